Background: an optimization exercise with open tools, aiming at small area and a short achievable clock period. Do not read the settings as production practice. Only simulation tests tie the RTL to the original design; equivalence was not proved. Order is by start time. A run may have started before the one above it ended, and the first run may already hold edits. The series may have gaps, and a smaller design here may also do less where the tests do not look. Power is estimated from default activity; no workload was simulated.

`flow/config.mk`:
```
export PLATFORM = sky130hd
export DESIGN_NAME = mips
export DESIGN_NICKNAME = mips
export VERILOG_FILES = /design/flow/design.v
export SDC_FILE = /design/flow/constraint.sdc
export NUM_CORES = 4
export LEC_CHECK = 0
export CAP_MARGIN = 20
export CORE_MARGIN = 2
export CORE_UTILIZATION = 40
export SLEW_MARGIN = 20
```
`flow/constraint.sdc`:
```
create_clock -name core_clock -period 9.0 [get_ports {clk}]
set_input_delay 1.8000 -clock core_clock [delete_from_list [all_inputs] [get_ports {clk}]]
set_output_delay 1.8000 -clock core_clock [all_outputs]
set_load 0.01 [all_outputs]
```
`flow/design.v`:
```
module adder_1_bit (input A, input B, input carryIn, output R);
	xor xor1(R,A,B,carryIn);
endmodule
module mux2x1_1bit (output out, input in1, in2, selection);
	wire selection_not;
	wire w1, w2;
	not not1(selection_not, selection);
	and and1(w1, in1, selection_not);
	and and2(w2, in2, selection);
	or or1(out, w1, w2);
endmodule
module mux2x1_32bit (output [31:0] out, input [31:0] in1, in2, input selection);
	mux2x1_1bit mux1(out[0], in1[0], in2[0], selection);
	mux2x1_1bit mux2(out[1], in1[1], in2[1], selection);
	mux2x1_1bit mux3(out[2], in1[2], in2[2], selection);
	mux2x1_1bit mux4(out[3], in1[3], in2[3], selection);
	mux2x1_1bit mux5(out[4], in1[4], in2[4], selection);
	mux2x1_1bit mux6(out[5], in1[5], in2[5], selection);
	mux2x1_1bit mux7(out[6], in1[6], in2[6], selection);
	mux2x1_1bit mux8(out[7], in1[7], in2[7], selection);
	mux2x1_1bit mux9(out[8], in1[8], in2[8], selection);
	mux2x1_1bit mux10(out[9], in1[9], in2[9], selection);
	mux2x1_1bit mux11(out[10], in1[10], in2[10], selection);
	mux2x1_1bit mux12(out[11], in1[11], in2[11], selection);
	mux2x1_1bit mux13(out[12], in1[12], in2[12], selection);
	mux2x1_1bit mux14(out[13], in1[13], in2[13], selection);
	mux2x1_1bit mux15(out[14], in1[14], in2[14], selection);
	mux2x1_1bit mux16(out[15], in1[15], in2[15], selection);
	mux2x1_1bit mux17(out[16], in1[16], in2[16], selection);
	mux2x1_1bit mux18(out[17], in1[17], in2[17], selection);
	mux2x1_1bit mux19(out[18], in1[18], in2[18], selection);
	mux2x1_1bit mux20(out[19], in1[19], in2[19], selection);
	mux2x1_1bit mux21(out[20], in1[20], in2[20], selection);
	mux2x1_1bit mux22(out[21], in1[21], in2[21], selection);
	mux2x1_1bit mux23(out[22], in1[22], in2[22], selection);
	mux2x1_1bit mux24(out[23], in1[23], in2[23], selection);
	mux2x1_1bit mux25(out[24], in1[24], in2[24], selection);
	mux2x1_1bit mux26(out[25], in1[25], in2[25], selection);
	mux2x1_1bit mux27(out[26], in1[26], in2[26], selection);
	mux2x1_1bit mux28(out[27], in1[27], in2[27], selection);
	mux2x1_1bit mux29(out[28], in1[28], in2[28], selection);
	mux2x1_1bit mux30(out[29], in1[29], in2[29], selection);
	mux2x1_1bit mux31(out[30], in1[30], in2[30], selection);
	mux2x1_1bit mux32(out[31], in1[31], in2[31], selection);
endmodule
module mux8x1_1bit (output R, input in1, in2, in3, in4, in5, in6, in7, in8, input [2:0] selection);
	wire [2:0] selection_not;
	wire w1, w2, w3, w4, w5, w6, w7, w8;
	not not1(selection_not[0], selection[0]);
	not not2(selection_not[1], selection[1]);
	not not3(selection_not[2], selection[2]);
	and and1(w1, in1, selection_not[2], selection_not[1], selection_not[0]);
	and and2(w2, in2, selection_not[2], selection_not[1], selection[0]);
	and and3(w3, in3, selection_not[2], selection[1], selection_not[0]);
	and and4(w4, in4, selection_not[2], selection[1], selection[0]);
	and and5(w5, in5, selection[2], selection_not[1], selection_not[0]);
	and and6(w6, in6, selection[2], selection_not[1], selection[0]);
	and and7(w7, in7, selection[2], selection[1], selection_not[0]);
	and and8(w8, in8, selection[2], selection[1], selection[0]);
	or or1(R, w1, w2, w3, w4, w5, w6, w7, w8);
endmodule
module mux8x1_32bit (output [31:0] out, input [31:0] in1, in2, in3, in4, in5, in6, in7, in8, input [2:0] selection);
	mux8x1_1bit mux1(out[0], in1[0], in2[0], in3[0], in4[0], in5[0], in6[0], in7[0], in8[0], selection);
	mux8x1_1bit mux2(out[1], in1[1], in2[1], in3[1], in4[1], in5[1], in6[1], in7[1], in8[1], selection);
	mux8x1_1bit mux3(out[2], in1[2], in2[2], in3[2], in4[2], in5[2], in6[2], in7[2], in8[2], selection);
	mux8x1_1bit mux4(out[3], in1[3], in2[3], in3[3], in4[3], in5[3], in6[3], in7[3], in8[3], selection);
	mux8x1_1bit mux5(out[4], in1[4], in2[4], in3[4], in4[4], in5[4], in6[4], in7[4], in8[4], selection);
	mux8x1_1bit mux6(out[5], in1[5], in2[5], in3[5], in4[5], in5[5], in6[5], in7[5], in8[5], selection);
	mux8x1_1bit mux7(out[6], in1[6], in2[6], in3[6], in4[6], in5[6], in6[6], in7[6], in8[6], selection);
	mux8x1_1bit mux8(out[7], in1[7], in2[7], in3[7], in4[7], in5[7], in6[7], in7[7], in8[7], selection);
	mux8x1_1bit mux9(out[8], in1[8], in2[8], in3[8], in4[8], in5[8], in6[8], in7[8], in8[8], selection);
	mux8x1_1bit mux10(out[9], in1[9], in2[9], in3[9], in4[9], in5[9], in6[9], in7[9], in8[9], selection);
	mux8x1_1bit mux11(out[10], in1[10], in2[10], in3[10], in4[10], in5[10], in6[10], in7[10], in8[10], selection);
	mux8x1_1bit mux12(out[11], in1[11], in2[11], in3[11], in4[11], in5[11], in6[11], in7[11], in8[11], selection);
	mux8x1_1bit mux13(out[12], in1[12], in2[12], in3[12], in4[12], in5[12], in6[12], in7[12], in8[12], selection);
	mux8x1_1bit mux14(out[13], in1[13], in2[13], in3[13], in4[13], in5[13], in6[13], in7[13], in8[13], selection);
	mux8x1_1bit mux15(out[14], in1[14], in2[14], in3[14], in4[14], in5[14], in6[14], in7[14], in8[14], selection);
	mux8x1_1bit mux16(out[15], in1[15], in2[15], in3[15], in4[15], in5[15], in6[15], in7[15], in8[15], selection);
	mux8x1_1bit mux17(out[16], in1[16], in2[16], in3[16], in4[16], in5[16], in6[16], in7[16], in8[16], selection);
	mux8x1_1bit mux18(out[17], in1[17], in2[17], in3[17], in4[17], in5[17], in6[17], in7[17], in8[17], selection);
	mux8x1_1bit mux19(out[18], in1[18], in2[18], in3[18], in4[18], in5[18], in6[18], in7[18], in8[18], selection);
	mux8x1_1bit mux20(out[19], in1[19], in2[19], in3[19], in4[19], in5[19], in6[19], in7[19], in8[19], selection);
	mux8x1_1bit mux21(out[20], in1[20], in2[20], in3[20], in4[20], in5[20], in6[20], in7[20], in8[20], selection);
	mux8x1_1bit mux22(out[21], in1[21], in2[21], in3[21], in4[21], in5[21], in6[21], in7[21], in8[21], selection);
	mux8x1_1bit mux23(out[22], in1[22], in2[22], in3[22], in4[22], in5[22], in6[22], in7[22], in8[22], selection);
	mux8x1_1bit mux24(out[23], in1[23], in2[23], in3[23], in4[23], in5[23], in6[23], in7[23], in8[23], selection);
	mux8x1_1bit mux25(out[24], in1[24], in2[24], in3[24], in4[24], in5[24], in6[24], in7[24], in8[24], selection);
	mux8x1_1bit mux26(out[25], in1[25], in2[25], in3[25], in4[25], in5[25], in6[25], in7[25], in8[25], selection);
	mux8x1_1bit mux27(out[26], in1[26], in2[26], in3[26], in4[26], in5[26], in6[26], in7[26], in8[26], selection);
	mux8x1_1bit mux28(out[27], in1[27], in2[27], in3[27], in4[27], in5[27], in6[27], in7[27], in8[27], selection);
	mux8x1_1bit mux29(out[28], in1[28], in2[28], in3[28], in4[28], in5[28], in6[28], in7[28], in8[28], selection);
	mux8x1_1bit mux30(out[29], in1[29], in2[29], in3[29], in4[29], in5[29], in6[29], in7[29], in8[29], selection);
	mux8x1_1bit mux31(out[30], in1[30], in2[30], in3[30], in4[30], in5[30], in6[30], in7[30], in8[30], selection);
	mux8x1_1bit mux32(out[31], in1[31], in2[31], in3[31], in4[31], in5[31], in6[31], in7[31], in8[31], selection);
endmodule
module my_and (output out, input in1, in2);
	and and1(out, in1, in2);
endmodule
module my_and_32_bit (output [31:0] out, input [31:0] in1, in2);
	my_and and1 (out[0], in1[0], in2[0]);
	my_and and2 (out[1], in1[1], in2[1]);
	my_and and3 (out[2], in1[2], in2[2]);
	my_and and4 (out[3], in1[3], in2[3]);
	my_and and5 (out[4], in1[4], in2[4]);
	my_and and6 (out[5], in1[5], in2[5]);
	my_and and7 (out[6], in1[6], in2[6]);
	my_and and8 (out[7], in1[7], in2[7]);
	my_and and9 (out[8], in1[8], in2[8]);
	my_and and10 (out[9], in1[9], in2[9]);
	my_and and11 (out[10], in1[10], in2[10]);
	my_and and12 (out[11], in1[11], in2[11]);
	my_and and13 (out[12], in1[12], in2[12]);
	my_and and14 (out[13], in1[13], in2[13]);
	my_and and15 (out[14], in1[14], in2[14]);
	my_and and16 (out[15], in1[15], in2[15]);
	my_and and17 (out[16], in1[16], in2[16]);
	my_and and18 (out[17], in1[17], in2[17]);
	my_and and19 (out[18], in1[18], in2[18]);
	my_and and20 (out[19], in1[19], in2[19]);
	my_and and21 (out[20], in1[20], in2[20]);
	my_and and22 (out[21], in1[21], in2[21]);
	my_and and23 (out[22], in1[22], in2[22]);
	my_and and24 (out[23], in1[23], in2[23]);
	my_and and25 (out[24], in1[24], in2[24]);
	my_and and26 (out[25], in1[25], in2[25]);
	my_and and27 (out[26], in1[26], in2[26]);
	my_and and28 (out[27], in1[27], in2[27]);
	my_and and29 (out[28], in1[28], in2[28]);
	my_and and30 (out[29], in1[29], in2[29]);
	my_and and31 (out[30], in1[30], in2[30]);
	my_and and32 (out[31], in1[31], in2[31]);
endmodule
module my_or (output out, input in1, in2);
	or or1(out, in1, in2);
endmodule
module my_or_32_bit (output [31:0] out, input [31:0] in1, in2);
	my_or or1 (out[0], in1[0], in2[0]);
	my_or or2 (out[1], in1[1], in2[1]);
	my_or or3 (out[2], in1[2], in2[2]);
	my_or or4 (out[3], in1[3], in2[3]);
	my_or or5 (out[4], in1[4], in2[4]);
	my_or or6 (out[5], in1[5], in2[5]);
	my_or or7 (out[6], in1[6], in2[6]);
	my_or or8 (out[7], in1[7], in2[7]);
	my_or or9 (out[8], in1[8], in2[8]);
	my_or or10 (out[9], in1[9], in2[9]);
	my_or or11 (out[10], in1[10], in2[10]);
	my_or or12 (out[11], in1[11], in2[11]);
	my_or or13 (out[12], in1[12], in2[12]);
	my_or or14 (out[13], in1[13], in2[13]);
	my_or or15 (out[14], in1[14], in2[14]);
	my_or or16 (out[15], in1[15], in2[15]);
	my_or or17 (out[16], in1[16], in2[16]);
	my_or or18 (out[17], in1[17], in2[17]);
	my_or or19 (out[18], in1[18], in2[18]);
	my_or or20 (out[19], in1[19], in2[19]);
	my_or or21 (out[20], in1[20], in2[20]);
	my_or or22 (out[21], in1[21], in2[21]);
	my_or or23 (out[22], in1[22], in2[22]);
	my_or or24 (out[23], in1[23], in2[23]);
	my_or or25 (out[24], in1[24], in2[24]);
	my_or or26 (out[25], in1[25], in2[25]);
	my_or or27 (out[26], in1[26], in2[26]);
	my_or or28 (out[27], in1[27], in2[27]);
	my_or or29 (out[28], in1[28], in2[28]);
	my_or or30 (out[29], in1[29], in2[29]);
	my_or or31 (out[30], in1[30], in2[30]);
	my_or or32 (out[31], in1[31], in2[31]);
endmodule
module my_xor (output out, input in1, in2);
	xor xor1(out, in1, in2);
endmodule
module my_xor_32_bit (output [31:0] out, input [31:0] in1, in2);
	my_xor xor1 (out[0], in1[0], in2[0]);
	my_xor xor2 (out[1], in1[1], in2[1]);
	my_xor xor3 (out[2], in1[2], in2[2]);
	my_xor xor4 (out[3], in1[3], in2[3]);
	my_xor xor5 (out[4], in1[4], in2[4]);
	my_xor xor6 (out[5], in1[5], in2[5]);
	my_xor xor7 (out[6], in1[6], in2[6]);
	my_xor xor8 (out[7], in1[7], in2[7]);
	my_xor xor9 (out[8], in1[8], in2[8]);
	my_xor xor10 (out[9], in1[9], in2[9]);
	my_xor xor11 (out[10], in1[10], in2[10]);
	my_xor xor12 (out[11], in1[11], in2[11]);
	my_xor xor13 (out[12], in1[12], in2[12]);
	my_xor xor14 (out[13], in1[13], in2[13]);
	my_xor xor15 (out[14], in1[14], in2[14]);
	my_xor xor16 (out[15], in1[15], in2[15]);
	my_xor xor17 (out[16], in1[16], in2[16]);
	my_xor xor18 (out[17], in1[17], in2[17]);
	my_xor xor19 (out[18], in1[18], in2[18]);
	my_xor xor20 (out[19], in1[19], in2[19]);
	my_xor xor21 (out[20], in1[20], in2[20]);
	my_xor xor22 (out[21], in1[21], in2[21]);
	my_xor xor23 (out[22], in1[22], in2[22]);
	my_xor xor24 (out[23], in1[23], in2[23]);
	my_xor xor25 (out[24], in1[24], in2[24]);
	my_xor xor26 (out[25], in1[25], in2[25]);
	my_xor xor27 (out[26], in1[26], in2[26]);
	my_xor xor28 (out[27], in1[27], in2[27]);
	my_xor xor29 (out[28], in1[28], in2[28]);
	my_xor xor30 (out[29], in1[29], in2[29]);
	my_xor xor31 (out[30], in1[30], in2[30]);
	my_xor xor32 (out[31], in1[31], in2[31]);
endmodule
module my_nor (output out, input in1, in2);
	wire temp;
	or or1(temp, in1, in2);
	not not1(out, temp);
endmodule
module my_nor_32_bit (output [31:0] out, input [31:0] in1, in2);
	my_nor nor1 (out[0], in1[0], in2[0]);
	my_nor nor2 (out[1], in1[1], in2[1]);
	my_nor nor3 (out[2], in1[2], in2[2]);
	my_nor nor4 (out[3], in1[3], in2[3]);
	my_nor nor5 (out[4], in1[4], in2[4]);
	my_nor nor6 (out[5], in1[5], in2[5]);
	my_nor nor7 (out[6], in1[6], in2[6]);
	my_nor nor8 (out[7], in1[7], in2[7]);
	my_nor nor9 (out[8], in1[8], in2[8]);
	my_nor nor10 (out[9], in1[9], in2[9]);
	my_nor nor11 (out[10], in1[10], in2[10]);
	my_nor nor12 (out[11], in1[11], in2[11]);
	my_nor nor13 (out[12], in1[12], in2[12]);
	my_nor nor14 (out[13], in1[13], in2[13]);
	my_nor nor15 (out[14], in1[14], in2[14]);
	my_nor nor16 (out[15], in1[15], in2[15]);
	my_nor nor17 (out[16], in1[16], in2[16]);
	my_nor nor18 (out[17], in1[17], in2[17]);
	my_nor nor19 (out[18], in1[18], in2[18]);
	my_nor nor20 (out[19], in1[19], in2[19]);
	my_nor nor21 (out[20], in1[20], in2[20]);
	my_nor nor22 (out[21], in1[21], in2[21]);
	my_nor nor23 (out[22], in1[22], in2[22]);
	my_nor nor24 (out[23], in1[23], in2[23]);
	my_nor nor25 (out[24], in1[24], in2[24]);
	my_nor nor26 (out[25], in1[25], in2[25]);
	my_nor nor27 (out[26], in1[26], in2[26]);
	my_nor nor28 (out[27], in1[27], in2[27]);
	my_nor nor29 (out[28], in1[28], in2[28]);
	my_nor nor30 (out[29], in1[29], in2[29]);
	my_nor nor31 (out[30], in1[30], in2[30]);
	my_nor nor32 (out[31], in1[31], in2[31]);
endmodule
module cla_4_bit (input [3:0] G, input [3:0] P, input carryIn, output [2:0] C);
	wire X, X0, X1, X2, X3, X4; 
	and i0(X, P[0], carryIn);
	or i1(C[0], G[0], X);
	and i2(X0, P[1], P[0], carryIn);
	and i3(X1, G[0], P[1]);
	or i4(C[1], G[1], X1, X0);
	and i5(X2, P[2], P[1], P[0], carryIn);
	and i6(X3, P[2], P[1], G[0]);
	and i7(X4, P[2], G[1]);
	or i8(C[2], G[2], X2, X3, X4);
endmodule
module cla_32_bit (input [7:0] G, input [7:0] P, input carryIn, output [7:0] C);
	wire x0, x1, x2, x3, x4, x5, x6, x7, x8, x9, x10, x11, x12, x13, x14, x15, x16, x17, x18, x19, x20, x21, x22, x23, x24, x25, x26, x27, x28, x29, x30, x31, x32, x33, x34, x35;
	and and1(x0, P[0], carryIn);
	or or1(C[0], x0, G[0]);  
	and and2(x1, P[1], P[0], carryIn);
	and and3(x2, G[0], P[1]);
	or or2(C[1], x2, x1, G[1]);  
	and and4(x3, P[2], G[1]);
	and and5(x4, P[2], P[1], G[0]);
	and and6(x5, P[2], P[1], P[0], carryIn);
	or or3(C[2], x5, x4, x3, G[2]);  
	and and7(x6, P[3], G[2]);
	and and8(x7, P[3], P[2], G[1]);
	and and9(x8, P[3], P[2], P[1], G[0]);
	and and10(x9, P[3], P[2], P[1], P[0], carryIn);
	or or4(C[3], x9, x8, x7, x6, G[3]);
	and and11(x10, P[4], G[3]);
	and and12(x11, P[4], P[3], G[2]);
	and and13(x12, P[4], P[3], P[2], G[1]);
	and and14(x13, P[4], P[3], P[2], P[1], G[0]);
	and and15(x14, P[4], P[3], P[2], P[1], P[0], carryIn);
	or or5(C[4], x14, x13, x12, x11, x10, G[4]);
	and and16(x15, P[5], G[4]);
	and and17(x16, P[5], P[4], G[3]);
	and and18(x17, P[5], P[4], P[3], G[2]);
	and and19(x18, P[5], P[4], P[3], P[2], G[1]);
	and and20(x19, P[5], P[4], P[3], P[2], P[1], G[0]);
	and and21(x20, P[5], P[4], P[3], P[2], P[1], P[0], carryIn);
	or or6(C[5], x20, x19, x18, x17, x16, x15, G[5]);
	and and22(x21, P[6], G[5]);
	and and23(x22, P[6], P[5], G[4]);
	and and24(x23, P[6], P[5], P[4], G[3]);
	and and25(x24, P[6], P[5], P[4], P[3], G[2]);
	and and26(x25, P[6], P[5], P[4], P[3], P[2], G[1]);
	and and27(x26, P[6], P[5], P[4], P[3], P[2], P[1], G[0]);
	and and28(x27, P[6], P[5], P[4], P[3], P[2], P[1], P[0], carryIn);
	or or7(C[6], x27, x26, x25, x24, x23, x22, x21, G[6]);
	and and29(x28, P[7], G[6]);
	and and30(x29, P[7], P[6], G[5]);
	and and31(x30, P[7], P[6], P[5], G[4]);
	and and32(x31, P[7], P[6], P[5], P[4], G[3]);
	and and33(x32, P[7], P[6], P[5], P[4], P[3], G[2]);
	and and34(x33, P[7], P[6], P[5], P[4], P[3], P[2], G[1]);
	and and35(x34, P[7], P[6], P[5], P[4], P[3], P[2], P[1], G[0]);
	and and36(x35, P[7], P[6], P[5], P[4], P[3], P[2], P[1], P[0], carryIn);
	or or8(C[7], x35, x34, x33, x32, x31, x30, x29, x28, G[7]);
endmodule
module design_p_and_g (output [31:0] G1, P1, output [7:0] G2, P2, input [31:0] A, B);
	wire x0,x1,x2,x3,x4,x5,x6,x7,x8,x9,x10,x11,x12,x13,x14,x15,x16,x17,x18,x19,x20,x21,x22,x23;
	and and1(G1[0], A[0], B[0]);
	or or1(P1[0], A[0], B[0]);
	and and2(G1[1], A[1], B[1]);
	or or2(P1[1], A[1], B[1]);
	and and3(G1[2], A[2], B[2]);
	or or3(P1[2], A[2], B[2]);
	and and4(G1[3], A[3], B[3]);
	or or4(P1[3], A[3], B[3]);
	and and33(x0, G1[0], P1[1], P1[2], P1[3]); 
	and and34(x1, P1[3], P1[2], G1[1]);
	and and35(x2, P1[3], G1[2]);
	or or33(G2[0], G1[3], x0, x1, x2);  
	and and36(P2[0], P1[0], P1[1], P1[2], P1[3]);  
	and and5(G1[4], A[4], B[4]);
	or or5(P1[4], A[4], B[4]);
	and and6(G1[5], A[5], B[5]);
	or or6(P1[5], A[5], B[5]);
	and and7(G1[6], A[6], B[6]);
	or or7(P1[6], A[6], B[6]);
	and and8(G1[7], A[7], B[7]);
	or or8(P1[7], A[7], B[7]);
	and and37(x3, G1[4], P1[5], P1[6], P1[7]); 
	and and38(x4, P1[7], P1[6], G1[5]);
	and and39(x5, P1[7], G1[6]);
	or or34(G2[1], G1[7], x3, x4, x5);  
	and and40(P2[1], P1[4], P1[5], P1[6], P1[7]);  
	and and9(G1[8], A[8], B[8]);
	or or9(P1[8], A[8], B[8]);
	and and10(G1[9], A[9], B[9]);
	or or10(P1[9], A[9], B[9]);
	and and11(G1[10], A[10], B[10]);
	or or11(P1[10], A[10], B[10]);
	and and12(G1[11], A[11], B[11]);
	or or12(P1[11], A[11], B[11]);
	and and41(x6, G1[8], P1[9], P1[10], P1[11]); 
	and and42(x7, P1[11], P1[10], G1[9]);
	and and43(x8, P1[11], G1[10]);
	or or35(G2[2], G1[11], x6, x7, x8);  
	and and44(P2[2], P1[8], P1[9], P1[10], P1[11]);  
	and and13(G1[12], A[12], B[12]);
	or or13(P1[12], A[12], B[12]);
	and and14(G1[13], A[13], B[13]);
	or or14(P1[13], A[13], B[13]);
	and and15(G1[14], A[14], B[14]);
	or or15(P1[14], A[14], B[14]);
	and and16(G1[15], A[15], B[15]);
	or or16(P1[15], A[15], B[15]);
	and and45(x9, G1[12], P1[13], P1[14], P1[15]); 
	and and46(x10, P1[15], P1[14], G1[13]);
	and and47(x11, P1[15], G1[14]);
	or or36(G2[3], G1[15], x9, x10, x11);  
	and and48(P2[3], P1[12], P1[13], P1[14], P1[15]);  
	and and17(G1[16], A[16], B[16]);
	or or17(P1[16], A[16], B[16]);
	and and18(G1[17], A[17], B[17]);
	or or18(P1[17], A[17], B[17]);
	and and19(G1[18], A[18], B[18]);
	or or19(P1[18], A[18], B[18]);
	and and20(G1[19], A[19], B[19]);
	or or20(P1[19], A[19], B[19]);
	and and49(x12, G1[16], P1[17], P1[18], P1[19]); 
	and and50(x13, P1[19], P1[18], G1[17]);
	and and51(x14, P1[19], G1[18]);
	or or37(G2[4], G1[19], x12, x13, x14);  
	and and52(P2[4], P1[16], P1[17], P1[18], P1[19]);  
	and and21(G1[20], A[20], B[20]);
	or or21(P1[20], A[20], B[20]);
	and and22(G1[21], A[21], B[21]);
	or or22(P1[21], A[21], B[21]);
	and and23(G1[22], A[22], B[22]);
	or or23(P1[22], A[22], B[22]);
	and and24(G1[23], A[23], B[23]);
	or or24(P1[23], A[23], B[23]);
	and and53(x15, G1[20], P1[21], P1[22], P1[23]); 
	and and54(x16, P1[23], P1[22], G1[21]);
	and and55(x17, P1[23], G1[22]);
	or or38(G2[5], G1[23], x15, x16, x17);  
	and and56(P2[5], P1[20], P1[21], P1[22], P1[23]);  
	and and25(G1[24], A[24], B[24]);
	or or25(P1[24], A[24], B[24]);
	and and26(G1[25], A[25], B[25]);
	or or26(P1[25], A[25], B[25]);
	and and27(G1[26], A[26], B[26]);
	or or27(P1[26], A[26], B[26]);
	and and28(G1[27], A[27], B[27]);
	or or28(P1[27], A[27], B[27]);
	and and57(x18, G1[24], P1[25], P1[26], P1[27]); 
	and and58(x19, P1[27], P1[26], G1[25]);
	and and59(x20, P1[27], G1[26]);
	or or39(G2[6], G1[27], x18, x19, x20);  
	and and60(P2[6], P1[24], P1[25], P1[26], P1[27]);  
	and and29(G1[28], A[28], B[28]);
	or or29(P1[28], A[28], B[28]);
	and and30(G1[29], A[29], B[29]);
	or or30(P1[29], A[29], B[29]);
	and and31(G1[30], A[30], B[30]);
	or or31(P1[30], A[30], B[30]);
	and and32(G1[31], A[31], B[31]);
	or or32(P1[31], A[31], B[31]);
	and and61(x21, G1[28], P1[29], P1[30], P1[31]); 
	and and62(x22, P1[31], P1[30], G1[29]);
	and and63(x23, P1[31], G1[30]);
	or or40(G2[7], G1[31], x21, x22, x23);  
	and and64(P2[7], P1[28], P1[29], P1[30], P1[31]);  
endmodule
module my_add (input [31:0] A, input [31:0] B, input [2:0] alu_op, output [31:0] Result);
wire w1,w2,w3,w4,w5;  
wire [31:0] temp;  
wire [31:0] xor_B;  
wire [31:0] R;  
wire [31:0] g,p,c;
wire [7:0] G,P,C;
xnor xnor1(w1, alu_op[2], alu_op[1]);
xnor xnor2(w2, alu_op[1], alu_op[0]);
or or1(w3, w2, w1);  
xor xor1(xor_B[0], w3, B[0]);
xor xor2(xor_B[1], w3, B[1]);
xor xor3(xor_B[2], w3, B[2]);
xor xor4(xor_B[3], w3, B[3]);
xor xor5(xor_B[4], w3, B[4]);
xor xor6(xor_B[5], w3, B[5]);
xor xor7(xor_B[6], w3, B[6]);
xor xor8(xor_B[7], w3, B[7]);
xor xor9(xor_B[8], w3, B[8]);
xor xor10(xor_B[9], w3, B[9]);
xor xor11(xor_B[10], w3, B[10]);
xor xor12(xor_B[11], w3, B[11]);
xor xor13(xor_B[12], w3, B[12]);
xor xor14(xor_B[13], w3, B[13]);
xor xor15(xor_B[14], w3, B[14]);
xor xor16(xor_B[15], w3, B[15]);
xor xor17(xor_B[16], w3, B[16]);
xor xor18(xor_B[17], w3, B[17]);
xor xor19(xor_B[18], w3, B[18]);
xor xor20(xor_B[19], w3, B[19]);
xor xor21(xor_B[20], w3, B[20]);
xor xor22(xor_B[21], w3, B[21]);
xor xor23(xor_B[22], w3, B[22]);
xor xor24(xor_B[23], w3, B[23]);
xor xor25(xor_B[24], w3, B[24]);
xor xor26(xor_B[25], w3, B[25]);
xor xor27(xor_B[26], w3, B[26]);
xor xor28(xor_B[27], w3, B[27]);
xor xor29(xor_B[28], w3, B[28]);
xor xor30(xor_B[29], w3, B[29]);
xor xor31(xor_B[30], w3, B[30]);
xor xor32(xor_B[31], w3, B[31]);
design_p_and_g p_and_g(.A(A), .B(xor_B), .G1(g), .P1(p), .G2(G), .P2(P));
cla_32_bit cla_32_bit_1(.G(G), .P(P), .carryIn(w3), .C(C));
cla_4_bit cla_4_bit_1(.G(g[3:0]), .P(p[3:0]), .carryIn(w3), .C(c[2:0]));
adder_1_bit adder_1_bit_1(.A(A[0]), .B(xor_B[0]), .carryIn(w3), .R(R[0]));
adder_1_bit adder_1_bit_2(.A(A[1]), .B(xor_B[1]), .carryIn(c[0]), .R(R[1]));
adder_1_bit adder_1_bit_3(.A(A[2]), .B(xor_B[2]), .carryIn(c[1]), .R(R[2]));
adder_1_bit adder_1_bit_4(.A(A[3]), .B(xor_B[3]), .carryIn(c[2]), .R(R[3]));
cla_4_bit cla_4_bit_2(.G(g[7:4]), .P(p[7:4]), .carryIn(C[0]), .C(c[6:4]));
adder_1_bit adder_1_bit_5(.A(A[4]), .B(xor_B[4]), .carryIn(C[0]), .R(R[4])); 
adder_1_bit adder_1_bit_6(.A(A[5]), .B(xor_B[5]), .carryIn(c[4]), .R(R[5]));
adder_1_bit adder_1_bit_7(.A(A[6]), .B(xor_B[6]), .carryIn(c[5]), .R(R[6]));
adder_1_bit adder_1_bit_8(.A(A[7]), .B(xor_B[7]), .carryIn(c[6]), .R(R[7]));
cla_4_bit cla_4_bit_3(.G(g[11:8]), .P(p[11:8]), .carryIn(C[1]), .C(c[10:8]));
adder_1_bit adder_1_bit_9(.A(A[8]), .B(xor_B[8]), .carryIn(C[1]), .R(R[8])); 
adder_1_bit adder_1_bit_10(.A(A[9]), .B(xor_B[9]), .carryIn(c[8]), .R(R[9]));
adder_1_bit adder_1_bit_11(.A(A[10]), .B(xor_B[10]), .carryIn(c[9]), .R(R[10]));
adder_1_bit adder_1_bit_12(.A(A[11]), .B(xor_B[11]), .carryIn(c[10]), .R(R[11]));
cla_4_bit cla_4_bit_4(.G(g[15:12]), .P(p[15:12]), .carryIn(C[2]), .C(c[14:12]));
adder_1_bit adder_1_bit_13(.A(A[12]), .B(xor_B[12]), .carryIn(C[2]), .R(R[12])); 
adder_1_bit adder_1_bit_14(.A(A[13]), .B(xor_B[13]), .carryIn(c[12]), .R(R[13]));
adder_1_bit adder_1_bit_15(.A(A[14]), .B(xor_B[14]), .carryIn(c[13]), .R(R[14]));
adder_1_bit adder_1_bit_16(.A(A[15]), .B(xor_B[15]), .carryIn(c[14]), .R(R[15]));
cla_4_bit cla_4_bit_5(.G(g[19:16]), .P(p[19:16]), .carryIn(C[3]), .C(c[18:16]));
adder_1_bit adder_1_bit_17(.A(A[16]), .B(xor_B[16]), .carryIn(C[3]), .R(R[16])); 
adder_1_bit adder_1_bit_18(.A(A[17]), .B(xor_B[17]), .carryIn(c[16]), .R(R[17]));
adder_1_bit adder_1_bit_19(.A(A[18]), .B(xor_B[18]), .carryIn(c[17]), .R(R[18]));
adder_1_bit adder_1_bit_20(.A(A[19]), .B(xor_B[19]), .carryIn(c[18]), .R(R[19]));
cla_4_bit cla_4_bit_6(.G(g[23:20]), .P(p[23:20]), .carryIn(C[4]), .C(c[22:20]));
adder_1_bit adder_1_bit_21(.A(A[20]), .B(xor_B[20]), .carryIn(C[4]), .R(R[20])); 
adder_1_bit adder_1_bit_22(.A(A[21]), .B(xor_B[21]), .carryIn(c[20]), .R(R[21]));
adder_1_bit adder_1_bit_23(.A(A[22]), .B(xor_B[22]), .carryIn(c[21]), .R(R[22]));
adder_1_bit adder_1_bit_24(.A(A[23]), .B(xor_B[23]), .carryIn(c[22]), .R(R[23]));
cla_4_bit cla_4_bit_7(.G(g[27:24]), .P(p[27:24]), .carryIn(C[5]), .C(c[26:24]));
adder_1_bit adder_1_bit_25(.A(A[24]), .B(xor_B[24]), .carryIn(C[5]), .R(R[24])); 
adder_1_bit adder_1_bit_26(.A(A[25]), .B(xor_B[25]), .carryIn(c[24]), .R(R[25]));
adder_1_bit adder_1_bit_27(.A(A[26]), .B(xor_B[26]), .carryIn(c[25]), .R(R[26]));
adder_1_bit adder_1_bit_28(.A(A[27]), .B(xor_B[27]), .carryIn(c[26]), .R(R[27]));
cla_4_bit cla_4_bit_8(.G(g[31:28]), .P(p[31:28]), .carryIn(C[6]), .C(c[30:28]));
adder_1_bit adder_1_bit_29(.A(A[28]), .B(xor_B[28]), .carryIn(C[6]), .R(R[28])); 
adder_1_bit adder_1_bit_30(.A(A[29]), .B(xor_B[29]), .carryIn(c[28]), .R(R[29]));
adder_1_bit adder_1_bit_31(.A(A[30]), .B(xor_B[30]), .carryIn(c[29]), .R(R[30]));
adder_1_bit adder_1_bit_32(.A(A[31]), .B(xor_B[31]), .carryIn(c[30]), .R(R[31]));
xor xor33(w4, C[7], c[30]);
xor xor34(temp[0], w4, R[31]);  
not not1(temp[1], alu_op[2]);
not not2(temp[2], alu_op[2]);
not not3(temp[3], alu_op[2]);
not not4(temp[4], alu_op[2]);
not not5(temp[5], alu_op[2]);
not not6(temp[6], alu_op[2]);
not not7(temp[7], alu_op[2]);
not not8(temp[8], alu_op[2]);
not not9(temp[9], alu_op[2]);
not not10(temp[10], alu_op[2]);
not not11(temp[11], alu_op[2]);
not not12(temp[12], alu_op[2]);
not not13(temp[13], alu_op[2]);
not not14(temp[14], alu_op[2]);
not not15(temp[15], alu_op[2]);
not not16(temp[16], alu_op[2]);
not not17(temp[17], alu_op[2]);
not not18(temp[18], alu_op[2]);
not not19(temp[19], alu_op[2]);
not not20(temp[20], alu_op[2]);
not not21(temp[21], alu_op[2]);
not not22(temp[22], alu_op[2]);
not not23(temp[23], alu_op[2]);
not not24(temp[24], alu_op[2]);
not not25(temp[25], alu_op[2]);
not not26(temp[26], alu_op[2]);
not not27(temp[27], alu_op[2]);
not not28(temp[28], alu_op[2]);
not not29(temp[29], alu_op[2]);
not not30(temp[30], alu_op[2]);
not not31(temp[31], alu_op[2]);
or or2(w5, alu_op[0], alu_op[1]);  
mux2x1_32bit mux1(Result, temp, R, w5);  
endmodule
module my_alu (output [31:0] alu_result, output zero_bit, input [31:0] alu_src1, alu_src2, input [2:0] alu_ctr);
wire [31:0] r1,r2,r3,r4,r5,r6;
wire temp;
my_and_32_bit my_and_32_bit_1(r1, alu_src1, alu_src2);
my_or_32_bit my_or_32_bit_1(r2, alu_src1, alu_src2);
my_xor_32_bit my_xor_32_bit_1(r3, alu_src1, alu_src2);
my_nor_32_bit my_nor_32_bit_1(r4, alu_src1, alu_src2);
my_add my_add_1(alu_src1, alu_src2, alu_ctr, r5);
mux8x1_32bit mux8x1_32bit_1(alu_result, r1,r2,r3,r4,r5,r5,r5,r5, alu_ctr);  
my_add my_add_2(alu_result, 32'b00000000000000000000000000000001, 3'b100, r6);
not not1(temp, alu_src1[31]);
and and1(zero_bit, temp, r6[0]);
endmodule
module alu_control (input [2:0] ALUop, input [5:0] function_code, output [2:0] alu_ctr);
wire n0,n1,n2,n3,n4,n5;
wire [3:0] r1;
wire t0,t1,t2,t3,t4,t5;
not not1(n0, function_code[0]);
not not2(n1, function_code[1]);
not not3(n2, function_code[2]);
not not4(n3, function_code[3]);
not not5(n4, function_code[4]);
not not6(n5, function_code[5]);
and and1(r1[0], ALUop[0], 1'b1);
and and2(r1[1], ALUop[1], 1'b1);
and and3(r1[2], ALUop[2], 1'b1);
and and6(t0, function_code[1], n0);  
and and7(t1, function_code[0], n1, function_code[2]);  
or or1(t2, t0, t1);
and and8(t4, function_code[0], function_code[1], n2);  
and and9(t3, function_code[0], function_code[1], function_code[2]);  
or or2(t5, t4, t0, t3);  
mux8x1_1bit my_mux1(alu_ctr[0], r1[0], r1[0], r1[0], r1[0], r1[0], r1[0], r1[0], t2, ALUop);
mux8x1_1bit my_mux2(alu_ctr[1], r1[1], r1[1], r1[1], r1[1], r1[1], r1[1], r1[1], t4, ALUop);
mux8x1_1bit my_mux3(alu_ctr[2], r1[2], r1[2], r1[2], r1[2], r1[2], r1[2], r1[2], t5, ALUop);
endmodule
module control_unit(output regDst, output branch, output memRead, output memWrite, output ALUsrc, output regWrite, output jump, output byteOperations, output move, output [2:0] ALUop, input [5:0] opcode);
	wire [5:0] opcode_not;
	wire r_type, lw, sw, bne, beq;
	wire andi, ori, slti, addi, subi, lb, sb, j, jal;
	wire temp1;
	not not1(opcode_not[0],opcode[0]);
	not not2(opcode_not[1],opcode[1]);
	not not3(opcode_not[2],opcode[2]);
	not not4(opcode_not[3],opcode[3]);
	not not5(opcode_not[4],opcode[4]);
	not not6(opcode_not[5],opcode[5]);
	and is_r_type(r_type,opcode_not[0],opcode_not[1],opcode_not[2],opcode_not[3],opcode_not[4],opcode_not[5]);
	and is_addi(addi, opcode_not[5], opcode_not[4], opcode_not[3], opcode_not[2], opcode[1], opcode_not[0]);
	and is_subi(subi,opcode_not[5], opcode_not[4], opcode_not[3], opcode_not[2], opcode[1], opcode[0]);
	and is_andi(andi, opcode_not[5], opcode_not[4], opcode_not[3], opcode[2], opcode_not[1], opcode_not[0]);
	and is_ori(ori, opcode_not[5], opcode_not[4], opcode_not[3], opcode[2], opcode_not[1], opcode[0]);
	and is_lw(lw, opcode_not[5], opcode_not[4], opcode[3], opcode_not[2], opcode_not[1], opcode_not[0]);
	and is_sw(sw, opcode_not[5], opcode[4], opcode_not[3], opcode_not[2], opcode_not[1], opcode_not[0]);
	and is_lb(lb,opcode_not[5], opcode_not[4], opcode[3], opcode_not[2], opcode_not[1], opcode[0]);
	and is_sb(sb,opcode_not[5], opcode[4], opcode_not[3], opcode_not[2], opcode_not[1], opcode[0]);
	and is_beq(beq, opcode[5], opcode_not[4], opcode_not[3], opcode_not[2], opcode[1], opcode[0]);
	and is_bne(bne, opcode[5], opcode_not[4], opcode_not[3], opcode[2], opcode[1], opcode[0]);
	and is_slti(slti, opcode_not[5], opcode_not[4], opcode_not[3], opcode[2], opcode[1], opcode[0]);
	and is_j(j,opcode[5], opcode[4], opcode[3], opcode_not[2], opcode_not[1], opcode_not[0]);
	and is_jal(jal,opcode[5], opcode[4], opcode[3], opcode_not[2], opcode_not[1], opcode[0]);
	and is_move(move,opcode[5], opcode_not[4], opcode_not[3], opcode_not[2], opcode_not[1], opcode_not[0]);
	and regDestination(regDst,r_type,1'b1);
	or isBranch(branch,bne,beq,j,jal);
	or isMemRead(memRead,lw,lb);
	or isMemWrite(memWrite,sw,sb);
	or orr1(temp1, r_type, beq, bne);
	not isALUsrc(ALUsrc, temp1);
	or isRegWrite(regWrite,r_type,lw,andi,ori,slti,addi,subi,lb,move, jal);
	or isJump(jump,j,jal);
	or isByteOperation(byteOperations,sb,lb);
	or aluop2(ALUop[2],r_type,slti,addi,lb,sb,lw,sw,subi,beq,bne,move);
	or aluop1(ALUop[1],r_type,subi,beq,bne);
	or aluop0(ALUop[0],r_type,ori,addi,lb,sb,lw,sw,move);
endmodule
module sign_extend (input [15:0] imm, output [31:0] sign_ext_imm);
and and1(sign_ext_imm[0], imm[0], 1'b1);
and and2(sign_ext_imm[1], imm[1], 1'b1);
and and3(sign_ext_imm[2], imm[2], 1'b1);
and and4(sign_ext_imm[3], imm[3], 1'b1);
and and5(sign_ext_imm[4], imm[4], 1'b1);
and and6(sign_ext_imm[5], imm[5], 1'b1);
and and7(sign_ext_imm[6], imm[6], 1'b1);
and and8(sign_ext_imm[7], imm[7], 1'b1);
and and9(sign_ext_imm[8], imm[8], 1'b1);
and and10(sign_ext_imm[9], imm[9], 1'b1);
and and11(sign_ext_imm[10], imm[10], 1'b1);
and and12(sign_ext_imm[11], imm[11], 1'b1);
and and13(sign_ext_imm[12], imm[12], 1'b1);
and and14(sign_ext_imm[13], imm[13], 1'b1);
and and15(sign_ext_imm[14], imm[14], 1'b1);
and and16(sign_ext_imm[15], imm[15], 1'b1);
and and17(sign_ext_imm[16], imm[15], 1'b1);
and and18(sign_ext_imm[17], imm[15], 1'b1);
and and19(sign_ext_imm[18], imm[15], 1'b1);
and and20(sign_ext_imm[19], imm[15], 1'b1);
and and21(sign_ext_imm[20], imm[15], 1'b1);
and and22(sign_ext_imm[21], imm[15], 1'b1);
and and23(sign_ext_imm[22], imm[15], 1'b1);
and and24(sign_ext_imm[23], imm[15], 1'b1);
and and25(sign_ext_imm[24], imm[15], 1'b1);
and and26(sign_ext_imm[25], imm[15], 1'b1);
and and27(sign_ext_imm[26], imm[15], 1'b1);
and and28(sign_ext_imm[27], imm[15], 1'b1);
and and29(sign_ext_imm[28], imm[15], 1'b1);
and and30(sign_ext_imm[29], imm[15], 1'b1);
and and31(sign_ext_imm[30], imm[15], 1'b1);
and and32(sign_ext_imm[31], imm[15], 1'b1);
endmodule
module shift_left_2(input [31:0] address, output [31:0] shifted_address);
and and1(shifted_address[2], 1'b1, address[0]);
and and2(shifted_address[3], 1'b1, address[1]);
and and3(shifted_address[4], 1'b1, address[2]);
and and4(shifted_address[5], 1'b1, address[3]);
and and5(shifted_address[6], 1'b1, address[4]);
and and6(shifted_address[7], 1'b1, address[5]);
and and7(shifted_address[8], 1'b1, address[6]);
and and8(shifted_address[9], 1'b1, address[7]);
and and9(shifted_address[10], 1'b1, address[8]);
and and10(shifted_address[11], 1'b1, address[9]);
and and11(shifted_address[12], 1'b1, address[10]);
and and12(shifted_address[13], 1'b1, address[11]);
and and13(shifted_address[14], 1'b1, address[12]);
and and14(shifted_address[15], 1'b1, address[13]);
and and15(shifted_address[16], 1'b1, address[14]);
and and16(shifted_address[17], 1'b1, address[15]);
and and17(shifted_address[18], 1'b1, address[16]);
and and18(shifted_address[19], 1'b1, address[17]);
and and19(shifted_address[20], 1'b1, address[18]);
and and20(shifted_address[21], 1'b1, address[19]);
and and21(shifted_address[22], 1'b1, address[20]);
and and22(shifted_address[23], 1'b1, address[21]);
and and23(shifted_address[24], 1'b1, address[22]);
and and24(shifted_address[25], 1'b1, address[23]);
and and25(shifted_address[26], 1'b1, address[24]);
and and26(shifted_address[27], 1'b1, address[25]);
and and27(shifted_address[28], 1'b1, address[26]);
and and28(shifted_address[29], 1'b1, address[27]);
and and29(shifted_address[30], 1'b1, address[28]);
and and30(shifted_address[31], 1'b1, address[29]);
not not1(shifted_address[0], 1'b1);
not not2(shifted_address[1], 1'b1);
endmodule
module extendForJump (input [25:0] jumpAdd, input [3:0] pcFirst4, output [31:0] out);
	not not1 (out[0], 1'b1);
	not not2 (out[1], 1'b1);
	and and1 (out[2], jumpAdd[0], 1'b1);
	and and2 (out[3], jumpAdd[1], 1'b1);
	and and3 (out[4], jumpAdd[2], 1'b1);
	and and4 (out[5], jumpAdd[3], 1'b1);
	and and5 (out[6], jumpAdd[4], 1'b1);
	and and6 (out[7], jumpAdd[5], 1'b1);
	and and7 (out[8], jumpAdd[6], 1'b1);
	and and8 (out[9], jumpAdd[7], 1'b1);
	and and9 (out[10], jumpAdd[8], 1'b1);
	and and10 (out[11], jumpAdd[9], 1'b1);
	and and11 (out[12], jumpAdd[10], 1'b1);
	and and12 (out[13], jumpAdd[11], 1'b1);
	and and13 (out[14], jumpAdd[12], 1'b1);
	and and14 (out[15], jumpAdd[13], 1'b1);
	and and15 (out[16], jumpAdd[14], 1'b1);
	and and16 (out[17], jumpAdd[15], 1'b1);
	and and17 (out[18], jumpAdd[16], 1'b1);
	and and18 (out[19], jumpAdd[17], 1'b1);
	and and19 (out[20], jumpAdd[18], 1'b1);
	and and20 (out[21], jumpAdd[19], 1'b1);
	and and21 (out[22], jumpAdd[20], 1'b1);
	and and22 (out[23], jumpAdd[21], 1'b1);
	and and23 (out[24], jumpAdd[22], 1'b1);
	and and24 (out[25], jumpAdd[23], 1'b1);
	and and25 (out[26], jumpAdd[24], 1'b1);
	and and26 (out[27], jumpAdd[25], 1'b1);
	and and27 (out[28], pcFirst4[0], 1'b1);
	and and28 (out[29], pcFirst4[1], 1'b1);
	and and29 (out[30], pcFirst4[2], 1'b1);
	and and30 (out[31], pcFirst4[3], 1'b1);
endmodule
module register_block(input clk, input rst, input [31:0] write_data, input [4:0] read_reg1, read_reg2, write_reg, input regWrite, byteOperations, output reg [31:0] read_data1, read_data2);
	reg [31:0] registers [31:0];
	integer i;
	always @ (posedge clk) begin
		if (rst) begin
			for (i = 0; i < 32; i = i + 1)
				registers[i] <= 32'b0;
		end else if (regWrite != 0) begin
			if (write_reg != 5'b00000) begin
				if (byteOperations) begin
					case (write_data[7])
						1'b1: registers[write_reg] <= {24'b111111111111111111111111, write_data[7:0]};
						1'b0: registers[write_reg] <= {24'b000000000000000000000000, write_data[7:0]};
					endcase
				end else begin
					registers[write_reg] <= write_data;
				end
			end
		end
	end
	always @ (*) begin
		if (byteOperations) begin
			case (registers[read_reg1][7])
				1'b1: read_data1 = {24'b111111111111111111111111, registers[read_reg1][7:0]};
				1'b0: read_data1 = {24'b000000000000000000000000, registers[read_reg1][7:0]};
			endcase
			case (registers[read_reg2][7])
				1'b1: read_data2 = {24'b111111111111111111111111, registers[read_reg2][7:0]};
				1'b0: read_data2 = {24'b000000000000000000000000, registers[read_reg2][7:0]};
			endcase
		end else begin
			read_data1 = registers[read_reg1];
			read_data2 = registers[read_reg2];
		end
	end
endmodule
module mips (
	input clk,
	input rst,
	output [31:0] imem_addr,
	input [31:0] imem_data,
	output [7:0] dmem_addr,
	output [31:0] dmem_wdata,
	output dmem_we,
	output dmem_re,
	output dmem_byte,
	input [31:0] dmem_rdata
);
	reg [31:0] pc;
	wire [31:0] instruction;
	wire [31:0] pc_4, writeData, readData1, readData2, sign_ext_imm, tempShift, addAluResult, aluInputTemp, aluResult, read_data, jOutput;
	wire regDst, branch, memRead, memWrite, ALUsrc, regWrite, jump, byteOperations, move, zero, resultOfAnd, jumpOrJumpAndLink, beq, bne, t1, t2, t3, notZero;
	wire [2:0] ALUop, alu_ctr;
	wire [4:0] writeRegister;
	wire [5:0] opcode_not;
		assign imem_addr = pc;
		assign instruction = imem_data;
		my_add add1(.A(pc), .B(32'b00000000000000000000000000000100), .alu_op(3'b101), .Result(pc_4));
		control_unit controlUnit(.regDst(regDst), .branch(branch), .memRead(memRead), .memWrite(memWrite), .ALUsrc(ALUsrc), .regWrite(regWrite), .jump(jump), .byteOperations(byteOperations), .move(move), .ALUop(ALUop), .opcode(instruction[31:26]));
		and and999 (jumpOrJumpAndLink, jump, instruction[26]);
		mux2x1_1bit mux1(.out(writeRegister[0]), .in1(instruction[16]), .in2(instruction[11]), .selection(regDst));
		mux2x1_1bit mux2(.out(writeRegister[1]), .in1(instruction[17]), .in2(instruction[12]), .selection(regDst));
		mux2x1_1bit mux3(.out(writeRegister[2]), .in1(instruction[18]), .in2(instruction[13]), .selection(regDst));
		mux2x1_1bit mux4(.out(writeRegister[3]), .in1(instruction[19]), .in2(instruction[14]), .selection(regDst));
		mux2x1_1bit mux5(.out(writeRegister[4]), .in1(instruction[20]), .in2(instruction[15]), .selection(regDst));
		extendForJump forJump(instruction[25:0], pc[31:28], jOutput);
		register_block registerBlock(.clk(clk), .rst(rst), .write_data(writeData), .read_reg1(instruction[25:21]), .read_reg2(instruction[20:16]), .write_reg(writeRegister), .regWrite(regWrite), .byteOperations(byteOperations), .read_data1(readData1), .read_data2(readData2));
		sign_extend signExtend(.imm(instruction[15:0]), .sign_ext_imm(sign_ext_imm));
		shift_left_2 shiftLeft2(.shifted_address(tempShift), .address(sign_ext_imm));
		my_add add2(.A(tempShift), .B(pc_4), .alu_op(3'b101), .Result(addAluResult));
		mux2x1_32bit mux6(.out(aluInputTemp), .in1(readData2), .in2(sign_ext_imm), .selection(ALUsrc));
		alu_control aluControl(.ALUop(ALUop), .function_code(instruction[5:0]), .alu_ctr(alu_ctr));
		my_alu myAlu(.alu_result(aluResult), .zero_bit(zero), .alu_src1(readData1), .alu_src2(aluInputTemp), .alu_ctr(alu_ctr));
		assign dmem_addr = aluResult[7:0];
		assign dmem_wdata = readData2;
		assign dmem_we = memWrite;
		assign dmem_re = memRead;
		assign dmem_byte = byteOperations;
		assign read_data = dmem_rdata;
		mux2x1_32bit mux7(.out(writeData), .in1(aluResult), .in2(read_data), .selection(memRead));
		not nott1 (opcode_not[5], instruction[31]);
		not nott2 (opcode_not[4], instruction[30]);
		not nott3 (opcode_not[3], instruction[29]);
		not nott4 (opcode_not[2], instruction[28]);
		not nott5 (opcode_not[1], instruction[27]);
		not nott6 (opcode_not[0], instruction[26]);
		not nott7 (notZero, zero);
		and is_beq(beq, instruction[31], opcode_not[4], opcode_not[3], opcode_not[2], instruction[27], instruction[26]);
		and is_bne(bne, instruction[31], opcode_not[4], opcode_not[3], instruction[28], instruction[27], instruction[26]);
		and andd1 (t1, beq, zero);
		and andd2 (t2, bne, notZero);
		or orr1 (t3, t1, t2);
		and and94(resultOfAnd, branch, t3);
		always @ (posedge clk) begin
			if (rst) begin
				pc <= 32'b0;
			end else if (jump) begin
				pc <= jOutput;
			end else begin
				case(resultOfAnd)
				1'b0: pc <= pc_4;
				1'b1: pc <= addAluResult;
				endcase
			end
		end
endmodule
```
`flow/run.sh`:
```
#!/bin/bash
# synth_recipe.tcl (not shown) runs the flow's synth.tcl, then flattens the netlist and writes it again
# the make line also repeats each setting of config.mk as NAME=value (left out here)
make -C /OpenROAD-flow-scripts/flow DESIGN_CONFIG=/design/flow/config.mk WORK_HOME=/design/flow/orfs CLKGATE_MAP_FILE= SYNTH_SCRIPT=/design/flow/synth_recipe.tcl finish
```
==> summary.txt, run 1 <==
Floorplan
  – Die Y-Extent: 396 um
  – FP Rows: 143
  – Die area: 157000 um^2
  – Area of the core: 152000 um^2
  – Chip width: 396 um
  – IO Pins: 141
  – Initial core utilization: 40.3%

Min path
  – Min-Delay Path Class: flip-flop to flip-flop

Timing
  – Fmax: 0.115 GHz
  – Min Tclk post-route: 8.72 ns
  – Final Setup Violations: 0
  – Final Hold Viols: 0
  – Slew Limit Fails: 0
  – Setup TNS: 0 ns
  – Final Cycle Share: 96.9%
  – Slew HR: 22.5%
  – Worst Max-Slew Pin Slew: 1.16 ns
  – Final worst slack: 0.281 ns
  – Clock skew: 0.0839 ns

Synthesis
  – Synth Area per Inst: 13.3 um^2
  – Yosys warning count: 2
  – Netlist cell types: 92
  – Ranking of synthesized cells by area: edfxtp_1, mux4_2, nor2_1
  – Most frequent cell after synthesis: nor2_1
  – Sequential-to-total area share from yosys stat: 51.0%
  – Synth area leader: edfxtp_1
  – Ys flop type: edfxtp_1
  – Share of the synthesized area in the top cell type: 50.1%
  – Cells after Synth: 4618
  – Asr flop ratio synth: 0%
  – Register bit total from synthesis: 1054
  – Post-synth EDFFs: 1024
  – Most frequent cells after synthesis: nor2_1, edfxtp_1, mux4_2
  – Cell Area, Synth: 61400 um^2

Drt
  – Overall routed net length: 226 mm
  – Antenna Nets Post-Route: 0
  – Vias: 44149
  – # DRC: 0
  – DRT iter0 DRCs: 6648
  – Vias/cell: 6.17
  – Initial DRT Pass Iterations: 6
  – Routed length per instance: 31.5 um

Global routing
  – GRT busiest layer: met2
  – GRT Util Overall: 28.5%
  – Largest net degree at the start of global routing: 56
  – First-pass GRT wire length: 318 mm
  – Initial antenna violation count: 7
  – Met1 usage: 39.2%
  – GRT met2 Usage: 43.1%
  – M3 GR Usage: 7.18%
  – Global route overflow: 0
  – Vias in the first global route: 43150

Setup path
  – Max FO, Critical Path: 16
  – Worst setup path category: input port to flip-flop
  – Slowest CP cell: mux4_2
  – CP bufs+invs: 7
  – Worst path max stage delay: 0.54 ns
  – Reg2reg setup slack: 1.27 ns
  – Reg2reg end: pc[27]
  – Worst Setup End Kind: flip-flop
  – FF-to-FF path depth: 36
  – Worst path required time: 9.62 ns
  – CP arrival: 9.34 ns
  – Critical Path Start: imem_data[16]
  – Crit path capture: pc[27]
  – CP dominant cell by count: a21oi_1
  – Worst r2r src: registerBlock.registers[15][5]
  – CP startpoint kind: input port
  – Largest delay contributor family on the critical path: compound AO/OA/AOI/OAI gates
  – Critical path depth: 38

Power and ir drop
  – Overall Power: 0.0132 W
  – Sw Ratio: 27.9%
  – Combinational Power Share: 20.2%
  – NetSw: 0.00367 W
  – Seq pwr share: 43.3%
  – P_leak: 27.4 nW
  – Pwr dens: 180 nW/um^2
  – Cell Int Power: 0.00951 W
  – Peak supply drop: 0.150 mV
  – Clock power frac: 36.5%

Clock tree
  – CTS buffer count: 112
  – Clock Latency Late Sink: 0.79 ns
  – Root buf cell: clkbuf_16
  – CTS tree: yes
  – Max clock buf depth: 3
  – Reg clk slew, reported paths: 0.06 ns
  – CTS H-Tree Depth: 3
  – CTS Sinks: 1054

Layout
  – Area grow syn2layout: 19.5%
  – Share of cells above drive strength 1: 31.9%
  – FF+latch area: 31400 um^2
  – Area of the multi-input gates: 28000 um^2
  – # fillers: 13143
  – Layout Nets: 5302
  – Final Instance Count excl. Fillers: 7156
  – Final core utilization: 48.2%

Placed design
  – Placement Setup Slack: -0.753 ns
  – Routability cong.: 0.933
  – Input/output buffers: 138
  – Placed cells: 6912
  – HPWL Detailed: 147 mm

Outcome
  – Outcome: timing/DRC/antenna clean

Job
  – Max cap viols: 0
==> through the flow <==
stage          area, um^2  hold slack [ns]
4_1_cts             72700            0.552
2_1_floorplan       62100            0.501
3_3_place_gp        68900            0.531
3_5_place_dp        68900            0.542
6_report            73400            0.552
5_1_grt             73400            0.587
==> timing repair <==
item | in CTS | in global routing
gates cloned | 0 | 6
resized for setup | 8 | 57
buffers inserted | 0 | 21
hold buffers | 0 | 0
pin swaps | 2 | 11
setup endpoints to repair | 14 | 33
==> state kept, by name, indices dropped and copies added (netlist names) <==
name / cells
registerBlock.registers: 1024
pc: 30
==> worst register-to-register path, delay by kind of cell (launching register included) <==
family | cells | cell delay (ns)
AOI/OAI and AO/OA | 12 | 1.97
xor gates and xnor gates | 2 | 0.36
adders and majority gates | 2 | 0.59
buffers and inverters | 5 | 0.71
DFF | 1 | 0.43
muxes | 5 | 1.78
and+or+nand+nor | 10 | 1.81
==> cell families after synthesis <==
kind of cell               count (synthesis)  share of synthesized area (%)
AOI/OAI and AO/OA                        368                           3.95
xor gates and xnor gates                  83                           1.20
adders and majority gates                209                           4.44
buffers and inverters                    658                           4.60
DFF                                     1054                           51.0
muxes                                    738                           24.6
other                                      1                        0.00610
and+or+nand+nor                         1507                           10.2
==> cells in the final DEF (no fill, tap or decap), types with 47 or more instances in the layout <==
cell type,Yosys,final
clkdlybuf4s50_1,0,120
mux2i_1,75,63
nand2_1,126,95
edfxtp_1,1024,1024
ha_1,194,188
a21oi_1,115,89
o21ai_0,80,73
buf_4,73,520
buf_12,0,68
mux2_2,49,47
nor2_1,1148,1141
mux4_2,613,613
clkbuf_16,0,122
inv_1,172,171
xnor2_1,61,54
==> power by group through the flow <==
stage / registers [W] / logic [W] / clock network (W)
6_report: 0.00571 / 0.00266 / 0.00481
5_1_grt: 0.00573 / 0.00279 / 0.00501
2_1_floorplan: 0.00576 / 0.00146 / 0
3_5_place_dp: 0.00581 / 0.00256 / 0
3_3_place_gp: 0.00579 / 0.00254 / 0
4_1_cts: 0.00570 / 0.00257 / 0.00482
==> routing by layer <==
metal	part of all wire, %	vias up
met3	13	511
met2	45	3154
met4	4.7	4
met5	0.012	-
met1	37	22498
li1	-	17982
==> worst min-delay path by stage <==
stage / startpoint / endpoint / slack [ns] / cells after the start
finish: pc[28] / pc[28] / 0.55 / 2
global route: pc[28] / pc[28] / 0.59 / 2
CTS: pc[28] / pc[28] / 0.55 / 2
detailed placement: pc[28] / pc[28] / 0.54 / 2
global placement: pc[28] / pc[28] / 0.53 / 2
floorplan: pc[28] / pc[28] / 0.50 / 2
==> layout make-up <==
type / count / area share, %
Sequential cell: 1054 / 42.7
Multi-Input combinational cell: 2939 / 38.2
Timing Repair Buffer: 744 / 9.62
Clock buffer: 124 / 3.94
Tap cell: 2030 / 3.46
Clock inverter: 87 / 1.20
Inverter: 176 / 0.907
Antenna cell: 2 / 0.00682
==> run 2, diff against run 1 <==
==> flow/design.v (replaced) <==
module mips (
	input clk,
	input rst,
	output [31:0] imem_addr,
	input [31:0] imem_data,
	output [7:0] dmem_addr,
	output [31:0] dmem_wdata,
	output dmem_we,
	output dmem_re,
	output dmem_byte,
	input [31:0] dmem_rdata
);
	reg [31:2] pc;
	assign imem_addr = {pc, 2'b00};
	wire [5:0] op = imem_data[31:26];
	wire [4:0] rs = imem_data[25:21];
	wire [4:0] rt = imem_data[20:16];
	wire [4:0] rd = imem_data[15:11];
	wire [2:0] fn = imem_data[2:0];
	wire [15:0] imm = imem_data[15:0];
	wire [31:0] se = {{16{imm[15]}}, imm};
	wire r_type = (op == 6'b000000);
	wire addi   = (op == 6'b000010);
	wire subi   = (op == 6'b000011);
	wire andi   = (op == 6'b000100);
	wire ori    = (op == 6'b000101);
	wire slti   = (op == 6'b000111);
	wire move   = (op == 6'b100000);
	wire lw     = (op == 6'b001000);
	wire lb     = (op == 6'b001001);
	wire sw     = (op == 6'b010000);
	wire sb     = (op == 6'b010001);
	wire beq    = (op == 6'b100011);
	wire bne    = (op == 6'b100111);
	wire j      = (op == 6'b111000);
	wire jal    = (op == 6'b111001);
	wire reg_write = r_type | lw | lb | andi | ori | slti | addi | subi | move | jal;
	wire [4:0] wa = r_type ? rd : rt;
	wire r_add = fn[1] & ~fn[0];
	wire r_sub = fn[1] & fn[0] & ~fn[2];
	wire r_slt = fn[1] & fn[0] & fn[2];
	wire r_or  = ~fn[1] & fn[0] & fn[2];
	wire use_rt  = r_type | beq | bne;
	wire do_sub  = r_type ? (fn[1] & fn[0]) : (subi | slti | beq | bne);
	wire res_or  = r_type ? r_or : ori;
	wire res_slt = r_type ? r_slt : slti;
	wire res_sum = r_type ? fn[1] & ~(fn[2] & fn[0]) : (addi | subi | move);
	wire [31:0] q [0:31];
	assign q[0] = 32'b0;
	wire [31:0] wd;
	wire [31:0] wd_r = rst ? 32'b0 : wd;
	genvar gi;
	generate
		for (gi = 1; gi < 32; gi = gi + 1) begin : g_reg
			wire en = rst | (reg_write & (wa == gi));
			reg [31:0] r;
			always @(posedge clk)
				if (en) r <= wd_r;
			assign q[gi] = r;
		end
	endgenerate
	reg [31:0] a, rtv;
	integer i;
	always @(*) begin
		a = 32'b0;
		rtv = 32'b0;
		for (i = 1; i < 32; i = i + 1) begin
			a   = a   | (q[i] & {32{rs == i}});
			rtv = rtv | (q[i] & {32{rt == i}});
		end
	end
	wire [31:0] b = use_rt ? rtv : se;
	wire [31:0] bx = b ^ {32{do_sub}};
	wire [31:0] sum = a + bx + {31'b0, do_sub};
	wire lt = (a[31] ^ b[31]) ? a[31] : sum[31];
	wire [31:0] res = res_sum ? sum :
	                  res_slt ? {31'b0, lt} :
	                  res_or  ? (a | b) : (a & b);
	assign wd = lw ? dmem_rdata :
	            lb ? {{24{dmem_rdata[7]}}, dmem_rdata[7:0]} : res;
	assign dmem_addr  = a[7:0] + imm[7:0];
	assign dmem_wdata = rtv;
	assign dmem_we    = sw | sb;
	assign dmem_re    = lw | lb;
	assign dmem_byte  = sb | lb;
	wire z = ~a[31] & (sum[31] | (a == rtv));
	wire take = (beq & z) | (bne & ~z);
	wire [31:2] pc4 = pc + 30'd1;
	wire [31:2] pcb = pc4 + se[29:0];
	always @(posedge clk) begin
		if (rst)
			pc <= 30'b0;
		else if (j | jal)
			pc <= {pc[31:28], imem_data[25:0]};
		else if (take)
			pc <= pcb;
		else
			pc <= pc4;
	end
endmodule
==> summary.txt, run 2 <==
Global routing
  – GRT Util Overall: 45.3% (+17 points)
  – Largest net degree at the start of global routing: 50 (-11%)
  – Vias in the first global route: 42983 (-0.39%)
  – Initial antenna violation count: 25 (+18)
  – First-pass GRT wire length: 394 mm (+24%)
  – Global route overflow: 0 (unchanged)

Layout
  – Largest reg by FF count: g.r
  – Layout Nets: 4514 (-15%)
  – Post-route cell area: 60500 um^2 (-18%)
  – Area grow syn2layout: 19.9%
  – Largest register FFs: 992 (-3.1%)
  – Commonest non-fill, non-tap cell in the layout: edfxtp_1
  – Most frequent cells in the layout: edfxtp_1, a22oi_1, and3_1
  – Share of cells above drive strength 1: 16.9% (-15 points)
  – Largest regs: g.r: 992 flops, pc: 30 flops
  – Final Instance Count excl. Fillers: 6132 (-14%)

Drt
  – Vias: 47002 (+6.5%)
  – Overall routed net length: 301 mm (+34%)
  – Antenna Nets Post-Route: 0 (unchanged)
  – Routed length per instance: 49.2 um (+56%)
  – # DRC: 0 (unchanged)
  – DRT iter0 DRCs: 10393 (+56%)
  – Initial DRT Pass Iterations: 10 (+4)
  – Vias/cell: 7.67 (+24%)

Timing
  – Min Tclk post-route: 9.01 ns (+0.291 ns)
  – Final Setup Violations: 1 (+1)
  – Final worst slack: -0.00977 ns (-0.291 ns)
  – Final Cycle Share: 100% (+3.2 points)
  – Clock skew: 0.0459 ns (-0.0379 ns)
  – Worst Max-Slew Pin Slew: 1.29 ns (+0.127 ns)
  – Slew Limit Fails: 0 (unchanged)
  – Unrepaired setup endpoints after global routing: false
  – Fmax: 0.111 GHz (-3.2%)
  – Slew HR: 14.1% (-8.5 points)
  – Final Hold Viols: 0 (unchanged)

Floorplan
  – Chip width: 359 um (-9.3%)
  – FP Rows: 130 (-9.1%)
  – Die area: 129000 um^2 (-18%)
  – Initial core utilization: 40.2% (-0.12 points)
  – Area of the core: 125000 um^2 (-18%)
  – Die Y-Extent: 359 um (-9.3%)
  – IO Pins: 141 (unchanged)

Clock tree
  – CTS tree: yes
  – Setup bufs post-CTS: 0 (unchanged)
  – CTS Sinks: 1022 (-3.0%)
  – Max clock buf depth: 3 (unchanged)
  – Clock Latency Late Sink: 0.79 ns (about the same)
  – CTS buffer count: 111 (-0.89%)
  – Reg clk slew, reported paths: 0.06 ns (about the same)
  – Root buf cell: clkbuf_16
  – CTS H-Tree Depth: 3 (unchanged)

Min path
  – Min-Delay Path Class: flip-flop to flip-flop

Setup path
  – CP arrival: 7.21 ns (-2.13 ns)
  – Worst path required time: 7.20 ns (-2.42 ns)
  – Worst Setup End Kind: output pin
  – Max FO, Critical Path: 14 (-2)
  – CP startpoint kind: input port
  – Worst setup path category: input port to output pin

Synthesis
  – Yosys warning count: 1 (-1)
  – Sequential-to-total area share from yosys stat: 60.3% (+9.2 points)
  – Most frequent cell after synthesis: edfxtp_1
  – Cell Area, Synth: 50400 um^2 (-18%)
  – Post-synth EDFFs: 992 (-3.1%)
  – Share of the synthesized area in the top cell type: 59.1% (+9.0 points)
  – Synth Area per Inst: 12.4 um^2 (-6.6%)
  – Register bit total from synthesis: 1022 (-3.0%)
  – Ranking of synthesized cells by area: edfxtp_1, a22oi_1, and3_1
  – Synth area leader: edfxtp_1
  – Netlist cell types: 87 (-5.4%)
  – Asr flop ratio synth: 0% (unchanged)
  – Cells after Synth: 4060 (-12%)
  – Ys flop type: edfxtp_1
  – Most frequent cells after synthesis: edfxtp_1, a22oi_1, and3_1

Power and ir drop
  – Pwr dens: 213 nW/um^2 (+19%)
  – P_leak: 23.4 nW (-15%)
  – Peak supply drop: 0.151 mV (+0.97%)

Placed design
  – Area after DPL: 56700 um^2 (-18%)
  – Input/output buffers: 138 (unchanged)
  – HPWL Detailed: 192 mm (+31%)
  – Placement Setup Slack: -0.207 ns (+0.546 ns)
  – Routability cong.: 1.02 (+8.7%)
  – Placed cells: 5912 (-14%)

Outcome
  – Outcome: finished with violations
  – SO Faults: setup timing

Job
  – Max cap viols: 0 (unchanged)
## run 2: cell types whose count changed after synthesis, moves of 65 or more
cell,before,now
mux4_2,613,1
a22oi_1,10,624
a2111oi_0,2,118
buf_4,73,8
nor2_1,1148,137
and3_1,18,413
inv_1,172,21
ha_1,194,69
nand4_1,6,105
nand3_1,33,160
## run 2: worst max-delay path, cell delays in order
cell and delay (ns):
clkdlybuf4s50_1 0.84, buf_4 0.28, nand3b_1 0.34, nor2_4 0.89, buf_4 0.55, a22oi_1 0.19, nand3_1 0.14, or4_1 0.18
buf_4 0.19, ha_1 0.28, a21oi_1 0.21, o21bai_1 0.09, a21oi_1 0.21, o21bai_1 0.09, a21oi_1 0.17, xnor2_1 0.14
clkdlybuf4s50_1 0.56
## run 2: cells by family after synthesis
family	after synthesis	synth area share [%]
buffers and inverters	348	2.88
adders and majority gates	102	2.43
DFF	1022	60.3
muxes	29	0.633
other	1	0.00744
and+or+nand+nor	1252	14.0
xor gates and xnor gates	148	2.57
AOI/OAI and AO/OA	1158	17.3
## run 2: layout make-up
class	instances	area [um^2]
Tap cell	1650	2060
Antenna cell	14	35.0
Inverter	22	82.6
Clock inverter	80	868
Clock buffer	125	2870
Multi-Input combinational cell	2691	19300
Sequential cell	1022	30400
Timing Repair Buffer	528	4800
Fill cell	11144	64900
## run 2: routing by layer
| metal | part of all wire (%) | vias up | wire, um | track usage [%] |
|---|---|---|---|---|
| li1 | - | 17173 | - | - |
| met1 | 35 | 23177 | 106000 | 57.4 |
| met3 | 16 | 1561 | 48400 | 18.0 |
| met4 | 9.1 | 22 | 27400 | 31.7 |
| met2 | 40 | 5069 | 120000 | 63.0 |
| met5 | 0.077 | - | 232 | 0.629 |
## run 2: worst paths after layout
check | from | endpoint | slack (ns) | cells after the start
min reg2reg | pc[28] | pc[28] | 0.56 | 2
min | pc[28] | pc[28] | 0.56 | 2
max reg2reg | g_reg[9].r[3] | g_reg[10].r[30] | 2.40 | 23
max | imem_data[23] | dmem_addr[7] | -0.01 | 17
## run 2: through the flow
step / utilization [%] / setup TNS, ns / hold slack, ns / power (W)
floorplan: - / 0 / 0.565 / 0.00682
global placement: 45.1 / -33.64 / 0.543 / 0.00803
detailed placement: 45.2 / -12.21 / 0.552 / 0.00802
CTS: 48.2 / 0 / 0.559 / 0.0127
global route: 48.2 / 0 / 0.640 / 0.0131
finish: 48.2 / -0.00977 / 0.564 / 0.0129
## run 2: power by group
| part | total, W | switching, W | internal (W) |
|---|---|---|---|
| Combinational | 0.00208 | 0.00144 | 0.000639 |
| Sequential | 0.00599 | 0.000271 | 0.00572 |
| Clock | 0.00480 | 0.00207 | 0.00273 |
| Total | 0.0129 | 0.00378 | 0.00909 |
## run 2: what timing repair did
item	4_1_cts	5_1_grt
setup endpoints to repair	0	1
gates resized for setup	0	1
hold endpoints to repair	0	0
hold buffers	0	0
==> run 3, diff against run 2 <==
--- a/flow/design.v
+++ b/flow/design.v
@@ -59,26 +59,36 @@
 			assign q[gi] = r;
 		end
 	endgenerate
-	reg [31:0] a, rtv;
-	integer i;
-	always @(*) begin
-		a = 32'b0;
-		rtv = 32'b0;
-		for (i = 1; i < 32; i = i + 1) begin
-			a   = a   | (q[i] & {32{rs == i}});
-			rtv = rtv | (q[i] & {32{rt == i}});
+	wire [32*31-1:0] q_all;
+	wire [8*31-1:0]  q_lo;
+	wire [24*31-1:0] q_hi;
+	genvar gk;
+	generate
+		for (gk = 1; gk < 32; gk = gk + 1) begin : g_flat
+			assign q_all[32*gk-1 -: 32] = q[gk];
+			assign q_lo[8*gk-1 -: 8]    = q[gk][7:0];
+			assign q_hi[24*gk-1 -: 24]  = q[gk][31:8];
 		end
-	end
+	endgenerate
+	wire [31:0] a, rtv;
+	wire [31:1] hot_a_lo, hot_a_hi, hot_b;
+	rf_dec u_dec_a_lo (.sel(rs), .hot(hot_a_lo));
+	rf_dec u_dec_a_hi (.sel(rs), .hot(hot_a_hi));
+	rf_dec u_dec_b    (.sel(rt), .hot(hot_b));
+	rf_mux #(.W(8))  u_rd_a_lo (.hot(hot_a_lo), .q(q_lo),  .d(a[7:0]));
+	rf_mux #(.W(24)) u_rd_a_hi (.hot(hot_a_hi), .q(q_hi),  .d(a[31:8]));
+	rf_mux #(.W(32)) u_rd_b    (.hot(hot_b),    .q(q_all), .d(rtv));
 	wire [31:0] b = use_rt ? rtv : se;
 	wire [31:0] bx = b ^ {32{do_sub}};
-	wire [31:0] sum = a + bx + {31'b0, do_sub};
+	wire [31:0] sum;
+	ks_add #(.W(32), .L(5)) u_alu_add (.x(a), .y(bx), .ci(do_sub), .s(sum));
 	wire lt = (a[31] ^ b[31]) ? a[31] : sum[31];
 	wire [31:0] res = res_sum ? sum :
 	                  res_slt ? {31'b0, lt} :
 	                  res_or  ? (a | b) : (a & b);
 	assign wd = lw ? dmem_rdata :
 	            lb ? {{24{dmem_rdata[7]}}, dmem_rdata[7:0]} : res;
-	assign dmem_addr  = a[7:0] + imm[7:0];
+	ks_add #(.W(8), .L(3)) u_addr_add (.x(a[7:0]), .y(imm[7:0]), .ci(1'b0), .s(dmem_addr));
 	assign dmem_wdata = rtv;
 	assign dmem_we    = sw | sb;
 	assign dmem_re    = lw | lb;
@@ -98,3 +108,53 @@
 			pc <= pc4;
 	end
 endmodule
+module ks_add #(parameter W = 32, parameter L = 5) (
+	input  [W-1:0] x,
+	input  [W-1:0] y,
+	input          ci,
+	output [W-1:0] s
+);
+	wire [W-1:0] g [0:L];
+	wire [W-1:0] p [0:L];
+	wire [W-1:0] hp = x ^ y;
+	assign g[0] = (x & y) | {{(W-1){1'b0}}, hp[0] & ci};
+	assign p[0] = hp;
+	genvar l, k;
+	generate
+		for (l = 0; l < L; l = l + 1) begin : g_lvl
+			for (k = 0; k < W; k = k + 1) begin : g_bit
+				if (k >= (1 << l)) begin : g_op
+					assign g[l+1][k] = g[l][k] | (p[l][k] & g[l][k - (1 << l)]);
+					assign p[l+1][k] = p[l][k] & p[l][k - (1 << l)];
+				end else begin : g_pass
+					assign g[l+1][k] = g[l][k];
+					assign p[l+1][k] = p[l][k];
+				end
+			end
+		end
+	endgenerate
+	assign s = hp ^ {g[L][W-2:0], ci};
+endmodule
+module rf_dec (
+	input  [4:0]  sel,
+	output [31:1] hot
+);
+	genvar i;
+	generate
+		for (i = 1; i < 32; i = i + 1) begin : g_hot
+			assign hot[i] = (sel == i);
+		end
+	endgenerate
+endmodule
+module rf_mux #(parameter W = 32) (
+	input  [31:1]       hot,
+	input  [W*31-1:0]   q,
+	output reg [W-1:0]  d
+);
+	integer i;
+	always @(*) begin
+		d = {W{1'b0}};
+		for (i = 1; i < 32; i = i + 1)
+			d = d | (q[W*i-1 -: W] & {W{hot[i]}});
+	end
+endmodule
--- a/flow/config.mk
+++ b/flow/config.mk
@@ -7,5 +7,7 @@
 export LEC_CHECK = 0
 export CAP_MARGIN = 20
 export CORE_MARGIN = 2
-export CORE_UTILIZATION = 40
+export CORE_UTILIZATION = 45
+export SETUP_SLACK_MARGIN = 2.5
 export SLEW_MARGIN = 20
+export SYNTH_HIERARCHICAL = 1
==> summary.txt, run 3 <==
Clock tree
  – CTS tree: yes
  – Clock Latency Late Sink: 0.72 ns (-0.07 ns)
  – CTS hold repair buffers: 0 (unchanged)
  – Max clock buf depth: 3 (unchanged)
  – CTS Sinks: 1022 (unchanged)
  – CTS H-Tree Depth: 3 (unchanged)
  – Reg clk slew, reported paths: 0.06 ns (about the same)
  – Root buf cell: clkbuf_16
  – CTS buffer count: 108 (-2.7%)

Synthesis
  – Netlist cell types: 88 (+1.1%)
  – Ranking of synthesized cells by area: edfxtp_1, a22oi_1, a221oi_2
  – Cell Area, Synth: 49800 um^2 (-1.3%)
  – Register bit total from synthesis: 1022 (unchanged)
  – Yosys warning count: 12 (+11)
  – Post-synth EDFFs: 992 (unchanged)
  – Share of the synthesized area in the top cell type: 59.8% (+0.75 points)
  – Cells after Synth: 3825 (-5.8%)
  – Sequential-to-total area share from yosys stat: 61.0% (+0.76 points)
  – Most frequent cell after synthesis: edfxtp_1
  – Most frequent cells after synthesis: edfxtp_1, a22oi_1, nor2_1
  – Asr flop ratio synth: 0% (unchanged)
  – Synth area leader: edfxtp_1
  – Synth Area per Inst: 13.0 um^2 (+4.8%)
  – Ys flop type: edfxtp_1

Setup path
  – CP arrival: 5.28 ns (-1.93 ns)
  – FF-to-FF path depth: 20 (-13%)
  – Worst-path cell chain: buf_6 > buf_6 > nand2_2 > nor2_1 > a22oi_1 > nand3_1 > or4_4 > fa_2 > inv_2 > fa_2 > nor2b_4 > o31a_1 > or4_4 > nand3_2 > buf_6
  – Worst Setup End Kind: output pin
  – Worst r2r src: g_reg[14].r[0]
  – Slowest CP cell: or4_4
  – CP dominant cell by count: buf_6
  – Reg2reg end: g_reg[13].r[24]
  – Worst setup path category: input port to output pin
  – Max FO, Critical Path: 8 (-6)
  – Reg2reg setup slack: 3.57 ns (+1.17 ns)
  – CP startpoint kind: input port
  – Worst path required time: 7.20 ns (about the same)
  – Worst path max stage delay: 0.60 ns (-0.29 ns)

Drt
  – # DRC: 0 (unchanged)
  – Vias/cell: 7.06 (-7.8%)
  – DRT iter0 DRCs: 7169 (-31%)
  – Routed length per instance: 36.3 um (-26%)
  – Antenna Nets Post-Route: 0 (unchanged)
  – Initial DRT Pass Iterations: 7 (-3)
  – Overall routed net length: 213 mm (-29%)
  – Vias: 41460 (-12%)

Layout
  – Area of the multi-input gates: 20100 um^2 (+3.9%)
  – # fillers: 8940 (-20%)
  – Area grow syn2layout: 24.6%
  – Largest regs: g.r: 992 flops, pc: 30 flops
  – Largest reg by FF count: g.r
  – Commonest non-fill, non-tap cell in the layout: edfxtp_1
  – Share of cells above drive strength 1: 24.4% (+7.5 points)
  – FF+latch area: 30400 um^2 (unchanged)
  – Largest register FFs: 992 (unchanged)
  – Most frequent cells in the layout: edfxtp_1, a22oi_1, buf_4
  – Final Instance Count excl. Fillers: 5869 (-4.3%)
  – Layout Nets: 4435 (-1.8%)

Min path
  – Worst hold start: pc[31]
  – Worst hold path endpoint: pc[31]
  – Min-Delay Path Class: flip-flop to flip-flop
  – Hold Crit Depth: 2 (unchanged)

Global routing
  – First-pass GRT wire length: 293 mm (-26%)
  – Vias in the first global route: 38673 (-10%)
  – Initial antenna violation count: 10 (-60%)
  – Largest net degree at the start of global routing: 49 (-2.0%)
  – GRT Util Overall: 36.7% (-8.7 points)
  – Global route overflow: 0 (unchanged)

Timing
  – Slew Limit Fails: 0 (unchanged)
  – Clock skew: 0.0515 ns (+0.00560 ns)
  – Fmax: 0.141 GHz (+27%)
  – Final Setup Violations: 0 (-1)
  – Setup TNS: 0 ns (+0.00977 ns)
  – Hold Slack: 0.623 ns (+0.0596 ns)
  – Unrepaired setup endpoints after global routing: true
  – Min Tclk post-route: 7.08 ns (-1.93 ns)
  – Final Cycle Share: 78.7% (-21 points)
  – Final Hold Viols: 0 (unchanged)
  – Slew HR: 23.9% (+9.8 points)
  – Worst Max-Slew Pin Slew: 1.14 ns (-0.149 ns)

Floorplan
  – Die Y-Extent: 337 um (-6.2%)
  – Area of the core: 110000 um^2 (-12%)
  – Chip width: 337 um (-6.2%)
  – IO Pins: 141 (unchanged)
  – FP Rows: 122 (-6.2%)
  – Die area: 113000 um^2 (-12%)
  – Initial core utilization: 45.2% (+5.0 points)

Placed design
  – Routability cong.: 1.04 (+2.2%)
  – HPWL Detailed: 138 mm (-28%)
  – Input/output buffers: 138 (unchanged)
  – Placed cells: 5496 (-7.0%)

Power and ir drop
  – P_leak: 21.9 nW (-6.1%)
  – Peak supply drop: 0.176 mV (+16%)
  – Pwr dens: 204 nW/um^2 (-4.3%)

Job
  – Max cap viols: 0 (unchanged)

Outcome
  – Outcome: timing/DRC/antenna clean
[run 3: logic make-up (layout without fill, tap and decap cells)]
family,count (synthesis),in the layout,synth area share [%]
buffers and inverters,304,847,2.69
DFF,1022,1022,61.0
and+or+nand+nor,879,886,9.37
other,1,6,0.00753
muxes,28,28,0.588
AOI/OAI and AO/OA,1349,1350,21.3
xor gates and xnor gates,142,142,2.50
adders and majority gates,100,100,2.49
[run 3: timing repair]
item / 4_1_cts / 5_1_grt
buffers inserted: 102 / 50
hold endpoints to repair: 0 / 0
endpoints found under the setup margin: 986 / 594
pin swaps: 87 / 57
resized for setup: 272 / 90
cloned: 14 / 8
[run 3: layout make-up]
cell class	count	area share [%]
Multi-Input combinational cell	2509	32.4
Antenna cell	3	0.0121
Tap cell	1488	3.00
Clock inverter	63	0.998
Timing Repair Buffer	614	9.88
Clock buffer	132	4.50
Inverter	38	0.230
Sequential cell	1022	49.0
[run 3: layer usage]
layer / wire length, um / GRT usage (%) / up-vias
li1: - / - / 16924
met1: 75400 / 46.9 / 20356
met2: 91800 / 54.7 / 3462
met3: 27800 / 9.49 / 708
met4: 17700 / 25.2 / 10
met5: 60 / 0 / -
[run 3: power breakdown]
group          leakage [nW]  internal, W  switching [W]  total (W)
Clock                  1.65      0.00251        0.00191    0.00442
Sequential             10.4      0.00571       0.000213    0.00592
Combinational          9.85     0.000863        0.00144    0.00230
[run 3: critical path: cells and delay by family]
family          cells  cell delay, ns
compound gates      2            0.55
fa+ha+maj           2            0.63
buf+inv             4            0.45
simple gates        7            1.84
[run 3: per-stage QoR]
step	worst slack (ns)	instance area (um^2)	power (W)	util, %
4_1_cts	1.99	61000	0.0124	55.3
3_3_place_gp	0.194	55600	0.00792	50.5
3_5_place_dp	0.151	55600	0.00793	50.5
5_1_grt	1.86	62000	0.0129	56.3
6_report	1.92	62000	0.0126	56.3
2_1_floorplan	2.43	50200	0.00695	-
[run 3: worst max-delay path by stage]
stage	endpoint	depth (start not counted)	slack, ns	start
floorplan	pc[19]	21	2.43	imem_data[20]
global placement	pc[22]	24	0.19	imem_data[16]
detailed placement	pc[22]	24	0.15	imem_data[16]
CTS	dmem_addr[6]	16	1.99	imem_data[22]
global route	dmem_addr[6]	15	1.86	imem_data[25]
finish	dmem_addr[6]	15	1.92	imem_data[24]
[run 3: per-module statistics from Yosys, one instance, submodules excluded, a selection]
module / cells / times used / flip-flops and latches
rf_dec: 46 / 3 / 0
mips: 1893 / 1 / 1022
==> run 4, diff against run 3 <==
--- a/flow/config.mk
+++ b/flow/config.mk
@@ -8,6 +8,6 @@
 export CAP_MARGIN = 20
 export CORE_MARGIN = 2
 export CORE_UTILIZATION = 45
-export SETUP_SLACK_MARGIN = 2.5
+export SETUP_SLACK_MARGIN = 1.0
 export SLEW_MARGIN = 20
 export SYNTH_HIERARCHICAL = 1
==> summary.txt, run 4 <==
Synthesis
  – Most frequent cell after synthesis: edfxtp_1
  – Register bit total from synthesis: 1022 (unchanged)
  – Synth area leader: edfxtp_1
  – Share of the synthesized area in the top cell type: 59.8% (unchanged)
  – Ranking of synthesized cells by area: edfxtp_1, a22oi_1, a221oi_2
  – Ys flop type: edfxtp_1
  – Synth Area per Inst: 13.0 um^2 (unchanged)
  – Cell Area, Synth: 49800 um^2 (unchanged)
  – Post-synth EDFFs: 992 (unchanged)
  – Yosys warning count: 12 (unchanged)
  – Cells after Synth: 3825 (unchanged)
  – Netlist cell types: 88 (unchanged)
  – Asr flop ratio synth: 0% (unchanged)
  – Most frequent cells after synthesis: edfxtp_1, a22oi_1, nor2_1
  – Sequential-to-total area share from yosys stat: 61.0% (unchanged)

Floorplan
  – Area of the core: 110000 um^2 (unchanged)
  – Initial core utilization: 45.2% (unchanged)
  – IO Pins: 141 (unchanged)
  – Chip width: 337 um (unchanged)
  – Die Y-Extent: 337 um (unchanged)
  – FP Rows: 122 (unchanged)
  – Die area: 113000 um^2 (unchanged)

Setup path
  – Slowest CP cell: or4_1
  – CP arrival: 8.34 ns (+3.06 ns)
  – Worst path required time: 9.47 ns (+2.27 ns)
  – Crit path capture: g_reg[8].r[30]
  – Worst path max stage delay: 0.77 ns (+0.17 ns)
  – Worst Setup End Kind: flip-flop
  – Worst setup path category: input port to flip-flop
  – CP startpoint kind: input port
  – Worst r2r src: g_reg[14].r[0]
  – Worst-path cell chain: clkdlybuf4s50_1 > or2_2 > nor2_4 > buf_4 > a22o_1 > a221oi_2 > nand3_1 > or4_1 > mux2_2 > xnor2_1 > ha_1 > nand2_1 > nor4_1 > a21oi_1 > a211oi_2 > nor3_1 > nor3_1 > a221oi_2 > nor3_2 > buf_4
  – Critical Path Start: imem_data[19]
  – Reg2reg setup slack: 3.22 ns (-0.35 ns)
  – Reg2reg end: g_reg[8].r[30]
  – FF-to-FF path depth: 16 (-20%)
  – Max FO, Critical Path: 31 (+23)

Global routing
  – GRT Util Overall: 33.2% (-3.4 points)
  – Initial antenna violation count: 9 (-1)
  – First-pass GRT wire length: 269 mm (-8.2%)
  – Largest net degree at the start of global routing: 77 (+57%)
  – Vias in the first global route: 36963 (-4.4%)
  – Global route overflow: 0 (unchanged)

Timing
  – Worst Max-Slew Pin Slew: 1.24 ns (+0.0999 ns)
  – Fmax: 0.127 GHz (-10%)
  – Slew HR: 17.2% (-6.7 points)
  – Clock skew: 0.0395 ns (-0.0120 ns)
  – Final Setup Violations: 0 (unchanged)
  – Unrepaired setup endpoints after global routing: false
  – Min Tclk post-route: 7.87 ns (+0.788 ns)
  – Final Hold Viols: 0 (unchanged)
  – Hold Slack: 0.615 ns (-0.00880 ns)
  – Setup TNS: 0 ns (unchanged)
  – Final Cycle Share: 87.5% (+8.8 points)
  – Slew Limit Fails: 0 (unchanged)

Clock tree
  – Max clock buf depth: 3 (unchanged)
  – CTS H-Tree Depth: 3 (unchanged)
  – Clock Latency Late Sink: 0.71 ns (about the same)
  – Root buf cell: clkbuf_16
  – CTS buffer count: 105 (-2.8%)
  – Reg clk slew, reported paths: 0.06 ns (about the same)
  – CTS tree: yes
  – CTS Sinks: 1022 (unchanged)

Placed design
  – Routability cong.: 0.961 (-7.3%)
  – Input/output buffers: 138 (unchanged)
  – Placed cells: 5439 (-1.0%)
  – HPWL Detailed: 132 mm (-4.6%)

Drt
  – Vias/cell: 6.95 (-1.6%)
  – # DRC: 0 (unchanged)
  – Vias: 39155 (-5.6%)
  – DRT iter0 DRCs: 5520 (-23%)
  – Antenna Nets Post-Route: 0 (unchanged)
  – Overall routed net length: 192 mm (-10%)
  – Routed length per instance: 34.0 um (-6.2%)
  – Initial DRT Pass Iterations: 10 (+3)

Layout
  – Area grow syn2layout: 16.6%
  – Layout Nets: 4206 (-5.2%)
  – Final Instance Count excl. Fillers: 5632 (-4.0%)
  – Share of cells above drive strength 1: 16.0% (-8.4 points)
  – Largest register FFs: 992 (unchanged)
  – Largest regs: g.r: 992 flops, pc: 30 flops
  – Most frequent cells in the layout: edfxtp_1, a22oi_1, buf_4
  – Commonest non-fill, non-tap cell in the layout: edfxtp_1
  – Largest reg by FF count: g.r

Outcome
  – Outcome: timing/DRC/antenna clean

Job
  – Max cap viols: 0 (unchanged)

Power and ir drop
  – P_leak: 20.2 nW (-7.9%)
  – Overall Power: 0.0120 W (-5.3%)
  – Peak supply drop: 0.160 mV (-8.8%)
  – Pwr dens: 206 nW/um^2 (+1.2%)

Min path
  – Min-Delay Path Class: flip-flop to flip-flop
==> run 4: cell types whose count changed in the layout (fill, tap and decap cells not counted), sizes merged, moves of 2 or more <==
cell           previous run  this run
clkbuf                  138       131
bufbuf                    3         0
clkdlybuf4s50           119       132
bufinv                   11         6
clkinv                   47        39
nor3                     67        61
inv                      39        41
clkdlybuf4s15             0         3
buf                     484       259
==> run 4: kinds of logic after synthesis <==
family          after synthesis  share of synthesized area, %
compound gates             1349                          21.3
xor+xnor                    142                          2.50
fa+ha+maj                   100                          2.49
buf+inv                     304                          2.69
flops                      1022                          61.0
mux                          28                         0.588
other cells                   1                       0.00753
simple gates                879                          9.37
==> run 4: critical path: cells and delay by family <==
kind | cells | cell delay (ns)
buffers and inverters | 3 | 1.29
adders and majority gates | 1 | 0.42
AOI/OAI and AO/OA | 5 | 1.19
xor gates and xnor gates | 1 | 0.14
and+or+nand+nor | 9 | 3.09
muxes | 1 | 0.35
==> run 4: timing repair <==
action,CTS,global route
hold buffers,0,0
resized for setup,20,7
buffers inserted,2,4
endpoints found under the setup margin,7,143
pin swaps,2,2
endpoints found under the hold margin,0,0
==> run 4: where the power goes <==
group / internal, W / total [W] / switching (W)
logic: 0.000629 / 0.00189 / 0.00126
clock network: 0.00231 / 0.00417 / 0.00186
registers: 0.00571 / 0.00591 / 0.000205
==> run 4: routing by layer <==
| metal | track usage, % | up-vias | wire length, um |
|---|---|---|---|
| li1 | - | 16422 | - |
| met1 | 42.8 | 19711 | 72100 |
| met2 | 51.4 | 2491 | 85900 |
| met3 | 5.52 | 525 | 17800 |
| met4 | 23.2 | 6 | 15700 |
| met5 | 0 | - | 48 |
==> run 4: Yosys stat by module (local to each module, per instance), excerpt <==
| module | cells inside | flip-flops and latches | area (um^2) |
|---|---|---|---|
| mips | 1893 | 1022 | 36200 |
| rf_dec | 46 | 0 | 218 |
==> run 4: worst min-delay path by stage <==
stage | startpoint | endpoint | slack (ns) | cells past startpoint
2_1_floorplan | pc[31] | pc[31] | 0.59 | 2
3_3_place_gp | pc[31] | pc[31] | 0.60 | 2
3_5_place_dp | pc[31] | pc[31] | 0.60 | 2
4_1_cts | pc[31] | pc[31] | 0.61 | 2
5_1_grt | pc[31] | pc[31] | 0.65 | 2
6_report | pc[31] | pc[31] | 0.61 | 2
==> run 4: layout make-up <==
| cell class | instances | area, um^2 |
|---|---|---|
| diodes | 4 | 10.0 |
| clock buffers | 131 | 2730 |
| clock inverters | 52 | 473 |
| fillers | 9395 | 52100 |
| inverters | 38 | 143 |
| multi-input cells | 2501 | 18800 |
| flip-flops and latches | 1022 | 30400 |
| well taps | 1488 | 1860 |
| repair buffers | 396 | 3640 |
==> run 4: stage by stage <==
step / utilization (%) / cell area (um^2) / setup slack (ns)
6_report: 52.7 / 58100 / 1.13
5_1_grt: 52.7 / 58100 / 1.02
4_1_cts: 52.6 / 58000 / 1.01
3_5_place_dp: 49.7 / 54700 / 0.275
3_3_place_gp: 49.7 / 54700 / 0.329
2_1_floorplan: - / 49800 / 1.29
==> run 5, diff against run 4 <==
--- a/flow/design.v
+++ b/flow/design.v
@@ -81,14 +81,18 @@
 	wire [31:0] b = use_rt ? rtv : se;
 	wire [31:0] bx = b ^ {32{do_sub}};
 	wire [31:0] sum;
-	ks_add #(.W(32), .L(5)) u_alu_add (.x(a), .y(bx), .ci(do_sub), .s(sum));
+	wire [31:0] alu_c;
+	ks_carry #(.W(32), .L(5)) u_alu_carry (.x(a), .y(bx), .ci(do_sub), .c(alu_c));
+	assign sum = a ^ bx ^ alu_c;
 	wire lt = (a[31] ^ b[31]) ? a[31] : sum[31];
 	wire [31:0] res = res_sum ? sum :
 	                  res_slt ? {31'b0, lt} :
 	                  res_or  ? (a | b) : (a & b);
 	assign wd = lw ? dmem_rdata :
 	            lb ? {{24{dmem_rdata[7]}}, dmem_rdata[7:0]} : res;
-	ks_add #(.W(8), .L(3)) u_addr_add (.x(a[7:0]), .y(imm[7:0]), .ci(1'b0), .s(dmem_addr));
+	wire [7:0] addr_c;
+	ks_carry #(.W(8), .L(3)) u_addr_carry (.x(a[7:0]), .y(imm[7:0]), .ci(1'b0), .c(addr_c));
+	assign dmem_addr = a[7:0] ^ imm[7:0] ^ addr_c;
 	assign dmem_wdata = rtv;
 	assign dmem_we    = sw | sb;
 	assign dmem_re    = lw | lb;
@@ -108,17 +112,16 @@
 			pc <= pc4;
 	end
 endmodule
-module ks_add #(parameter W = 32, parameter L = 5) (
+module ks_carry #(parameter W = 32, parameter L = 5) (
 	input  [W-1:0] x,
 	input  [W-1:0] y,
 	input          ci,
-	output [W-1:0] s
+	output [W-1:0] c
 );
 	wire [W-1:0] g [0:L];
 	wire [W-1:0] p [0:L];
-	wire [W-1:0] hp = x ^ y;
-	assign g[0] = (x & y) | {{(W-1){1'b0}}, hp[0] & ci};
-	assign p[0] = hp;
+	assign g[0] = {x[W-2:0] & y[W-2:0], ci};
+	assign p[0] = {x[W-2:0] | y[W-2:0], 1'b0};
 	genvar l, k;
 	generate
 		for (l = 0; l < L; l = l + 1) begin : g_lvl
@@ -133,7 +136,7 @@
 			end
 		end
 	endgenerate
-	assign s = hp ^ {g[L][W-2:0], ci};
+	assign c = g[L];
 endmodule
 module rf_dec (
 	input  [4:0]  sel,
--- a/flow/config.mk
+++ b/flow/config.mk
@@ -8,6 +8,6 @@
 export CAP_MARGIN = 20
 export CORE_MARGIN = 2
 export CORE_UTILIZATION = 45
-export SETUP_SLACK_MARGIN = 1.0
+export SETUP_SLACK_MARGIN = 2.5
 export SLEW_MARGIN = 20
 export SYNTH_HIERARCHICAL = 1
==> summary.txt, run 5 <==
Layout
  – Share of cells above drive strength 1: 27.5% (+12 points)
  – Largest register FFs: 992 (unchanged)
  – Layout Nets: 4348 (+3.4%)
  – # fillers: 8599 (-8.5%)
  – Commonest non-fill, non-tap cell in the layout: edfxtp_1
  – Largest regs: g.r: 992 flops, pc: 30 flops
  – Final core utilization: 57.9% (+5.2 points)
  – Largest reg by FF count: g.r
  – Area grow syn2layout: 27.7%
  – Most frequent cells in the layout: edfxtp_1, a22oi_1, buf_4

Synthesis
  – Yosys warning count: 12 (unchanged)
  – Synth Area per Inst: 13.2 um^2 (+1.7%)
  – Cell Area, Synth: 49300 um^2 (-1.1%)
  – Cells after Synth: 3721 (-2.7%)

Drt
  – Vias/cell: 7.20 (+3.6%)
  – DRT iter0 DRCs: 6883 (+25%)
  – # DRC: 0 (unchanged)
  – Routed length per instance: 37.0 um (+8.6%)
  – Initial DRT Pass Iterations: 11 (+1)
  – Vias: 41414 (+5.8%)
  – Antenna Nets Post-Route: 0 (unchanged)
  – Overall routed net length: 213 mm (+11%)

Power and ir drop
  – Combinational Power Share: 18.0% (+2.2 points)
  – Peak supply drop: 0.177 mV (+11%)
  – Sw Ratio: 27.8% (+0.080 points)
  – P_leak: 22.1 nW (+9.4%)
  – NetSw: 0.00351 W (+5.6%)
  – Cell Int Power: 0.00910 W (+5.2%)
  – Seq pwr share: 47.0% (-2.4 points)
  – Clock power frac: 35.0% (about the same)
  – Pwr dens: 200 nW/um^2 (-2.8%)

Timing
  – Unrepaired setup endpoints after global routing: true
  – Worst Max-Slew Pin Slew: 1.27 ns (+0.0347 ns)
  – Clock skew: 0.0299 ns (-0.00959 ns)
  – Slew Limit Fails: 0 (unchanged)
  – Min Tclk post-route: 7.59 ns (-0.278 ns)
  – Final Setup Violations: 0 (unchanged)
  – Setup TNS: 0 ns (unchanged)
  – Final Hold Viols: 0 (unchanged)
  – Slew HR: 14.9% (-2.3 points)
  – Hold Slack: 0.618 ns (+0.00346 ns)
  – Final Cycle Share: 84.4% (-3.1 points)
  – Final worst slack: 1.41 ns (+0.278 ns)
  – Fmax: 0.132 GHz (+3.7%)

Floorplan
  – IO Pins: 141 (unchanged)
  – Die area: 112000 um^2 (-1.1%)
  – Initial core utilization: 45.3% (+0.12 points)
  – FP Rows: 121 (-0.82%)
  – Die Y-Extent: 335 um (-0.55%)
  – Chip width: 335 um (-0.55%)
  – Area of the core: 109000 um^2 (-1.4%)

Setup path
  – Worst r2r src: g_reg[14].r[1]
  – Critical Path Start: imem_data[16]
  – Worst setup path category: input port to flip-flop
  – Worst path required time: 9.57 ns (+0.10 ns)
  – Worst Setup End Kind: flip-flop
  – CP startpoint kind: input port
  – Worst path max stage delay: 0.61 ns (-0.16 ns)
  – Slowest CP cell: or4_4
  – CP arrival: 8.16 ns (-0.18 ns)
  – Max FO, Critical Path: 15 (-52%)

Clock tree
  – Root buf cell: clkbuf_16
  – CTS tree: yes
  – CTS hold repair buffers: 0 (unchanged)
  – Clock Latency Late Sink: 0.72 ns (about the same)
  – Max clock buf depth: 3 (unchanged)
  – CTS H-Tree Depth: 3 (unchanged)
  – CTS Sinks: 1022 (unchanged)
  – Reg clk slew, reported paths: 0.06 ns (about the same)
  – CTS buffer count: 107 (+1.9%)

Global routing
  – Initial antenna violation count: 8 (-1)
  – First-pass GRT wire length: 290 mm (+7.7%)
  – Vias in the first global route: 38683 (+4.7%)
  – Largest net degree at the start of global routing: 59 (-23%)
  – GRT Util Overall: 36.4% (+3.2 points)
  – Global route overflow: 0 (unchanged)

Min path
  – Min-Delay Path Class: flip-flop to flip-flop
  – Worst hold start: pc[31]

Outcome
  – Outcome: timing/DRC/antenna clean

Placed design
  – Routability cong.: 0.989 (+2.9%)
  – HPWL Detailed: 129 mm (-2.2%)
  – Input/output buffers: 138 (unchanged)
  – Placement Setup Slack: -0.0143 ns (-0.289 ns)

Job
  – Max cap viols: 0 (unchanged)
run 5: layout make-up:
type / instances / area (um^2) / area share (%)
Tap cell: 1414 / 1770 / 2.81
Multi-Input combinational cell: 2444 / 20400 / 32.5
Inverter: 22 / 82.6 / 0.131
Timing Repair Buffer: 649 / 6790 / 10.8
Clock inverter: 81 / 738 / 1.17
Sequential cell: 1022 / 30400 / 48.3
Clock buffer: 116 / 2710 / 4.31
Antenna cell: 2 / 5.00 / 0.00796
run 5: power by group through the flow:
| stage | logic, W | clock network (W) | registers [W] |
|---|---|---|---|
| floorplan | 0.000942 | 0 | 0.00597 |
| global placement | 0.00174 | 0 | 0.00600 |
| detailed placement | 0.00175 | 0 | 0.00601 |
| CTS | 0.00201 | 0.00443 | 0.00592 |
| global route | 0.00232 | 0.00461 | 0.00597 |
| finish | 0.00227 | 0.00441 | 0.00593 |
run 5: worst paths after layout:
path / cells past startpoint / to / slack (ns)
min: 2 / pc[31] / 0.62
max: 30 / g_reg[6].r[0] / 1.41
max reg2reg: 23 / g_reg[6].r[0] / 2.72
min reg2reg: 2 / pc[31] / 0.62
run 5: timing repair:
item	4_1_cts	5_1_grt
gates resized for setup	401	140
setup buffers	170	51
pin swaps	204	105
gates cloned	32	21
hold endpoints to repair	0	0
endpoints found under the setup margin	950	749
run 5: stage by stage:
stage	instances	total power [W]	cell area [um^2]
floorplan	3726	0.00691	49800
CTS	5675	0.0124	61300
finish	5750	0.0126	62900
global placement	5274	0.00774	54500
global route	5748	0.0129	62900
detailed placement	5276	0.00776	54500
run 5: metal layers:
layer  up-vias  track usage [%]  routed length, um
li1      16666                -                  -
met1     20556             45.0              74000
met2      3327             54.4              91700
met3       859             11.2              27400
met4         6             26.0              19400
met5         -                0                 47
run 5: worst max-delay path: cells and delay by family:
kind | cells | cell delay [ns]
buf+inv | 8 | 1.23
compound gates | 9 | 2.05
mux | 2 | 0.41
xor+xnor | 2 | 0.34
simple gates | 9 | 2.31
==> run 6, diff against run 5 <==
==> flow/config.mk (replaced) <==
export PLATFORM = sky130hd
export DESIGN_NAME = mips
export DESIGN_NICKNAME = mips
export VERILOG_FILES = /design/flow/design.v
export SDC_FILE = /design/flow/constraint.sdc
export NUM_CORES = 4
export LEC_CHECK = 0
export ABC_AREA = 1
export CAP_MARGIN = 20
export CORE_MARGIN = 2
export CORE_UTILIZATION = 50
export SETUP_SLACK_MARGIN = 3.0
export SLEW_MARGIN = 20
export SYNTH_HIERARCHICAL = 1
==> summary.txt, run 6 <==
Clock tree
  – Root buf cell: clkbuf_16
  – Max clock buf depth: 3 (unchanged)
  – Reg clk slew, reported paths: 0.07 ns (about the same)
  – CTS buffer count: 112 (+4.7%)
  – CTS Sinks: 1022 (unchanged)
  – CTS H-Tree Depth: 3 (unchanged)
  – Clock Latency Late Sink: 0.75 ns (+0.03 ns)
  – CTS tree: yes

Timing
  – Worst Max-Slew Pin Slew: 2.06 ns (+0.788 ns)
  – Min Tclk post-route: 6.04 ns (-1.56 ns)
  – Clock skew: 0.0508 ns (+0.0209 ns)
  – Final worst slack: 2.96 ns (+1.56 ns)
  – Slew Limit Fails: 3 (+3)
  – Final Hold Viols: 0 (unchanged)
  – Slew HR: -39.0% (-54 points)
  – Final Cycle Share: 67.1% (-17 points)
  – Setup TNS: 0 ns (unchanged)
  – Final Setup Violations: 0 (unchanged)
  – Fmax: 0.166 GHz (+26%)
  – Unrepaired setup endpoints after global routing: true

Min path
  – Worst hold start: pc[30]
  – Worst hold path endpoint: pc[30]
  – Hold Crit Depth: 2 (unchanged)
  – Min-Delay Path Class: flip-flop to flip-flop

Layout
  – Share of cells above drive strength 1: 12.5% (-15 points)
  – Largest reg by FF count: g.r
  – Most frequent cells in the layout: nand2_1, edfxtp_1, nor2_1
  – # fillers: 9814 (+14%)
  – Layout Nets: 7693 (+77%)
  – Area grow syn2layout: 18.9%
  – Largest regs: g.r: 992 flops, pc: 30 flops
  – Largest register FFs: 992 (unchanged)
  – Commonest non-fill, non-tap cell in the layout: nand2_1

Global routing
  – Global route overflow: 0 (unchanged)
  – First-pass GRT wire length: 300 mm (+3.5%)
  – GRT Util Overall: 35.0% (-1.4 points)
  – Largest net degree at the start of global routing: 46 (-22%)
  – Vias in the first global route: 46774 (+21%)
  – Initial antenna violation count: 4 (-4)

Setup path
  – Reg2reg setup slack: 4.66 ns (+1.94 ns)
  – Reg2reg end: pc[31]
  – CP startpoint kind: input port
  – FF-to-FF path depth: 22 (-4.3%)
  – Worst Setup End Kind: output pin
  – Max FO, Critical Path: 11 (-4)
  – Worst r2r src: pc[2]
  – CP arrival: 4.24 ns (-3.92 ns)
  – Worst path required time: 7.20 ns (-2.37 ns)
  – Worst setup path category: input port to output pin

Floorplan
  – Die Y-Extent: 342 um (+2.0%)
  – Chip width: 342 um (+2.0%)
  – FP Rows: 123 (+1.7%)
  – Die area: 117000 um^2 (+4.1%)
  – IO Pins: 141 (unchanged)
  – Initial core utilization: 50.5% (+5.2 points)
  – Area of the core: 113000 um^2 (+3.8%)

Synthesis
  – Synth Area per Inst: 7.83 um^2 (-41%)
  – Cells after Synth: 7278 (+96%)
  – Cell Area, Synth: 57000 um^2 (+16%)
  – Yosys warning count: 12 (unchanged)

Drt
  – Routed length per instance: 23.2 um (-37%)
  – Vias: 50998 (+23%)
  – # DRC: 0 (unchanged)
  – Initial DRT Pass Iterations: 7 (-4)
  – Vias/cell: 5.55 (-23%)
  – Overall routed net length: 213 mm (+0.16%)
  – Antenna Nets Post-Route: 0 (unchanged)
  – DRT iter0 DRCs: 6004 (-13%)

Placed design
  – Placement Setup Slack: 1.12 ns (+1.13 ns)
  – HPWL Detailed: 135 mm (+4.8%)
  – Input/output buffers: 138 (unchanged)
  – Routability cong.: 0.964 (-2.5%)

Outcome
  – Outcome: finished with violations
  – SO Faults: capacitance limit, slew limit

Power and ir drop
  – Cell Int Power: 0.00896 W (-1.5%)
  – Pwr dens: 188 nW/um^2 (-6.3%)
  – Clock power frac: 35.6% (+0.6 points)
  – Seq pwr share: 47.1% (about the same)
  – P_leak: 31.8 nW (+44%)
  – Peak supply drop: 0.172 mV (-3.0%)
  – NetSw: 0.00377 W (+7.3%)
  – Combinational Power Share: 17.2% (-0.8 points)
  – Sw Ratio: 29.6% (+1.7 points)

Job
  – Max cap viols: 1 (+1)
-- run 6: what timing repair did --
action | 4_1_cts | 5_1_grt
setup buffers | 74 | 63
cloned | 10 | 12
endpoints found under the setup margin | 979 | 556
gates resized for setup | 474 | 178
pin swaps | 49 | 85
endpoints found under the hold margin | 0 | 0
hold buffers | 0 | 0
-- run 6: cell type report --
cell class	instances	area (um^2)	share of cell area, %
diodes	2	5.00	0.00739
clock buffers	139	2900	4.29
clock inverters	69	652	0.962
inverters	394	1530	2.26
multi-input cells	5632	25800	38.0
flip-flops and latches	1022	30400	44.9
well taps	1500	1880	2.77
repair buffers	429	4610	6.81
-- run 6: how the worst max path moves through the flow --
stage | startpoint | to
floorplan | imem_data[20] | g_reg[10].r[0]
global placement | imem_data[24] | dmem_addr[6]
detailed placement | imem_data[24] | dmem_addr[6]
CTS | imem_data[25] | dmem_addr[7]
global route | imem_data[24] | dmem_addr[7]
finish | imem_data[24] | dmem_addr[7]
-- run 6: power groups by stage --
stage          clock, W  combinational [W]  sequential [W]
6_report        0.00454            0.00219         0.00600
5_1_grt         0.00474            0.00235         0.00605
4_1_cts         0.00456            0.00205         0.00599
3_3_place_gp          0            0.00194         0.00608
3_5_place_dp          0            0.00195         0.00609
2_1_floorplan         0            0.00115         0.00606
-- run 6: stage by stage --
step	power, W	hold slack, ns	cell area (um^2)	instances	utilization [%]
after CTS	0.0126	0.630	66300	9110	58.8
after global placement	0.00801	0.602	60500	8818	53.6
final	0.0127	0.619	67700	9187	60.0
after detailed placement	0.00804	0.616	60500	8818	53.6
after global routing	0.0131	0.656	67700	9185	60.0
after floorplan	0.00720	0.526	57000	7281	-
-- run 6: routing by layer --
layer	track usage [%]	vias up	routed length [um]
met1	47.9	23910	84300
li1	-	23669	-
met4	13.9	2	9230
met2	54.6	2901	94300
met3	7.47	516	25000
met5	0	-	13
-- run 6: worst max-delay path: stages --
cell and delay (ns):
buf_12 0.14, inv_4 0.06, nand2_4 0.11, nor3_1 0.08, buf_4 0.18, nand2_1 0.07, nand2_1 0.07, nor2_1 0.21
nand2_1 0.15, nor2_1 0.21, nand2_4 0.12, nor2_2 0.15, nor2_2 0.06, and2_1 0.15, nand2_1 0.06, nand2_1 0.06
xnor2_1 0.17, xor2_1 0.20, buf_2 0.16
==> run 7, diff against run 6 <==
==> flow/design.v (replaced) <==
module mips (
	input clk,
	input rst,
	output [31:0] imem_addr,
	input [31:0] imem_data,
	output [7:0] dmem_addr,
	output [31:0] dmem_wdata,
	output dmem_we,
	output dmem_re,
	output dmem_byte,
	input [31:0] dmem_rdata
);
	reg [31:2] pc;
	assign imem_addr = {pc, 2'b00};
	wire [5:0] op = imem_data[31:26];
	wire [4:0] rs = imem_data[25:21];
	wire [4:0] rt = imem_data[20:16];
	wire [4:0] rd = imem_data[15:11];
	wire [2:0] fn = imem_data[2:0];
	wire [15:0] imm = imem_data[15:0];
	wire [31:0] se = {{16{imm[15]}}, imm};
	wire r_type = (op == 6'b000000);
	wire addi   = (op == 6'b000010);
	wire subi   = (op == 6'b000011);
	wire andi   = (op == 6'b000100);
	wire ori    = (op == 6'b000101);
	wire slti   = (op == 6'b000111);
	wire move   = (op == 6'b100000);
	wire lw     = (op == 6'b001000);
	wire lb     = (op == 6'b001001);
	wire sw     = (op == 6'b010000);
	wire sb     = (op == 6'b010001);
	wire beq    = (op == 6'b100011);
	wire bne    = (op == 6'b100111);
	wire j      = (op == 6'b111000);
	wire jal    = (op == 6'b111001);
	wire reg_write = r_type | lw | lb | andi | ori | slti | addi | subi | move | jal;
	wire [4:0] wa = r_type ? rd : rt;
	wire r_slt = fn[1] & fn[0] & fn[2];
	wire r_or  = ~fn[1] & fn[0] & fn[2];
	wire use_rt  = r_type | beq | bne;
	wire do_sub  = r_type ? (fn[1] & fn[0]) : (subi | slti | beq | bne);
	wire res_or  = r_type ? r_or : ori;
	wire res_slt = r_type ? r_slt : slti;
	wire res_sum = r_type ? fn[1] & ~(fn[2] & fn[0]) : (addi | subi | move);
	wire [31:0] q [0:31];
	assign q[0] = 32'b0;
	wire [31:0] wd_r;
	genvar gi;
	generate
		for (gi = 1; gi < 32; gi = gi + 1) begin : g_reg
			wire en = rst | (reg_write & (wa == gi));
			reg [31:0] r;
			always @(posedge clk)
				if (en) r <= wd_r;
			assign q[gi] = r;
		end
	endgenerate
	wire [32*31-1:0] q_all;
	wire [8*31-1:0]  q_lo;
	wire [24*31-1:0] q_hi;
	genvar gk;
	generate
		for (gk = 1; gk < 32; gk = gk + 1) begin : g_flat
			assign q_all[32*gk-1 -: 32] = q[gk];
			assign q_lo[8*gk-1 -: 8]    = q[gk][7:0];
			assign q_hi[24*gk-1 -: 24]  = q[gk][31:8];
		end
	endgenerate
	wire [31:0] a_n, r_n;
	wire [31:1] hot_a_lo, hot_a_hi, hot_b;
	rf_dec u_dec_a_lo (.sel(rs), .hot(hot_a_lo));
	rf_dec u_dec_a_hi (.sel(rs), .hot(hot_a_hi));
	rf_dec u_dec_b    (.sel(rt), .hot(hot_b));
	rf_port #(.W(8))  u_rd_a_lo (.hot(hot_a_lo), .q(q_lo),  .d_n(a_n[7:0]));
	rf_port #(.W(24)) u_rd_a_hi (.hot(hot_a_hi), .q(q_hi),  .d_n(a_n[31:8]));
	rf_port #(.W(32)) u_rd_b    (.hot(hot_b),    .q(q_all), .d_n(r_n));
	wire [31:0] a   = ~a_n;
	wire [31:0] rtv = ~r_n;
	wire [31:0] b, bx_n;
	wire [31:0] se_n = ~se;
	genvar gb;
	generate
		for (gb = 0; gb < 32; gb = gb + 1) begin : g_bop
			c_mux2i u_bm (.s(use_rt), .a1(r_n[gb]), .a0(se_n[gb]), .y(b[gb]));
			c_xnor2 u_bx (.a(b[gb]), .b(do_sub), .y(bx_n[gb]));
		end
	endgenerate
	wire [31:0] sum;
	ks_add_n #(.W(32), .L(5)) u_alu_add (.x_n(a_n), .y_n(bx_n), .ci(do_sub), .s(sum));
	wire lt_x = a[31] ^ b[31];
	wire lt_1 = lt_x ? a[31] : 1'b1;	 
	wire lt_0 = lt_x ? a[31] : 1'b0;	 
	wire sel_mem  = lw | lb;
	wire sel_sum  = ~rst & ~sel_mem & res_sum;
	wire sel_slt  = ~rst & ~sel_mem & ~res_sum & res_slt;
	wire [31:0] logic_res = res_or ? (a | b) : (a & b);
	wire [31:0] other = rst ? 32'b0 :
	                    lw ? dmem_rdata :
	                    lb ? {{24{dmem_rdata[7]}}, dmem_rdata[7:0]} :
	                    (res_sum | res_slt) ? 32'b0 : logic_res;
	wire early0 = other[0] | (sel_sum & sum[0]);
	wire wd0_1  = early0 | (sel_slt & lt_1);
	wire wd0_0  = early0 | (sel_slt & lt_0);
	c_mux2 u_wd0 (.s(sum[31]), .a1(wd0_1), .a0(wd0_0), .y(wd_r[0]));
	genvar gw;
	generate
		for (gw = 1; gw < 32; gw = gw + 1) begin : g_wd
			c_a21o u_wd (.a1(sum[gw]), .a2(sel_sum), .b1(other[gw]), .y(wd_r[gw]));
		end
	endgenerate
	wire [7:0] imm_n = ~imm[7:0];
	ks_add_n #(.W(8), .L(3)) u_addr_add (.x_n(a_n[7:0]), .y_n(imm_n), .ci(1'b0), .s(dmem_addr));
	assign dmem_wdata = rtv;
	assign dmem_we    = sw | sb;
	assign dmem_re    = lw | lb;
	assign dmem_byte  = sb | lb;
	wire eq = (a_n == r_n);
	wire take1 = (beq & ~a[31]) | (bne & a[31]);
	wire take0 = (beq & ~a[31] & eq) | (bne & ~(~a[31] & eq));
	wire [31:2] pc4 = pc + 30'd1;
	wire [31:2] pcb = pc4 + se[29:0];
	wire jump = j | jal;
	wire [31:2] pc_nt = rst ? 30'b0 : jump ? {pc[31:28], imem_data[25:0]} : pc4;
	wire [31:2] pc_tk = rst ? 30'b0 : jump ? {pc[31:28], imem_data[25:0]} : pcb;
	wire [31:2] pc_s1 = take1 ? pc_tk : pc_nt;
	wire [31:2] pc_s0 = take0 ? pc_tk : pc_nt;
	wire [31:2] pc_next;
	genvar gp;
	generate
		for (gp = 2; gp < 32; gp = gp + 1) begin : g_pc
			c_mux2 u_pc (.s(sum[31]), .a1(pc_s1[gp]), .a0(pc_s0[gp]), .y(pc_next[gp]));
		end
	endgenerate
	always @(posedge clk)
		pc <= pc_next;
endmodule
module rf_dec (
	input  [4:0]  sel,
	output [31:1] hot
);
	genvar i;
	generate
		for (i = 1; i < 32; i = i + 1) begin : g_hot
			assign hot[i] = (sel == i);
		end
	endgenerate
endmodule
module rf_port #(parameter W = 32) (
	input  [31:1]     hot,
	input  [W*31-1:0] q,
	output [W-1:0]    d_n
);
	genvar b, t;
	generate
		for (b = 0; b < W; b = b + 1) begin : g_bit
			wire [10:0] t_n;
			for (t = 0; t < 10; t = t + 1) begin : g_grp
				c_a222oi u_g (
					.a1(q[W*(3*t+1)-W+b]), .a2(hot[3*t+1]),
					.b1(q[W*(3*t+2)-W+b]), .b2(hot[3*t+2]),
					.c1(q[W*(3*t+3)-W+b]), .c2(hot[3*t+3]),
					.y(t_n[t]));
			end
			c_nand2 u_g31 (.a(q[W*31-W+b]), .b(hot[31]), .y(t_n[10]));
			wire [2:0] u;
			c_nand4 u_u0 (.a(t_n[0]), .b(t_n[1]), .c(t_n[2]), .d(t_n[3]), .y(u[0]));
			c_nand4 u_u1 (.a(t_n[4]), .b(t_n[5]), .c(t_n[6]), .d(t_n[7]), .y(u[1]));
			c_nand3 u_u2 (.a(t_n[8]), .b(t_n[9]), .c(t_n[10]), .y(u[2]));
			c_nor3  u_d  (.a(u[0]), .b(u[1]), .c(u[2]), .y(d_n[b]));
		end
	endgenerate
endmodule
module ks_add_n #(parameter W = 32, parameter L = 5) (
	input  [W-1:0] x_n,
	input  [W-1:0] y_n,
	input          ci,
	output [W-1:0] s
);
	wire [W-1:0] h;
	wire [W-1:0] g [0:L];
	wire [W-1:0] p [0:L];
	genvar l, k;
	generate
		for (k = 0; k < W; k = k + 1) begin : g_pg
			c_xor2 u_h (.a(x_n[k]), .b(y_n[k]), .y(h[k]));
			if (k < W - 1) begin : g_gp
				c_nor2  u_g (.a(x_n[k]), .b(y_n[k]), .y(g[0][k+1]));
				c_nand2 u_p (.a(x_n[k]), .b(y_n[k]), .y(p[0][k+1]));
			end
		end
		assign g[0][0] = ci;
		assign p[0][0] = 1'b0;
		for (l = 1; l <= L; l = l + 1) begin : g_lvl
			for (k = 0; k < W; k = k + 1) begin : g_pos
				if (k >= (1 << (l - 1))) begin : g_op
					if (l % 2 == 1) begin : g_odd
						c_a21oi u_g (.a1(p[l-1][k]), .a2(g[l-1][k - (1 << (l - 1))]), .b1(g[l-1][k]), .y(g[l][k]));
						if (l < L && k >= (1 << l)) begin : g_p
							c_nand2 u_p (.a(p[l-1][k]), .b(p[l-1][k - (1 << (l - 1))]), .y(p[l][k]));
						end else begin : g_np
							assign p[l][k] = 1'b0;
						end
					end else begin : g_even
						c_o21ai u_g (.a1(p[l-1][k]), .a2(g[l-1][k - (1 << (l - 1))]), .b1(g[l-1][k]), .y(g[l][k]));
						if (l < L && k >= (1 << l)) begin : g_p
							c_nor2 u_p (.a(p[l-1][k]), .b(p[l-1][k - (1 << (l - 1))]), .y(p[l][k]));
						end else begin : g_np
							assign p[l][k] = 1'b0;
						end
					end
				end else begin : g_pass
					c_inv u_g (.a(g[l-1][k]), .y(g[l][k]));
					assign p[l][k] = 1'b0;
				end
			end
		end
		for (k = 0; k < W; k = k + 1) begin : g_sum
			c_xnor2 u_s (.a(h[k]), .b(g[L][k]), .y(s[k]));
		end
	endgenerate
endmodule
module c_inv   (input a, output y); assign y = ~a; endmodule
module c_nand2 (input a, b, output y); assign y = ~(a & b); endmodule
module c_nand3 (input a, b, c, output y); assign y = ~(a & b & c); endmodule
module c_nand4 (input a, b, c, d, output y); assign y = ~(a & b & c & d); endmodule
module c_nor2  (input a, b, output y); assign y = ~(a | b); endmodule
module c_nor3  (input a, b, c, output y); assign y = ~(a | b | c); endmodule
module c_xor2  (input a, b, output y); assign y = a ^ b; endmodule
module c_xnor2 (input a, b, output y); assign y = ~(a ^ b); endmodule
module c_a21oi (input a1, a2, b1, output y); assign y = ~((a1 & a2) | b1); endmodule
module c_o21ai (input a1, a2, b1, output y); assign y = ~((a1 | a2) & b1); endmodule
module c_a21o  (input a1, a2, b1, output y); assign y = (a1 & a2) | b1; endmodule
module c_mux2i (input s, a1, a0, output y); assign y = ~(s ? a1 : a0); endmodule
module c_mux2  (input s, a1, a0, output y); assign y = s ? a1 : a0; endmodule
module c_a222oi (input a1, a2, b1, b2, c1, c2, output y);
	assign y = ~((a1 & a2) | (b1 & b2) | (c1 & c2));
endmodule
==> flow/config.mk (replaced) <==
export PLATFORM = sky130hd
export DESIGN_NAME = mips
export DESIGN_NICKNAME = mips
export VERILOG_FILES = /design/flow/design.v
export SDC_FILE = /design/flow/constraint.sdc
export NUM_CORES = 4
export LEC_CHECK = 0
export CAP_MARGIN = 20
export CORE_MARGIN = 2
export CORE_UTILIZATION = 45
export SETUP_SLACK_MARGIN = 2.5
export SLEW_MARGIN = 20
export SYNTH_HIERARCHICAL = 1
==> summary.txt, run 7 <==
Drt
  – # DRC: 0 (unchanged)
  – Overall routed net length: 207 mm (-2.9%)
  – Initial DRT Pass Iterations: 11 (+4)
  – DRT iter0 DRCs: 8927 (+49%)
  – Vias: 41301 (-19%)
  – Vias/cell: 7.34 (+32%)
  – Antenna Nets Post-Route: 0 (unchanged)
  – Routed length per instance: 36.7 um (+59%)

Timing
  – Final Setup Violations: 0 (unchanged)
  – Worst Max-Slew Pin Slew: 1.10 ns (-0.962 ns)
  – Final Cycle Share: 72.8% (+5.7 points)
  – Unrepaired setup endpoints after global routing: true
  – Slew HR: 25.9% (+65 points)
  – Setup TNS: 0 ns (unchanged)
  – Final worst slack: 2.44 ns (-0.517 ns)
  – Min Tclk post-route: 6.56 ns (+0.517 ns)
  – Final Hold Viols: 0 (unchanged)
  – Clock skew: 0.0359 ns (-0.0150 ns)
  – Slew Limit Fails: 0 (-3)
  – Fmax: 0.153 GHz (-7.9%)

Floorplan
  – Die area: 112000 um^2 (-4.4%)
  – Area of the core: 108000 um^2 (-3.9%)
  – Die Y-Extent: 334 um (-2.2%)
  – Chip width: 334 um (-2.2%)
  – IO Pins: 141 (unchanged)
  – Initial core utilization: 45.2% (-5.3 points)
  – FP Rows: 121 (-1.6%)

Layout
  – Most frequent cells in the layout: edfxtp_1, a222oi_1, nand2_1
  – Largest reg by FF count: g.r
  – Largest regs: g.r: 992 flops, pc: 30 flops
  – Share of cells above drive strength 1: 19.8% (+7.2 points)
  – Layout Nets: 4228 (-45%)
  – Largest register FFs: 992 (unchanged)
  – Final Instance Count excl. Fillers: 5625 (-39%)
  – # fillers: 9090 (-7.4%)
  – Commonest non-fill, non-tap cell in the layout: edfxtp_1
  – Area grow syn2layout: 20.4%
  – Antenna fix cells: 0 (-2)

Synthesis
  – Register bit total from synthesis: 1022
  – Most frequent cell after synthesis: edfxtp_1
  – Sequential-to-total area share from yosys stat: 62.0%
  – Most frequent cells after synthesis: edfxtp_1, a222oi_1, nor2_1
  – Post-synth EDFFs: 992
  – Largest family of logic cells by synthesized area: compound AO/OA/AOI/OAI gates
  – Synth Area in Simple Gates: 10.3%
  – Ys flop type: edfxtp_1
  – Asr flop ratio synth: 0%
  – Mux cell area share after synthesis: 2.22%
  – Synth Area per Inst: 13.4 um^2 (+71%)
  – Share of the synthesized area in the top cell type: 60.8%
  – Netlist cell types: 77
  – Cells after Synth: 3666 (-50%)
  – Ranking of synthesized cells by area: edfxtp_1, a222oi_1, xnor2_1
  – Cell Area, Synth: 49000 um^2 (-14%)
  – Synth Area in Compound Gates: 19.6%
  – Synth area leader: edfxtp_1
  – Post-Synth Adder-Cell Area: 0.935%
  – Yosys warning count: 9 (-3)
  – Post-Synth XOR/XNOR Area: 3.49%

Clock tree
  – Clock Latency Late Sink: 0.73 ns (-0.02 ns)
  – CTS H-Tree Depth: 3 (unchanged)
  – Reg clk slew, reported paths: 0.06 ns (about the same)
  – CTS buffer count: 106 (-5.4%)
  – CTS Sinks: 1022 (unchanged)
  – CTS tree: yes
  – Root buf cell: clkbuf_16
  – Max clock buf depth: 3 (unchanged)

Placed design
  – Input/output buffers: 138 (unchanged)
  – Routability cong.: 1.07 (+11%)
  – HPWL Detailed: 131 mm (-3.0%)
  – Placement Setup Slack: 0.950 ns (-0.167 ns)
  – Placed cells: 5311 (-40%)

Global routing
  – GRT Util Overall: 36.1% (+1.1 points)
  – Largest net degree at the start of global routing: 66 (+43%)
  – First-pass GRT wire length: 287 mm (-4.4%)
  – Vias in the first global route: 39098 (-16%)
  – Global route overflow: 0 (unchanged)
  – Initial antenna violation count: 3 (-1)

Min path
  – Min-Delay Path Class: flip-flop to flip-flop

Setup path
  – Max FO, Critical Path: 16 (+5)
  – Worst setup path category: input port to output pin
  – Worst path required time: 7.20 ns (about the same)
  – CP startpoint kind: input port
  – CP arrival: 4.76 ns (+0.52 ns)
  – Worst Setup End Kind: output pin

Power and ir drop
  – P_leak: 20.7 nW (-35%)
  – Pwr dens: 214 nW/um^2 (+14%)
  – Peak supply drop: 0.178 mV (+3.3%)

Job
  – Max cap viols: 0 (-1)

Outcome
  – Outcome: timing/DRC/antenna clean
[run 7: repair_timing]
action | 4_1_cts | 5_1_grt
hold buffers | 0 | 0
resized for setup | 165 | 52
pin swaps | 69 | 37
endpoints found under the hold margin | 0 | 0
buffers inserted | 94 | 16
cloned | 10 | 0
endpoints found under the setup margin | 873 | 283
[run 7: worst paths after layout]
kind	from	end	slack (ns)	cells past startpoint
setup / recovery	imem_data[18]	dmem_wdata[4]	2.44	10
hold reg to reg	pc[2]	pc[2]	0.85	4
hold / removal	pc[2]	pc[2]	0.85	4
setup reg to reg	g_reg[15].r[10]	g_reg[18].r[0]	4.24	15
[run 7: cell type report]
class,count,area [um^2],area share [%]
clock inverter,64,583,0.988
sequential,1022,30400,51.5
tap,1414,1770,3.00
clock buffer,129,2760,4.68
multi-input combinational,2479,19400,32.9
inverter,105,395,0.670
timing repair buffer,412,3710,6.29
[run 7: cell families after synthesis]
| family | Yosys count |
|---|---|
| adder cells (fa/ha/maj) | 36 |
| multiplexers | 92 |
| AO/OA/AOI/OAI | 1137 |
| flip-flops | 1022 |
| AND/OR/NAND/NOR | 1005 |
| other | 1 |
| buffers and inverters | 178 |
| XOR/XNOR | 195 |
[run 7: per-stage QoR]
stage / total power [W] / utilization, % / hold WS, ns / area, um^2
floorplan: 0.00727 / - / 0.795 / 49100
finish: 0.0127 / 54.4 / 0.854 / 59000
global placement: 0.00822 / 49.8 / 0.833 / 53900
global route: 0.0130 / 54.4 / 0.905 / 59000
CTS: 0.0126 / 54.1 / 0.855 / 58700
detailed placement: 0.00823 / 49.8 / 0.841 / 53900
[run 7: per-layer routing]
| metal | up-vias | share of wire (%) | track usage, % |
|---|---|---|---|
| li1 | 16798 | - | - |
| met1 | 20187 | 35 | 47.2 |
| met2 | 3659 | 43 | 53.2 |
| met3 | 653 | 15 | 10.2 |
| met4 | 4 | 7.3 | 22.4 |
| met5 | - | 0.012 | 0 |
[run 7: worst max-delay path, stage by stage]
cell	delay, ns
buf_2	0.31
nand3b_1	0.22
buf_12	0.15
buf_4	0.16
nor2_4	0.14
a222oi_1	0.49
nand4_1	0.41
nor3_4	0.39
inv_1	0.16
clkdlybuf4s50_1	0.51
[run 7: per-module statistics from Yosys, one instance, submodules excluded, a selection]
module    area [um^2]  cells  flip-flops and latches  times used
c_a21o           7.51      1                       0          31
c_a21oi          8.76      1                       0          86
c_a222oi         10.0      1                       0         640
c_inv            3.75      1                       0          38
c_mux2           15.0      1                       0          31
c_mux2i          10.0      1                       0          32
c_nand3          5.00      1                       0          64
c_nand4          6.26      1                       0         128
c_nor2           3.75      1                       0          86
c_nor3           10.0      1                       0          64
c_o21ai          5.00      1                       0          60
c_xnor2          8.76      1                       0          72
c_xor2           8.76      1                       0          40
mips            36100   1994                    1022           1
rf_dec            218     46                       0           3
[run 7: report_power, final]
group / internal [W] / switching [W]
registers: 0.00575 / 0.000241
logic: 0.000786 / 0.00158
clock network: 0.00239 / 0.00191
==> run 8, diff against run 7 <==
--- a/flow/design.v
+++ b/flow/design.v
@@ -72,7 +72,9 @@
 	rf_dec u_dec_a_lo (.sel(rs), .hot(hot_a_lo));
 	rf_dec u_dec_a_hi (.sel(rs), .hot(hot_a_hi));
 	rf_dec u_dec_b    (.sel(rt), .hot(hot_b));
-	rf_port #(.W(8))  u_rd_a_lo (.hot(hot_a_lo), .q(q_lo),  .d_n(a_n[7:0]));
+	wire [7:0] a_lo;
+	rf_port_fast #(.W(8)) u_rd_a_lo (.hot(hot_a_lo), .q(q_lo), .d(a_lo));
+	assign a_n[7:0] = ~a_lo;
 	rf_port #(.W(24)) u_rd_a_hi (.hot(hot_a_hi), .q(q_hi),  .d_n(a_n[31:8]));
 	rf_port #(.W(32)) u_rd_b    (.hot(hot_b),    .q(q_all), .d_n(r_n));
 	wire [31:0] a   = ~a_n;
@@ -109,8 +111,7 @@
 			c_a21o u_wd (.a1(sum[gw]), .a2(sel_sum), .b1(other[gw]), .y(wd_r[gw]));
 		end
 	endgenerate
-	wire [7:0] imm_n = ~imm[7:0];
-	ks_add_n #(.W(8), .L(3)) u_addr_add (.x_n(a_n[7:0]), .y_n(imm_n), .ci(1'b0), .s(dmem_addr));
+	ks_add_p8 u_addr_add (.x(a_lo), .y(imm[7:0]), .s(dmem_addr));
 	assign dmem_wdata = rtv;
 	assign dmem_we    = sw | sb;
 	assign dmem_re    = lw | lb;
@@ -168,6 +169,81 @@
 			c_nand4 u_u1 (.a(t_n[4]), .b(t_n[5]), .c(t_n[6]), .d(t_n[7]), .y(u[1]));
 			c_nand3 u_u2 (.a(t_n[8]), .b(t_n[9]), .c(t_n[10]), .y(u[2]));
 			c_nor3  u_d  (.a(u[0]), .b(u[1]), .c(u[2]), .y(d_n[b]));
+		end
+	endgenerate
+endmodule
+module rf_port_fast #(parameter W = 8) (
+	input  [31:1]     hot,
+	input  [W*31-1:0] q,
+	output [W-1:0]    d
+);
+	genvar b, t;
+	generate
+		for (b = 0; b < W; b = b + 1) begin : g_bit
+			wire [15:0] t_n;
+			for (t = 0; t < 15; t = t + 1) begin : g_grp
+				c_a22oi u_g (
+					.a1(q[W*(2*t+1)-W+b]), .a2(hot[2*t+1]),
+					.b1(q[W*(2*t+2)-W+b]), .b2(hot[2*t+2]),
+					.y(t_n[t]));
+			end
+			c_nand2 u_g31 (.a(q[W*31-W+b]), .b(hot[31]), .y(t_n[15]));
+			wire [3:0] u;
+			wire [1:0] v_n;
+			c_nand4 u_u0 (.a(t_n[0]),  .b(t_n[1]),  .c(t_n[2]),  .d(t_n[3]),  .y(u[0]));
+			c_nand4 u_u1 (.a(t_n[4]),  .b(t_n[5]),  .c(t_n[6]),  .d(t_n[7]),  .y(u[1]));
+			c_nand4 u_u2 (.a(t_n[8]),  .b(t_n[9]),  .c(t_n[10]), .d(t_n[11]), .y(u[2]));
+			c_nand4 u_u3 (.a(t_n[12]), .b(t_n[13]), .c(t_n[14]), .d(t_n[15]), .y(u[3]));
+			c_nor2  u_v0 (.a(u[0]), .b(u[1]), .y(v_n[0]));
+			c_nor2  u_v1 (.a(u[2]), .b(u[3]), .y(v_n[1]));
+			c_nand2 u_d  (.a(v_n[0]), .b(v_n[1]), .y(d[b]));
+		end
+	endgenerate
+endmodule
+module ks_add_p8 (
+	input  [7:0] x,
+	input  [7:0] y,
+	output [7:0] s
+);
+	wire [7:0] h, gn0, pn0;
+	wire [7:0] g1, p1;	 
+	wire [7:0] gn2, pn2;	 
+	wire [7:0] g3;		 
+	genvar k;
+	generate
+		for (k = 0; k < 8; k = k + 1) begin : g_pg
+			c_xor2  u_h (.a(x[k]), .b(y[k]), .y(h[k]));
+			c_nand2 u_g (.a(x[k]), .b(y[k]), .y(gn0[k]));
+			c_nor2  u_p (.a(x[k]), .b(y[k]), .y(pn0[k]));
+		end
+		for (k = 0; k < 7; k = k + 1) begin : g_l1
+			if (k == 0) begin : g_pass
+				c_inv u_g (.a(gn0[0]), .y(g1[0]));
+				assign p1[0] = 1'b0;
+			end else begin : g_op
+				c_o21ai u_g (.a1(pn0[k]), .a2(gn0[k-1]), .b1(gn0[k]), .y(g1[k]));
+				c_nor2  u_p (.a(pn0[k]), .b(pn0[k-1]), .y(p1[k]));
+			end
+		end
+		for (k = 0; k < 7; k = k + 1) begin : g_l2
+			if (k < 2) begin : g_pass
+				c_inv u_g (.a(g1[k]), .y(gn2[k]));
+				assign pn2[k] = 1'b1;
+			end else begin : g_op
+				c_a21oi u_g (.a1(p1[k]), .a2(g1[k-2]), .b1(g1[k]), .y(gn2[k]));
+				c_nand2 u_p (.a(p1[k]), .b(p1[k-2]), .y(pn2[k]));
+			end
+		end
+		for (k = 0; k < 7; k = k + 1) begin : g_l3
+			if (k < 4) begin : g_pass
+				c_inv u_g (.a(gn2[k]), .y(g3[k]));
+			end else begin : g_op
+				c_o21ai u_g (.a1(pn2[k]), .a2(gn2[k-4]), .b1(gn2[k]), .y(g3[k]));
+			end
+		end
+		assign s[0] = h[0];
+		for (k = 1; k < 8; k = k + 1) begin : g_sum
+			c_xor2 u_s (.a(h[k]), .b(g3[k-1]), .y(s[k]));
 		end
 	endgenerate
 endmodule
@@ -233,6 +309,7 @@
 module c_a21o  (input a1, a2, b1, output y); assign y = (a1 & a2) | b1; endmodule
 module c_mux2i (input s, a1, a0, output y); assign y = ~(s ? a1 : a0); endmodule
 module c_mux2  (input s, a1, a0, output y); assign y = s ? a1 : a0; endmodule
+module c_a22oi (input a1, a2, b1, b2, output y); assign y = ~((a1 & a2) | (b1 & b2)); endmodule
 module c_a222oi (input a1, a2, b1, b2, c1, c2, output y);
 	assign y = ~((a1 & a2) | (b1 & b2) | (c1 & c2));
 endmodule
==> summary.txt, run 8 <==
Synthesis
  – Share of the synthesized area in the top cell type: 60.0% (-0.75 points)
  – Asr flop ratio synth: 0% (unchanged)
  – Register bit total from synthesis: 1022 (unchanged)
  – Synth area leader: edfxtp_1
  – Ranking of synthesized cells by area: edfxtp_1, a222oi_1, a22oi_2
  – Sequential-to-total area share from yosys stat: 61.2% (-0.77 points)
  – Ys flop type: edfxtp_1
  – Netlist cell types: 71 (-7.8%)
  – Synth Area per Inst: 13.4 um^2 (+0.57%)
  – Cell Area, Synth: 49600 um^2 (+1.3%)
  – Cells after Synth: 3691 (+0.68%)
  – Yosys warning count: 8 (-1)
  – Post-synth EDFFs: 992 (unchanged)
  – Most frequent cell after synthesis: edfxtp_1
  – Most frequent cells after synthesis: edfxtp_1, a222oi_1, nor2_1

Power and ir drop
  – P_leak: 21.0 nW (+1.3%)
  – Sw Ratio: 29.1% (-0.42 points)
  – Pwr dens: 216 nW/um^2 (+0.68%)
  – NetSw: 0.00378 W (+1.1%)
  – Cell Int Power: 0.00921 W (+3.2%)
  – Peak supply drop: 0.184 mV (+3.3%)
  – Combinational Power Share: 18.0% (-0.7 points)
  – Clock power frac: 35.8% (+1.8 points)
  – Seq pwr share: 46.2% (-1.1 points)

Drt
  – Initial DRT Pass Iterations: 14 (+3)
  – Vias/cell: 7.15 (-2.6%)
  – Routed length per instance: 35.5 um (-3.4%)
  – Antenna Nets Post-Route: 0 (unchanged)
  – DRT iter0 DRCs: 9139 (+2.4%)
  – Vias: 41208 (-0.23%)
  – # DRC: 0 (unchanged)
  – Overall routed net length: 205 mm (-0.98%)

Timing
  – Fmax: 0.152 GHz (-0.15%)
  – Worst Max-Slew Pin Slew: 1.11 ns (+0.00662 ns)
  – Min Tclk post-route: 6.57 ns (+0.00959 ns)
  – Final Cycle Share: 72.9% (+0.11 points)
  – Setup TNS: 0 ns (unchanged)
  – Slew Limit Fails: 0 (unchanged)
  – Final Hold Viols: 0 (unchanged)
  – Slew HR: 25.9% (about the same)
  – Final Setup Violations: 0 (unchanged)
  – Clock skew: 0.0584 ns (+0.0225 ns)
  – Unrepaired setup endpoints after global routing: false

Outcome
  – Outcome: timing/DRC/antenna clean

Global routing
  – GRT Util Overall: 35.3% (-0.81 points)
  – First-pass GRT wire length: 285 mm (-0.70%)
  – Vias in the first global route: 38386 (-1.8%)
  – Global route overflow: 0 (unchanged)
  – Initial antenna violation count: 2 (-1)
  – Largest net degree at the start of global routing: 57 (-14%)

Placed design
  – Placed cells: 5437 (+2.4%)
  – Area after DPL: 54900 um^2 (+1.7%)
  – Input/output buffers: 138 (unchanged)
  – Routability cong.: 0.966 (-9.9%)
  – HPWL Detailed: 130 mm (-0.90%)

Min path
  – Min-Delay Path Class: flip-flop to flip-flop
  – Worst hold start: pc[31]

Layout
  – Commonest non-fill, non-tap cell in the layout: edfxtp_1
  – Area grow syn2layout: 21.2%
  – Largest reg by FF count: g.r
  – Final core utilization: 55.1% (+0.65 points)
  – Layout Nets: 4293 (+1.5%)
  – Most frequent cells in the layout: edfxtp_1, a222oi_1, buf_4
  – Largest register FFs: 992 (unchanged)
  – Share of cells above drive strength 1: 22.4% (+2.6 points)
  – Largest regs: g.r: 992 flops, pc: 30 flops
  – Post-route cell area: 60100 um^2 (+1.9%)
  – Final Instance Count excl. Fillers: 5763 (+2.5%)

Floorplan
  – Initial core utilization: 45.5% (+0.25 points)
  – Die Y-Extent: 336 um (+0.62%)
  – IO Pins: 141 (unchanged)
  – Area of the core: 109000 um^2 (+0.70%)
  – FP Rows: 121 (unchanged)
  – Chip width: 336 um (+0.62%)
  – Die area: 113000 um^2 (+1.2%)

Setup path
  – Worst setup path category: input port to output pin
  – Worst Setup End Kind: output pin
  – Max FO, Critical Path: 8 (-8)
  – Critical Path Start: imem_data[19]
  – CP startpoint kind: input port
  – CP arrival: 4.77 ns (about the same)
  – Worst r2r src: pc[2]
  – Worst path required time: 7.20 ns (about the same)

Clock tree
  – CTS Sinks: 1022 (unchanged)
  – Max clock buf depth: 3 (unchanged)
  – CTS tree: yes
  – Root buf cell: clkbuf_16
  – Clock Latency Late Sink: 0.73 ns (about the same)
  – Reg clk slew, reported paths: 0.06 ns (about the same)
  – CTS buffer count: 107 (+0.94%)
  – CTS H-Tree Depth: 3 (unchanged)
  – CTS hold repair buffers: 0 (unchanged)

Job
  – Max cap viols: 0 (unchanged)
-- run 8: cell types whose count changed in the layout (fill, tap and decap cells not counted), moves of 12 or more --
cell / before / now
xor2_1: 63 / 79
nand2_1: 274 / 262
a222oi_1: 640 / 561
nand3_1: 96 / 83
a22oi_2: 0 / 120
buf_4: 245 / 280
nand4_1: 147 / 160
nor3_4: 38 / 22
-- run 8: what timing repair did --
| item | in CTS | in global routing |
|---|---|---|
| gates resized for setup | 144 | 29 |
| pin swaps | 44 | 27 |
| setup buffers | 77 | 29 |
| gates cloned | 15 | 0 |
| setup endpoints to repair | 484 | 118 |
-- run 8: kinds of logic after synthesis --
| family | Yosys count | share of synthesized area, % |
|---|---|---|
| flip-flops | 1022 | 61.2 |
| multiplexers | 85 | 2.04 |
| XOR/XNOR | 199 | 3.51 |
| other | 1 | 0.00756 |
| AND/OR/NAND/NOR | 988 | 10.0 |
| adder cells (fa/ha/maj) | 44 | 1.08 |
| AO/OA/AOI/OAI | 1170 | 20.6 |
| buffers and inverters | 182 | 1.44 |
-- run 8: area by class of cell --
| cell class | count | area (um^2) |
|---|---|---|
| Inverter | 112 | 422 |
| Timing Repair Buffer | 445 | 3970 |
| Clock inverter | 83 | 956 |
| Sequential cell | 1022 | 30400 |
| Multi-Input combinational cell | 2503 | 19800 |
| Clock buffer | 121 | 2730 |
| Fill cell | 9001 | 49000 |
| Tap cell | 1476 | 1850 |
| Antenna cell | 1 | 2.50 |
-- run 8: final timing paths --
| path | cells past startpoint | end | slack [ns] |
|---|---|---|---|
| max reg2reg | 15 | pc[29] | 4.07 |
| max | 10 | dmem_wdata[20] | 2.43 |
| min reg2reg | 3 | pc[31] | 0.88 |
| min | 3 | pc[31] | 0.88 |
-- run 8: modules after synthesis (local to each module, per instance), excerpt --
module / cells / times used / flip-flops and latches / area, um^2
c_xnor2: 1 / 64 / 0 / 8.76
c_mux2i: 1 / 32 / 0 / 10.0
c_a21o: 1 / 31 / 0 / 7.51
c_a222oi: 1 / 560 / 0 / 10.0
c_nand3: 1 / 56 / 0 / 5.00
c_o21ai: 1 / 63 / 0 / 5.00
-- run 8: critical path, cell delays in order --
cell             delay [ns]
buf_2                  0.25
or2_4                  0.24
buf_4                  0.19
nor2_4                 0.10
buf_4                  0.21
a222oi_1               0.48
nand4_1                0.43
nor3_4                 0.40
inv_1                  0.14
clkdlybuf4s50_1        0.50
-- run 8: through the flow --
step	power, W	hold slack, ns	setup WS, ns
4_1_cts	0.0129	0.876	2.44
5_1_grt	0.0133	0.942	2.50
3_3_place_gp	0.00823	0.853	0.864
2_1_floorplan	0.00727	0.812	2.51
3_5_place_dp	0.00824	0.858	0.882
6_report	0.0130	0.878	2.43
-- run 8: per-layer routing --
layer  wire [um]  GRT usage [%]
met3       26700           8.24
met5          13              0
met1       77000           48.6
met2       87500           51.8
met4       13300           19.3
-- run 8: power groups by stage --
stage | clock network, W | registers [W] | logic (W)
2_1_floorplan | 0 | 0.00603 | 0.00124
3_3_place_gp | 0 | 0.00608 | 0.00215
3_5_place_dp | 0 | 0.00609 | 0.00216
4_1_cts | 0.00468 | 0.00599 | 0.00224
5_1_grt | 0.00487 | 0.00604 | 0.00243
6_report | 0.00465 | 0.00600 | 0.00233
==> run 9, diff against run 8 <==
--- a/flow/config.mk
+++ b/flow/config.mk
@@ -7,7 +7,8 @@
 export LEC_CHECK = 0
 export CAP_MARGIN = 20
 export CORE_MARGIN = 2
-export CORE_UTILIZATION = 45
+export CORE_UTILIZATION = 55
+export CTS_BUF_LIST = sky130_fd_sc_hd__clkbuf_4 sky130_fd_sc_hd__clkbuf_8
 export SETUP_SLACK_MARGIN = 2.5
 export SLEW_MARGIN = 20
 export SYNTH_HIERARCHICAL = 1
==> summary.txt, run 9 <==
Layout
  – Layout Nets: 4265 (-0.65%)
  – Commonest non-fill, non-tap cell in the layout: edfxtp_1
  – Largest reg by FF count: g.r
  – Area of the multi-input gates: 19900 um^2 (+0.18%)
  – Most frequent cells in the layout: edfxtp_1, a222oi_1, nand2_1
  – Area grow syn2layout: 18.2%
  – Largest register FFs: 992 (unchanged)
  – # fillers: 6635 (-26%)
  – Share of cells above drive strength 1: 22.7% (+0.28 points)
  – Largest regs: g.r: 992 flops, pc: 30 flops
  – FF+latch area: 30400 um^2 (unchanged)

Power and ir drop
  – Pwr dens: 210 nW/um^2 (-2.9%)
  – Clock power frac: 32.4% (-3.4 points)
  – NetSw: 0.00373 W (-1.4%)
  – Sw Ratio: 30.3% (+1.2 points)
  – Peak supply drop: 0.160 mV (-13%)
  – Seq pwr share: 48.9% (+2.7 points)
  – Combinational Power Share: 18.7% (+0.7 points)
  – P_leak: 20.4 nW (-2.6%)
  – Cell Int Power: 0.00857 W (-6.9%)

Setup path
  – Worst path required time: 7.20 ns (about the same)
  – Worst-path cell chain: clkdlybuf4s18_2 > or2_4 > nor2_4 > buf_4 > a222oi_1 > nand4_1 > nor3_4 > buf_6 > inv_1 > clkdlybuf4s50_1
  – Max FO, Critical Path: 9 (+1)
  – Worst path max stage delay: 0.49 ns (about the same)
  – Worst Setup End Kind: output pin
  – Largest delay contributor family on the critical path: buffers and inverters
  – Slowest CP cell: a222oi_1
  – Worst setup path category: input port to output pin
  – CP arrival: 4.79 ns (+0.02 ns)
  – CP bufs+invs: 5 (unchanged)
  – CP startpoint kind: input port

Timing
  – Unrepaired setup endpoints after global routing: true
  – Final Hold Viols: 0 (unchanged)
  – Final Cycle Share: 73.2% (+0.23 points)
  – Setup TNS: 0 ns (unchanged)
  – Worst Max-Slew Pin Slew: 1.13 ns (+0.0215 ns)
  – Final Setup Violations: 0 (unchanged)
  – Hold Slack: 0.871 ns (-0.00767 ns)
  – Clock skew: 0.0549 ns (-0.00345 ns)
  – Slew HR: 24.6% (-1.3 points)
  – Slew Limit Fails: 0 (unchanged)
  – Fmax: 0.152 GHz (-0.32%)
  – Min Tclk post-route: 6.59 ns (+0.0210 ns)

Synthesis
  – Netlist cell types: 71 (unchanged)
  – Asr flop ratio synth: 0% (unchanged)
  – Most frequent cells after synthesis: edfxtp_1, a222oi_1, nor2_1
  – Cells after Synth: 3691 (unchanged)
  – Ys flop type: edfxtp_1
  – Post-synth EDFFs: 992 (unchanged)
  – Most frequent cell after synthesis: edfxtp_1
  – Cell Area, Synth: 49600 um^2 (unchanged)
  – Register bit total from synthesis: 1022 (unchanged)
  – Share of the synthesized area in the top cell type: 60.0% (unchanged)
  – Sequential-to-total area share from yosys stat: 61.2% (unchanged)
  – Yosys warning count: 8 (unchanged)
  – Synth Area per Inst: 13.4 um^2 (unchanged)
  – Synth area leader: edfxtp_1
  – Ranking of synthesized cells by area: edfxtp_1, a222oi_1, a22oi_2

Floorplan
  – IO Pins: 141 (unchanged)
  – Area of the core: 89700 um^2 (-18%)
  – FP Rows: 110 (-9.1%)
  – Die Y-Extent: 304 um (-9.4%)
  – Initial core utilization: 55.3% (+9.8 points)
  – Die area: 92600 um^2 (-18%)
  – Chip width: 304 um (-9.4%)

Drt
  – Routed length per instance: 35.9 um (+0.99%)
  – Antenna Nets Post-Route: 0 (unchanged)
  – Overall routed net length: 196 mm (-4.1%)
  – Initial DRT Pass Iterations: 14 (unchanged)
  – Vias: 41565 (+0.87%)
  – Vias/cell: 7.60 (+6.3%)
  – # DRC: 0 (unchanged)
  – DRT iter0 DRCs: 8440 (-7.6%)

Global routing
  – Vias in the first global route: 39931 (+4.0%)
  – GRT Util Overall: 41.2% (+5.9 points)
  – Initial antenna violation count: 10 (+8)
  – Global route overflow: 0 (unchanged)
  – Largest net degree at the start of global routing: 58 (+1.8%)
  – First-pass GRT wire length: 276 mm (-3.1%)

Placed design
  – Input/output buffers: 138 (unchanged)
  – HPWL Detailed: 127 mm (-1.9%)
  – Routability cong.: 1.01 (+4.5%)

Clock tree
  – CTS Sinks: 1022 (unchanged)
  – Max clock buf depth: 3 (unchanged)
  – Reg clk slew, reported paths: 0.05 ns (about the same)
  – CTS tree: yes
  – Root buf cell: clkbuf_8
  – CTS H-Tree Depth: 4 (+1)
  – Clock Latency Late Sink: 0.87 ns (+0.14 ns)
  – CTS buffer count: 166 (+55%)

Min path
  – Min-Delay Path Class: flip-flop to flip-flop

Outcome
  – Outcome: timing/DRC/antenna clean

Job
  – Max cap viols: 0 (unchanged)
-- run 9: area by class of cell --
cell class	instances	share of cell area, %
repair buffers	372	5.62
multi-input cells	2489	33.9
well taps	1176	2.51
clock inverters	78	0.926
inverters	112	0.719
clock buffers	213	4.54
flip-flops and latches	1022	51.8
diodes	8	0.0341
-- run 9: cell families (layout without fill, tap and decap cells) --
kind of cell             Yosys count  in the layout  synth area share [%]
buffers and inverters            182            775                  1.44
other                              1             10               0.00756
AO/OA/AOI/OAI                   1170           1170                  20.6
multiplexers                      85             85                  2.04
flip-flops                      1022           1022                  61.2
adder cells (fa/ha/maj)           44             44                  1.08
XOR/XNOR                         199            199                  3.51
AND/OR/NAND/NOR                  988            989                  10.0
-- run 9: tightest hold or removal path, stage by stage, from the launching register on --
cell      delay (ns)
dfxtp_1         0.37
o21ai_0         0.10
a221oi_1        0.08
mux2_4          0.27
-- run 9: power groups by stage --
| stage | logic (W) | registers, W | clock network [W] |
|---|---|---|---|
| after CTS | 0.00221 | 0.00601 | 0.00400 |
| final | 0.00230 | 0.00602 | 0.00398 |
| after floorplan | 0.00124 | 0.00603 | 0 |
| after global placement | 0.00209 | 0.00607 | 0 |
| after detailed placement | 0.00212 | 0.00610 | 0 |
| after global routing | 0.00239 | 0.00605 | 0.00419 |
-- run 9: timing repair --
action | CTS | global route
setup endpoints to repair | 876 | 210
pin swaps | 65 | 25
resized for setup | 193 | 38
cloned | 1 | 0
buffers inserted | 62 | 19
hold buffers | 0 | 0
-- run 9: worst paths after layout --
path                                     from       endpoint  slack, ns  cells after the start
worst max register to register          pc[2]         pc[29]       3.89                     15
worst min-delay path                   pc[31]         pc[31]       0.87                      3
worst max-delay path            imem_data[19]  dmem_wdata[3]       2.41                     10
worst min register to register         pc[31]         pc[31]       0.87                      3
-- run 9: through the flow --
step                power, W  worst slack (ns)  cells  area (um^2)  util (%)
floorplan            0.00727              2.51   3692        49700         -
global placement     0.00816             0.674   5089        54100      60.2
detailed placement   0.00822             0.636   5089        54100      60.3
CTS                   0.0122              2.30   5443        58400      65.1
global route          0.0126              2.45   5470        58700      65.4
finish                0.0123              2.41   5470        58700      65.4
-- run 9: routing by layer --
layer	vias up	routed length, um	share of wire, %	GRT usage [%]
met2	3882	85800	44	62.3
met3	722	28800	15	10.6
met5	-	26	0.013	0.413
met4	4	15300	7.8	27.4
li1	16839	-	-	-
met1	20118	66200	34	52.8
-- run 9: Yosys stat by module, one instance, submodules excluded, a selection --
| module | flip-flops and latches | cells | area, um^2 | times used |
|---|---|---|---|---|
| c_o21ai | 0 | 1 | 5.00 | 63 |
| mips | 1022 | 1961 | 35900 | 1 |
| c_xor2 | 0 | 1 | 8.76 | 47 |
| c_mux2i | 0 | 1 | 10.0 | 32 |
| c_nand3 | 0 | 1 | 5.00 | 56 |
| c_xnor2 | 0 | 1 | 8.76 | 64 |
| c_a21o | 0 | 1 | 7.51 | 31 |
==> run 10, diff against run 9 <==
--- a/flow/design.v
+++ b/flow/design.v
@@ -67,29 +67,25 @@
 			assign q_hi[24*gk-1 -: 24]  = q[gk][31:8];
 		end
 	endgenerate
-	wire [31:0] a_n, r_n;
+	wire [31:0] a, rtv;
 	wire [31:1] hot_a_lo, hot_a_hi, hot_b;
 	rf_dec u_dec_a_lo (.sel(rs), .hot(hot_a_lo));
 	rf_dec u_dec_a_hi (.sel(rs), .hot(hot_a_hi));
 	rf_dec u_dec_b    (.sel(rt), .hot(hot_b));
-	wire [7:0] a_lo;
-	rf_port_fast #(.W(8)) u_rd_a_lo (.hot(hot_a_lo), .q(q_lo), .d(a_lo));
-	assign a_n[7:0] = ~a_lo;
-	rf_port #(.W(24)) u_rd_a_hi (.hot(hot_a_hi), .q(q_hi),  .d_n(a_n[31:8]));
-	rf_port #(.W(32)) u_rd_b    (.hot(hot_b),    .q(q_all), .d_n(r_n));
-	wire [31:0] a   = ~a_n;
-	wire [31:0] rtv = ~r_n;
-	wire [31:0] b, bx_n;
-	wire [31:0] se_n = ~se;
+	rf_port_fast #(.W(8))  u_rd_a_lo (.hot(hot_a_lo), .q(q_lo),  .d(a[7:0]));
+	rf_port_fast #(.W(24)) u_rd_a_hi (.hot(hot_a_hi), .q(q_hi),  .d(a[31:8]));
+	rf_port_fast #(.W(32)) u_rd_b    (.hot(hot_b),    .q(q_all), .d(rtv));
+	wire [31:0] b_n, bx;
 	genvar gb;
 	generate
 		for (gb = 0; gb < 32; gb = gb + 1) begin : g_bop
-			c_mux2i u_bm (.s(use_rt), .a1(r_n[gb]), .a0(se_n[gb]), .y(b[gb]));
-			c_xnor2 u_bx (.a(b[gb]), .b(do_sub), .y(bx_n[gb]));
+			c_mux2i u_bm (.s(use_rt), .a1(rtv[gb]), .a0(se[gb]), .y(b_n[gb]));
+			c_xnor2 u_bx (.a(b_n[gb]), .b(do_sub), .y(bx[gb]));
 		end
 	endgenerate
+	wire [31:0] b = ~b_n;
 	wire [31:0] sum;
-	ks_add_n #(.W(32), .L(5)) u_alu_add (.x_n(a_n), .y_n(bx_n), .ci(do_sub), .s(sum));
+	ks_add_p #(.W(32), .L(5)) u_alu_add (.x(a), .y(bx), .ci_n(~do_sub), .s(sum));
 	wire lt_x = a[31] ^ b[31];
 	wire lt_1 = lt_x ? a[31] : 1'b1;	 
 	wire lt_0 = lt_x ? a[31] : 1'b0;	 
@@ -111,12 +107,12 @@
 			c_a21o u_wd (.a1(sum[gw]), .a2(sel_sum), .b1(other[gw]), .y(wd_r[gw]));
 		end
 	endgenerate
-	ks_add_p8 u_addr_add (.x(a_lo), .y(imm[7:0]), .s(dmem_addr));
+	ks_add_p8 u_addr_add (.x(a[7:0]), .y(imm[7:0]), .s(dmem_addr));
 	assign dmem_wdata = rtv;
 	assign dmem_we    = sw | sb;
 	assign dmem_re    = lw | lb;
 	assign dmem_byte  = sb | lb;
-	wire eq = (a_n == r_n);
+	wire eq = (a == rtv);
 	wire take1 = (beq & ~a[31]) | (bne & a[31]);
 	wire take0 = (beq & ~a[31] & eq) | (bne & ~(~a[31] & eq));
 	wire [31:2] pc4 = pc + 30'd1;
@@ -147,31 +143,6 @@
 		end
 	endgenerate
 endmodule
-module rf_port #(parameter W = 32) (
-	input  [31:1]     hot,
-	input  [W*31-1:0] q,
-	output [W-1:0]    d_n
-);
-	genvar b, t;
-	generate
-		for (b = 0; b < W; b = b + 1) begin : g_bit
-			wire [10:0] t_n;
-			for (t = 0; t < 10; t = t + 1) begin : g_grp
-				c_a222oi u_g (
-					.a1(q[W*(3*t+1)-W+b]), .a2(hot[3*t+1]),
-					.b1(q[W*(3*t+2)-W+b]), .b2(hot[3*t+2]),
-					.c1(q[W*(3*t+3)-W+b]), .c2(hot[3*t+3]),
-					.y(t_n[t]));
-			end
-			c_nand2 u_g31 (.a(q[W*31-W+b]), .b(hot[31]), .y(t_n[10]));
-			wire [2:0] u;
-			c_nand4 u_u0 (.a(t_n[0]), .b(t_n[1]), .c(t_n[2]), .d(t_n[3]), .y(u[0]));
-			c_nand4 u_u1 (.a(t_n[4]), .b(t_n[5]), .c(t_n[6]), .d(t_n[7]), .y(u[1]));
-			c_nand3 u_u2 (.a(t_n[8]), .b(t_n[9]), .c(t_n[10]), .y(u[2]));
-			c_nor3  u_d  (.a(u[0]), .b(u[1]), .c(u[2]), .y(d_n[b]));
-		end
-	endgenerate
-endmodule
 module rf_port_fast #(parameter W = 8) (
 	input  [31:1]     hot,
 	input  [W*31-1:0] q,
@@ -247,10 +218,10 @@
 		end
 	endgenerate
 endmodule
-module ks_add_n #(parameter W = 32, parameter L = 5) (
-	input  [W-1:0] x_n,
-	input  [W-1:0] y_n,
-	input          ci,
+module ks_add_p #(parameter W = 32, parameter L = 5) (
+	input  [W-1:0] x,
+	input  [W-1:0] y,
+	input          ci_n,
 	output [W-1:0] s
 );
 	wire [W-1:0] h;
@@ -259,40 +230,40 @@
 	genvar l, k;
 	generate
 		for (k = 0; k < W; k = k + 1) begin : g_pg
-			c_xor2 u_h (.a(x_n[k]), .b(y_n[k]), .y(h[k]));
+			c_xor2 u_h (.a(x[k]), .b(y[k]), .y(h[k]));
 			if (k < W - 1) begin : g_gp
-				c_nor2  u_g (.a(x_n[k]), .b(y_n[k]), .y(g[0][k+1]));
-				c_nand2 u_p (.a(x_n[k]), .b(y_n[k]), .y(p[0][k+1]));
+				c_nand2 u_g (.a(x[k]), .b(y[k]), .y(g[0][k+1]));
+				c_nor2  u_p (.a(x[k]), .b(y[k]), .y(p[0][k+1]));
 			end
 		end
-		assign g[0][0] = ci;
-		assign p[0][0] = 1'b0;
+		assign g[0][0] = ci_n;
+		assign p[0][0] = 1'b1;
 		for (l = 1; l <= L; l = l + 1) begin : g_lvl
 			for (k = 0; k < W; k = k + 1) begin : g_pos
 				if (k >= (1 << (l - 1))) begin : g_op
 					if (l % 2 == 1) begin : g_odd
-						c_a21oi u_g (.a1(p[l-1][k]), .a2(g[l-1][k - (1 << (l - 1))]), .b1(g[l-1][k]), .y(g[l][k]));
+						c_o21ai u_g (.a1(p[l-1][k]), .a2(g[l-1][k - (1 << (l - 1))]), .b1(g[l-1][k]), .y(g[l][k]));
 						if (l < L && k >= (1 << l)) begin : g_p
-							c_nand2 u_p (.a(p[l-1][k]), .b(p[l-1][k - (1 << (l - 1))]), .y(p[l][k]));
+							c_nor2 u_p (.a(p[l-1][k]), .b(p[l-1][k - (1 << (l - 1))]), .y(p[l][k]));
 						end else begin : g_np
 							assign p[l][k] = 1'b0;
 						end
 					end else begin : g_even
-						c_o21ai u_g (.a1(p[l-1][k]), .a2(g[l-1][k - (1 << (l - 1))]), .b1(g[l-1][k]), .y(g[l][k]));
+						c_a21oi u_g (.a1(p[l-1][k]), .a2(g[l-1][k - (1 << (l - 1))]), .b1(g[l-1][k]), .y(g[l][k]));
 						if (l < L && k >= (1 << l)) begin : g_p
-							c_nor2 u_p (.a(p[l-1][k]), .b(p[l-1][k - (1 << (l - 1))]), .y(p[l][k]));
+							c_nand2 u_p (.a(p[l-1][k]), .b(p[l-1][k - (1 << (l - 1))]), .y(p[l][k]));
 						end else begin : g_np
-							assign p[l][k] = 1'b0;
+							assign p[l][k] = 1'b1;
 						end
 					end
 				end else begin : g_pass
 					c_inv u_g (.a(g[l-1][k]), .y(g[l][k]));
-					assign p[l][k] = 1'b0;
+					assign p[l][k] = (l % 2 == 1) ? 1'b0 : 1'b1;
 				end
 			end
 		end
 		for (k = 0; k < W; k = k + 1) begin : g_sum
-			c_xnor2 u_s (.a(h[k]), .b(g[L][k]), .y(s[k]));
+			c_xor2 u_s (.a(h[k]), .b(g[L][k]), .y(s[k]));
 		end
 	endgenerate
 endmodule
==> summary.txt, run 10 <==
Setup path
  – CP arrival: 4.80 ns (about the same)
  – Worst setup path category: input port to output pin
  – Slowest CP cell: clkdlybuf4s50_1
  – Worst Setup End Kind: output pin
  – Worst path required time: 7.20 ns (about the same)
  – CP startpoint kind: input port
  – Worst-path cell chain: clkdlybuf4s15_2 > nand3b_1 > buf_4 > buf_4 > nor2_4 > buf_12 > buf_12 > a22oi_2 > nand4_1 > nor2_1 > nand2_1 > clkdlybuf4s50_1
  – Worst path max stage delay: 0.58 ns (+0.09 ns)
  – Max FO, Critical Path: 13 (+4)

Synthesis
  – Share of the synthesized area in the top cell type: 54.3% (-5.8 points)
  – Post-synth EDFFs: 992 (unchanged)
  – Synth area leader: edfxtp_1
  – Synth Area per Inst: 13.3 um^2 (-1.0%)
  – Yosys warning count: 8 (unchanged)
  – Ys flop type: edfxtp_1
  – Most frequent cell after synthesis: edfxtp_1
  – Register bit total from synthesis: 1022 (unchanged)
  – Cells after Synth: 4125 (+12%)
  – Netlist cell types: 79 (+11%)
  – Cell Area, Synth: 54900 um^2 (+11%)
  – Ranking of synthesized cells by area: edfxtp_1, a22oi_2, nand4_1
  – Asr flop ratio synth: 0% (unchanged)
  – Most frequent cells after synthesis: edfxtp_1, a22oi_2, nor2_1
  – Sequential-to-total area share from yosys stat: 55.4% (-5.9 points)

Global routing
  – First-pass GRT wire length: 285 mm (+3.2%)
  – GRT Util Overall: 38.6% (-2.7 points)
  – Initial antenna violation count: 8 (-2)
  – Largest net degree at the start of global routing: 63 (+8.6%)
  – Vias in the first global route: 40758 (+2.1%)
  – Global route overflow: 0 (unchanged)

Drt
  – Antenna Nets Post-Route: 0 (unchanged)
  – # DRC: 0 (unchanged)
  – Initial DRT Pass Iterations: 6 (-8)
  – Vias: 42212 (+1.6%)
  – Vias/cell: 6.88 (-9.4%)
  – Routed length per instance: 32.8 um (-8.6%)
  – Overall routed net length: 201 mm (+2.4%)
  – DRT iter0 DRCs: 4846 (-43%)

Power and ir drop
  – Pwr dens: 191 nW/um^2 (-8.8%)
  – Peak supply drop: 0.145 mV (-9.4%)
  – P_leak: 21.7 nW (+6.2%)
  – Overall Power: 0.0125 W (+1.5%)

Timing
  – Final Hold Viols: 0 (unchanged)
  – Slew Limit Fails: 0 (unchanged)
  – Hold Slack: 0.895 ns (+0.0240 ns)
  – Fmax: 0.152 GHz (-0.14%)
  – Unrepaired setup endpoints after global routing: true
  – Final Cycle Share: 73.3% (+0.11 points)
  – Final Setup Violations: 0 (unchanged)
  – Setup TNS: 0 ns (unchanged)
  – Slew HR: 19.5% (-5.1 points)
  – Worst Max-Slew Pin Slew: 1.20 ns (+0.0763 ns)
  – Clock skew: 0.0402 ns (-0.0148 ns)
  – Min Tclk post-route: 6.60 ns (+0.00954 ns)

Outcome
  – Outcome: timing/DRC/antenna clean

Layout
  – Layout Nets: 4798 (+12%)
  – Largest reg by FF count: g.r
  – Most frequent cells in the layout: edfxtp_1, a22oi_2, nand2_1
  – Largest register FFs: 992 (unchanged)
  – Area of the multi-input gates: 25000 um^2 (+26%)
  – # fillers: 7309 (+10%)
  – Area grow syn2layout: 19.0%
  – Commonest non-fill, non-tap cell in the layout: edfxtp_1
  – Largest regs: g.r: 992 flops, pc: 30 flops
  – FF+latch area: 30400 um^2 (unchanged)
  – Share of cells above drive strength 1: 38.5% (+16 points)

Clock tree
  – Root buf cell: clkbuf_8
  – Reg clk slew, reported paths: 0.05 ns (about the same)
  – CTS buffer count: 172 (+3.6%)
  – Max clock buf depth: 3 (unchanged)
  – CTS tree: yes
  – Clock Latency Late Sink: 0.86 ns (about the same)
  – CTS H-Tree Depth: 4 (unchanged)
  – CTS Sinks: 1022 (unchanged)

Floorplan
  – Area of the core: 98700 um^2 (+10%)
  – Die Y-Extent: 320 um (+5.1%)
  – Initial core utilization: 55.6% (+0.30 points)
  – Die area: 102000 um^2 (+10%)
  – IO Pins: 141 (unchanged)
  – Chip width: 320 um (+5.1%)
  – FP Rows: 115 (+4.5%)

Job
  – Max cap viols: 0 (unchanged)

Min path
  – Min-Delay Path Class: flip-flop to flip-flop

Placed design
  – Input/output buffers: 138 (unchanged)
  – HPWL Detailed: 134 mm (+5.3%)
  – Routability cong.: 0.992 (-1.8%)
## run 10: stage by stage
stage	cell area, um^2	worst slack (ns)	instances	utilization [%]
after global placement	60000	0.907	5673	60.8
after detailed placement	60000	0.861	5673	60.8
after floorplan	55200	2.51	4126	-
after global routing	65300	2.44	6132	66.2
final	65300	2.40	6132	66.2
after CTS	65000	2.51	6112	65.9
## run 10: per-layer routing
layer | wire [um] | GRT usage (%)
met1 | 80700 | 52.7
met4 | 8070 | 15.6
met3 | 19200 | 7.55
met2 | 92900 | 60.8
met5 | 0 | 0
## run 10: Yosys stat by module (local to each module, per instance), a selection
module | cell area, um^2 | flops+latches | copies in the design | cells inside
ks_add_p8 | 7.51 | 0 | 1 | 1
c_a21oi | 8.76 | 0 | 59 | 1
c_xnor2 | 8.76 | 0 | 32 | 1
c_inv | 3.75 | 0 | 38 | 1
c_a22oi | 12.5 | 0 | 960 | 1
c_nand4 | 6.26 | 0 | 256 | 1
c_xor2 | 8.76 | 0 | 79 | 1
c_mux2 | 15.0 | 0 | 31 | 1
mips | 35900 | 1022 | 1 | 1947
c_o21ai | 5.00 | 0 | 84 | 1
c_a21o | 7.51 | 0 | 31 | 1
rf_dec | 218 | 0 | 3 | 46
## run 10: logic make-up (layout without fill, tap and decap cells)
kind of cell             after synthesis  in the layout  share of synthesized area, %
AO/OA/AOI/OAI                       1430           1430                          27.3
adder cells (fa/ha/maj)               42             42                         0.944
AND/OR/NAND/NOR                     1206           1213                          10.3
other                                  1              9                       0.00683
multiplexers                          85             85                          1.86
flip-flops                          1022           1022                          55.4
buffers and inverters                140            845                          1.08
XOR/XNOR                             199            199                          3.18
## run 10: timing repair
item,in CTS,in global routing
pin swaps,46,8
gates resized for setup,117,38
buffers inserted,116,11
endpoints found under the setup margin,582,259
hold buffers,0,0
cloned,7,0
## run 10: area by class of cell
cell class / count / area share, %
clock buffer: 235 / 4.39
sequential: 1022 / 46.5
inverter: 72 / 0.420
multi-input combinational: 2971 / 38.3
antenna: 7 / 0.0268
clock inverter: 81 / 0.786
tap: 1287 / 2.47
timing repair buffer: 457 / 7.09
## run 10: path summary, 6_finish.rpt
path	from	endpoint	slack, ns	cells after the start
worst max-delay path	imem_data[17]	dmem_wdata[26]	2.40	12
worst min-delay path	pc[2]	pc[2]	0.89	4
worst max register to register	pc[9]	pc[31]	4.19	15
worst min register to register	pc[2]	pc[2]	0.89	4
## run 10: power by group
part / internal (W) / switching [W]
clock: 0.00217 / 0.00196
sequential: 0.00577 / 0.000353
combinational: 0.000719 / 0.00152
total: 0.00865 / 0.00383
## run 10: critical path: cells and delay by family
kind,cells,cell delay (ns)
buf+inv,6,1.67
compound gates,1,0.15
simple gates,5,1.15
==> run 11, diff against run 10 <==
==> flow/design.v: back to that of run 8 <==
==> flow/flow/run.sh (new file) <==
#!/bin/bash
# The standard layout, with the port buffers made from plain buffers
# (buffer_ports otherwise picks a delay buffer for every port).
set -euo pipefail
export BUFFER_PORTS_ARGS="-buffer_cell sky130_fd_sc_hd__buf_4"
bash standard.sh > standard.log 2>&1
==> flow/standard.sh (new file) <==
#!/bin/bash
# synth_recipe.tcl (not shown) runs the flow's synth.tcl, then flattens the netlist and writes it again
# the make line also repeats each setting of config.mk as NAME=value (left out here)
make -C /OpenROAD-flow-scripts/flow DESIGN_CONFIG=/design/flow/config.mk WORK_HOME=/design/flow/orfs CLKGATE_MAP_FILE= SYNTH_SCRIPT=/design/flow/synth_recipe.tcl "${@:-finish}"
removed: flow/run.sh
==> summary.txt, run 11 <==
Setup path
  – CP arrival: 4.84 ns (+0.04 ns)
  – Worst path max stage delay: 0.74 ns (+0.16 ns)
  – Worst r2r src: g_reg[10].r[3]
  – Reg2reg setup slack: 3.82 ns (-0.37 ns)
  – Critical path depth: 9 (-3)
  – Max FO, Critical Path: 32 (+19)
  – Reg2reg end: g_reg[12].r[0]
  – CP startpoint kind: input port
  – Critical Path Start: imem_data[19]
  – CP dominant cell by count: buf_4
  – FF-to-FF path depth: 14 (-1)
  – Slowest CP cell: nor3_2
  – Worst Setup End Kind: output pin
  – Worst setup path category: input port to output pin
  – Worst path required time: 7.20 ns (about the same)
  – CP bufs+invs: 4 (-2)
  – Largest delay contributor family on the critical path: simple AND/OR/NAND/NOR gates
  – Crit path capture: dmem_wdata[30]
  – Worst-path cell chain: buf_4 > or2_2 > nor2_2 > buf_4 > a222oi_1 > nand4_1 > nor3_2 > inv_1 > buf_4

Synthesis
  – Asr flop ratio synth: 0% (unchanged)
  – Most frequent cells after synthesis: edfxtp_1, a222oi_1, nor2_1
  – Synth Area in Compound Gates: 20.6% (-6.7 points)
  – Ranking of synthesized cells by area: edfxtp_1, a222oi_1, a22oi_2
  – Post-synth EDFFs: 992 (unchanged)
  – Synth Area per Inst: 13.4 um^2 (+1.0%)
  – Share of the synthesized area in the top cell type: 60.0% (+5.8 points)
  – Synth area leader: edfxtp_1
  – Largest family of logic cells by synthesized area: compound AO/OA/AOI/OAI gates
  – Register bit total from synthesis: 1022 (unchanged)
  – Post-Synth XOR/XNOR Area: 3.51% (+0.34 points)
  – Synth Area in Simple Gates: 10.0% (-0.23 points)
  – Netlist cell types: 71 (-10%)
  – Ys flop type: edfxtp_1
  – Cells after Synth: 3691 (-11%)
  – Sequential-to-total area share from yosys stat: 61.2% (+5.9 points)
  – Mux cell area share after synthesis: 2.04% (+0.18 points)
  – Cell Area, Synth: 49600 um^2 (-9.6%)
  – Most frequent cell after synthesis: edfxtp_1
  – Post-Synth Adder-Cell Area: 1.08% (+0.14 points)
  – Yosys warning count: 8 (unchanged)

Drt
  – Vias: 41298 (-2.2%)
  – Initial DRT Pass Iterations: 14 (+8)
  – Vias/cell: 7.67 (+11%)
  – # DRC: 0 (unchanged)
  – Overall routed net length: 196 mm (-2.5%)
  – DRT iter0 DRCs: 9559 (+97%)
  – Antenna Nets Post-Route: 0 (unchanged)
  – Routed length per instance: 36.4 um (+11%)

Clock tree
  – Reg clk slew, reported paths: 0.07 ns (+0.02 ns)
  – Root buf cell: clkbuf_8
  – CTS H-Tree Depth: 4 (unchanged)
  – Clock Latency Late Sink: 0.90 ns (+0.04 ns)
  – CTS buffer count: 166 (-3.5%)
  – CTS tree: yes
  – CTS Sinks: 1022 (unchanged)
  – Max clock buf depth: 3 (unchanged)

Layout
  – Area grow syn2layout: 15.5%
  – Largest reg by FF count: g.r
  – Area of the multi-input gates: 19600 um^2 (-22%)
  – Largest register FFs: 992 (unchanged)
  – FF+latch area: 30400 um^2 (unchanged)
  – Final Instance Count excl. Fillers: 5384 (-12%)
  – Commonest non-fill, non-tap cell in the layout: edfxtp_1
  – Most frequent cells in the layout: edfxtp_1, a222oi_1, buf_4
  – # fillers: 6732 (-7.9%)
  – Share of cells above drive strength 1: 24.0% (-15 points)
  – Largest regs: g.r: 992 flops, pc: 30 flops
  – Layout Nets: 4186 (-13%)

Placed design
  – Routability cong.: 1.13 (+14%)
  – HPWL Detailed: 127 mm (-5.2%)
  – Placed cells: 5055 (-11%)
  – Input/output buffers: 138 (unchanged)

Power and ir drop
  – Pwr dens: 212 nW/um^2 (+11%)
  – P_leak: 20.0 nW (-7.8%)
  – Peak supply drop: 0.159 mV (+10%)

Global routing
  – Global route overflow: 0 (unchanged)
  – GRT busiest layer: met2
  – Initial antenna violation count: 4 (-4)
  – Vias in the first global route: 39788 (-2.4%)
  – Largest net degree at the start of global routing: 59 (-6.3%)
  – GRT Util Overall: 41.3% (+2.7 points)
  – M3 GR Usage: 11.8% (+4.2 points)
  – Met1 usage: 53.5% (+0.84 points)
  – First-pass GRT wire length: 277 mm (-2.8%)
  – GRT met2 Usage: 60.5% (-0.34 points)

Outcome
  – Outcome: timing/DRC/antenna clean

Floorplan
  – Die Y-Extent: 304 um (-4.9%)
  – Initial core utilization: 55.3% (-0.30 points)
  – IO Pins: 141 (unchanged)
  – Die area: 92600 um^2 (-9.5%)
  – Area of the core: 89700 um^2 (-9.1%)
  – FP Rows: 110 (-4.3%)
  – Chip width: 304 um (-4.9%)

Timing
  – Worst Max-Slew Pin Slew: 1.17 ns (-0.0361 ns)
  – Min Tclk post-route: 6.64 ns (+0.0462 ns)
  – Fmax: 0.151 GHz (-0.70%)
  – Setup TNS: 0 ns (unchanged)
  – Final Cycle Share: 73.8% (+0.51 points)
  – Slew Limit Fails: 0 (unchanged)
  – Final Setup Violations: 0 (unchanged)
  – Unrepaired setup endpoints after global routing: true
  – Clock skew: 0.0517 ns (+0.0115 ns)
  – Slew HR: 21.9% (+2.4 points)
  – Final Hold Viols: 0 (unchanged)

Job
  – Max cap viols: 0 (unchanged)

Min path
  – Min-Delay Path Class: flip-flop to flip-flop
[run 11: cell types whose count changed after synthesis, moves of 40 or more]
cell,before,now
a22oi_2,960,120
nor3_2,1,57
a222oi_1,0,561
nand4_1,274,160
nand2_1,380,269
nand3_1,30,85
nor2_1,411,287
inv_1,72,112
[run 11: power breakdown]
group | switching, W | internal [W]
sequential | 0.000268 | 0.00575
clock | 0.00187 | 0.00210
combinational | 0.00151 | 0.000668
[run 11: tightest hold or removal path: stages, from the launching register on]
cell and delay, ns:
dfxtp_1 0.39, o21ai_0 0.11, a221oi_1 0.07, mux2_4 0.26
[run 11: per-layer routing]
| layer | part of all wire (%) | wire length, um |
|---|---|---|
| met4 | 8.2 | 16000 |
| met2 | 43 | 83400 |
| met5 | 0.0066 | 13 |
| met1 | 35 | 68300 |
| met3 | 14 | 28100 |
[run 11: cell type report]
cell class / instances / area share (%)
sequential: 1022 / 53.1
multi-input combinational: 2488 / 34.1
clock buffer: 214 / 4.64
timing repair buffer: 294 / 3.96
tap: 1176 / 2.57
clock inverter: 76 / 0.891
inverter: 112 / 0.736
antenna: 2 / 0.00874
[run 11: per-stage QoR]
step / util (%) / total power [W] / setup slack, ns / instance area, um^2 / hold slack, ns
after floorplan: - / 0.00727 / 2.51 / 49700 / 0.812
after global placement: 59.5 / 0.00810 / 1.50 / 53400 / 0.815
after detailed placement: 59.5 / 0.00815 / 1.48 / 53400 / 0.862
after CTS: 63.3 / 0.0121 / 2.48 / 56800 / 0.870
after global routing: 63.8 / 0.0125 / 2.41 / 57300 / 0.926
final: 63.8 / 0.0122 / 2.36 / 57300 / 0.883
[run 11: modules after synthesis (local to each module, per instance), excerpt]
module | cells | times used | flip-flops and latches | area (um^2)
c_mux2 | 1 | 31 | 0 | 15.0
c_a222oi | 1 | 560 | 0 | 10.0
c_mux2i | 1 | 32 | 0 | 10.0
c_xnor2 | 1 | 64 | 0 | 8.76
c_xor2 | 1 | 47 | 0 | 8.76
ks_add_p8 | 1 | 1 | 0 | 7.51
c_nand4 | 1 | 144 | 0 | 6.26
c_nand3 | 1 | 56 | 0 | 5.00
c_nor2 | 1 | 102 | 0 | 3.75
[run 11: how the worst min path moves through the flow]
stage                     startpoint      to  slack, ns  cells after the start
after floorplan               pc[30]  pc[30]       0.81                      3
after global placement        pc[30]  pc[30]       0.82                      3
after detailed placement      pc[30]  pc[30]       0.86                      3
after CTS                     pc[31]  pc[31]       0.87                      3
after global routing          pc[30]  pc[30]       0.93                      3
final                         pc[31]  pc[31]       0.88                      3
[run 11: cells by family after synthesis]
kind of cell / count (synthesis)
AND/OR/NAND/NOR: 988
XOR/XNOR: 199
other: 1
multiplexers: 85
adder cells (fa/ha/maj): 44
buffers and inverters: 182
AO/OA/AOI/OAI: 1170
flip-flops: 1022
[run 11: timing repair]
item                       4_1_cts  5_1_grt
setup buffers                    2       35
pin swaps                        0       17
setup endpoints to repair       38      630
gates resized for setup         67       28
hold buffers                     0        0
==> run 12, diff against run 11 <==
--- a/flow/config.mk
+++ b/flow/config.mk
@@ -9,6 +9,6 @@
 export CORE_MARGIN = 2
 export CORE_UTILIZATION = 55
 export CTS_BUF_LIST = sky130_fd_sc_hd__clkbuf_4 sky130_fd_sc_hd__clkbuf_8
-export SETUP_SLACK_MARGIN = 2.5
+export SETUP_SLACK_MARGIN = 3.0
 export SLEW_MARGIN = 20
 export SYNTH_HIERARCHICAL = 1
==> summary.txt, run 12 <==
Timing
  – Unrepaired setup endpoints after global routing: true
  – Setup TNS: 0 ns (unchanged)
  – Final Cycle Share: 68.6% (-5.2 points)
  – Min Tclk post-route: 6.18 ns (-0.465 ns)
  – Final Hold Viols: 0 (unchanged)
  – Final Setup Violations: 0 (unchanged)
  – Worst Max-Slew Pin Slew: 1.23 ns (+0.0647 ns)
  – Clock skew: 0.0510 ns (-0.000727 ns)
  – Slew HR: 16.9% (-5.0 points)
  – Fmax: 0.162 GHz (+7.5%)
  – Slew Limit Fails: 0 (unchanged)

Global routing
  – Vias in the first global route: 39873 (+0.21%)
  – Global route overflow: 0 (unchanged)
  – Initial antenna violation count: 3 (-1)
  – First-pass GRT wire length: 276 mm (-0.24%)
  – GRT Util Overall: 41.4% (+0.12 points)
  – Largest net degree at the start of global routing: 59 (unchanged)

Drt
  – Antenna Nets Post-Route: 0 (unchanged)
  – Vias: 41549 (+0.61%)
  – Initial DRT Pass Iterations: 14 (unchanged)
  – Vias/cell: 7.58 (-1.2%)
  – Routed length per instance: 36.3 um (-0.32%)
  – Overall routed net length: 199 mm (+1.5%)
  – DRT iter0 DRCs: 8419 (-12%)
  – # DRC: 0 (unchanged)

Job
  – Max cap viols: 0 (unchanged)

Setup path
  – FF-to-FF path depth: 15 (+1)
  – Critical path depth: 15 (+6)
  – Worst-path cell chain: buf_12 > or3b_4 > nor2_2 > buf_6 > buf_4 > a22oi_2 > nand4_1 > nor2_4 > nand2_4 > nor2_4 > nor2_2 > a21oi_2 > o21ai_2 > xor2_1 > buf_4
  – CP bufs+invs: 4 (unchanged)
  – CP arrival: 4.38 ns (-0.46 ns)
  – Worst Setup End Kind: output pin
  – Slowest CP cell: or3b_4
  – CP startpoint kind: input port
  – Worst path required time: 7.20 ns (about the same)
  – Max FO, Critical Path: 17 (-47%)
  – Largest delay contributor family on the critical path: simple AND/OR/NAND/NOR gates
  – Worst path max stage delay: 0.34 ns (-0.40 ns)
  – Worst setup path category: input port to output pin

Layout
  – Share of cells above drive strength 1: 27.1% (+3.2 points)
  – Final core utilization: 65.3% (+1.5 points)
  – # fillers: 6652 (-1.2%)
  – Layout Nets: 4275 (+2.1%)
  – Largest register FFs: 992 (unchanged)
  – Most frequent cells in the layout: edfxtp_1, a222oi_1, buf_4
  – Commonest non-fill, non-tap cell in the layout: edfxtp_1
  – Area grow syn2layout: 18.1%
  – Largest regs: g.r: 992 flops, pc: 30 flops
  – Largest reg by FF count: g.r

Synthesis
  – Ranking of synthesized cells by area: edfxtp_1, a222oi_1, a22oi_2
  – Cell Area, Synth: 49600 um^2 (unchanged)
  – Post-Synth XOR/XNOR Area: 3.51% (unchanged)
  – Share of the synthesized area in the top cell type: 60.0% (unchanged)
  – Register bit total from synthesis: 1022 (unchanged)
  – Mux cell area share after synthesis: 2.04% (unchanged)
  – Synth Area per Inst: 13.4 um^2 (unchanged)
  – Netlist cell types: 71 (unchanged)
  – Sequential-to-total area share from yosys stat: 61.2% (unchanged)
  – Most frequent cell after synthesis: edfxtp_1
  – Synth Area in Simple Gates: 10.0% (unchanged)
  – Ys flop type: edfxtp_1
  – Cells after Synth: 3691 (unchanged)
  – Synth area leader: edfxtp_1
  – Yosys warning count: 8 (unchanged)
  – Post-Synth Adder-Cell Area: 1.08% (unchanged)
  – Post-synth EDFFs: 992 (unchanged)
  – Most frequent cells after synthesis: edfxtp_1, a222oi_1, nor2_1
  – Asr flop ratio synth: 0% (unchanged)
  – Largest family of logic cells by synthesized area: compound AO/OA/AOI/OAI gates
  – Synth Area in Compound Gates: 20.6% (unchanged)

Floorplan
  – Die Y-Extent: 304 um (unchanged)
  – Die area: 92600 um^2 (unchanged)
  – Initial core utilization: 55.3% (unchanged)
  – FP Rows: 110 (unchanged)
  – Area of the core: 89700 um^2 (unchanged)
  – Chip width: 304 um (unchanged)
  – IO Pins: 141 (unchanged)

Min path
  – Hold Crit Depth: 3 (unchanged)
  – Min-Delay Path Class: flip-flop to flip-flop

Power and ir drop
  – P_leak: 20.6 nW (+3.0%)
  – Pwr dens: 209 nW/um^2 (-1.6%)
  – Overall Power: 0.0123 W (+0.68%)
  – Peak supply drop: 0.141 mV (-11%)

Placed design
  – Routability cong.: 1.05 (-7.5%)
  – HPWL Detailed: 127 mm (-0.38%)
  – Input/output buffers: 138 (unchanged)

Clock tree
  – CTS hold repair buffers: 0 (unchanged)
  – CTS H-Tree Depth: 4 (unchanged)
  – CTS Sinks: 1022 (unchanged)
  – Max clock buf depth: 3 (unchanged)
  – CTS tree: yes
  – Clock Latency Late Sink: 0.86 ns (-0.04 ns)
  – CTS buffer count: 166 (unchanged)
  – Reg clk slew, reported paths: 0.06 ns (about the same)
  – Root buf cell: clkbuf_8

Outcome
  – Outcome: timing/DRC/antenna clean
run 12: cell type report:
cell class / count / area [um^2] / share of cell area, %
clock buffers: 214 / 2650 / 4.51
flip-flops and latches: 1022 / 30400 / 51.9
diodes: 2 / 5.00 / 0.00854
repair buffers: 383 / 3180 / 5.43
well taps: 1176 / 1470 / 2.51
multi-input cells: 2488 / 20000 / 34.1
inverters: 112 / 422 / 0.720
clock inverters: 84 / 526 / 0.897
run 12: modules after synthesis (local to each module, per instance), a selection:
| module | cell area (um^2) | copies in the design |
|---|---|---|
| c_nand4 | 6.26 | 144 |
| c_xor2 | 8.76 | 47 |
| c_a22oi | 12.5 | 120 |
| ks_add_p8 | 7.51 | 1 |
| c_xnor2 | 8.76 | 64 |
| c_a21o | 7.51 | 31 |
| c_o21ai | 5.00 | 63 |
| c_inv | 3.75 | 38 |
| c_nand3 | 5.00 | 56 |
| c_mux2i | 10.0 | 32 |
run 12: per-layer routing:
layer / part of all wire (%) / GRT usage (%)
met1: 35 / 53.2
met2: 44 / 62.2
met3: 14 / 11.0
met4: 7.6 / 27.6
met5: 0.0081 / 0
run 12: cell families (layout without fill, tap and decap cells):
logic type               count (synthesis)  count (layout)
multiplexers                            85              85
flip-flops                            1022            1022
AND/OR/NAND/NOR                        988             988
XOR/XNOR                               199             199
adder cells (fa/ha/maj)                 44              44
AO/OA/AOI/OAI                         1170            1170
buffers and inverters                  182             793
other                                    1               4
run 12: final timing paths:
check        slack [ns]            to           from
min                0.86        pc[30]         pc[30]
min reg2reg        0.86        pc[30]         pc[30]
max reg2reg        4.05        pc[29]          pc[2]
max                2.82  dmem_addr[6]  imem_data[21]
run 12: power by group:
group / internal [W] / total, W / switching (W)
combinational: 0.000763 / 0.00232 / 0.00156
clock: 0.00200 / 0.00392 / 0.00192
sequential: 0.00575 / 0.00601 / 0.000264
run 12: tightest hold or removal path, cell delays in order, from the launching register on:
cell,delay (ns)
dfxtp_1,0.40
xnor2_1,0.17
a32o_1,0.13
mux2_4,0.13
run 12: stage by stage:
step	worst slack (ns)	cells	instance area, um^2	hold slack (ns)
after floorplan	2.64	3692	49700	0.812
after global placement	1.64	5063	53500	0.831
after detailed placement	1.62	5063	53500	0.834
after CTS	2.69	5391	57400	0.864
after global routing	2.81	5481	58600	0.920
final	2.82	5481	58600	0.860
run 12: what timing repair did:
item,in CTS,in global routing
setup endpoints to repair,971,846
cloned,0,0
buffers inserted,30,87
resized for setup,117,103
pin swaps,39,76
==> run 13, diff against run 12 <==
--- a/flow/config.mk
+++ b/flow/config.mk
@@ -9,6 +9,6 @@
 export CORE_MARGIN = 2
 export CORE_UTILIZATION = 55
 export CTS_BUF_LIST = sky130_fd_sc_hd__clkbuf_4 sky130_fd_sc_hd__clkbuf_8
-export SETUP_SLACK_MARGIN = 3.0
+export SETUP_SLACK_MARGIN = 3.5
 export SLEW_MARGIN = 20
 export SYNTH_HIERARCHICAL = 1
==> summary.txt, run 13 <==
Power and ir drop
  – Sw Ratio: 31.1% (+0.58 points)
  – Clock power frac: 31.2% (-0.8 points)
  – Cell Int Power: 0.00872 W (+2.5%)
  – Combinational Power Share: 21.3% (+2.4 points)
  – Pwr dens: 204 nW/um^2 (-2.3%)
  – Peak supply drop: 0.141 mV (-0.63%)
  – Overall Power: 0.0127 W (+3.3%)
  – NetSw: 0.00394 W (+5.3%)
  – Seq pwr share: 47.5% (-1.6 points)
  – P_leak: 22.0 nW (+6.5%)

Synthesis
  – Share of the synthesized area in the top cell type: 60.0% (unchanged)
  – Ys flop type: edfxtp_1
  – Post-Synth XOR/XNOR Area: 3.51% (unchanged)
  – Ranking of synthesized cells by area: edfxtp_1, a222oi_1, a22oi_2
  – Synth Area in Simple Gates: 10.0% (unchanged)
  – Yosys warning count: 8 (unchanged)
  – Cell Area, Synth: 49600 um^2 (unchanged)
  – Cells after Synth: 3691 (unchanged)
  – Asr flop ratio synth: 0% (unchanged)
  – Post-synth EDFFs: 992 (unchanged)
  – Post-Synth Adder-Cell Area: 1.08% (unchanged)
  – Netlist cell types: 71 (unchanged)
  – Register bit total from synthesis: 1022 (unchanged)
  – Largest family of logic cells by synthesized area: compound AO/OA/AOI/OAI gates
  – Synth area leader: edfxtp_1
  – Sequential-to-total area share from yosys stat: 61.2% (unchanged)
  – Most frequent cells after synthesis: edfxtp_1, a222oi_1, nor2_1
  – Synth Area in Compound Gates: 20.6% (unchanged)
  – Mux cell area share after synthesis: 2.04% (unchanged)
  – Synth Area per Inst: 13.4 um^2 (unchanged)
  – Most frequent cell after synthesis: edfxtp_1

Setup path
  – Worst setup path category: input port to output pin
  – Worst path max stage delay: 0.35 ns (about the same)
  – Worst Setup End Kind: output pin
  – Max FO, Critical Path: 8 (-9)
  – CP arrival: 4.21 ns (-0.17 ns)
  – CP bufs+invs: 3 (-1)
  – Worst path required time: 7.20 ns (about the same)
  – Largest delay contributor family on the critical path: simple AND/OR/NAND/NOR gates
  – CP startpoint kind: input port
  – Worst-path cell chain: buf_16 > or3b_4 > nor2_4 > buf_8 > a22oi_2 > nand4_1 > nor2_4 > nand2_4 > nor2_4 > o21ai_4 > a21oi_2 > o21ai_2 > xor2_1 > buf_4
  – CP dominant cell by count: nor2_4
  – Slowest CP cell: or3b_4

Global routing
  – M3 GR Usage: 13.5% (+2.4 points)
  – Met1 usage: 56.1% (+2.9 points)
  – GRT Util Overall: 44.0% (+2.6 points)
  – GRT met2 Usage: 64.3% (+2.1 points)
  – First-pass GRT wire length: 290 mm (+5.1%)
  – Initial antenna violation count: 6 (+3)
  – Largest net degree at the start of global routing: 59 (unchanged)
  – GRT busiest layer: met2
  – Global route overflow: 0 (unchanged)
  – Vias in the first global route: 40652 (+2.0%)

Clock tree
  – CTS Sinks: 1022 (unchanged)
  – Max clock buf depth: 3 (unchanged)
  – CTS hold repair buffers: 0 (unchanged)
  – Reg clk slew, reported paths: 0.06 ns (about the same)
  – CTS tree: yes
  – Root buf cell: clkbuf_8
  – Clock Latency Late Sink: 0.89 ns (+0.03 ns)
  – CTS buffer count: 166 (unchanged)
  – CTS H-Tree Depth: 4 (unchanged)

Floorplan
  – Die area: 92600 um^2 (unchanged)
  – IO Pins: 141 (unchanged)
  – Chip width: 304 um (unchanged)
  – Die Y-Extent: 304 um (unchanged)
  – Area of the core: 89700 um^2 (unchanged)
  – Initial core utilization: 55.3% (unchanged)
  – FP Rows: 110 (unchanged)

Drt
  – Vias/cell: 7.71 (+1.7%)
  – Routed length per instance: 38.1 um (+5.2%)
  – Overall routed net length: 215 mm (+8.0%)
  – DRT iter0 DRCs: 9435 (+12%)
  – Antenna Nets Post-Route: 0 (unchanged)
  – # DRC: 0 (unchanged)
  – Initial DRT Pass Iterations: 15 (+1)
  – Vias: 43395 (+4.4%)

Timing
  – Fmax: 0.166 GHz (+2.7%)
  – Final Cycle Share: 66.8% (-1.8 points)
  – Final worst slack: 2.99 ns (+0.163 ns)
  – Clock skew: 0.0622 ns (+0.0113 ns)
  – Slew Limit Fails: 0 (unchanged)
  – Setup TNS: 0 ns (unchanged)
  – Unrepaired setup endpoints after global routing: true
  – Final Hold Viols: 0 (unchanged)
  – Slew HR: 13.4% (-3.5 points)
  – Min Tclk post-route: 6.01 ns (-0.163 ns)
  – Worst Max-Slew Pin Slew: 1.29 ns (+0.0517 ns)
  – Final Setup Violations: 0 (unchanged)

Placed design
  – Area after DPL: 53500 um^2 (unchanged)
  – Routability cong.: 1.05 (unchanged)
  – Placement Setup Slack: 1.62 ns (unchanged)
  – HPWL Detailed: 127 mm (unchanged)
  – Input/output buffers: 138 (unchanged)
  – Placed cells: 5063 (unchanged)

Layout
  – Final Instance Count excl. Fillers: 5629 (+2.7%)
  – Post-route cell area: 61900 um^2 (+5.7%)
  – Commonest non-fill, non-tap cell in the layout: edfxtp_1
  – Area grow syn2layout: 24.8%
  – Largest register FFs: 992 (unchanged)
  – Share of cells above drive strength 1: 32.1% (+5.0 points)
  – Largest reg by FF count: g.r
  – Most frequent cells in the layout: edfxtp_1, a222oi_1, buf_4
  – Largest regs: g.r: 992 flops, pc: 30 flops
  – Layout Nets: 4423 (+3.5%)

Job
  – Max cap viols: 0 (unchanged)

Outcome
  – Outcome: timing/DRC/antenna clean

Min path
  – Min-Delay Path Class: flip-flop to flip-flop
-- run 13: cell counts after synthesis --
No cell type changed its count.
-- run 13: through the flow --
| stage | hold slack [ns] | util (%) |
|---|---|---|
| 2_1_floorplan | 0.812 | - |
| 3_3_place_gp | 0.831 | 59.6 |
| 3_5_place_dp | 0.834 | 59.6 |
| 4_1_cts | 0.864 | 66.6 |
| 5_1_grt | 0.920 | 69.0 |
| 6_report | 0.867 | 69.0 |
-- run 13: timing repair --
item | in CTS | in global routing
cloned | 24 | 13
setup endpoints to repair | 1062 | 991
pin swaps | 178 | 126
buffers inserted | 135 | 94
resized for setup | 371 | 234
-- run 13: layout make-up --
cell class                 instances  area (um^2)
antenna                            2         5.00
timing repair buffer             524         5530
sequential                      1022        30400
inverter                         112          434
tap                             1176         1470
clock buffer                     214         2650
clock inverter                    84          526
multi-input combinational       2495        20900
fill                            6293        27800
-- run 13: logic make-up after synthesis --
kind of cell / count (synthesis)
buffers and inverters: 182
adder cells (fa/ha/maj): 44
multiplexers: 85
flip-flops: 1022
AO/OA/AOI/OAI: 1170
other: 1
XOR/XNOR: 199
AND/OR/NAND/NOR: 988
-- run 13: final timing paths --
| check | startpoint | to | slack (ns) | cells after the start |
|---|---|---|---|---|
| hold / removal | pc[30] | pc[30] | 0.87 | 3 |
| hold reg to reg | pc[30] | pc[30] | 0.87 | 3 |
| setup reg to reg | pc[2] | pc[29] | 4.01 | 15 |
| setup / recovery | imem_data[23] | dmem_addr[6] | 2.99 | 14 |
-- run 13: worst register-to-register path, cell delays in order (launching register included) --
cell	delay [ns]
dfxtp_1	0.60
ha_1	0.34
and3_1	0.42
and2_1	0.30
nand2_1	0.10
xnor2_1	0.33
ha_1	0.40
a21oi_1	0.27
o21ai_1	0.16
or3b_1	0.41
nor3_1	0.33
o31ai_1	0.22
a311oi_1	0.36
xor2_1	0.26
a221oi_1	0.12
mux2_4	0.28
-- run 13: per-module statistics from Yosys, one instance, submodules excluded, excerpt --
module,cell area (um^2),copies in the design,flops+latches,cells inside
c_mux2i,10.0,32,0,1
c_a22oi,12.5,120,0,1
c_nand3,5.00,56,0,1
c_nor2,3.75,102,0,1
c_xor2,8.76,47,0,1
ks_add_p8,7.51,1,0,1
mips,35900,1,1022,1961
rf_dec,218,3,0,46
c_o21ai,5.00,63,0,1
c_nand2,3.75,167,0,1
c_mux2,15.0,31,0,1
c_nand4,6.26,144,0,1
-- run 13: per-layer routing --
layer  vias to the layer above  routed length (um)
met5                         -                  27
met4                         4               19500
met3                       881               33300
met2                      4275               90600
met1                     21032               71100
li1                      17203                   -
-- run 13: power by group through the flow --
stage	combinational, W	sequential (W)	clock, W
floorplan	0.00124	0.00603	0
global placement	0.00204	0.00607	0
detailed placement	0.00206	0.00610	0
CTS	0.00232	0.00600	0.00395
global route	0.00277	0.00605	0.00416
finish	0.00270	0.00602	0.00394
==> run 14, diff against run 13 <==
--- a/flow/config.mk
+++ b/flow/config.mk
@@ -7,8 +7,8 @@
 export LEC_CHECK = 0
 export CAP_MARGIN = 20
 export CORE_MARGIN = 2
-export CORE_UTILIZATION = 55
+export CORE_UTILIZATION = 65
 export CTS_BUF_LIST = sky130_fd_sc_hd__clkbuf_4 sky130_fd_sc_hd__clkbuf_8
-export SETUP_SLACK_MARGIN = 3.5
+export SETUP_SLACK_MARGIN = 3.0
 export SLEW_MARGIN = 20
 export SYNTH_HIERARCHICAL = 1
==> summary.txt, run 14 <==
Power and ir drop
  – NetSw: 0.00388 W (-1.5%)
  – Sw Ratio: 31.1% (-0.034 points)
  – Pwr dens: 210 nW/um^2 (+2.7%)
  – P_leak: 21.0 nW (-4.5%)
  – Clock power frac: 32.0% (+0.8 points)
  – Seq pwr share: 48.4% (+0.9 points)
  – Peak supply drop: 0.188 mV (+34%)
  – Combinational Power Share: 19.6% (-1.7 points)
  – Cell Int Power: 0.00860 W (-1.4%)

Synthesis
  – Ys flop type: edfxtp_1
  – Post-Synth Adder-Cell Area: 1.08% (unchanged)
  – Sequential-to-total area share from yosys stat: 61.2% (unchanged)
  – Post-Synth XOR/XNOR Area: 3.51% (unchanged)
  – Register bit total from synthesis: 1022 (unchanged)
  – Share of the synthesized area in the top cell type: 60.0% (unchanged)
  – Post-synth EDFFs: 992 (unchanged)
  – Synth area leader: edfxtp_1
  – Synth Area per Inst: 13.4 um^2 (unchanged)
  – Yosys warning count: 8 (unchanged)
  – Synth Area in Simple Gates: 10.0% (unchanged)
  – Most frequent cell after synthesis: edfxtp_1
  – Asr flop ratio synth: 0% (unchanged)
  – Ranking of synthesized cells by area: edfxtp_1, a222oi_1, a22oi_2
  – Mux cell area share after synthesis: 2.04% (unchanged)
  – Most frequent cells after synthesis: edfxtp_1, a222oi_1, nor2_1
  – Netlist cell types: 71 (unchanged)
  – Largest family of logic cells by synthesized area: compound AO/OA/AOI/OAI gates
  – Cells after Synth: 3691 (unchanged)
  – Synth Area in Compound Gates: 20.6% (unchanged)
  – Cell Area, Synth: 49600 um^2 (unchanged)

Global routing
  – Initial antenna violation count: 7 (+1)
  – GRT Util Overall: 50.0% (+6.0 points)
  – Vias in the first global route: 41674 (+2.5%)
  – Largest net degree at the start of global routing: 59 (unchanged)
  – Global route overflow: 0 (unchanged)
  – First-pass GRT wire length: 281 mm (-3.3%)

Timing
  – Setup TNS: 0 ns (unchanged)
  – Worst Max-Slew Pin Slew: 1.28 ns (-0.00231 ns)
  – Final Setup Violations: 0 (unchanged)
  – Min Tclk post-route: 6.53 ns (+0.519 ns)
  – Final Cycle Share: 72.6% (+5.8 points)
  – Slew HR: 14.4% (+0.97 points)
  – Slew Limit Fails: 0 (unchanged)
  – Clock skew: 0.0739 ns (+0.0117 ns)
  – Final Hold Viols: 0 (unchanged)
  – Fmax: 0.153 GHz (-8.0%)
  – Unrepaired setup endpoints after global routing: true

Floorplan
  – Die area: 78600 um^2 (-15%)
  – IO Pins: 141 (unchanged)
  – Chip width: 280 um (-7.9%)
  – Area of the core: 75700 um^2 (-16%)
  – FP Rows: 101 (-8.2%)
  – Initial core utilization: 65.5% (+10 points)
  – Die Y-Extent: 280 um (-7.9%)

Setup path
  – Worst r2r src: pc[2]
  – Reg2reg setup slack: 3.97 ns (-0.04 ns)
  – Critical path depth: 15 (+1)
  – Worst Setup End Kind: output pin
  – Critical Path Start: imem_data[23]
  – CP arrival: 4.73 ns (+0.52 ns)
  – Max FO, Critical Path: 8 (unchanged)
  – Crit path capture: dmem_addr[7]
  – CP bufs+invs: 4 (+1)
  – Worst-path cell chain: clkbuf_16 > nand3b_1 > buf_6 > nor2_4 > buf_12 > a22oi_2 > nand4_1 > nor2_4 > nand2_4 > nor2_4 > nor2_2 > a21oi_2 > o21ai_1 > xor2_1 > buf_4
  – Reg2reg end: pc[29]
  – CP dominant cell by count: nor2_4
  – Worst path required time: 7.20 ns (about the same)
  – Largest delay contributor family on the critical path: simple AND/OR/NAND/NOR gates
  – Worst path max stage delay: 0.59 ns (+0.24 ns)
  – Worst setup path category: input port to output pin
  – CP startpoint kind: input port
  – Slowest CP cell: nand4_1
  – FF-to-FF path depth: 15 (unchanged)

Drt
  – Antenna Nets Post-Route: 0 (unchanged)
  – # DRC: 0 (unchanged)
  – Overall routed net length: 208 mm (-3.1%)
  – Vias: 44044 (+1.5%)
  – Vias/cell: 8.30 (+7.7%)
  – Routed length per instance: 39.2 um (+2.8%)
  – DRT iter0 DRCs: 11521 (+22%)
  – Initial DRT Pass Iterations: 15 (unchanged)

Clock tree
  – Root buf cell: clkbuf_8
  – CTS Sinks: 1022 (unchanged)
  – CTS buffer count: 160 (-3.6%)
  – Clock Latency Late Sink: 0.88 ns (about the same)
  – CTS hold repair buffers: 0 (unchanged)
  – Reg clk slew, reported paths: 0.05 ns (about the same)
  – CTS H-Tree Depth: 4 (unchanged)
  – Max clock buf depth: 3 (unchanged)
  – CTS tree: yes

Layout
  – Area grow syn2layout: 19.8%
  – Most frequent cells in the layout: edfxtp_1, a222oi_1, buf_4
  – Area of the multi-input gates: 20300 um^2 (-3.1%)
  – Final Instance Count excl. Fillers: 5307 (-5.7%)
  – Largest register FFs: 992 (unchanged)
  – # fillers: 4371 (-31%)
  – Commonest non-fill, non-tap cell in the layout: edfxtp_1
  – Share of cells above drive strength 1: 27.7% (-4.4 points)
  – Layout Nets: 4302 (-2.7%)
  – FF+latch area: 30400 um^2 (unchanged)
  – Largest reg by FF count: g.r
  – Largest regs: g.r: 992 flops, pc: 30 flops

Placed design
  – Input/output buffers: 138 (unchanged)
  – Placed cells: 4844 (-4.3%)
  – Routability cong.: 1.04 (-0.61%)
  – HPWL Detailed: 124 mm (-2.5%)

Min path
  – Min-Delay Path Class: flip-flop to flip-flop

Outcome
  – Outcome: timing/DRC/antenna clean

Job
  – Max cap viols: 0 (unchanged)
## run 14: cell counts after synthesis
No cell type changed its count.
## run 14: modules after synthesis (local to each module, per instance), a selection
| module | cell area (um^2) | flip-flops and latches | times used | cells inside |
|---|---|---|---|---|
| c_a21o | 7.51 | 0 | 31 | 1 |
| c_inv | 3.75 | 0 | 38 | 1 |
| c_a222oi | 10.0 | 0 | 560 | 1 |
| c_nand2 | 3.75 | 0 | 167 | 1 |
| rf_dec | 218 | 0 | 3 | 46 |
| c_a22oi | 12.5 | 0 | 120 | 1 |
| c_nand3 | 5.00 | 0 | 56 | 1 |
| c_o21ai | 5.00 | 0 | 63 | 1 |
| c_a21oi | 8.76 | 0 | 80 | 1 |
| c_xnor2 | 8.76 | 0 | 64 | 1 |
## run 14: per-stage QoR
| stage | cell area, um^2 | hold WS, ns | total power [W] | setup WS, ns | utilization [%] |
|---|---|---|---|---|---|
| after floorplan | 49700 | 0.812 | 0.00727 | 2.64 | - |
| after global placement | 53100 | 0.853 | 0.00807 | 1.70 | 70.1 |
| after detailed placement | 53100 | 0.868 | 0.00814 | 1.68 | 70.1 |
| after CTS | 57800 | 0.900 | 0.0121 | 2.80 | 76.4 |
| after global routing | 59400 | 0.956 | 0.0127 | 2.53 | 78.5 |
| final | 59400 | 0.899 | 0.0125 | 2.47 | 78.5 |
## run 14: power groups by stage
stage / Sequential (W) / Clock, W / Combinational, W
floorplan: 0.00603 / 0 / 0.00124
detailed placement: 0.00611 / 0 / 0.00203
CTS: 0.00601 / 0.00395 / 0.00212
global placement: 0.00607 / 0 / 0.00200
global route: 0.00607 / 0.00416 / 0.00250
finish: 0.00604 / 0.00400 / 0.00244
## run 14: routing by layer
metal / vias to the layer above / wire length (um) / track usage (%) / share of wire, %
met5: - / 243 / 0 / 0.12
li1: 16936 / - / - / -
met3: 1410 / 38200 / 19.6 / 18
met1: 20436 / 61300 / 59.5 / 29
met4: 10 / 22000 / 41.7 / 11
met2: 5252 / 86300 / 71.8 / 41
## run 14: timing repair
item,CTS,global route
setup buffers,65,95
hold endpoints to repair,0,0
resized for setup,195,123
pin swaps,58,91
endpoints found under the setup margin,978,798
cloned,2,8
## run 14: cells by family after synthesis
kind of cell,count (synthesis)
adder cells (fa/ha/maj),44
buffers and inverters,182
XOR/XNOR,199
AND/OR/NAND/NOR,988
flip-flops,1022
AO/OA/AOI/OAI,1170
multiplexers,85
other,1
## run 14: how the worst min path moves through the flow
stage | slack (ns) | cells after the start | start | to
global route | 0.96 | 3 | pc[30] | pc[30]
global placement | 0.85 | 3 | pc[30] | pc[30]
finish | 0.90 | 3 | pc[31] | pc[31]
CTS | 0.90 | 3 | pc[30] | pc[30]
floorplan | 0.81 | 3 | pc[30] | pc[30]
detailed placement | 0.87 | 3 | pc[30] | pc[30]
## run 14: worst min-delay path: stages (launching register included)
cell	delay (ns)
dfxtp_1	0.37
o21ai_0	0.13
a221oi_1	0.08
mux2_4	0.26
## run 14: area by class of cell
cell class	instances	share of cell area, %
antenna	4	0.0168
clock buffer	209	4.33
timing repair buffer	411	6.59
inverter	112	0.709
multi-input combinational	2493	34.1
tap	978	2.06
clock inverter	78	1.03
sequential	1022	51.1
==> run 15, diff against run 14 <==
--- a/flow/config.mk
+++ b/flow/config.mk
@@ -7,8 +7,10 @@
 export LEC_CHECK = 0
 export CAP_MARGIN = 20
 export CORE_MARGIN = 2
-export CORE_UTILIZATION = 65
+export CORE_UTILIZATION = 55
 export CTS_BUF_LIST = sky130_fd_sc_hd__clkbuf_4 sky130_fd_sc_hd__clkbuf_8
+export CTS_CLUSTER_DIAMETER = 80
+export CTS_CLUSTER_SIZE = 15
 export SETUP_SLACK_MARGIN = 3.0
 export SLEW_MARGIN = 20
 export SYNTH_HIERARCHICAL = 1
==> summary.txt, run 15 <==
Outcome
  – Outcome: timing/DRC/antenna clean

Setup path
  – CP startpoint kind: input port
  – Largest delay contributor family on the critical path: simple AND/OR/NAND/NOR gates
  – Worst-path cell chain: buf_12 > or3b_4 > buf_12 > buf_4 > nor2_4 > buf_4 > a22oi_2 > nand4_1 > nor2_1 > nand2_4 > nand2_1 > o21ai_2 > buf_4 > a21oi_2 > inv_2 > xor2_4 > buf_4
  – CP arrival: 4.34 ns (-0.39 ns)
  – Slowest CP cell: nor2_1
  – Worst setup path category: input port to output pin
  – Worst path required time: 7.20 ns (about the same)
  – Worst Setup End Kind: output pin
  – Max FO, Critical Path: 5 (-3)
  – CP dominant cell by count: buf_4
  – CP bufs+invs: 7 (+3)
  – Worst path max stage delay: 0.42 ns (-0.17 ns)

Floorplan
  – Die Y-Extent: 304 um (+8.6%)
  – Initial core utilization: 55.3% (-10 points)
  – Chip width: 304 um (+8.6%)
  – Die area: 92600 um^2 (+18%)
  – FP Rows: 110 (+8.9%)
  – IO Pins: 141 (unchanged)
  – Area of the core: 89700 um^2 (+19%)

Timing
  – Final worst slack: 2.86 ns (+0.397 ns)
  – Unrepaired setup endpoints after global routing: true
  – Final Setup Violations: 0 (unchanged)
  – Min Tclk post-route: 6.14 ns (-0.397 ns)
  – Final Cycle Share: 68.2% (-4.4 points)
  – Worst Max-Slew Pin Slew: 1.23 ns (-0.0507 ns)
  – Slew HR: 17.0% (+2.6 points)
  – Clock skew: 0.0455 ns (-0.0284 ns)
  – Fmax: 0.163 GHz (+6.5%)
  – Setup TNS: 0 ns (unchanged)
  – Slew Limit Fails: 0 (unchanged)
  – Final Hold Viols: 0 (unchanged)
  – Hold Slack: 0.870 ns (-0.0293 ns)

Synthesis
  – Synth Area per Inst: 13.4 um^2 (unchanged)
  – Ranking of synthesized cells by area: edfxtp_1, a222oi_1, a22oi_2
  – Sequential-to-total area share from yosys stat: 61.2% (unchanged)
  – Share of the synthesized area in the top cell type: 60.0% (unchanged)
  – Cell Area, Synth: 49600 um^2 (unchanged)
  – Most frequent cells after synthesis: edfxtp_1, a222oi_1, nor2_1
  – Synth area leader: edfxtp_1
  – Most frequent cell after synthesis: edfxtp_1
  – Netlist cell types: 71 (unchanged)
  – Post-synth EDFFs: 992 (unchanged)
  – Cells after Synth: 3691 (unchanged)
  – Asr flop ratio synth: 0% (unchanged)
  – Ys flop type: edfxtp_1
  – Yosys warning count: 8 (unchanged)
  – Register bit total from synthesis: 1022 (unchanged)

Layout
  – Largest reg by FF count: g.r
  – Layout Nets: 4152 (-3.5%)
  – Largest register FFs: 992 (unchanged)
  – Most frequent cells in the layout: edfxtp_1, a222oi_1, buf_4
  – Largest regs: g.r: 992 flops, pc: 30 flops
  – Share of cells above drive strength 1: 23.9% (-3.9 points)
  – Area grow syn2layout: 13.8%
  – Commonest non-fill, non-tap cell in the layout: edfxtp_1
  – Final core utilization: 62.9% (-16 points)

Global routing
  – Initial antenna violation count: 2 (-5)
  – Vias in the first global route: 39160 (-6.0%)
  – GRT Util Overall: 41.1% (-8.9 points)
  – GRT met2 Usage: 62.1% (-9.7 points)
  – GRT busiest layer: met2
  – Met1 usage: 53.3% (-6.2 points)
  – First-pass GRT wire length: 275 mm (-2.3%)
  – M3 GR Usage: 9.65% (-9.9 points)
  – Global route overflow: 0 (unchanged)
  – Largest net degree at the start of global routing: 59 (unchanged)

Drt
  – Routed length per instance: 37.5 um (-4.2%)
  – Initial DRT Pass Iterations: 17 (+2)
  – Vias: 40760 (-7.5%)
  – Antenna Nets Post-Route: 0 (unchanged)
  – Overall routed net length: 197 mm (-5.3%)
  – Vias/cell: 7.77 (-6.4%)
  – # DRC: 0 (unchanged)
  – DRT iter0 DRCs: 8138 (-29%)

Min path
  – Min-Delay Path Class: flip-flop to flip-flop

Placed design
  – Input/output buffers: 138 (unchanged)
  – Placement Setup Slack: 1.62 ns (-0.0618 ns)
  – Routability cong.: 1.05 (+0.62%)
  – HPWL Detailed: 127 mm (+2.6%)

Clock tree
  – CTS buffer count: 81 (-49%)
  – Root buf cell: clkbuf_8
  – Max clock buf depth: 3 (unchanged)
  – CTS Sinks: 1022 (unchanged)
  – CTS H-Tree Depth: 3 (-1)
  – Reg clk slew, reported paths: 0.10 ns (+0.05 ns)
  – CTS hold repair buffers: 0 (unchanged)
  – Clock Latency Late Sink: 0.79 ns (-0.09 ns)
  – CTS tree: yes

Job
  – Max cap viols: 0 (unchanged)

Power and ir drop
  – Peak supply drop: 0.147 mV (-22%)
  – P_leak: 19.4 nW (-7.4%)
  – Pwr dens: 191 nW/um^2 (-9.0%)
## run 15: layout make-up
class | instances | area, um^2
fillers | 6788 | 33300
repair buffers | 345 | 2840
clock buffers | 88 | 1170
multi-input cells | 2488 | 20000
well taps | 1176 | 1470
clock inverters | 14 | 166
flip-flops and latches | 1022 | 30400
inverters | 112 | 422
diodes | 2 | 5.00
## run 15: cell families after synthesis
logic type	Yosys count	share of synthesized area, %
flip-flops	1022	61.2
adder cells (fa/ha/maj)	44	1.08
buffers and inverters	182	1.44
AO/OA/AOI/OAI	1170	20.6
XOR/XNOR	199	3.51
AND/OR/NAND/NOR	988	10.0
other	1	0.00756
multiplexers	85	2.04
## run 15: worst paths after layout
path	to	depth (start not counted)	slack (ns)	from
worst max register to register	pc[31]	15	3.99	pc[2]
worst max-delay path	dmem_addr[4]	17	2.86	imem_data[21]
worst min register to register	pc[30]	3	0.87	pc[30]
worst min-delay path	pc[30]	3	0.87	pc[30]
## run 15: where the power goes
| group | switching (W) | leakage (nW) | internal [W] |
|---|---|---|---|
| clock | 0.00156 | 0.690 | 0.000904 |
| sequential | 0.000264 | 10.5 | 0.00574 |
| combinational | 0.00156 | 8.28 | 0.000757 |
## run 15: modules after synthesis (local to each module, per instance), excerpt
module / copies in the design / cells
mips: 1 / 1961
rf_dec: 3 / 46
c_mux2: 31 / 1
c_a22oi: 120 / 1
c_nor3: 56 / 1
c_mux2i: 32 / 1
c_a222oi: 560 / 1
c_a21oi: 80 / 1
c_xnor2: 64 / 1
c_xor2: 47 / 1
c_a21o: 31 / 1
ks_add_p8: 1 / 1
c_nand4: 144 / 1
c_o21ai: 63 / 1
c_nand2: 167 / 1
c_inv: 38 / 1
## run 15: metal layers
metal / vias up / part of all wire (%)
met1: 20021 / 35
met4: 2 / 7.9
met2: 3589 / 44
met5: - / 0.0066
met3: 658 / 13
li1: 16490 / -
## run 15: per-stage QoR
| step | instance area, um^2 | power (W) | instances |
|---|---|---|---|
| after floorplan | 49700 | 0.00727 | 3692 |
| after global routing | 56500 | 0.0111 | 5247 |
| after detailed placement | 53500 | 0.00817 | 5063 |
| after global placement | 53500 | 0.00812 | 5063 |
| after CTS | 55800 | 0.0106 | 5214 |
| final | 56500 | 0.0108 | 5247 |
## run 15: tightest hold or removal path, stage by stage, from the launching register on
cell,delay [ns]
dfxtp_1,0.42
xnor2_1,0.17
a32o_1,0.13
mux2_4,0.13
## run 15: what timing repair did
item,4_1_cts,5_1_grt
endpoints found under the setup margin,1000,834
pin swaps,58,52
gates cloned,0,1
hold endpoints to repair,0,0
gates resized for setup,152,74
buffers inserted,49,29
==> run 16, diff against run 15 <==
--- a/flow/config.mk
+++ b/flow/config.mk
@@ -9,8 +9,7 @@
 export CORE_MARGIN = 2
 export CORE_UTILIZATION = 55
 export CTS_BUF_LIST = sky130_fd_sc_hd__clkbuf_4 sky130_fd_sc_hd__clkbuf_8
-export CTS_CLUSTER_DIAMETER = 80
-export CTS_CLUSTER_SIZE = 15
+export PLACE_DENSITY = 0.75
 export SETUP_SLACK_MARGIN = 3.0
 export SLEW_MARGIN = 20
 export SYNTH_HIERARCHICAL = 1
==> summary.txt, run 16 <==
Drt
  – Max layer used: met5
  – Antenna Nets Post-Route: 0 (unchanged)
  – Wl on met1: 64.0 mm (-7.0%)
  – Met2 routed WL: 81.9 mm (-5.2%)
  – Routed wl met3: 35.4 mm (+35%)
  – # DRC: 0 (unchanged)
  – Vias: 42911 (+5.3%)
  – Initial DRT Pass Iterations: 15 (-2)
  – Routed length per instance: 36.5 um (-2.8%)
  – Overall routed net length: 200 mm (+1.6%)
  – DRT iter0 DRCs: 11347 (+39%)
  – Vias/cell: 7.82 (+0.69%)

Synthesis
  – Post-Synth Adder-Cell Area: 1.08% (unchanged)
  – Ranking of synthesized cells by area: edfxtp_1, a222oi_1, a22oi_2
  – Cell Area, Synth: 49600 um^2 (unchanged)
  – Synth Area per Inst: 13.4 um^2 (unchanged)
  – Register bit total from synthesis: 1022 (unchanged)
  – Ys flop type: edfxtp_1
  – Most frequent cells after synthesis: edfxtp_1, a222oi_1, nor2_1
  – Share of the synthesized area in the top cell type: 60.0% (unchanged)
  – Netlist cell types: 71 (unchanged)
  – Synth Area in Simple Gates: 10.0% (unchanged)
  – Synth area leader: edfxtp_1
  – Sequential-to-total area share from yosys stat: 61.2% (unchanged)
  – Asr flop ratio synth: 0% (unchanged)
  – Post-Synth XOR/XNOR Area: 3.51% (unchanged)
  – Post-synth EDFFs: 992 (unchanged)
  – Mux cell area share after synthesis: 2.04% (unchanged)
  – Largest family of logic cells by synthesized area: compound AO/OA/AOI/OAI gates
  – Synth Area in Compound Gates: 20.6% (unchanged)
  – Most frequent cell after synthesis: edfxtp_1
  – Yosys warning count: 8 (unchanged)
  – Cells after Synth: 3691 (unchanged)

Timing
  – Final worst slack: 2.81 ns (-0.0550 ns)
  – Slew Limit Fails: 0 (unchanged)
  – Final Cycle Share: 68.8% (+0.61 points)
  – Clock skew: 0.0441 ns (-0.00140 ns)
  – Fmax: 0.162 GHz (-0.89%)
  – Unrepaired setup endpoints after global routing: true
  – Final Setup Violations: 0 (unchanged)
  – Hold Slack: 0.862 ns (-0.00769 ns)
  – Setup TNS: 0 ns (unchanged)
  – Min Tclk post-route: 6.19 ns (+0.0550 ns)
  – Slew HR: 10.4% (-6.6 points)
  – Worst Max-Slew Pin Slew: 1.34 ns (+0.111 ns)
  – Final Hold Viols: 0 (unchanged)

Placed design
  – Routability cong.: 1.00 (-4.0%)
  – Input/output buffers: 138 (unchanged)
  – Placement Setup Slack: 1.53 ns (-0.0930 ns)
  – HPWL Detailed: 117 mm (-7.7%)

Layout
  – Largest regs: g.r: 992 flops, pc: 30 flops
  – Share of cells above drive strength 1: 27.3% (+3.5 points)
  – Commonest non-fill, non-tap cell in the layout: edfxtp_1
  – Most frequent cells in the layout: edfxtp_1, a222oi_1, buf_4
  – Largest register FFs: 992 (unchanged)
  – # fillers: 6342 (-6.6%)
  – Largest reg by FF count: g.r
  – Area grow syn2layout: 19.4%
  – Layout Nets: 4288 (+3.3%)

Setup path
  – Worst Setup End Kind: output pin
  – Reg2reg end: pc[29]
  – FF-to-FF path depth: 15 (unchanged)
  – CP arrival: 4.39 ns (+0.05 ns)
  – Worst path required time: 7.20 ns (about the same)
  – Critical path depth: 11 (-6)
  – Worst r2r src: pc[2]
  – Critical Path Start: imem_data[20]
  – CP bufs+invs: 6 (-1)
  – Reg2reg setup slack: 3.90 ns (-0.09 ns)
  – Max FO, Critical Path: 10 (+5)
  – Slowest CP cell: nand4_1
  – Worst setup path category: input port to output pin
  – Worst-path cell chain: buf_4 > or2_4 > buf_6 > nor2_4 > buf_12 > a222oi_1 > nand4_1 > nor3_4 > buf_4 > inv_2 > buf_4
  – Worst path max stage delay: 0.70 ns (+0.28 ns)
  – CP dominant cell by count: buf_4
  – Largest delay contributor family on the critical path: simple AND/OR/NAND/NOR gates
  – CP startpoint kind: input port

Floorplan
  – Die Y-Extent: 304 um (unchanged)
  – Area of the core: 89700 um^2 (unchanged)
  – Chip width: 304 um (unchanged)
  – IO Pins: 141 (unchanged)
  – FP Rows: 110 (unchanged)
  – Die area: 92600 um^2 (unchanged)
  – Initial core utilization: 55.3% (unchanged)

Min path
  – Hold Crit Depth: 3 (unchanged)
  – Min-Delay Path Class: flip-flop to flip-flop
  – Worst hold path endpoint: pc[31]
  – Worst hold start: pc[31]

Outcome
  – Outcome: timing/DRC/antenna clean

Clock tree
  – CTS hold repair buffers: 0 (unchanged)
  – Clock Latency Late Sink: 0.87 ns (+0.08 ns)
  – Root buf cell: clkbuf_8
  – CTS Sinks: 1022 (unchanged)
  – Reg clk slew, reported paths: 0.06 ns (-0.04 ns)
  – CTS buffer count: 161 (+99%)
  – CTS tree: yes
  – CTS H-Tree Depth: 4 (+1)
  – Max clock buf depth: 3 (unchanged)

Job
  – Max cap viols: 0 (unchanged)

Global routing
  – First-pass GRT wire length: 271 mm (-1.1%)
  – Global route overflow: 0 (unchanged)
  – Vias in the first global route: 40231 (+2.7%)
  – Largest net degree at the start of global routing: 59 (unchanged)
  – GRT Util Overall: 40.2% (-0.88 points)
  – Initial antenna violation count: 2 (unchanged)

Power and ir drop
  – Peak supply drop: 0.186 mV (+27%)
  – P_leak: 20.9 nW (+7.6%)
  – Pwr dens: 209 nW/um^2 (+9.5%)
-- run 16: through the flow --
step / instances / util (%) / total power (W) / cell area (um^2)
after CTS: 5384 / 64.1 / 0.0121 / 57600
final: 5486 / 66.0 / 0.0124 / 59200
after floorplan: 3692 / - / 0.00727 / 49700
after global routing: 5486 / 66.0 / 0.0127 / 59200
after detailed placement: 5055 / 59.5 / 0.00812 / 53400
after global placement: 5055 / 59.5 / 0.00807 / 53400
-- run 16: metal layers --
layer | GRT usage [%] | vias to the layer above
li1 | - | 16888
met1 | 50.4 | 20281
met2 | 57.6 | 4691
met3 | 14.3 | 1047
met4 | 29.7 | 4
met5 | 1.14 | -
-- run 16: worst register-to-register path: cells and delay by family, from the launching register on --
family | cells | cell delay [ns]
adder cells (fa/ha/maj) | 2 | 0.77
multiplexers | 1 | 0.28
AO/OA/AOI/OAI | 5 | 1.20
flip-flops | 1 | 0.63
XOR/XNOR | 2 | 0.50
AND/OR/NAND/NOR | 5 | 1.61
-- run 16: how the worst max path moves through the flow --
stage / endpoint / slack, ns
2_1_floorplan: g_reg[10].r[0] / 2.64
3_3_place_gp: g_reg[3].r[0] / 1.65
3_5_place_dp: g_reg[3].r[0] / 1.53
4_1_cts: dmem_addr[6] / 2.94
5_1_grt: dmem_addr[6] / 2.86
6_report: dmem_wdata[8] / 2.81
-- run 16: modules after synthesis (local to each module, per instance), excerpt --
module / cell area, um^2 / flip-flops and latches / cells inside
c_o21ai: 5.00 / 0 / 1
c_a21o: 7.51 / 0 / 1
c_nand2: 3.75 / 0 / 1
c_mux2i: 10.0 / 0 / 1
c_xnor2: 8.76 / 0 / 1
c_nor3: 10.0 / 0 / 1
c_nor2: 3.75 / 0 / 1
rf_dec: 218 / 0 / 46
mips: 35900 / 1022 / 1961
c_nand3: 5.00 / 0 / 1
c_a222oi: 10.0 / 0 / 1
-- run 16: power breakdown --
group / leakage [nW] / total (W) / switching [W] / internal, W
combinational: 8.75 / 0.00235 / 0.00157 / 0.000779
sequential: 10.5 / 0.00602 / 0.000270 / 0.00575
clock: 1.68 / 0.00401 / 0.00193 / 0.00207
-- run 16: timing repair --
action,CTS,global route
setup endpoints to repair,705,939
pin swaps,38,64
gates cloned,1,16
setup buffers,42,84
resized for setup,122,148
-- run 16: final cells by class --
cell class / count / area [um^2] / area share [%]
Antenna cell: 1 / 2.50 / 0.00422
Clock buffer: 209 / 2580 / 4.36
Clock inverter: 77 / 621 / 1.05
Inverter: 112 / 422 / 0.712
Multi-Input combinational cell: 2493 / 20000 / 33.8
Sequential cell: 1022 / 30400 / 51.3
Tap cell: 1176 / 1470 / 2.48
Timing Repair Buffer: 396 / 3740 / 6.31
-- run 16: kinds of logic after synthesis --
family          Yosys count
simple gates            988
buf+inv                 182
other cells               1
xor+xnor                199
fa+ha+maj                44
compound gates         1170
mux                      85
flops                  1022
==> run 17, diff against run 16 <==
--- a/flow/config.mk
+++ b/flow/config.mk
@@ -9,7 +9,8 @@
 export CORE_MARGIN = 2
 export CORE_UTILIZATION = 55
 export CTS_BUF_LIST = sky130_fd_sc_hd__clkbuf_4 sky130_fd_sc_hd__clkbuf_8
-export PLACE_DENSITY = 0.75
-export SETUP_SLACK_MARGIN = 3.0
+export CTS_CLUSTER_DIAMETER = 80
+export CTS_CLUSTER_SIZE = 15
+export SETUP_SLACK_MARGIN = 3.3
 export SLEW_MARGIN = 20
 export SYNTH_HIERARCHICAL = 1
==> summary.txt, run 17 <==
Clock tree
  – CTS Sinks: 1022 (unchanged)
  – Reg clk slew, reported paths: 0.10 ns (+0.04 ns)
  – Clock Latency Late Sink: 0.80 ns (-0.07 ns)
  – CTS tree: yes
  – CTS hold repair buffers: 0 (unchanged)
  – Max clock buf depth: 3 (unchanged)
  – Root buf cell: clkbuf_8
  – CTS buffer count: 81 (-50%)
  – CTS H-Tree Depth: 3 (-1)

Outcome
  – Outcome: finished with violations
  – SO Faults: capacitance limit, slew limit

Power and ir drop
  – Peak supply drop: 0.146 mV (-22%)
  – P_leak: 21.3 nW (+2.0%)
  – Pwr dens: 184 nW/um^2 (-12%)

Synthesis
  – Ys flop type: edfxtp_1
  – Synth Area per Inst: 13.4 um^2 (unchanged)
  – Most frequent cell after synthesis: edfxtp_1
  – Synth area leader: edfxtp_1
  – Asr flop ratio synth: 0% (unchanged)
  – Sequential-to-total area share from yosys stat: 61.2% (unchanged)
  – Post-synth EDFFs: 992 (unchanged)
  – Ranking of synthesized cells by area: edfxtp_1, a222oi_1, a22oi_2
  – Cell Area, Synth: 49600 um^2 (unchanged)
  – Share of the synthesized area in the top cell type: 60.0% (unchanged)
  – Netlist cell types: 71 (unchanged)
  – Yosys warning count: 8 (unchanged)
  – Cells after Synth: 3691 (unchanged)
  – Most frequent cells after synthesis: edfxtp_1, a222oi_1, nor2_1
  – Register bit total from synthesis: 1022 (unchanged)

Timing
  – Setup TNS: 0 ns (unchanged)
  – Worst Max-Slew Pin Slew: 1.69 ns (+0.350 ns)
  – Final Setup Violations: 0 (unchanged)
  – Min Tclk post-route: 6.09 ns (-0.103 ns)
  – Unrepaired setup endpoints after global routing: true
  – Final Hold Viols: 0 (unchanged)
  – Clock skew: 0.0441 ns (+0.0000391 ns)
  – Final Cycle Share: 67.6% (-1.1 points)
  – Fmax: 0.164 GHz (+1.7%)
  – Slew Limit Fails: 8 (+8)
  – Slew HR: -13.8% (-24 points)

Placed design
  – Placed cells: 5063 (+0.16%)
  – Routability cong.: 1.05 (+4.2%)
  – HPWL Detailed: 127 mm (+8.3%)
  – Input/output buffers: 138 (unchanged)

Global routing
  – Met1 usage: 56.7% (+6.3 points)
  – First-pass GRT wire length: 289 mm (+6.3%)
  – Global route overflow: 0 (unchanged)
  – GRT Util Overall: 43.6% (+3.4 points)
  – M3 GR Usage: 11.7% (-2.6 points)
  – Largest net degree at the start of global routing: 59 (unchanged)
  – Initial antenna violation count: 2 (unchanged)
  – Vias in the first global route: 40059 (-0.43%)
  – GRT met2 Usage: 63.7% (+6.1 points)
  – GRT busiest layer: met2

Drt
  – Overall routed net length: 216 mm (+8.1%)
  – Routed length per instance: 39.4 um (+7.9%)
  – Vias: 43067 (+0.36%)
  – Antenna Nets Post-Route: 0 (unchanged)
  – Initial DRT Pass Iterations: 12 (-3)
  – Vias/cell: 7.84 (+0.25%)
  – # DRC: 0 (unchanged)
  – DRT iter0 DRCs: 9970 (-12%)

Setup path
  – Slowest CP cell: nand4_1
  – Max FO, Critical Path: 8 (-2)
  – CP startpoint kind: input port
  – Worst setup path category: input port to output pin
  – Worst-path cell chain: buf_12 > buf_8 > buf_6 > or3b_4 > buf_6 > nor2_4 > buf_12 > buf_12 > a222oi_1 > nand4_1 > nor3_4 > inv_2 > buf_6
  – Worst path required time: 7.20 ns (about the same)
  – CP arrival: 4.29 ns (-0.10 ns)
  – Worst Setup End Kind: output pin
  – Worst path max stage delay: 0.57 ns (-0.13 ns)

Layout
  – Final core utilization: 67.6% (+1.6 points)
  – Most frequent cells in the layout: edfxtp_1, a222oi_1, buf_4
  – Largest regs: g.r: 992 flops, pc: 30 flops
  – Commonest non-fill, non-tap cell in the layout: edfxtp_1
  – Area grow syn2layout: 22.3%
  – Layout Nets: 4397 (+2.5%)
  – Final Instance Count excl. Fillers: 5492 (+0.11%)
  – Share of cells above drive strength 1: 30.1% (+2.7 points)
  – Largest reg by FF count: g.r
  – Largest register FFs: 992 (unchanged)

Floorplan
  – Chip width: 304 um (unchanged)
  – FP Rows: 110 (unchanged)
  – Area of the core: 89700 um^2 (unchanged)
  – Initial core utilization: 55.3% (unchanged)
  – IO Pins: 141 (unchanged)
  – Die Y-Extent: 304 um (unchanged)
  – Die area: 92600 um^2 (unchanged)

Job
  – Max cap viols: 2 (+2)

Min path
  – Min-Delay Path Class: flip-flop to flip-flop
==> run 17: modules after synthesis, one instance, submodules excluded, a selection <==
| module | copies in the design | cell area [um^2] |
|---|---|---|
| c_mux2i | 32 | 10.0 |
| c_a21o | 31 | 7.51 |
| c_mux2 | 31 | 15.0 |
| rf_dec | 3 | 218 |
| c_o21ai | 63 | 5.00 |
| c_nor3 | 56 | 10.0 |
| c_a222oi | 560 | 10.0 |
| c_xnor2 | 64 | 8.76 |
| c_nand4 | 144 | 6.26 |
| c_inv | 38 | 3.75 |
| c_a21oi | 80 | 8.76 |
| c_nand3 | 56 | 5.00 |
==> run 17: metrics by stage <==
step                      total power [W]  worst slack (ns)  cell area (um^2)  hold slack, ns
final                              0.0112              2.91             60700           0.873
after global routing               0.0114              2.93             60700           0.931
after CTS                          0.0108              3.03             58200           0.875
after detailed placement          0.00817              1.62             53500           0.834
after global placement            0.00812              1.64             53500           0.831
after floorplan                   0.00727              2.64             49700           0.812
==> run 17: routing by layer <==
metal | wire length (um) | part of all wire [%]
met3 | 34200 | 16
met2 | 91600 | 42
met5 | 78 | 0.036
met4 | 19600 | 9.1
met1 | 70800 | 33
==> run 17: area by class of cell <==
class,count,area (um^2)
Timing Repair Buffer,583,6230
Tap cell,1176,1470
Inverter,112,437
Clock inverter,14,166
Clock buffer,88,1170
Fill cell,6322,29100
Antenna cell,2,5.00
Multi-Input combinational cell,2495,20800
Sequential cell,1022,30400
==> run 17: logic make-up (layout without fill, tap and decap cells) <==
logic type                 after synthesis  count (layout)  synth area share (%)
AOI/OAI and AO/OA                     1170            1174                  20.6
DFF                                   1022            1022                  61.2
and+or+nand+nor                        988             988                  10.0
xor gates and xnor gates               199             199                  3.51
buffers and inverters                  182             797                  1.44
muxes                                   85              88                  2.04
adders and majority gates               44              44                  1.08
other                                    1               4               0.00756
==> run 17: path summary, 6_finish.rpt <==
kind                       from              to  slack [ns]  cells past startpoint
setup / recovery  imem_data[16]  dmem_wdata[23]        2.91                     13
hold / removal           pc[30]          pc[30]        0.87                      3
setup reg to reg          pc[2]          pc[29]        3.98                     15
hold reg to reg          pc[30]          pc[30]        0.87                      3
==> run 17: timing repair <==
item | in CTS | in global routing
gates cloned | 20 | 15
setup endpoints to repair | 1062 | 968
pin swaps | 187 | 177
setup buffers | 164 | 124
gates resized for setup | 358 | 224
==> run 17: worst max-delay path, delay by kind of cell <==
family / cells / cell delay [ns]
AO/OA/AOI/OAI: 1 / 0.46
buffers and inverters: 8 / 0.87
AND/OR/NAND/NOR: 4 / 1.14
==> run 17: where the power goes <==
group,switching (W),total [W],internal (W)
registers,0.000267,0.00600,0.00574
logic,0.00174,0.00271,0.000965
clock network,0.00158,0.00248,0.000903
total,0.00359,0.0112,0.00760

static timing again, ports no longer ideal:
In the flow no input, the clock included, has a driving cell. The finished layouts below were timed again as built, in two steps.
Step 1 (the two cells are an assumption about what drives the block):
set clk [get_ports {clk}]
set_driving_cell -lib_cell sky130_fd_sc_hd__clkbuf_16 $clk
set_driving_cell -lib_cell sky130_fd_sc_hd__buf_2 [delete_from_list [all_inputs] $clk]
Step 2 also shifts input and output timing later by t, the mid clock arrival at the registers, as if the neighbouring blocks saw the same clock.
Three values: ideal ports, drivers, drivers and shift; two values: the first two.
run | t (ns) | setup WS [ns] | hold WS [ns]
run 1 | 0.834 | 0.281 / 0.104 / -0.715 | 0.552 / 0.552 / 0.552
run 2 | 0.837 | -0.010 / -0.037 / -0.491 | 0.564 / 0.564 / 0.564
run 3 | 0.774 | 1.916 / 1.869 / 1.364 | 0.623 / 0.623 / 0.623
run 4 | 0.766 | 1.128 / 1.069 / 0.404 | 0.615 / 0.615 / 0.615
run 5 | 0.781 | 1.406 / 1.432 / 0.651 | 0.618 / 0.618 / 0.618
run 6 | 0.791 | 2.962 / 2.886 / 2.210 | 0.619 / 0.619 / 0.619
run 7 | 0.781 | 2.444 / 2.382 / 1.871 | 0.854 / 0.854 / 0.854
run 8 | 0.788 | 2.435 / 2.413 / 1.741 | 0.878 / 0.878 / 0.878
run 9 | 0.918 | 2.414 / 2.377 / 1.717 | 0.871 / 0.871 / 0.871
run 10 | 0.917 | 2.404 / 2.379 / 1.734 | 0.895 / 0.895 / 0.895
run 11 | 0.944 | 2.358 / 2.325 / 1.542 | 0.883 / 0.883 / 0.883
run 12 | 0.909 | 2.823 / 2.769 / 1.955 | 0.860 / 0.860 / 0.860
run 13 | 0.926 | 2.987 / 2.787 / 2.065 | 0.867 / 0.867 / 0.867
run 14 | 0.908 | 2.467 / 2.256 / 1.782 | 0.899 / 0.899 / 0.899
run 15 | 0.843 | 2.865 / 2.764 / 2.011 | 0.870 / 0.870 / 0.870
run 16 | 0.921 | 2.810 / 2.722 / 1.965 | 0.862 / 0.862 / 0.862
run 17 | 0.854 | 2.913 / 2.650 / 2.065 | 0.873 / 0.873 / 0.873
With both steps, setup timing fails in run 1, where it was met with ideal ports. For run 1, which loses most, drivers alone change the setup slack by -0.177 ns; drivers and shift together by -0.996 ns.
